Background: an optimization exercise with open tools, aiming at small area. Do not read the settings as production practice.
RTL that was checked went through simulation tests only; none was proved equivalent to the original.
Order is by start time. A run may have started before the one above it ended, and the first run may already hold edits.
Not every run is shown, and edits may drop behaviour that the tests do not exercise.
For runs 3 to 6, only the layout was checked, not whether the RTL still works.
The clock port is modelled as an ideal driver; clocking choices that lean on that would not hold on a real chip.

==> flow/design.v <==
module fifo13(input clk,resetn,wr_en,sreset_0,re_enb,lfd_state,
              input [7:0]d_in,
              output empty,full,
              output reg[7:0]d_out);
reg[3:0]read_poin;
reg[3:0]write_poin;
reg [4:0]fifo_counter;
reg [6:0]pkt_count;
reg lfd_s;
reg[8:0]mem[15:0];
integer i;
wire do_write,do_read;
assign empty=(fifo_counter==5'b0)?1'b1:1'b0;
assign full=(fifo_counter==5'b10000)?1'b1:1'b0;
assign do_write=wr_en && (!full);
assign do_read=re_enb && (!empty);
always@(posedge clk)
begin
if(!resetn)
lfd_s<=1'b0;
else
lfd_s<=lfd_state;
end
always@(posedge clk)
begin
if(!resetn || sreset_0)
begin
for(i=0;i<16;i=i+1)
mem[i]<=9'b0;
write_poin<=4'b0;
read_poin<=4'b0;
fifo_counter<=5'b0;
pkt_count<=7'b0;
d_out<=8'b0;
end
else
begin
if(do_write)
begin
mem[write_poin]<={lfd_s,d_in};
write_poin<=write_poin+1'b1;
end
if(do_read)
begin
d_out<=mem[read_poin][7:0];
read_poin<=read_poin+1'b1;
if(mem[read_poin][8])
pkt_count<={1'b0,mem[read_poin][7:2]}+7'd1;
else if(pkt_count!=7'd0)
pkt_count<=pkt_count-7'd1;
end
else if(pkt_count==7'd0)
d_out<=8'b0;
if(do_write && !do_read)
fifo_counter<=fifo_counter+1'b1;
else if(do_read && !do_write)
fifo_counter<=fifo_counter-1'b1;
end
end
endmodule
module fsm13( input clk,resetn,pktvalid,
            input fifofull,fifoempty0,fifoempty1,fifoempty2,lowpktvalid,
            input [1:0]data,
            input [1:0]addr,
            output detectadd,ldstate,lafstate,lpstate,fullstate,writeenreg,rstintreg,lfdstate,busy);
reg [2:0]state,nextstate;
localparam
dadress = 3'b000,
lfirstdata   = 3'b001,
waittillempty=3'b010,
loaddata=3'b011,
loadparity=3'b100,
checkparity=3'b101,
fifofullstate=3'b110,
loadafterdata=3'b111;
wire data_empty,addr_empty;
assign data_empty=(data==2'b00)?fifoempty0:(data==2'b01)?fifoempty1:(data==2'b10)?fifoempty2:1'b0;
assign addr_empty=(addr==2'b00)?fifoempty0:(addr==2'b01)?fifoempty1:(addr==2'b10)?fifoempty2:1'b0;
always@(posedge clk)
begin
if(!resetn)
state<=dadress;
else
state<=nextstate;
end
always@(*)
begin
case(state)
dadress : if(pktvalid && (data!=2'b11) && data_empty)
           nextstate=lfirstdata;
          else if(pktvalid && (data!=2'b11))
           nextstate=waittillempty;
          else
           nextstate=dadress;
lfirstdata: nextstate=loaddata;
waittillempty: if(addr_empty)
              nextstate=lfirstdata;
             else
              nextstate=waittillempty;
loaddata: if(fifofull)
           nextstate=fifofullstate;
          else if(!pktvalid)
           nextstate=loadparity;
          else
           nextstate=loaddata;
loadparity: if(fifofull)
             nextstate=loadparity;
            else
             nextstate=checkparity;
checkparity: nextstate=dadress;
fifofullstate: if(!fifofull)
              nextstate=loadafterdata;
              else
                nextstate=fifofullstate;
loadafterdata: if(lowpktvalid)
                 nextstate=loadparity;
               else
                 nextstate=loaddata;
default: nextstate=dadress;
endcase
end
assign detectadd=(state==dadress)? 1'b1 :1'b0;
assign ldstate=(state==loaddata)?1'b1 : 1'b0;
assign lfdstate=(state==lfirstdata)?1'b1:1'b0;
assign lafstate=(state==loadafterdata)?1'b1:1'b0;
assign lpstate=(state==loadparity)?1'b1:1'b0;
assign fullstate=(state==fifofullstate)?1'b1:1'b0;
assign writeenreg=((state==loaddata)||(state==loadparity)||(state==loadafterdata))?1'b1:1'b0;
assign rstintreg=((state==checkparity))?1'b1:1'b0;
assign busy = ((state==lfirstdata)||(state==loadparity)||(state==fifofullstate)||(state==loadafterdata)||(state==waittillempty)||(state==checkparity))?1'b1:1'b0;
endmodule
module syn13(input [1:0]data_in,
             input clk,resetn,detect_add,wr_en_reg,pkt_valid,ren0,ren1,ren2,full0,full1,full2,empty0,empty1,empty2,
             output  validout_0,validout_1,validout_2,
             output reg sreset_0,sreset_1,sreset_2,
             output fifo_full,
             output [2:0]write_enb,
             output reg [1:0]addr);
integer readcount0;
integer readcount1;
integer readcount2;
assign validout_0=~empty0;
assign validout_1=~empty1;
assign validout_2=~empty2;
always@(posedge clk)
begin
if(!resetn)
addr<=2'b00;
else if(detect_add && pkt_valid)
addr<=data_in;
end
assign fifo_full=(addr==2'b00)?full0:(addr==2'b01)?full1:(addr==2'b10)?full2:1'b0;
assign write_enb=(!wr_en_reg)?3'b000:
                 (addr==2'b00)?3'b001:
                 (addr==2'b01)?3'b010:
                 (addr==2'b10)?3'b100:3'b000;
always@(posedge clk)
begin
if(!resetn)
	begin
	readcount0<=0;
	sreset_0<=1'b0;
	end
else if(~validout_0 || ren0)
	begin
	readcount0<=0;
	sreset_0<=1'b0;
	end
else if(readcount0==30)
	begin
	sreset_0<=1'b1;
	readcount0<=0;
	end
else
	begin
	readcount0<=readcount0+1;
	sreset_0<=1'b0;
	end
end
always@(posedge clk)
begin
if(!resetn)
	begin
	readcount1<=0;
	sreset_1<=1'b0;
	end
else if(~validout_1 || ren1)
	begin
	readcount1<=0;
	sreset_1<=1'b0;
	end
else if(readcount1==30)
	begin
	sreset_1<=1'b1;
	readcount1<=0;
	end
else
	begin
	readcount1<=readcount1+1;
	sreset_1<=1'b0;
	end
end
always@(posedge clk)
begin
if(!resetn)
	begin
	readcount2<=0;
	sreset_2<=1'b0;
	end
else if(~validout_2 || ren2)
	begin
	readcount2<=0;
	sreset_2<=1'b0;
	end
else if(readcount2==30)
	begin
	sreset_2<=1'b1;
	readcount2<=0;
	end
else
	begin
	readcount2<=readcount2+1;
	sreset_2<=1'b0;
	end
end
endmodule
module register13(input clk,resetn,pktvalid,fifofull,rstintreg,detectadd,ldstate,lafstate,lpstate,fullstate,lfdstate,
                  input [7:0]datain,
                  output reg lowpktvalid,error,
                  output reg [7:0]dout);
reg [7:0]temp,temp2,intparity,packetparity;
always@(posedge clk)
begin
if(!resetn)
  lowpktvalid<=1'b0;
else if(rstintreg)
  lowpktvalid<=1'b0;
else if(ldstate && (!pktvalid))
  lowpktvalid<=1'b1;
end
always@(posedge clk)
begin
if(!resetn)
  begin
  dout<=8'b0;
  temp<=8'b0;
  temp2<=8'b0;
  end
else
  begin
  if(detectadd && pktvalid)
    temp<=datain;
  if(lfdstate)
    dout<=temp;
  else if(ldstate && (!fifofull))
    dout<=datain;
  else if(lafstate)
    dout<=temp2;
  if(ldstate && fifofull)
    temp2<=datain;
  end
end
always@(posedge clk)
begin
if(!resetn)
  intparity<=8'b0;
else if(detectadd)
  intparity<=datain;
else if(ldstate && pktvalid)
  intparity<=intparity^datain;
end
always@(posedge clk)
begin
if(!resetn)
  packetparity<=8'b0;
else if((!pktvalid) && (ldstate))
  packetparity<=datain;
end
always@(posedge clk)
begin
if(!resetn)
  error<=1'b0;
else if(lpstate)
  error<=(packetparity!=intparity)?1'b1:1'b0;
end
endmodule
module router13(input clk,resetn,read_enb_0,read_enb_1,read_enb_2,pkt_valid,
              input [7:0]data_in,
              output [7:0]data_out_0,data_out_1,data_out_2,
              output vld_out_0,vld_out_1,vld_out_2,error,busy);
wire [2:0]write_enb;
wire [1:0]datain;
wire [1:0]addr;
wire detect_add,wr_en_reg,full0,full1,full2,empty0,empty1,empty2,soft_reset_0,
         soft_reset_1,soft_reset_2,fifo_full;
wire low_pkt_valid,ld_state,laf_state,lp_state,full_state,rst_int_reg,lfd_state;
wire [7:0]d_in;
assign datain={data_in[1],data_in[0]};
syn13 synchronizer(datain,clk,resetn,detect_add,wr_en_reg,pkt_valid,read_enb_0,read_enb_1,read_enb_2,full0,full1,full2,empty0,empty1,empty2,vld_out_0,vld_out_1,vld_out_2,
             soft_reset_0,soft_reset_1,soft_reset_2,fifo_full,write_enb,addr);
fsm13 fsm1(clk,resetn,pkt_valid,
           fifo_full,empty0,empty1,empty2,low_pkt_valid,
          datain,addr,detect_add,ld_state,laf_state,lp_state,full_state,wr_en_reg,rst_int_reg,lfd_state,busy);
fifo13 fifo1(clk,resetn,write_enb[0],soft_reset_0,read_enb_0,lfd_state,
        d_in,empty0,full0,data_out_0);
fifo13 fifo2(clk,resetn,write_enb[1],soft_reset_1,read_enb_1,lfd_state,
        d_in,empty1,full1,data_out_1);
fifo13 fifo3(clk,resetn,write_enb[2],soft_reset_2,read_enb_2,lfd_state,
        d_in,empty2,full2,data_out_2);
register13 register(clk,resetn,pkt_valid,fifo_full,rst_int_reg,detect_add,ld_state,laf_state,lp_state,full_state,lfd_state,data_in,low_pkt_valid,error,d_in);
endmodule
==> flow/run.sh <==
#!/bin/bash
# synth_recipe.tcl (not shown) runs the flow's synth.tcl, then flattens the netlist and writes it again
# the make line also repeats each setting of config.mk as NAME=value (left out here)
make -C /OpenROAD-flow-scripts/flow DESIGN_CONFIG=/design/flow/config.mk WORK_HOME=/design/flow/orfs CLKGATE_MAP_FILE= SYNTH_SCRIPT=/design/flow/synth_recipe.tcl finish
==> flow/config.mk <==
export PLATFORM = sky130hd
export DESIGN_NAME = router13
export DESIGN_NICKNAME = router13
export VERILOG_FILES = /design/flow/design.v
export SDC_FILE = /design/flow/constraint.sdc
export NUM_CORES = 4
export LEC_CHECK = 0
export CAP_MARGIN = 20
export CORE_MARGIN = 2
export CORE_UTILIZATION = 40
export PLACE_DENSITY = 0.6
export SLEW_MARGIN = 20
==> flow/constraint.sdc <==
create_clock -name core_clock -period 5.0 [get_ports {clk}]
set_input_delay 1.0000 -clock core_clock [delete_from_list [all_inputs] [get_ports {clk}]]
set_output_delay 1.0000 -clock core_clock [all_outputs]
set_load 0.01 [all_outputs]
==> results of run 1 <==
cells in the mapped netlist, drive strengths merged, types with 27 or more instances:
| library cell | count | share of area, % |
|---|---|---|
| edfxtp | 432 | 42 |
| mux4 | 118 | 8.6 |
| nand4 | 27 | 0.54 |
| and3 | 167 | 3.4 |
| a21oi | 98 | 1.6 |
| ha | 43 | 1.7 |
| nor2 | 229 | 2.8 |
| xor2 | 82 | 2.3 |
| xnor2 | 45 | 1.3 |
| nor3 | 29 | 0.55 |
| a22oi | 48 | 1.2 |
| inv | 43 | 0.52 |
| dfxtp | 241 | 16 |
| nand2 | 175 | 2.1 |
| and2 | 304 | 6.1 |
| buf | 30 | 0.51 |
| nand3 | 89 | 1.4 |
| o21ai | 79 | 1.3 |
| nor4 | 30 | 0.60 |
| clkbuf | 150 | 1.8 |
cell type report:
class	instances	area (sq um)
antenna	1	2.50
multi-input combinational	1740	12400
clock inverter	34	383
inverter	43	161
sequential	673	17800
clock buffer	104	2100
fill	6923	42200
tap	1040	1300
timing repair buffer	101	880
stage by stage:
step           hold WS [ps]  util [%]  area (sq um)  cells
3_3_place_gp            443      42.1         32500   3595
3_5_place_dp            451      42.1         32500   3596
2_1_floorplan           437         -         31100   2636
5_1_grt                 484      45.4         35000   3735
4_1_cts                 459      45.4         35000   3734
6_report                458      45.4         35000   3736
flip-flops by register name, summed over array words and instances, names as in the netlist, 8 cells and up, named ones only:
| signal | count |
|---|---|
| fifo1.mem | 144 |
| fifo2.mem | 144 |
| fifo3.mem | 144 |
| synchronizer.readcount0 | 32 |
| synchronizer.readcount1 | 32 |
| synchronizer.readcount2 | 32 |
| fifo1.d_out | 8 |
| fifo2.d_out | 8 |
| fifo3.d_out | 8 |
| register.dout | 8 |
| register.intparity | 8 |
| register.packetparity | 8 |
| register.temp2 | 8 |
path summary, 6_finish.rpt:
kind | startpoint | to | slack [ps]
hold reg to reg | register.temp[2]$_SDFFE_PN0P_ | register.temp[2]$_SDFFE_PN0P_ | 460
hold / removal | register.temp[2]$_SDFFE_PN0P_ | register.temp[2]$_SDFFE_PN0P_ | 460
setup / recovery | fsm1.state[2]$_SDFF_PN0_ | fifo2.fifo_counter[4]$_SDFFE_PP0P_ | 1270
setup reg to reg | fsm1.state[2]$_SDFF_PN0_ | fifo2.fifo_counter[4]$_SDFFE_PP0P_ | 1270
metal layers:
layer / up-vias / GRT usage, % / part of all wire (%)
li1: 9536 / - / -
met1: 10100 / 25.9 / 44
met2: 547 / 31.5 / 48
met3: 102 / 2.52 / 5.2
met4: 0 / 5.52 / 2.1
met5: - / 0 / 0
logic make-up (layout without fill, tap and decap cells):
kind of cell,Yosys count,count (layout)
AO/OA/AOI/OAI,307,307
XOR/XNOR,127,127
adder cells (fa/ha/maj),46,46
buffers and inverters,223,282
flip-flops,673,673
multiplexers,126,126
other,0,1
AND/OR/NAND/NOR,1134,1134
tightest hold or removal path, cell delays in order (launching register included):
cell     delay (ps)
dfxtp_1         310
nand2_1          50
a21oi_1          50
==> summary.md, run 1 <==
| Metric | Value |
|---|---|
| Status | `no timing/DRC/antenna violations` |
| Minimum clock period | `3730 ps` |
| Post-cts resize count | `0` |
| RSZ-0062 raised after global routing | `no` |
| Clock Pin Slew Worst Setup and Hold Paths | `60 ps` |
| Post-route clock skew | `19.2 ps` |
| # IOs | `43` |
| Crit path DAT | `4270 ps` |
| Sum Neg Setup Slack | `0 ps` |
| Synth Instances | `2636` |
| Slowest CP cell | `dfxtp_1` |
| First-pass GRT wire length | `117000 microns` |
| Core area | `77200 sq um` |
| F_max | `268 MHz` |
| Post-CTS setup buffers | `0` |
| #FFs+latches synth | `673` |
| Clock sinks | `673` |
| Gpl congestion | `0.815` |
| Final setup violation count | `0` |
| Worst slack at placement | `1050 ps` |
| Layout cells sized above 1 | `12.1%` |
| Syn_area_per_cell | `11.8 sq um` |
| Remaining DRCs | `0` |
| Synth Warn # | `4` |
| XOR/XNOR Fraction of Synth Area | `3.58%` |
| Worst relative slew slack | `27.9%` |
| Die area | `79900 sq um` |
| DR vias | `20300` |
| HPWL Detailed | `48500 microns` |
| Critical path's top delay family | `compound AO/OA/AOI/OAI gates` |
| Post-Synth Simple-Gate Area | `19.5%` |
| Largest stage delay, worst path | `520 ps` |
| Worst path depth | `11` |
| Max Cap Viol | `0` |
| Mux share of post-synthesis cell area | `8.82%` |
| Cells along the critical path | `or3b_1 > a21oi_1 > o211a_1 > ha_1 > inv_1 > fa_1 > a21o_1 > a21oi_1 > xnor2_1 > or3_1 > a21oi_1` |
| P&R area growth vs syn | `12.8%` |
| Worst Path Required | `5540 ps` |
| Pin count of the biggest net entering global routing | `50` |
| Syn_nets | `2696` |
| TritonCTS clock tree | `built` |
| Root Driver | `clkbuf_16` |
| CTS Buffer Depth | `3` |
| Number of port buffers | `42` |
| Async SR Flop Fraction | `0%` |
| Worst Setup Start Kind | `flop` |
| Hold Path Class | `flop to flop` |
| Post-route clock period utilization | `74.6%` |
| Row cnt | `102` |
| Slew @ Worst Pin | `1080 ps` |
| Part of the Yosys area used for sequential elements | `57.3%` |
| Initial antenna violation count | `0` |
| H-Tree Depth | `3` |
| CP Max Fanout | `11` |
| Die X | `283 microns` |
| Post-Syn Area | `31100 sq um` |
| Reg2Reg Depth | `11` |
| Hold Vio Cnt, Final | `0` |
| Routed length per placed instance | `20.0 microns` |
| Critical path endpoint category | `flop` |
| Number of synthesized flops with an enable pin | `432` |
| Most used DFF post-synth | `edfxtp_1` |
| PnR worst setup slack | `1270 ps` |
| Adder-cell share of the synthesized area | `1.93%` |
| Num CTS Buffers | `74` |
| Max-slew violation count | `0` |
| Most frequent CP cell | `a21oi_1` |
| Crit Path Class | `flop to flop` |
| Die Ht | `283 microns` |
| Detailed-route vias per instance | `5.43` |
| Nets | `2693` |
| Iter 0 DRT Violations | `1695` |
| Distinct cell type count after synthesis | `74` |
| Starting Density | `40.2%` |
| All-Layer GR Usage | `18.9%` |
| Latest clock arrival within the worst-skew pair | `620 ps` |
| Final ANT Viol Nets | `0` |
| Pre-Repair DR Iteration Count | `5` |
| Hold buffer count at cts | `0` |
| Total grt overflow | `0` |
| Commonest non-fill, non-tap cell in the layout | `edfxtp_1` |
| Hold depth | `2` |
| Vias in the first global route | `20100` |
| Detailed-route wire length | `74800 microns` |
| Worst Path Buf+Inv | `1` |
| Largest family of logic cells by synthesized area | `simple AND/OR/NAND/NOR gates` |
| Synth Area in Compound Gates | `6.07%` |
| Most frequent cells in the layout | `432 x edfxtp_1, 302 x and2_1, 232 x dfxtp_1, 227 x nor2_1, 175 x nand2_1` |
Power of run 1 is not shown: the default activity estimate is doubtful for this run.
==> run 2, diff against run 1 <==
==> flow/design.v (replaced) <==
module router13(input clk,resetn,read_enb_0,read_enb_1,read_enb_2,pkt_valid,
              input [7:0]data_in,
              output [7:0]data_out_0,data_out_1,data_out_2,
              output vld_out_0,vld_out_1,vld_out_2,error,busy);
localparam DA=3'b000, LFD=3'b001, WTE=3'b010, LD=3'b011,
           LP=3'b100, CP=3'b101, FFS=3'b110, LAF=3'b111;
reg [2:0]state,nextstate;
reg [1:0]addr;
reg [7:0]dout,temp2,par;
reg lpv,lfd_s,error_r;
wire [2:0]empty,full;
wire st_da=(state==DA), st_ld=(state==LD), st_lp=(state==LP), st_laf=(state==LAF);
wire wr_st=st_ld|st_lp|st_laf;
wire [1:0]din_a=data_in[1:0];
wire data_empty=(din_a==2'd0)?empty[0]:(din_a==2'd1)?empty[1]:(din_a==2'd2)?empty[2]:1'b0;
wire addr_empty=(addr==2'd0)?empty[0]:(addr==2'd1)?empty[1]:(addr==2'd2)?empty[2]:1'b0;
wire fifo_full=(addr==2'd0)?full[0]:(addr==2'd1)?full[1]:(addr==2'd2)?full[2]:1'b0;
wire [2:0]we={wr_st&&addr==2'd2,wr_st&&addr==2'd1,wr_st&&addr==2'd0};
always@(posedge clk)
  if(!resetn) state<=DA; else state<=nextstate;
always@(*)
  case(state)
  DA: nextstate=(pkt_valid&&din_a!=2'b11)?(data_empty?LFD:WTE):DA;
  LFD: nextstate=LD;
  WTE: nextstate=addr_empty?LFD:WTE;
  LD: nextstate=fifo_full?FFS:(!pkt_valid?LP:LD);
  LP: nextstate=fifo_full?LP:CP;
  CP: nextstate=DA;
  FFS: nextstate=fifo_full?FFS:LAF;
  default: nextstate=lpv?LP:LD;
  endcase
assign busy=!(st_da|st_ld);
always@(posedge clk)
  if(!resetn) addr<=2'b00;
  else if(st_da&&pkt_valid) addr<=din_a;
always@(posedge clk)
  if(!resetn) lfd_s<=1'b0; else lfd_s<=(state==LFD);
always@(posedge clk)
begin
  if((st_da&&pkt_valid)||(st_ld&&!fifo_full)) dout<=data_in;
  else if(st_laf) dout<=temp2;
  if(st_ld&&fifo_full) temp2<=data_in;
  if(st_ld) lpv<=!pkt_valid;
end
always@(posedge clk)
  if(st_da) par<=data_in;
  else if(st_ld) par<=par^data_in;
always@(posedge clk)
  if(!resetn) error_r<=1'b0;
  else if(st_lp) error_r<=|par;
assign error=error_r;
wire [2:0]ren={read_enb_2,read_enb_1,read_enb_0};
wire [23:0]dq;
genvar n;
generate for(n=0;n<3;n=n+1) begin:f
  reg [7:0]mem[0:15];
  reg [4:0]rp,wp;
  reg [6:0]pc;
  reg hdr;
  reg [7:0]q;
  reg [4:0]cnt;
  reg sr;
  wire e=(rp==wp);
  wire fl=(rp[3:0]==wp[3:0])&&(rp[4]!=wp[4]);
  wire dw=we[n]&&!fl;
  wire dr=ren[n]&&!e;
  wire clr=!resetn||sr;
  wire [7:0]m=mem[rp[3:0]];
  assign empty[n]=e;
  assign full[n]=fl;
  assign dq[8*n+:8]=q;
  always@(posedge clk)
    if(dw) mem[wp[3:0]]<=dout;
  always@(posedge clk)
    if(clr) begin
      rp<=5'd0; wp<=5'd0; pc<=7'd0; hdr<=1'b0; q<=8'd0;
    end else begin
      if(dw) wp<=wp+1'b1;
      if(dw&&lfd_s) hdr<=1'b1;
      else if(dr) hdr<=1'b0;
      if(dr) begin
        rp<=rp+1'b1;
        q<=m;
        if(hdr) pc<={1'b0,m[7:2]}+7'd1;
        else if(pc!=7'd0) pc<=pc-7'd1;
      end else if(pc==7'd0) q<=8'd0;
    end
  always@(posedge clk)
    if(!resetn||e||ren[n]) begin cnt<=5'd0; sr<=1'b0; end
    else if(cnt==5'd30) begin cnt<=5'd0; sr<=1'b1; end
    else begin cnt<=cnt+1'b1; sr<=1'b0; end
end endgenerate
assign data_out_0=dq[7:0];
assign data_out_1=dq[15:8];
assign data_out_2=dq[23:16];
assign vld_out_0=!empty[0];
assign vld_out_1=!empty[1];
assign vld_out_2=!empty[2];
endmodule
==> run 2 against run 1 <==
Core utilization rose by 0.40 points. Global-route usage fell by 2.1 points. Critical endpoint is now vld_out_0. Cell count fell by 42%. Synthesized cell count fell by 48%. Clock skew rose by 4.0 ps. Final area fell by 30%. Still clean.
==> summary.md, run 2 <==
| Metric | Value |
|---|---|
| First-pass GRT wire length | `71500 microns` |
| Pin count of the biggest net entering global routing | `49` |
| Pre-Repair DR Iteration Count | `7` |
| Part of the Yosys area used for sequential elements | `67.6%` |
| Total grt overflow | `0` |
| Hold Path Class | `flop to flop` |
| Initial antenna violation count | `0` |
| P&R area growth vs syn | `13.7%` |
| Root Driver | `clkbuf_16` |
| Async SR Flop Fraction | `0%` |
| Final ANT Viol Nets | `0` |
| Detailed-route vias per instance | `5.47` |
| All-Layer GR Usage | `16.8%` |
| Top Layer Used | `met4` |
| WHS | `463 ps` |
| Post-cts resize count | `0` |
| Row cnt | `85` |
| Commonest non-fill, non-tap cell in the layout | `edfxtp_1` |
| PnR worst setup slack | `1240 ps` |
| Remaining DRCs | `0` |
| WL met2 | `22200 microns` |
| Post-CTS setup buffers | `0` |
| RSZ-0062 raised after global routing | `no` |
| Met3 wire length | `2250 microns` |
| Most used DFF post-synth | `edfxtp_1` |
| Synth Warn # | `1` |
| Sum Neg Setup Slack | `0 ps` |
| Crit Path Class | `flop to output pin` |
| H-Tree Depth | `2` |
| HPWL Detailed | `29600 microns` |
| Clock Pin Slew Worst Setup and Hold Paths | `60 ps` |
| Max Cap Viol | `0` |
| Die X | `236 microns` |
| Num CTS Buffers | `53` |
| Number of synthesized flops with an enable pin | `409` |
| Worst relative slew slack | `34.7%` |
| Synth top area share | `56.9%` |
| Iter 0 DRT Violations | `1027` |
| DR vias | `11900` |
| Latest clock arrival within the worst-skew pair | `610 ps` |
| F_max | `266 MHz` |
| Fillers | `4665` |
| Die area | `55800 sq um` |
| Wire length on met1 | `20900 microns` |
| Syn_nets | `1418` |
| Gpl congestion | `0.815` |
| Vias in the first global route | `11900` |
| Largest register FFs | `384` |
| Post-route clock period utilization | `75.2%` |
| Die Ht | `236 microns` |
| Nets | `1490` |
| Core area | `53600 sq um` |
| Clock sinks | `524` |
| CTS Buffer Depth | `3` |
| Post-Syn Area | `21600 sq um` |
| Status | `no timing/DRC/antenna violations` |
| Cells along the critical path | `xor2_1 > nor4_2 > nand2_1 > clkdlybuf4s50_1` |
| Minimum clock period | `3760 ps` |
| Layout cells sized above 1 | `14.1%` |
| CP Max Fanout | `10` |
| Syn_area_per_cell | `15.7 sq um` |
| Most frequent cells in the layout | `409 x edfxtp_1, 122 x nor2_1, 112 x dfxtp_1, 103 x nand2_1, 63 x mux4_2` |
| Routed length per placed instance | `21.3 microns` |
| Number of port buffers | `42` |
| Detailed-route wire length | `46600 microns` |
| Critical path endpoint category | `output pin` |
| Worst Path Required | `4000 ps` |
| #FFs+latches synth | `524` |
| Area leader, netlist | `edfxtp_1` |
| Hold buffer count at cts | `0` |
| Slowest CP cell | `dfxtp_1` |
| Top-count cell post-synth | `edfxtp_1` |
| Top cells by count, synth | `409 x edfxtp_1, 122 x nor2_1, 115 x dfxtp_1` |
| Crit path DAT | `2760 ps` |
| Largest stage delay, worst path | `590 ps` |
| Starting Density | `40.3%` |
| Ant. Diodes | `0` |
| Slew @ Worst Pin | `975 ps` |
| Hold Vio Cnt, Final | `0` |
| # IOs | `43` |
| Distinct cell type count after synthesis | `73` |
| Synth Instances | `1374` |
| Post-route clock skew | `23.3 ps` |
| Ranking of synthesized cells by area | `edfxtp_1 57%, dfxtp_1 11%, mux4_2 6.6%, mux4_1 5.0%, nor2_1 2.1%` |
| Worst slack at placement | `1640 ps` |
| TritonCTS clock tree | `built` |
| Final setup violation count | `0` |
| Worst Setup Start Kind | `flop` |
| Max-slew violation count | `0` |
## run 2: changes by cell type in the layout (fill, tap and decap cells not counted), sizes merged, moves of 51 or more
cell and change:
dfxtp -126, a21oi -51, nand2 -71, and3 -164, nor2 -107, and2 -301
## run 2: critical path, delay by kind of cell (launching register included)
kind / cells / cell delay, ps
buffers and inverters: 1 / 590
and+or+nand+nor: 2 / 840
DFF: 1 / 590
xor gates and xnor gates: 1 / 140
## run 2: metrics by stage
stage	cells	instance area (sq um)	util [%]
2_1_floorplan	1374	21600	-
3_3_place_gp	2085	22800	42.5
3_5_place_dp	2085	22800	42.5
4_1_cts	2182	24500	45.8
5_1_grt	2184	24500	45.8
6_report	2184	24500	45.8
## run 2: cells by family after synthesis
logic type	Yosys count	synth area share (%)
flip-flops	524	67.6
AO/OA/AOI/OAI	178	5.63
multiplexers	113	12.2
adder cells (fa/ha/maj)	30	1.74
buffers and inverters	90	2.20
AND/OR/NAND/NOR	377	8.20
XOR/XNOR	62	2.52
## run 2: path summary, 6_finish.rpt
path / cells past startpoint / from / end / slack, ps
setup / recovery: 4 / f[0].wp[3]$_SDFFE_PP0P_ / vld_out_0 / 1240
hold / removal: 1 / f[2].cnt[0]$_SDFF_PP0_ / f[2].cnt[0]$_SDFF_PP0_ / 460
setup reg to reg: 5 / state[2]$_SDFF_PN0_ / f[0].mem[3][5]$_DFFE_PP_ / 1800
hold reg to reg: 1 / f[2].cnt[0]$_SDFF_PP0_ / f[2].cnt[0]$_SDFF_PP0_ / 460
## run 2: area by class of cell
type | count | area [sq um] | share of cell area, %
flip-flops and latches | 524 | 14600 | 59.4
inverters | 31 | 116 | 0.474
well taps | 696 | 871 | 3.55
clock buffers | 67 | 1430 | 5.82
clock inverters | 30 | 315 | 1.28
repair buffers | 76 | 671 | 2.73
multi-input cells | 760 | 6560 | 26.7
## run 2: metal layers
metal,up-vias,track usage (%)
met1,6083,23.4
met3,69,2.55
met5,-,0
li1,5488,-
met2,297,27.2
met4,0,5.73
Power of run 2 is not shown: the default activity estimate is doubtful for this run.
==> run 3, diff against run 2 <==
--- a/flow/design.v
+++ b/flow/design.v
@@ -66,5 +66,10 @@
   wire dr=ren[n]&&!e;
   wire clr=!resetn||sr;
-  wire [7:0]m=mem[rp[3:0]];
+  reg [7:0]m;
+  integer i;
+  always@(*) begin
+    m=8'd0;
+    for(i=0;i<16;i=i+1) m=m|({8{rp[3:0]==i}}&mem[i]);
+  end
   assign empty[n]=e;
   assign full[n]=fl;
--- a/flow/config.mk
+++ b/flow/config.mk
@@ -8,5 +8,6 @@
 export CAP_MARGIN = 20
 export CORE_MARGIN = 2
-export CORE_UTILIZATION = 40
-export PLACE_DENSITY = 0.6
+export CORE_UTILIZATION = 60
+export CTS_BUF_LIST = sky130_fd_sc_hd__clkbuf_2 sky130_fd_sc_hd__clkbuf_4
+export PLACE_DENSITY = 0.7
 export SLEW_MARGIN = 20
==> run 3 against run 2 <==
First-iteration DRC count is 31% higher. Worst hold slack hardly changed. Highest routed layer unchanged. Largest cell class unchanged. Cell count increased by 3.6%. Synthesized area fell by 1.5%. Non-clock buffer count increased by 2. Synthesized cell count grew 16%. Die area fell by 34%. Wire length increased by 7.9%.
==> summary.md, run 3 <==
| Metric | Value |
|---|---|
| CTS Buffer Depth | `3` |
| Worst relative slew slack | `26.2%` |
| Iter 0 DRT Violations | `1342` |
| P&R area growth vs syn | `12.2%` |
| Clock sinks | `512` |
| Worst Path Required | `4000 ps` |
| Largest register FFs | `384` |
| Row cnt | `68` |
| Commonest non-fill, non-tap cell in the layout | `edfxtp_1` |
| Core area | `34700 sq um` |
| Area leader, netlist | `edfxtp_1` |
| Initial antenna violation count | `1` |
| Ranking of synthesized cells by area | `edfxtp_1 58%, dfxtp_1 9.7%, nand2_1 2.3%, nor2_1 2.2%, ha_1 2.2%` |
| Fillers | `2498` |
| RSZ-0062 raised after global routing | `no` |
| Crit path DAT | `2870 ps` |
| Sum Neg Setup Slack | `0 ps` |
| Synth Warn # | `1` |
| Max-slew violation count | `0` |
| Pin count of the biggest net entering global routing | `49` |
| Max Cap Viol | `0` |
| Die Ht | `192 microns` |
| Post-DP Area | `22100 sq um` |
| CP Max Fanout | `40` |
| Starting Density | `61.3%` |
| Pre-Repair DR Iteration Count | `8` |
| Latest clock arrival within the worst-skew pair | `800 ps` |
| Post-route cell area | `23900 sq um` |
| Final ANT Viol Nets | `0` |
| Post-route clock skew | `38.9 ps` |
| Part of the Yosys area used for sequential elements | `67.4%` |
| Hold Vio Cnt, Final | `0` |
| Total grt overflow | `0` |
| Post-route clock period utilization | `77.5%` |
| Hold Path Class | `flop to flop` |
| Slowest CP cell | `clkdlybuf4s50_1` |
| Synth top area share | `57.7%` |
| Most used DFF post-synth | `edfxtp_1` |
| Worst Path Buf+Inv | `2` |
| Detailed-route vias per instance | `6.22` |
| Routed length per placed instance | `22.2 microns` |
| Die X | `192 microns` |
| Post-Syn Area | `21300 sq um` |
| Slew @ Worst Pin | `1100 ps` |
| Critical path's top delay family | `buffers and inverters` |
| Status | `no timing/DRC/antenna violations` |
| Final setup violation count | `0` |
| Syn_area_per_cell | `13.4 sq um` |
| All-Layer GR Usage | `27.9%` |
| Gpl congestion | `0.846` |
| Layout cells sized above 1 | `16.8%` |
| Critical path endpoint category | `output pin` |
| F_max | `258 MHz` |
| Hold buffer count at cts | `0` |
| #FFs+latches synth | `512` |
| Top-count cell post-synth | `edfxtp_1` |
| Vias in the first global route | `13700` |
| Minimum clock period | `3870 ps` |
| Root Driver | `clkbuf_4` |
| First-pass GRT wire length | `77400 microns` |
| Distinct cell type count after synthesis | `84` |
| HPWL Detailed | `30000 microns` |
| Async SR Flop Fraction | `0%` |
| Syn_nets | `1641` |
| Number of port buffers | `42` |
| Nets | `1758` |
| Cells along the critical path | `buf_4 > xor2_2 > nor4_4 > nand2_2 > clkdlybuf4s50_1` |
| Num CTS Buffers | `133` |
| TritonCTS clock tree | `built` |
| Post-cts resize count | `0` |
| Crit Path Class | `flop to output pin` |
| # IOs | `43` |
| Die area | `37000 sq um` |
| Number of synthesized flops with an enable pin | `409` |
| Synth Instances | `1589` |
| Most frequent cells in the layout | `409 x edfxtp_1, 201 x clkbuf_4, 133 x nand2_1, 127 x nor2_1, 102 x dfxtp_1` |
| Detailed-route wire length | `50300 microns` |
| DR vias | `14100` |
| Worst Setup Start Kind | `flop` |
| Largest stage delay, worst path | `530 ps` |
| H-Tree Depth | `4` |
| Top cells by count, synth | `409 x edfxtp_1, 133 x nand2_1, 127 x nor2_1` |
| Remaining DRCs | `0` |
| Post-CTS setup buffers | `0` |
| Clock Pin Slew Worst Setup and Hold Paths | `60 ps` |
run 3: changes by cell type in the layout (fill, tap and decap cells not counted), sizes merged, moves of 10 or more:
cell | previous run | this run
a22oi | 27 | 60
a22o | 4 | 17
xnor2 | 24 | 34
o21ai | 31 | 42
a222oi | 1 | 22
a21oi | 47 | 61
nand3 | 50 | 68
mux4 | 104 | 9
a221oi | 4 | 41
mux2i | 1 | 17
clkbuf | 68 | 201
dfxtp | 115 | 103
nand2 | 104 | 137
run 3: cell type report:
type,instances,area (sq um),area share [%]
Sequential cell,512,14300,60.1
Multi-Input combinational cell,947,6390,26.8
Clock buffer,201,1510,6.32
Timing Repair Buffer,78,691,2.89
Tap cell,455,569,2.38
Clock inverter,35,239,1.00
Inverter,34,128,0.535
Antenna cell,1,2.50,0.0105
run 3: per-layer routing:
| metal | up-vias | global-route usage [%] | routed length, microns |
|---|---|---|---|
| li1 | 6429 | - | - |
| met1 | 6887 | 38.9 | 20700 |
| met2 | 671 | 43.1 | 23800 |
| met3 | 85 | 7.16 | 4650 |
| met4 | 0 | 9.84 | 1080 |
| met5 | - | 0 | 0 |
run 3: worst paths after layout:
kind,from,to,slack [ps],cells after the start
worst max-delay path,f[1].rp[2]$_SDFFE_PP0P_,vld_out_1,1130,5
worst min-delay path,f[0].cnt[0]$_SDFF_PP0_,f[0].cnt[0]$_SDFF_PP0_,460,1
worst max register to register,f[1].rp[2]$_SDFFE_PP0P_,f[1].mem[5][0]$_DFFE_PP_,1780,7
worst min register to register,f[0].cnt[0]$_SDFF_PP0_,f[0].cnt[0]$_SDFF_PP0_,460,1
run 3: cells by family (layout without fill, tap and decap cells):
family	Yosys count	count (layout)	synth area share, %
XOR/XNOR	65	65	2.75
AND/OR/NAND/NOR	461	461	10.5
flip-flops	512	512	67.4
other	0	1	0
adder cells (fa/ha/maj)	38	38	2.24
AO/OA/AOI/OAI	342	342	11.8
multiplexers	41	41	2.56
buffers and inverters	130	348	2.72
run 3: stage by stage:
stage	utilization, %	cells	hold slack (ps)	setup slack, ps
finish	68.8	2263	463	1130
global route	68.8	2263	486	925
CTS	68.7	2262	467	1080
detailed placement	63.7	2026	454	1760
global placement	63.6	2026	444	1750
floorplan	-	1589	430	2400
Power of run 3 is not shown: the default activity estimate is doubtful for this run.
==> run 4, diff against run 3 <==
--- a/flow/config.mk
+++ b/flow/config.mk
@@ -8,6 +8,6 @@
 export CAP_MARGIN = 20
 export CORE_MARGIN = 2
-export CORE_UTILIZATION = 60
-export CTS_BUF_LIST = sky130_fd_sc_hd__clkbuf_2 sky130_fd_sc_hd__clkbuf_4
-export PLACE_DENSITY = 0.7
+export CORE_UTILIZATION = 40
+export CTS_BUF_LIST = sky130_fd_sc_hd__clkbuf_4
+export PLACE_DENSITY = 0.6
 export SLEW_MARGIN = 20
==> run 4 against run 3 <==
Count of clock-buffer cells in the layout rose by 6. Critical path depth did not move. Register-to-register slack got worse by 140 ps. First-iteration DRC count rose by 8.9%. Synthesized area did not move. Wire length rose by 6.1%. Critical endpoint is now vld_out_2.
==> summary.md, run 4 <==
| Metric | Value |
|---|---|
| Detailed-route wire length | `53400 microns` |
| Largest register FFs | `384` |
| Post-Syn Area | `21300 sq um` |
| Adder-cell share of the synthesized area | `2.24%` |
| Hold Vio Cnt, Final | `0` |
| Core area | `52600 sq um` |
| First-pass GRT wire length | `81200 microns` |
| Distinct cell type count after synthesis | `84` |
| CTS Buffer Depth | `3` |
| TritonCTS clock tree | `built` |
| Minimum clock period | `4020 ps` |
| Remaining DRCs | `0` |
| Pre-Repair DR Iteration Count | `6` |
| Most used DFF post-synth | `edfxtp_1` |
| Critical path endpoint category | `output pin` |
| Slew @ Worst Pin | `1160 ps` |
| Syn_area_per_cell | `13.4 sq um` |
| Top cells by count, synth | `409 x edfxtp_1, 133 x nand2_1, 127 x nor2_1` |
| Clock Pin Slew Worst Setup and Hold Paths | `60 ps` |
| Synth Warn # | `1` |
| Post-CTS setup buffers | `0` |
| Mux share of post-synthesis cell area | `2.56%` |
| Crit Path Class | `flop to output pin` |
| Worst r2r src | `f[1].rp[3]$_SDFFE_PP0P_` |
| Root Driver | `clkbuf_4` |
| Fillers | `4771` |
| Reg2Reg Depth | `6` |
| Crit path to | `vld_out_2` |
| # IOs | `43` |
| RSZ-0062 raised after global routing | `no` |
| Number of port buffers | `42` |
| Gpl congestion | `0.865` |
| Post-Synth Simple-Gate Area | `10.5%` |
| #FFs+latches synth | `512` |
| Number of synthesized flops with an enable pin | `409` |
| Pin count of the biggest net entering global routing | `49` |
| Die Ht | `235 microns` |
| FF/Latch Area | `14300 sq um` |
| Part of the Yosys area used for sequential elements | `67.4%` |
| Largest family of logic cells by synthesized area | `compound AO/OA/AOI/OAI gates` |
| Nets | `1765` |
| Post-route clock skew | `55.7 ps` |
| Synth Instances | `1589` |
| R2r setup slk | `1640 ps` |
| F_max | `249 MHz` |
| Row cnt | `84` |
| Worst hold start | `f[0].cnt[0]$_SDFF_PP0_` |
| Hold Path Class | `flop to flop` |
| Top-count cell post-synth | `edfxtp_1` |
| Max Cap Viol | `0` |
| All-Layer GR Usage | `19.5%` |
| Latest clock arrival within the worst-skew pair | `860 ps` |
| Critical Path Start | `f[2].rp[2]$_SDFFE_PP0P_` |
| Post-cts resize count | `0` |
| Max-slew violation count | `0` |
| H-Tree Depth | `4` |
| Die area | `55000 sq um` |
| Multi-input logic area | `6370 sq um` |
| Area leader, netlist | `edfxtp_1` |
| Iter 0 DRT Violations | `1462` |
| Num CTS Buffers | `135` |
| P&R area growth vs syn | `14.4%` |
| DR vias | `14100` |
| Worst Setup Start Kind | `flop` |
| PnR worst setup slack | `982 ps` |
| Worst slack at placement | `1710 ps` |
| Final ANT Viol Nets | `0` |
| Sum Neg Setup Slack | `0 ps` |
| Clock sinks | `512` |
| Synth Area in Compound Gates | `11.8%` |
| Syn_nets | `1641` |
| Worst relative slew slack | `22.7%` |
| Starting Density | `40.5%` |
| XOR/XNOR Fraction of Synth Area | `2.75%` |
| CP Max Fanout | `25` |
| Synth top area share | `57.7%` |
| Most frequent cells in the layout | `409 x edfxtp_1, 207 x clkbuf_4, 133 x nand2_1, 127 x nor2_1, 102 x dfxtp_1` |
| Layout cells sized above 1 | `17.4%` |
| Async SR Flop Fraction | `0%` |
| Total grt overflow | `0` |
| Final setup violation count | `0` |
| Post-route clock period utilization | `80.4%` |
| Status | `no timing/DRC/antenna violations` |
| Initial antenna violation count | `1` |
| Worst Path Required | `4000 ps` |
| Die X | `235 microns` |
| Commonest non-fill, non-tap cell in the layout | `edfxtp_1` |
| R2r endpoint | `f[1].mem[14][4]$_DFFE_PP_` |
| Routed length per placed instance | `21.3 microns` |
| Crit path DAT | `3020 ps` |
| Vias in the first global route | `14000` |
| Ranking of synthesized cells by area | `edfxtp_1 58%, dfxtp_1 9.7%, nand2_1 2.3%, nor2_1 2.2%, ha_1 2.2%` |
| Hold buffer count at cts | `0` |
| HPWL Detailed | `32900 microns` |
| Detailed-route vias per instance | `5.62` |
## run 4: cell counts after synthesis
Identical to the previous run, type by type.
## run 4: cell type report
class                      instances  area share (%)
sequential                       512            59.0
multi-input combinational        947            26.2
clock buffer                     207            6.39
tap                              688            3.54
timing repair buffer              83            2.98
clock inverter                    30            1.39
inverter                          34           0.525
antenna                            1          0.0103
## run 4: cell families (layout without fill, tap and decap cells)
family / count (synthesis) / count (layout)
AND/OR/NAND/NOR: 461 / 461
XOR/XNOR: 65 / 65
buffers and inverters: 130 / 354
AO/OA/AOI/OAI: 342 / 342
multiplexers: 41 / 41
adder cells (fa/ha/maj): 38 / 38
other: 0 / 1
flip-flops: 512 / 512
## run 4: worst max-delay path, stage by stage (launching register included)
cell	delay (ps)
dfxtp_1	910
xnor2_1	200
nand4_1	210
nor2_1	230
inv_1	140
clkdlybuf4s50_1	510
## run 4: how the worst min path moves through the flow
| stage | endpoint | slack (ps) | cells after the start |
|---|---|---|---|
| 4_1_cts | f[0].q[2]$_SDFFE_PP0P_ | 470 | 2 |
| 3_3_place_gp | f[0].cnt[0]$_SDFF_PP0_ | 440 | 1 |
| 5_1_grt | f[0].q[2]$_SDFFE_PP0P_ | 490 | 2 |
| 3_5_place_dp | f[2].cnt[0]$_SDFF_PP0_ | 460 | 1 |
| 2_1_floorplan | f[1].cnt[0]$_SDFF_PP0_ | 430 | 1 |
| 6_report | f[0].cnt[0]$_SDFF_PP0_ | 460 | 1 |
## run 4: metrics by stage
step                util, %  cells  hold WS (ps)  instance area [sq um]
floorplan                 -   1589           430                  21300
global placement       42.6   2263           445                  22400
detailed placement     42.6   2263           456                  22400
CTS                    46.2   2500           469                  24300
global route           46.3   2502           486                  24300
finish                 46.3   2502           462                  24300
## run 4: layer usage
metal | up-vias | global-route usage, % | share of wire [%]
met4 | 0 | 6.17 | 1.7
met5 | - | 0 | 0
met1 | 6967 | 27.0 | 44
met3 | 73 | 5.23 | 8.6
met2 | 589 | 30.0 | 46
li1 | 6435 | - | -
Power of run 4 is not shown: the default activity estimate is doubtful for this run.
==> run 5, diff against run 4 <==
--- a/flow/design.v
+++ b/flow/design.v
@@ -56,9 +56,10 @@
   reg [7:0]mem[0:15];
   reg [4:0]rp,wp;
-  reg [6:0]pc;
-  reg hdr;
+  reg [5:0]pc;       
+  reg pnz;           
+  reg hdr;           
   reg [7:0]q;
-  reg [4:0]cnt;
-  reg sr;
+  reg [4:0]cnt;      
+  wire sr=&cnt;
   wire e=(rp==wp);
   wire fl=(rp[3:0]==wp[3:0])&&(rp[4]!=wp[4]);
@@ -79,5 +80,5 @@
   always@(posedge clk)
     if(clr) begin
-      rp<=5'd0; wp<=5'd0; pc<=7'd0; hdr<=1'b0; q<=8'd0;
+      rp<=5'd0; wp<=5'd0; pnz<=1'b0; hdr<=1'b0; q<=8'd0;
     end else begin
       if(dw) wp<=wp+1'b1;
@@ -87,12 +88,15 @@
         rp<=rp+1'b1;
         q<=m;
-        if(hdr) pc<={1'b0,m[7:2]}+7'd1;
-        else if(pc!=7'd0) pc<=pc-7'd1;
-      end else if(pc==7'd0) q<=8'd0;
+        if(hdr) begin pc<=m[7:2]; pnz<=1'b1; end
+        else if(pnz) begin
+          pc<=pc-1'b1;
+          if(pc==6'd0) pnz<=1'b0;
+        end
+      end else if(!pnz) q<=8'd0;
     end
   always@(posedge clk)
-    if(!resetn||e||ren[n]) begin cnt<=5'd0; sr<=1'b0; end
-    else if(cnt==5'd30) begin cnt<=5'd0; sr<=1'b1; end
-    else begin cnt<=cnt+1'b1; sr<=1'b0; end
+    if(!resetn||e||ren[n]) cnt<=5'd0;
+    else if(sr) cnt<=5'd1;
+    else cnt<=cnt+1'b1;
 end endgenerate
 assign data_out_0=dq[7:0];
==> flow/flow/run.sh (new file) <==
#!/bin/bash
# Standard ORFS layout with port buffers of the smallest buffer and a clock
# tree of clkbuf_8 leaf clusters without dummy loads.
export BUFFER_PORTS_ARGS="-buffer_cell sky130_fd_sc_hd__buf_1"
export CTS_ARGS="-sink_clustering_enable -repair_clock_nets -dont_use_dummy_load -buf_list sky130_fd_sc_hd__clkbuf_8 -sink_clustering_size ${CTS_SIZE:-18} -sink_clustering_max_diameter ${CTS_DIAM:-70}"
bash standard.sh > standard.log 2>&1
==> flow/standard.sh (new file) <==
#!/bin/bash
# synth_recipe.tcl (not shown) runs the flow's synth.tcl, then flattens the netlist and writes it again
# the make line also repeats each setting of config.mk as NAME=value (left out here)
make -C /OpenROAD-flow-scripts/flow DESIGN_CONFIG=/design/flow/config.mk WORK_HOME=/design/flow/orfs CLKGATE_MAP_FILE= SYNTH_SCRIPT=/design/flow/synth_recipe.tcl "${@:-finish}"
==> flow/config.mk (replaced) <==
export PLATFORM = sky130hd
export DESIGN_NAME = router13
export DESIGN_NICKNAME = router13
export VERILOG_FILES = /design/flow/design.v
export SDC_FILE = /design/flow/constraint.sdc
export NUM_CORES = 4
export LEC_CHECK = 0
export CAP_MARGIN = 5
export CORE_MARGIN = 2
export CORE_UTILIZATION = 60
export GPL_TIMING_DRIVEN = 0
export PLACE_DENSITY = 0.7
export SLEW_MARGIN = 5
removed: flow/run.sh
==> run 5 against run 4 <==
Critical path type unchanged. Die area down 35%. Setup slack better by 350 ps. Still clean on timing, DRC and antenna. Core utilization rose by 19 points. Wire length is 4.8% lower.
==> summary.md, run 5 <==
| Metric | Value |
|---|---|
| Worst Setup Start Kind | `flop` |
| Final ANT Viol Nets | `0` |
| CTS Buffer Depth | `3` |
| Nets | `1608` |
| Status | `no timing/DRC/antenna violations` |
| Remaining DRCs | `0` |
| Post-CTS setup buffers | `0` |
| Die Ht | `190 microns` |
| Largest register FFs | `384` |
| Synth top area share | `61.9%` |
| Cells along the critical path | `clkbuf_1 > nand2_1 > o21ai_1 > inv_1 > buf_1` |
| Die area | `36000 sq um` |
| Top cells by count, synth | `427 x edfxtp_1, 114 x nor2_1, 103 x nand2_1` |
| Hold Path Class | `flop to flop` |
| Final setup violation count | `0` |
| Most used DFF post-synth | `edfxtp_1` |
| #FFs+latches synth | `509` |
| Post-route clock period utilization | `73.4%` |
| Worst relative slew slack | `14.1%` |
| Pre-Repair DR Iteration Count | `9` |
| Max-slew violation count | `0` |
| Hold buffer count at cts | `0` |
| Slowest CP cell | `o21ai_1` |
| Pin count of the biggest net entering global routing | `30` |
| Most frequent cells in the layout | `427 x edfxtp_1, 114 x nor2_1, 103 x nand2_1, 82 x dfxtp_1, 61 x buf_1` |
| Number of synthesized flops with an enable pin | `427` |
| Die X | `190 microns` |
| Sum Neg Setup Slack | `0 ps` |
| TritonCTS clock tree | `built` |
| Routed length per placed instance | `25.3 microns` |
| Async SR Flop Fraction | `0%` |
| Clock Pin Slew Worst Setup and Hold Paths | `70 ps` |
| Post-route clock skew | `40.5 ps` |
| Worst Path Required | `4000 ps` |
| Minimum clock period | `3670 ps` |
| Crit Path Class | `flop to output pin` |
| DR vias | `13000` |
| R2r setup slk | `1710 ps` |
| Layout cells sized above 1 | `8.48%` |
| All-Layer GR Usage | `28.3%` |
| Critical Path Start | `state[1]$_SDFF_PN0_` |
| Crit path to | `busy` |
| # IOs | `43` |
| Syn_area_per_cell | `14.2 sq um` |
| Part of the Yosys area used for sequential elements | `69.9%` |
| Post-Syn Area | `20700 sq um` |
| Max Cap Viol | `0` |
| Synth Warn # | `1` |
| Worst r2r src | `f[1].rp[1]$_SDFFE_PP0P_` |
| Gpl congestion | `0.871` |
| Hold Vio Cnt, Final | `0` |
| Top-count cell post-synth | `edfxtp_1` |
| Num CTS Buffers | `35` |
| Slew @ Worst Pin | `1280 ps` |
| Largest stage delay, worst path | `730 ps` |
| H-Tree Depth | `2` |
| Root Driver | `clkbuf_8` |
| Critical path endpoint category | `output pin` |
| Distinct cell type count after synthesis | `68` |
| Critical path's top delay family | `compound AO/OA/AOI/OAI gates` |
| Vias in the first global route | `12600` |
| Ranking of synthesized cells by area | `edfxtp_1 62%, dfxtp_1 7.9%, a222oi_1 2.2%, ha_1 2.1%, nor2_1 2.1%` |
| P&R area growth vs syn | `8.05%` |
| First-pass GRT wire length | `76100 microns` |
| RSZ-0062 raised after global routing | `no` |
| CP Max Fanout | `10` |
| Starting Density | `60.4%` |
| R2r endpoint | `f[1].pc[4]$_DFFE_PP_` |
| Latest clock arrival within the worst-skew pair | `570 ps` |
| Ant. Diodes | `0` |
| Syn_nets | `1507` |
| Synth Instances | `1458` |
| Area leader, netlist | `edfxtp_1` |
| Detailed-route wire length | `50800 microns` |
| HPWL Detailed | `34400 microns` |
| Crit path DAT | `2670 ps` |
| Commonest non-fill, non-tap cell in the layout | `edfxtp_1` |
| Iter 0 DRT Violations | `1664` |
| Core area | `34300 sq um` |
| Worst path depth | `5` |
| Initial antenna violation count | `0` |
| Worst Path Buf+Inv | `3` |
| Number of port buffers | `42` |
| Reg2Reg Depth | `11` |
| Row cnt | `68` |
| Detailed-route vias per instance | `6.47` |
| Total grt overflow | `0` |
| Post-cts resize count | `0` |
| Clock sinks | `509` |
| F_max | `273 MHz` |
==> run 5: how the worst min path moves through the flow <==
| stage | slack (ps) | end | from | cells after the start |
|---|---|---|---|---|
| 6_report | 480 | f[1].q[7]$_SDFFE_PP0P_ | f[1].q[7]$_SDFFE_PP0P_ | 2 |
| 3_5_place_dp | 470 | f[1].q[7]$_SDFFE_PP0P_ | f[1].q[7]$_SDFFE_PP0P_ | 2 |
| 2_1_floorplan | 440 | f[2].cnt[0]$_SDFF_PP0_ | f[2].cnt[0]$_SDFF_PP0_ | 1 |
| 4_1_cts | 480 | f[1].q[7]$_SDFFE_PP0P_ | f[1].q[7]$_SDFFE_PP0P_ | 2 |
| 3_3_place_gp | 460 | f[2].cnt[0]$_SDFF_PP0_ | f[2].cnt[0]$_SDFF_PP0_ | 1 |
| 5_1_grt | 510 | f[2].q[4]$_SDFFE_PP0P_ | f[2].q[4]$_SDFFE_PP0P_ | 2 |
==> run 5: cells by family after synthesis <==
kind of cell	after synthesis	share of synthesized area, %
multiplexers	56	3.54
adder cells (fa/ha/maj)	35	2.12
XOR/XNOR	66	2.79
flip-flops	509	69.9
AO/OA/AOI/OAI	305	11.1
AND/OR/NAND/NOR	365	8.30
buffers and inverters	122	2.31
==> run 5: worst reg2reg max path, stage by stage, from the launching register on <==
cell	delay, ps
dfxtp_1	390
inv_1	110
ha_1	170
clkbuf_1	420
clkbuf_1	520
buf_1	550
a222oi_1	270
o2bb2ai_1	250
nand2_1	80
nand3_1	170
nand2_1	70
o21ai_0	90
==> run 5: through the flow <==
stage,setup slack (ps),std cells,hold WS (ps),util [%],cell area [sq um]
floorplan,2230,1458,436,-,20700
global placement,1320,1955,455,62.5,21400
detailed placement,1650,1977,467,63.8,21900
CTS,1040,2012,483,65.2,22400
global route,1110,2012,514,65.2,22400
finish,1330,2012,480,65.2,22400
==> run 5: area by class of cell <==
class,instances,area [sq um]
plain buffers,88,350
clock buffers,35,482
multi-input cells,827,5820
inverters,34,128
repair buffers,64,556
fillers,2520,11900
flip-flops and latches,509,14500
well taps,455,569
==> run 5: metal layers <==
layer	track usage, %	vias to the layer above	part of all wire [%]
li1	-	5807	-
met1	40.8	6433	41
met2	45.2	693	47
met3	5.28	84	9.9
met4	7.16	0	2.1
met5	0	-	0
Power of run 5 is not shown: the default activity estimate is doubtful for this run.
==> run 6, diff against run 5 <==
--- a/flow/config.mk
+++ b/flow/config.mk
@@ -6,8 +6,8 @@
 export NUM_CORES = 4
 export LEC_CHECK = 0
-export CAP_MARGIN = 5
+export CAP_MARGIN = 20
 export CORE_MARGIN = 2
 export CORE_UTILIZATION = 60
 export GPL_TIMING_DRIVEN = 0
 export PLACE_DENSITY = 0.7
-export SLEW_MARGIN = 5
+export SLEW_MARGIN = 20
==> run 6 against run 5 <==
Largest cell class unchanged. Core utilization shrank 0.11 points. Global-route usage grew 0.15 points. Non-clock buffer count grew 5. Register-to-register slack lost 90 ps. Count of clock-buffer cells in the layout is the same. Die area is the same. Final area shrank 0.17%. Flip-flop and latch count is the same. Clock skew grew 2.7 ps. Via count grew 1.2%.
==> summary.md, run 6 <==
| Metric | Value |
|---|---|
| Num CTS Buffers | `35` |
| Most frequent cells in the layout | `427 x edfxtp_1, 113 x nor2_1, 103 x nand2_1, 82 x dfxtp_1, 61 x buf_1` |
| Crit path DAT | `2600 ps` |
| R2r endpoint | `f[1].pc[4]$_DFFE_PP_` |
| Worst relative slew slack | `24.5%` |
| Fillers | `2480` |
| Most used DFF post-synth | `edfxtp_1` |
| F_max | `277 MHz` |
| Post-route clock skew | `43.2 ps` |
| Minimum clock period | `3600 ps` |
| P&R area growth vs syn | `7.86%` |
| Synth top area share | `61.9%` |
| Layout cells sized above 1 | `8.90%` |
| Post-route clock period utilization | `72.1%` |
| Post-Synth Simple-Gate Area | `8.30%` |
| XOR/XNOR Fraction of Synth Area | `2.79%` |
| DR vias | `13200` |
| Clock sinks | `509` |
| # IOs | `43` |
| #FFs+latches synth | `509` |
| Status | `no timing/DRC/antenna violations` |
| Hold Path Class | `flop to flop` |
| Worst Setup Start Kind | `flop` |
| Row cnt | `68` |
| Clock Pin Slew Worst Setup and Hold Paths | `80 ps` |
| Worst Path Required | `4000 ps` |
| Part of the Yosys area used for sequential elements | `69.9%` |
| Post-CTS setup buffers | `0` |
| R2r setup slk | `1620 ps` |
| Worst r2r src | `f[1].rp[0]$_SDFFE_PP0P_` |
| Worst hold start | `f[1].q[7]$_SDFFE_PP0P_` |
| Routed length per placed instance | `25.2 microns` |
| Max Cap Viol | `0` |
| TritonCTS clock tree | `built` |
| Reg2Reg Depth | `11` |
| Synth Warn # | `1` |
| Hold EP | `f[1].q[7]$_SDFFE_PP0P_` |
| Top-count cell post-synth | `edfxtp_1` |
| Syn_area_per_cell | `14.2 sq um` |
| Synth Area in Compound Gates | `11.1%` |
| Starting Density | `60.4%` |
| Ant. Diodes | `0` |
| Number of synthesized flops with an enable pin | `427` |
| CP Max Fanout | `10` |
| Async SR Flop Fraction | `0%` |
| Final setup violation count | `0` |
| Total grt overflow | `0` |
| Die area | `36000 sq um` |
| Gpl congestion | `0.871` |
| Die Ht | `190 microns` |
| Nets | `1613` |
| Distinct cell type count after synthesis | `68` |
| RSZ-0062 raised after global routing | `no` |
| Pre-Repair DR Iteration Count | `7` |
| Vias in the first global route | `12700` |
| Number of port buffers | `42` |
| Initial antenna violation count | `0` |
| Mux share of post-synthesis cell area | `3.54%` |
| Hold buffer count at cts | `0` |
| Remaining DRCs | `0` |
| Max-slew violation count | `0` |
| All-Layer GR Usage | `28.5%` |
| Critical path endpoint category | `output pin` |
| First-pass GRT wire length | `76400 microns` |
| Adder-cell share of the synthesized area | `2.12%` |
| Top cells by count, synth | `427 x edfxtp_1, 114 x nor2_1, 103 x nand2_1` |
| Root Driver | `clkbuf_8` |
| Die X | `190 microns` |
| Hold Vio Cnt, Final | `0` |
| Syn_nets | `1507` |
| Critical Path Start | `state[1]$_SDFF_PN0_` |
| Crit Path Class | `flop to output pin` |
| Iter 0 DRT Violations | `1936` |
| Detailed-route wire length | `50800 microns` |
| Post-cts resize count | `0` |
| Largest register FFs | `384` |
| Detailed-route vias per instance | `6.53` |
| H-Tree Depth | `2` |
| Largest family of logic cells by synthesized area | `compound AO/OA/AOI/OAI gates` |
| Hold depth | `2` |
| Area leader, netlist | `edfxtp_1` |
| Core area | `34300 sq um` |
| Final ANT Viol Nets | `0` |
| Synth Instances | `1458` |
| Pin count of the biggest net entering global routing | `25` |
| Ranking of synthesized cells by area | `edfxtp_1 62%, dfxtp_1 7.9%, a222oi_1 2.2%, ha_1 2.1%, nor2_1 2.1%` |
| Latest clock arrival within the worst-skew pair | `570 ps` |
| Post-Syn Area | `20700 sq um` |
| CTS Buffer Depth | `3` |
| HPWL Detailed | `34800 microns` |
| Commonest non-fill, non-tap cell in the layout | `edfxtp_1` |
| Slew @ Worst Pin | `1130 ps` |
| Sum Neg Setup Slack | `0 ps` |
-- run 6: cell count changes in the layout (fill, tap and decap cells not counted), sizes merged --
cell	delta
buf	+5
-- run 6: worst max-delay path, stage by stage (launching register included) --
cell and delay (ps):
dfxtp_1 420, clkbuf_1 390, nand2_1 330, o21ai_1 680
inv_1 80, buf_1 150
-- run 6: logic make-up (layout without fill, tap and decap cells) --
kind of cell	Yosys count	count (layout)
buffers and inverters	122	226
AOI/OAI and AO/OA	305	305
xor gates and xnor gates	66	66
adders and majority gates	35	35
muxes	56	56
and+or+nand+nor	365	365
DFF	509	509
-- run 6: final cells by class --
class | count | area, sq um | area share (%)
tap | 455 | 569 | 2.55
sequential | 509 | 14500 | 64.8
timing repair buffer | 69 | 509 | 2.28
clock buffer | 35 | 482 | 2.16
multi-input combinational | 827 | 5830 | 26.1
inverter | 34 | 128 | 0.571
buffer | 88 | 350 | 1.57
-- run 6: how the worst max path moves through the flow --
stage | end | slack [ps] | cells after the start
5_1_grt | busy | 1150 | 5
6_report | busy | 1400 | 5
4_1_cts | busy | 1380 | 5
3_3_place_gp | f[2].mem[2][3]$_DFFE_PP_ | 1320 | 6
3_5_place_dp | f[2].mem[10][3]$_DFFE_PP_ | 1750 | 5
2_1_floorplan | busy | 2230 | 4
-- run 6: routing by layer --
layer  vias up  wire, microns  track usage [%]
met5         -              0                0
met4         0           1430             8.62
met3       109           5020             5.37
met2       716          23600             45.0
met1      6535          20800             40.8
li1       5807              -                -
-- run 6: metrics by stage --
step / cell area (sq um) / std cells / setup WS [ps] / hold slack, ps / utilization [%]
after global routing: 22300 / 2017 / 1150 / 518 / 65.1
final: 22300 / 2017 / 1400 / 481 / 65.1
after detailed placement: 21800 / 1981 / 1750 / 467 / 63.7
after CTS: 22300 / 2016 / 1380 / 485 / 65.1
after floorplan: 20700 / 1458 / 2230 / 436 / -
after global placement: 21400 / 1955 / 1320 / 455 / 62.5
Power of run 6 is not shown: the default activity estimate is doubtful for this run.
==> run 7, diff against run 6 <==
--- a/flow/design.v
+++ b/flow/design.v
@@ -55,5 +55,6 @@
 generate for(n=0;n<3;n=n+1) begin:f
   reg [7:0]mem[0:15];
-  reg [4:0]rp,wp;
+  reg [3:0]rp,wp;    
+  reg rw,ww;         
   reg [5:0]pc;       
   reg pnz;           
@@ -61,7 +62,7 @@
   reg [7:0]q;
   reg [4:0]cnt;      
-  wire sr=&cnt;
-  wire e=(rp==wp);
-  wire fl=(rp[3:0]==wp[3:0])&&(rp[4]!=wp[4]);
+  wire sr=(cnt==5'b10000);
+  wire e=(rp==wp)&&(rw==ww);
+  wire fl=(rp==wp)&&(rw!=ww);
   wire dw=we[n]&&!fl;
   wire dr=ren[n]&&!e;
@@ -71,5 +72,5 @@
   always@(*) begin
     m=8'd0;
-    for(i=0;i<16;i=i+1) m=m|({8{rp[3:0]==i}}&mem[i]);
+    for(i=0;i<16;i=i+1) m=m|({8{rp==i}}&mem[i]);
   end
   assign empty[n]=e;
@@ -77,14 +78,18 @@
   assign dq[8*n+:8]=q;
   always@(posedge clk)
-    if(dw) mem[wp[3:0]]<=dout;
+    if(dw) mem[wp]<=dout;
   always@(posedge clk)
     if(clr) begin
-      rp<=5'd0; wp<=5'd0; pnz<=1'b0; hdr<=1'b0; q<=8'd0;
+      rp<=4'd0; wp<=4'd0; rw<=1'b0; ww<=1'b0; pnz<=1'b0; hdr<=1'b0; q<=8'd0;
     end else begin
-      if(dw) wp<=wp+1'b1;
+      if(dw) begin
+        wp<={wp[2:0],wp[3]^wp[2]^(wp[2:0]==3'd0)};
+        if(wp==4'b1000) ww<=!ww;
+      end
       if(dw&&lfd_s) hdr<=1'b1;
       else if(dr) hdr<=1'b0;
       if(dr) begin
-        rp<=rp+1'b1;
+        rp<={rp[2:0],rp[3]^rp[2]^(rp[2:0]==3'd0)};
+        if(rp==4'b1000) rw<=!rw;
         q<=m;
         if(hdr) begin pc<=m[7:2]; pnz<=1'b1; end
@@ -97,6 +102,5 @@
   always@(posedge clk)
     if(!resetn||e||ren[n]) cnt<=5'd0;
-    else if(sr) cnt<=5'd1;
-    else cnt<=cnt+1'b1;
+    else cnt<={cnt[3:0],cnt[4]^cnt[2]^(cnt[3:0]==4'd0)};
 end endgenerate
 assign data_out_0=dq[7:0];
--- a/flow/config.mk
+++ b/flow/config.mk
@@ -8,6 +8,5 @@
 export CAP_MARGIN = 20
 export CORE_MARGIN = 2
-export CORE_UTILIZATION = 60
-export GPL_TIMING_DRIVEN = 0
-export PLACE_DENSITY = 0.7
+export CORE_UTILIZATION = 75
+export PLACE_DENSITY = 0.85
 export SLEW_MARGIN = 20
==> run 7 against run 6 <==
Cell count fell by 10%. Flip-flop and latch count did not move. Critical endpoint is now vld_out_0. Synthesized cell count is 0.34% lower. Via count shrank 1.8%. Clock skew shrank 15 ps. Still clean. Critical path depth shrank 1.
==> summary.md, run 7 <==
| Metric | Value |
|---|---|
| Syn_area_per_cell | `14.3 sq um` |
| Synth Instances | `1453` |
| Sum Neg Setup Slack | `0 ps` |
| Hold Path Class | `flop to flop` |
| Part of the Yosys area used for sequential elements | `69.8%` |
| CP Max Fanout | `23` |
| CTS Buffer Depth | `3` |
| Max-slew violation count | `0` |
| Cells along the critical path | `xnor2_1 > nand4_2 > or2_2 > buf_1` |
| Iter 0 DRT Violations | `1944` |
| Core area | `27000 sq um` |
| Nets | `1516` |
| Crit path DAT | `2530 ps` |
| All-Layer GR Usage | `32.6%` |
| Detailed-route wire length | `46200 microns` |
| Ranking of synthesized cells by area | `edfxtp_1 62%, dfxtp_1 7.9%, ha_1 1.8%, nand2_1 1.8%, a22oi_1 1.8%` |
| Post-Syn Area | `20700 sq um` |
| F_max | `283 MHz` |
| Pre-Repair DR Iteration Count | `7` |
| Num CTS Buffers | `34` |
| Most frequent cells in the layout | `427 x edfxtp_1, 99 x nand2_1, 82 x dfxtp_1, 79 x nor2_1, 71 x a21oi_1` |
| Die area | `29000 sq um` |
| Detailed-route vias per instance | `7.14` |
| Synth Warn # | `1` |
| Minimum clock period | `3530 ps` |
| Top cells by count, synth | `427 x edfxtp_1, 99 x nand2_1, 82 x dfxtp_1` |
| Synth top area share | `61.8%` |
| Latest clock arrival within the worst-skew pair | `560 ps` |
| Initial antenna violation count | `1` |
| Slew @ Worst Pin | `1050 ps` |
| RSZ-0062 raised after global routing | `no` |
| Routed length per placed instance | `25.5 microns` |
| Post-CTS setup buffers | `0` |
| Clock Pin Slew Worst Setup and Hold Paths | `100 ps` |
| Max Cap Viol | `0` |
| Crit Path Class | `flop to output pin` |
| Vias in the first global route | `12300` |
| Status | `no timing/DRC/antenna violations` |
| P&R area growth vs syn | `4.55%` |
| H-Tree Depth | `2` |
| HPWL Detailed | `28700 microns` |
| Post-cts resize count | `0` |
| Final setup violation count | `0` |
| Hold Vio Cnt, Final | `0` |
| Die X | `170 microns` |
| Util after Layout | `80.2%` |
| Commonest non-fill, non-tap cell in the layout | `edfxtp_1` |
| Hold buffer count at cts | `0` |
| Number of synthesized flops with an enable pin | `427` |
| # IOs | `43` |
| Post-route clock skew | `28.5 ps` |
| Remaining DRCs | `0` |
| Largest register FFs | `384` |
| Gpl congestion | `0.857` |
| Total grt overflow | `0` |
| Worst Setup Start Kind | `flop` |
| Fillers | `1513` |
| Worst relative slew slack | `29.7%` |
| Critical path endpoint category | `output pin` |
| Top-count cell post-synth | `edfxtp_1` |
| Most used DFF post-synth | `edfxtp_1` |
| Post-route clock period utilization | `70.6%` |
| Number of port buffers | `42` |
| Area leader, netlist | `edfxtp_1` |
| Starting Density | `76.7%` |
| Distinct cell type count after synthesis | `70` |
| Root Driver | `clkbuf_8` |
| TritonCTS clock tree | `built` |
| First-pass GRT wire length | `70800 microns` |
| DR vias | `12900` |
| #FFs+latches synth | `509` |
| Pin count of the biggest net entering global routing | `49` |
| Slowest CP cell | `dfxtp_1` |
| Layout cells sized above 1 | `8.50%` |
| Syn_nets | `1497` |
| Final ANT Viol Nets | `0` |
| Async SR Flop Fraction | `0%` |
| Worst Path Required | `4000 ps` |
| Largest stage delay, worst path | `980 ps` |
| Die Ht | `170 microns` |
| Clock sinks | `509` |
| Row cnt | `60` |
==> run 7: cell count changes in the layout (fill, tap and decap cells not counted), moves of 13 or more <==
cell      before  now
clkbuf_1      59    0
nor2_1       113   79
xor2_1        38   10
buf_4         12   33
buf_1         61   42
and3_1         8   24
buf_8         13    0
o21ai_0       43   56
==> run 7: critical path: cells and delay by family (launching register included) <==
family	cells	cell delay, ps
DFF	1	980
xor gates and xnor gates	1	210
and+or+nand+nor	2	650
buffers and inverters	1	140
==> run 7: logic make-up after synthesis <==
| logic type | synth area share, % |
|---|---|
| AO/OA/AOI/OAI | 12.1 |
| XOR/XNOR | 1.78 |
| adder cells (fa/ha/maj) | 1.81 |
| buffers and inverters | 2.43 |
| flip-flops | 69.8 |
| multiplexers | 3.95 |
| AND/OR/NAND/NOR | 8.15 |
==> run 7: area by class of cell <==
| class | instances | area [sq um] | share of cell area, % |
|---|---|---|---|
| timing repair buffer | 76 | 410 | 1.89 |
| sequential | 509 | 14500 | 66.7 |
| clock buffer | 34 | 468 | 2.16 |
| antenna | 1 | 2.50 | 0.0115 |
| tap | 341 | 427 | 1.97 |
| multi-input combinational | 822 | 5800 | 26.8 |
| inverter | 29 | 109 | 0.502 |
==> run 7: through the flow <==
| step | hold slack, ps | area (sq um) | std cells | worst slack [ps] |
|---|---|---|---|---|
| floorplan | 421 | 20700 | 1453 | 2280 |
| global placement | 424 | 21200 | 1776 | 1840 |
| detailed placement | 438 | 21200 | 1776 | 1700 |
| CTS | 461 | 21600 | 1810 | 1470 |
| global route | 476 | 21700 | 1812 | 1300 |
| finish | 462 | 21700 | 1812 | 1470 |
==> run 7: path summary, 6_finish.rpt <==
path,startpoint,end,slack (ps),depth (start not counted)
min reg2reg,f[2].cnt[3]$_SDFF_PP0_,f[2].cnt[4]$_SDFF_PP0_,460,1
max,f[0].rp[0]$_SDFFE_PP0P_,vld_out_0,1470,4
max reg2reg,state[2]$_SDFF_PN0_,f[1].mem[12][3]$_DFFE_PP_,1670,5
min,f[2].cnt[3]$_SDFF_PP0_,f[2].cnt[4]$_SDFF_PP0_,460,1
==> run 7: routing by layer <==
layer	track usage (%)	wire (microns)
met3	5.35	5410
met1	48.0	17600
met5	0	0
met4	10.4	1560
met2	51.1	21700
Power of run 7 is not shown: the default activity estimate is doubtful for this run.
==> run 8, diff against run 7 <==
--- a/flow/config.mk
+++ b/flow/config.mk
@@ -8,5 +8,5 @@
 export CAP_MARGIN = 20
 export CORE_MARGIN = 2
-export CORE_UTILIZATION = 75
-export PLACE_DENSITY = 0.85
+export CORE_UTILIZATION = 60
+export PLACE_DENSITY = 0.7
 export SLEW_MARGIN = 20
==> run 8 against run 7 <==
Via count shrank 1.7%. Core utilization shrank 16 points. Largest cell class unchanged. Clock skew grew 19 ps. Flip-flop and latch count is the same. Die area grew 24%. Cell count grew 6.5%. Synthesized cell count is the same. Highest routed layer unchanged. Critical path depth grew 1. Register-to-register slack lost 120 ps. Setup slack gained 80 ps. Worst hold slack gained 3.3 ps.
==> summary.md, run 8 <==
| Metric | Value |
|---|---|
| Status | `no timing/DRC/antenna violations` |
| Async SR Flop Fraction | `0%` |
| Worst r2r src | `state[2]$_SDFF_PN0_` |
| Largest register FFs | `384` |
| Row cnt | `68` |
| Detailed-route vias per instance | `6.59` |
| Synth Warn # | `1` |
| Crit path DAT | `3660 ps` |
| First-pass GRT wire length | `73100 microns` |
| Hold Vio Cnt, Final | `0` |
| Hold buffer count at cts | `0` |
| Ranking of synthesized cells by area | `edfxtp_1 62%, dfxtp_1 7.9%, ha_1 1.8%, nand2_1 1.8%, a22oi_1 1.8%` |
| Hold Path Class | `flop to flop` |
| TritonCTS clock tree | `built` |
| Core area | `34300 sq um` |
| Part of the Yosys area used for sequential elements | `69.8%` |
| Most frequent cells in the layout | `427 x edfxtp_1, 99 x nand2_1, 82 x dfxtp_1, 79 x nor2_1, 71 x a21oi_1` |
| Vias in the first global route | `12100` |
| Worst relative slew slack | `26.4%` |
| Cell total after placement | `1893` |
| Number of synthesized flops with an enable pin | `427` |
| Iter 0 DRT Violations | `1637` |
| RSZ-0062 raised after global routing | `no` |
| DR vias | `12700` |
| Post-Syn Area | `20700 sq um` |
| Num CTS Buffers | `35` |
| Worst Path Buf+Inv | `0` |
| All-Layer GR Usage | `26.8%` |
| Layout cells sized above 1 | `8.55%` |
| Synth Instances | `1453` |
| CTS Buffer Depth | `3` |
| Slew @ Worst Pin | `1100 ps` |
| Crit Path Class | `flop to flop` |
| Top-count cell post-synth | `edfxtp_1` |
| Pin count of the biggest net entering global routing | `49` |
| Distinct cell type count after synthesis | `70` |
| Worst slack at placement | `1580 ps` |
| Sum Neg Setup Slack | `0 ps` |
| Post-route clock skew | `48.0 ps` |
| Starting Density | `60.5%` |
| Nets | `1520` |
| Slowest CP cell | `nor3_1` |
| Top cells by count, synth | `427 x edfxtp_1, 99 x nand2_1, 82 x dfxtp_1` |
| Non-filler cells in the finished layout | `1929` |
| F_max | `290 MHz` |
| HPWL Detailed | `29400 microns` |
| Clock Pin Slew Worst Setup and Hold Paths | `110 ps` |
| CP Max Fanout | `16` |
| Max Cap Viol | `0` |
| Largest stage delay, worst path | `860 ps` |
| Max-slew violation count | `0` |
| Area leader, netlist | `edfxtp_1` |
| P&R area growth vs syn | `5.36%` |
| Cells along the critical path | `or3b_1 > a21oi_1 > a21boi_2 > nand2_1 > nor3_1` |
| Die X | `190 microns` |
| Critical path's top delay family | `simple AND/OR/NAND/NOR gates` |
| # IOs | `43` |
| PnR worst setup slack | `1550 ps` |
| Hold depth | `2` |
| Die area | `36100 sq um` |
| Post-DP Area | `21300 sq um` |
| R2r endpoint | `f[1].mem[4][4]$_DFFE_PP_` |
| Worst hold start | `f[2].cnt[2]$_SDFF_PP0_` |
| Die Ht | `190 microns` |
| Most used DFF post-synth | `edfxtp_1` |
| Clock sinks | `509` |
| Minimum clock period | `3450 ps` |
| Latest clock arrival within the worst-skew pair | `570 ps` |
| Detailed-route wire length | `47800 microns` |
| Commonest non-fill, non-tap cell in the layout | `edfxtp_1` |
| Gpl congestion | `0.847` |
| Number of port buffers | `42` |
| Post-route clock period utilization | `69.0%` |
| Worst Path Required | `5210 ps` |
| #FFs+latches synth | `509` |
| Remaining DRCs | `0` |
| Initial antenna violation count | `0` |
| Root Driver | `clkbuf_8` |
| Synth top area share | `61.8%` |
| Critical path endpoint category | `flop` |
| Reg2Reg Depth | `5` |
| Total grt overflow | `0` |
| H-Tree Depth | `2` |
| Post-CTS setup buffers | `0` |
| Post-route cell area | `21800 sq um` |
| Final ANT Viol Nets | `0` |
| Ant. Diodes | `0` |
| Hold EP | `f[2].cnt[3]$_SDFF_PP0_` |
| Worst Setup Start Kind | `flop` |
| Syn_area_per_cell | `14.3 sq um` |
| R2r setup slk | `1550 ps` |
| Pre-Repair DR Iteration Count | `9` |
| Routed length per placed instance | `24.8 microns` |
| Syn_nets | `1497` |
| Post-cts resize count | `0` |
| Final setup violation count | `0` |
run 8: worst max path at each step:
stage | start | endpoint | slack (ps) | cells after the start
floorplan | state[0]$_SDFF_PN0_ | busy | 2280 | 4
global placement | state[2]$_SDFF_PN0_ | f[1].mem[0][5]$_DFFE_PP_ | 1750 | 5
detailed placement | state[2]$_SDFF_PN0_ | f[1].mem[4][7]$_DFFE_PP_ | 1580 | 5
CTS | state[2]$_SDFF_PN0_ | f[1].mem[4][0]$_DFFE_PP_ | 1580 | 5
global route | state[2]$_SDFF_PN0_ | f[1].mem[12][0]$_DFFE_PP_ | 1390 | 5
finish | state[2]$_SDFF_PN0_ | f[1].mem[4][4]$_DFFE_PP_ | 1550 | 5
run 8: metal layers:
metal / global-route usage (%) / wire [microns] / vias to the layer above
li1: - / - / 5681
met1: 39.8 / 20300 / 6324
met2: 41.5 / 22000 / 624
met3: 4.00 / 4180 / 87
met4: 7.90 / 1290 / 0
met5: 0 / 0 / -
run 8: tightest hold or removal path, cell delays in order, from the launching register on:
cell	delay (ps)
dfxtp_1	320
inv_1	80
nor4_1	60
run 8: per-stage QoR:
| stage | hold WS [ps] | util (%) |
|---|---|---|
| 6_report | 465 | 63.7 |
| 2_1_floorplan | 421 | - |
| 3_3_place_gp | 432 | 62.2 |
| 3_5_place_dp | 438 | 62.3 |
| 4_1_cts | 460 | 63.7 |
| 5_1_grt | 480 | 63.7 |
run 8: final cells by class:
type | count | area, sq um
Timing Repair Buffer | 79 | 435
Multi-Input combinational cell | 822 | 5790
Tap cell | 455 | 569
Clock buffer | 35 | 482
Fill cell | 2589 | 12400
Inverter | 29 | 109
Sequential cell | 509 | 14500
run 8: cells by family after synthesis:
group / Yosys count / synth area share, %
adders and majority gates: 30 / 1.81
muxes: 63 / 3.95
xor gates and xnor gates: 40 / 1.78
and+or+nand+nor: 342 / 8.15
DFF: 509 / 69.8
AOI/OAI and AO/OA: 347 / 12.1
buffers and inverters: 122 / 2.43
Power of run 8 is not shown: the default activity estimate is doubtful for this run.
==> run 9, diff against run 8 <==
==> flow/flow/run.sh (replaced) <==
#!/bin/bash
# The standard layout (standard.sh) with three changes:
#  - synthesis maps logic with an area-oriented ABC script (flow/abc_area.script);
#    everything else in synthesis, registers included, is the standard synthesis
#  - port buffers use the smallest buffer
#  - the clock tree uses clkbuf_8 leaf clusters and no dummy loads
set -e
here=$(pwd)
{
  echo 'proc abc {args} {'
  echo '  set i [lsearch -exact $args -script]'
  echo "  if {\$i >= 0} { set args [lreplace \$args [expr {\$i + 1}] [expr {\$i + 1}] $here/flow/abc_area.script] }"
  echo '  yosys abc {*}$args'
  echo '}'
  cat synth_recipe.tcl
} > area_synth.tcl
sed "s#SYNTH_SCRIPT=[^ ]*#SYNTH_SCRIPT=$here/area_synth.tcl#" standard.sh > area_standard.sh
export BUFFER_PORTS_ARGS="-buffer_cell sky130_fd_sc_hd__buf_1"
export CTS_ARGS="-sink_clustering_enable -repair_clock_nets -dont_use_dummy_load -buf_list sky130_fd_sc_hd__clkbuf_8 -sink_clustering_size 18 -sink_clustering_max_diameter 70"
bash area_standard.sh > standard.log 2>&1
==> flow/flow/abc_area.script (new file) <==
strash
&get -n
&st
&dch
&nf -a
&st
&dch
&nf -a
&put
==> run 9 against run 8 <==
Still clean. Wire length down 4.8%. Register-to-register slack better by 80 ps. Sequential share of layout area up 2.9 points. Final area down 4.1%. Clock skew down 12 ps. Setup slack worse by 120 ps. Worst hold slack worse by 1.6 ps. Critical path depth unchanged. Maximum frequency down 3.3%. Non-clock buffer count down 13. Synthesized cell count down 12%. First-iteration DRC count up 4.2%. Highest routed layer unchanged.
==> summary.md, run 9 <==
| Metric | Value |
|---|---|
| Die area | `34000 sq um` |
| Post-cts resize count | `0` |
| Die Ht | `184 microns` |
| Most used DFF post-synth | `edfxtp_1` |
| Remaining DRCs | `0` |
| Die X | `184 microns` |
| Worst Setup Start Kind | `flop` |
| Latest clock arrival within the worst-skew pair | `570 ps` |
| Syn_nets | `1317` |
| HPWL Detailed | `28900 microns` |
| Hold EP | `f[2].cnt[3]$_SDFF_PP0_` |
| CTS Buffer Depth | `3` |
| Iter 0 DRT Violations | `1706` |
| Total grt overflow | `0` |
| Top cells by count, synth | `427 x edfxtp_1, 102 x nor2_1, 82 x dfxtp_1` |
| #FFs+latches synth | `509` |
| R2r setup slk | `1630 ps` |
| Core area | `32300 sq um` |
| Mux share of post-synthesis cell area | `0.570%` |
| Worst Path Required | `4000 ps` |
| Layout cells sized above 1 | `5.03%` |
| Synth top area share | `65.7%` |
| Root Driver | `clkbuf_8` |
| Pin count of the biggest net entering global routing | `49` |
| Largest register FFs | `384` |
| Detailed-route wire length | `45500 microns` |
| # IOs | `43` |
| Num CTS Buffers | `34` |
| Post-route clock period utilization | `71.3%` |
| Multi-input logic area | `5000 sq um` |
| Pre-Repair DR Iteration Count | `9` |
| Area leader, netlist | `edfxtp_1` |
| Worst relative slew slack | `24.2%` |
| Sum Neg Setup Slack | `0 ps` |
| Starting Density | `60.5%` |
| Distinct cell type count after synthesis | `44` |
| Fillers | `2388` |
| Clock Pin Slew Worst Setup and Hold Paths | `110 ps` |
| Adder-cell share of the synthesized area | `1.92%` |
| Synth Warn # | `1` |
| Gpl congestion | `0.868` |
| Post-CTS setup buffers | `0` |
| Max-slew violation count | `0` |
| Ranking of synthesized cells by area | `edfxtp_1 66%, dfxtp_1 8.4%, a222oi_1 3.7%, a22oi_1 2.7%, nor2_1 2.0%` |
| Most frequent cells in the layout | `427 x edfxtp_1, 102 x nor2_1, 82 x dfxtp_1, 74 x nand2_1, 72 x a222oi_1` |
| Hold depth | `2` |
| Post-Syn Area | `19500 sq um` |
| Initial antenna violation count | `0` |
| Hold Path Class | `flop to flop` |
| Part of the Yosys area used for sequential elements | `74.1%` |
| Crit Path Class | `flop to output pin` |
| Minimum clock period | `3560 ps` |
| Status | `no timing/DRC/antenna violations` |
| R2r endpoint | `dout[2]$_DFFE_PP_` |
| CP Max Fanout | `20` |
| Row cnt | `66` |
| FF/Latch Area | `14500 sq um` |
| Synth Instances | `1273` |
| Nets | `1419` |
| Largest family of logic cells by synthesized area | `compound AO/OA/AOI/OAI gates` |
| Worst r2r src | `f[1].rp[1]$_SDFFE_PP0P_` |
| Detailed-route vias per instance | `6.46` |
| Crit path DAT | `2560 ps` |
| All-Layer GR Usage | `27.1%` |
| Post-route clock skew | `36.3 ps` |
| Syn_area_per_cell | `15.3 sq um` |
| Hold Vio Cnt, Final | `0` |
| Number of synthesized flops with an enable pin | `427` |
| Commonest non-fill, non-tap cell in the layout | `edfxtp_1` |
| H-Tree Depth | `2` |
| Async SR Flop Fraction | `0%` |
| XOR/XNOR Fraction of Synth Area | `1.84%` |
| First-pass GRT wire length | `67900 microns` |
| P&R area growth vs syn | `7.25%` |
| F_max | `281 MHz` |
| Max Cap Viol | `0` |
| Post-Synth Simple-Gate Area | `10.4%` |
| Number of port buffers | `42` |
| TritonCTS clock tree | `built` |
| Slew @ Worst Pin | `1130 ps` |
| RSZ-0062 raised after global routing | `no` |
| Hold buffer count at cts | `0` |
| Top-count cell post-synth | `edfxtp_1` |
| Synth Area in Compound Gates | `10.5%` |
| Clock sinks | `509` |
| DR vias | `11700` |
| Vias in the first global route | `11100` |
| Final ANT Viol Nets | `0` |
| Critical path endpoint category | `output pin` |
| Reg2Reg Depth | `6` |
| Routed length per placed instance | `25.0 microns` |
| Worst hold start | `f[2].cnt[2]$_SDFF_PP0_` |
| Final setup violation count | `0` |
## run 9: final cells by class
type,instances,share of cell area [%]
antenna,1,0.0119
clock buffer,34,2.23
multi-input combinational,731,23.9
timing repair buffer,66,1.61
sequential,509,69.1
inverter,33,0.591
tap,442,2.64
## run 9: how the worst max path moves through the flow
stage,startpoint,endpoint,slack (ps),depth (start not counted)
after detailed placement,f[1].rp[0]$_SDFFE_PP0P_,dout[5]$_DFFE_PP_,1640,6
after floorplan,f[0].rp[1]$_SDFFE_PP0P_,dout[0]$_DFFE_PP_,2380,6
after CTS,f[1].rp[1]$_SDFFE_PP0P_,vld_out_1,1450,5
final,f[1].rp[1]$_SDFFE_PP0P_,vld_out_1,1440,5
after global placement,resetn,f[0].pc[0]$_DFFE_PP_,1830,4
after global routing,f[1].rp[0]$_SDFFE_PP0P_,vld_out_1,1310,5
## run 9: routing by layer
metal	vias up	share of wire, %	GRT usage [%]
met5	-	0	0
met4	0	1.6	5.47
met3	47	9.0	5.41
met2	510	48	43.4
met1	5875	42	39.3
li1	5306	-	-
## run 9: cells by family (layout without fill, tap and decap cells)
family	count (synthesis)	in the layout
DFF	509	509
adders and majority gates	30	30
xor gates and xnor gates	41	41
muxes	10	10
other	0	1
and+or+nand+nor	388	388
buffers and inverters	33	133
AOI/OAI and AO/OA	262	262
## run 9: per-stage QoR
step | worst slack (ps) | utilization, % | std cells | instance area [sq um] | hold slack (ps)
3_5_place_dp | 1640 | 63.3 | 1781 | 20400 | 449
2_1_floorplan | 2380 | - | 1273 | 19500 | 428
4_1_cts | 1450 | 64.8 | 1815 | 20900 | 463
3_3_place_gp | 1830 | 63.3 | 1781 | 20400 | 439
5_1_grt | 1310 | 64.9 | 1815 | 20900 | 486
6_report | 1440 | 64.9 | 1816 | 20900 | 463
## run 9: worst max-delay path, stage by stage, from the launching register on
cell,delay [ps]
dfxtp_1,700
xnor2_1,180
nand4_1,340
nor2_1,390
clkinv_1,230
buf_1,180
Power of run 9 is not shown: the default activity estimate is doubtful for this run.
==> run 10, diff against run 9 <==
--- a/flow/config.mk
+++ b/flow/config.mk
@@ -8,5 +8,5 @@
 export CAP_MARGIN = 20
 export CORE_MARGIN = 2
-export CORE_UTILIZATION = 60
-export PLACE_DENSITY = 0.7
+export CORE_UTILIZATION = 75
+export PLACE_DENSITY = 0.85
 export SLEW_MARGIN = 20
==> run 10 against run 9 <==
Non-clock buffer count is the same. Wire length shrank 2.1%. Critical path depth is the same. Worst hold slack lost 3.6 ps. Clock skew shrank 0.72 ps. Critical path type unchanged. First-iteration DRC count grew 34%. Synthesized area is the same. Still clean on timing, DRC and antenna. Die area shrank 20%.
==> summary.md, run 10 <==
| Metric | Value |
|---|---|
| Hold Vio Cnt, Final | `0` |
| Syn_nets | `1317` |
| RSZ-0062 raised after global routing | `no` |
| Distinct cell type count after synthesis | `44` |
| Async SR Flop Fraction | `0%` |
| Die area | `27300 sq um` |
| Synth Instances | `1273` |
| Remaining DRCs | `0` |
| Ant. Diodes | `0` |
| Core area | `25800 sq um` |
| Slew @ Worst Pin | `1180 ps` |
| CP Max Fanout | `20` |
| Layout cells sized above 1 | `4.88%` |
| Most frequent cells in the layout | `427 x edfxtp_1, 102 x nor2_1, 82 x dfxtp_1, 74 x nand2_1, 72 x a222oi_1` |
| Crit path DAT | `2520 ps` |
| Hold buffer count at cts | `0` |
| First-pass GRT wire length | `66200 microns` |
| Area leader, netlist | `edfxtp_1` |
| Num CTS Buffers | `34` |
| Initial antenna violation count | `1` |
| Synth Warn # | `1` |
| F_max | `284 MHz` |
| Final setup violation count | `0` |
| Worst relative slew slack | `21.4%` |
| Clock sinks | `509` |
| Row cnt | `59` |
| Largest stage delay, worst path | `690 ps` |
| Post-Syn Area | `19500 sq um` |
| Synth top area share | `65.7%` |
| Slowest CP cell | `dfxtp_1` |
| Max Cap Viol | `0` |
| Number of synthesized flops with an enable pin | `427` |
| # IOs | `43` |
| Total grt overflow | `0` |
| Number of port buffers | `42` |
| Minimum clock period | `3520 ps` |
| Post-CTS setup buffers | `0` |
| Part of the Yosys area used for sequential elements | `74.1%` |
| Starting Density | `75.6%` |
| Root Driver | `clkbuf_8` |
| Largest register FFs | `384` |
| Top-count cell post-synth | `edfxtp_1` |
| Nets | `1419` |
| Detailed-route wire length | `44500 microns` |
| Crit Path Class | `flop to output pin` |
| Routed length per placed instance | `26.0 microns` |
| Most used DFF post-synth | `edfxtp_1` |
| Sum Neg Setup Slack | `0 ps` |
| Cells along the critical path | `xnor2_1 > nand4_1 > nor2_1 > clkinv_1 > buf_1` |
| Final ANT Viol Nets | `0` |
| Die X | `165 microns` |
| Critical path endpoint category | `output pin` |
| Worst Setup Start Kind | `flop` |
| Pin count of the biggest net entering global routing | `49` |
| Die Ht | `165 microns` |
| Pre-Repair DR Iteration Count | `8` |
| DR vias | `12100` |
| Iter 0 DRT Violations | `2283` |
| Worst Path Required | `4000 ps` |
| CTS Buffer Depth | `3` |
| Hold Path Class | `flop to flop` |
| Clock Pin Slew Worst Setup and Hold Paths | `110 ps` |
| Status | `no timing/DRC/antenna violations` |
| Latest clock arrival within the worst-skew pair | `560 ps` |
| Top cells by count, synth | `427 x edfxtp_1, 102 x nor2_1, 82 x dfxtp_1` |
| HPWL Detailed | `28800 microns` |
| Ranking of synthesized cells by area | `edfxtp_1 66%, dfxtp_1 8.4%, a222oi_1 3.7%, a22oi_1 2.7%, nor2_1 2.0%` |
| Post-route clock period utilization | `70.5%` |
| #FFs+latches synth | `509` |
| Commonest non-fill, non-tap cell in the layout | `edfxtp_1` |
| Post-route clock skew | `35.6 ps` |
| P&R area growth vs syn | `6.50%` |
| All-Layer GR Usage | `33.1%` |
| Detailed-route vias per instance | `7.09` |
| Syn_area_per_cell | `15.3 sq um` |
| TritonCTS clock tree | `built` |
| H-Tree Depth | `2` |
| Gpl congestion | `0.924` |
| Post-cts resize count | `0` |
| Max-slew violation count | `0` |
| Vias in the first global route | `11400` |
## run 10: cell counts after synthesis
No cell type changed its count.
## run 10: final cells by class
| type | instances | area, sq um |
|---|---|---|
| Fill cell | 1416 | 5040 |
| Inverter | 33 | 124 |
| Clock buffer | 34 | 468 |
| Tap cell | 335 | 419 |
| Sequential cell | 509 | 14500 |
| Timing Repair Buffer | 66 | 338 |
| Multi-Input combinational cell | 731 | 4990 |
## run 10: metrics by stage
| stage | worst slack (ps) | hold slack [ps] | instance area (sq um) | instances | utilization (%) |
|---|---|---|---|---|---|
| final | 1480 | 460 | 20800 | 1708 | 80.5 |
| after global routing | 1300 | 485 | 20800 | 1708 | 80.5 |
| after CTS | 1450 | 462 | 20800 | 1708 | 80.4 |
| after detailed placement | 1700 | 448 | 20300 | 1674 | 78.6 |
| after global placement | 1880 | 440 | 20300 | 1674 | 78.6 |
| after floorplan | 2380 | 428 | 19500 | 1273 | - |
## run 10: worst max-delay path: cells and delay by family, from the launching register on
family | cells | cell delay (ps)
XOR/XNOR | 1 | 180
flip-flops | 1 | 690
buffers and inverters | 2 | 350
AND/OR/NAND/NOR | 2 | 730
## run 10: logic make-up (layout without fill, tap and decap cells)
group | Yosys count | after routing | synth area share [%]
adder cells (fa/ha/maj) | 30 | 30 | 1.92
flip-flops | 509 | 509 | 74.1
AND/OR/NAND/NOR | 388 | 388 | 10.4
buffers and inverters | 33 | 133 | 0.634
multiplexers | 10 | 10 | 0.570
XOR/XNOR | 41 | 41 | 1.84
AO/OA/AOI/OAI | 262 | 262 | 10.5
## run 10: path summary, 6_finish.rpt
check	from	to	slack, ps	cells after the start
setup / recovery	f[1].rp[1]$_SDFFE_PP0P_	vld_out_1	1480	5
hold / removal	f[1].q[1]$_SDFFE_PP0P_	f[1].q[1]$_SDFFE_PP0P_	460	2
setup reg to reg	f[1].rp[1]$_SDFFE_PP0P_	dout[2]$_DFFE_PP_	1570	6
hold reg to reg	f[1].q[1]$_SDFFE_PP0P_	f[1].q[1]$_SDFFE_PP0P_	460	2
## run 10: routing by layer
metal  global-route usage, %  vias up  wire, microns
met5                       0        -             13
met3                    5.14      118           5110
li1                        -     5304              -
met2                    54.0      802          21600
met4                    11.1        2           1420
met1                    46.6     5877          16400
Power of run 10 is not shown: the default activity estimate is doubtful for this run.
==> run 11, diff against run 10 <==
--- a/flow/design.v
+++ b/flow/design.v
@@ -52,17 +52,38 @@
 wire [2:0]ren={read_enb_2,read_enb_1,read_enb_0};
 wire [23:0]dq;
+function [4:0]pos(input integer k);
+  case(k)
+    0: pos=5'd0;
+    1: pos=5'd1;
+    2: pos=5'd2;
+    3: pos=5'd4;
+    4: pos=5'd9;
+    5: pos=5'd18;
+    6: pos=5'd5;
+    7: pos=5'd11;
+    8: pos=5'd22;
+    9: pos=5'd12;
+    10: pos=5'd25;
+    11: pos=5'd19;
+    12: pos=5'd7;
+    13: pos=5'd15;
+    14: pos=5'd31;
+    15: pos=5'd30;
+    16: pos=5'd28;
+    default: pos=5'd0;
+  endcase
+endfunction
 genvar n;
 generate for(n=0;n<3;n=n+1) begin:f
   reg [7:0]mem[0:15];
-  reg [3:0]rp,wp;    
-  reg rw,ww;         
+  reg [4:0]cnt;      
   reg [5:0]pc;       
   reg pnz;           
   reg hdr;           
   reg [7:0]q;
-  reg [4:0]cnt;      
-  wire sr=(cnt==5'b10000);
-  wire e=(rp==wp)&&(rw==ww);
-  wire fl=(rp==wp)&&(rw!=ww);
+  reg [4:0]tmr;      
+  wire sr=(tmr==5'b10000);
+  wire e=(cnt==5'd0);
+  wire fl=(cnt==5'd28);
   wire dw=we[n]&&!fl;
   wire dr=ren[n]&&!e;
@@ -72,5 +93,5 @@
   always@(*) begin
     m=8'd0;
-    for(i=0;i<16;i=i+1) m=m|({8{rp==i}}&mem[i]);
+    for(i=0;i<16;i=i+1) m=m|({8{cnt==pos(i+1)}}&mem[i]);
   end
   assign empty[n]=e;
@@ -78,18 +99,17 @@
   assign dq[8*n+:8]=q;
   always@(posedge clk)
-    if(dw) mem[wp]<=dout;
+    if(dw) begin
+      mem[0]<=dout;
+      for(i=1;i<16;i=i+1) mem[i]<=mem[i-1];
+    end
   always@(posedge clk)
     if(clr) begin
-      rp<=4'd0; wp<=4'd0; rw<=1'b0; ww<=1'b0; pnz<=1'b0; hdr<=1'b0; q<=8'd0;
+      cnt<=5'd0; pnz<=1'b0; hdr<=1'b0; q<=8'd0;
     end else begin
-      if(dw) begin
-        wp<={wp[2:0],wp[3]^wp[2]^(wp[2:0]==3'd0)};
-        if(wp==4'b1000) ww<=!ww;
-      end
+      if(dw&&!dr) cnt<={cnt[3:0],cnt[4]^cnt[2]^(cnt[3:0]==4'd0)};
+      else if(dr&&!dw) cnt<={cnt[0]^cnt[3]^(cnt[4:1]==4'd0),cnt[4:1]};
       if(dw&&lfd_s) hdr<=1'b1;
       else if(dr) hdr<=1'b0;
       if(dr) begin
-        rp<={rp[2:0],rp[3]^rp[2]^(rp[2:0]==3'd0)};
-        if(rp==4'b1000) rw<=!rw;
         q<=m;
         if(hdr) begin pc<=m[7:2]; pnz<=1'b1; end
@@ -101,6 +121,6 @@
     end
   always@(posedge clk)
-    if(!resetn||e||ren[n]) cnt<=5'd0;
-    else cnt<={cnt[3:0],cnt[4]^cnt[2]^(cnt[3:0]==4'd0)};
+    if(!resetn||e||ren[n]) tmr<=5'd0;
+    else tmr<={tmr[3:0],tmr[4]^tmr[2]^(tmr[3:0]==4'd0)};
 end endgenerate
 assign data_out_0=dq[7:0];
==> run 11 against run 10 <==
Still clean. Setup slack better by 300 ps. Core utilization up 1.1 points. First-iteration DRC count down 8.8%. Worst hold slack worse by 9.5 ps. Flip-flop and latch count down 15. Via count down 8.0%. Wire length down 9.6%. Maximum frequency up 9.2%. Die area down 5.4%. Non-clock buffer count up 5. Synthesized area down 5.5%. Count of clock-buffer cells in the layout down 3. Highest routed layer is now met4.
==> summary.md, run 11 <==
| Metric | Value |
|---|---|
| F_max | `310 MHz` |
| Clock Pin Slew Worst Setup and Hold Paths | `110 ps` |
| Status | `no timing/DRC/antenna violations` |
| Post-route clock skew | `37.8 ps` |
| Most frequent cells in the layout | `427 x edfxtp_1, 94 x a22oi_1, 69 x nand2_1, 68 x nor2_1, 65 x dfxtp_1` |
| XOR/XNOR Fraction of Synth Area | `1.14%` |
| DR vias | `11100` |
| Post-Syn Area | `18400 sq um` |
| RSZ-0062 raised after global routing | `no` |
| Final ANT Viol Nets | `0` |
| Hold Path Class | `flop to flop` |
| Pin count of the biggest net entering global routing | `131` |
| Top cells by count, synth | `427 x edfxtp_1, 94 x a22oi_1, 69 x nand2_1, 69 x nor2_1, 67 x dfxtp_1` |
| Die X | `161 microns` |
| Area leader, netlist | `edfxtp_1` |
| Remaining DRCs | `0` |
| Synth Instances | `1136` |
| Mux share of post-synthesis cell area | `1.72%` |
| Nets | `1263` |
| Number of synthesized flops with an enable pin | `427` |
| Latest clock arrival within the worst-skew pair | `640 ps` |
| Worst relative slew slack | `29.7%` |
| Clock sinks | `494` |
| H-Tree Depth | `1` |
| Detailed-route wire length | `40200 microns` |
| Syn_area_per_cell | `16.2 sq um` |
| Post-CTS setup buffers | `0` |
| Most used DFF post-synth | `edfxtp_1` |
| Die Ht | `161 microns` |
| Part of the Yosys area used for sequential elements | `76.8%` |
| Largest register FFs | `384` |
| Worst Setup Start Kind | `flop` |
| Layout cells sized above 1 | `6.14%` |
| Synth Warn # | `4` |
| Worst Path Required | `4000 ps` |
| Crit path DAT | `2230 ps` |
| Core area | `24200 sq um` |
| Pre-Repair DR Iteration Count | `6` |
| TritonCTS clock tree | `built` |
| CTS Buffer Depth | `3` |
| Final setup violation count | `0` |
| Max Cap Viol | `0` |
| Distinct cell type count after synthesis | `47` |
| Die area | `25900 sq um` |
| Post-Synth Simple-Gate Area | `8.78%` |
| WHS | `450 ps` |
| CP Max Fanout | `9` |
| Top-count cell post-synth | `edfxtp_1` |
| Critical path endpoint category | `output pin` |
| Total grt overflow | `0` |
| All-Layer GR Usage | `31.4%` |
| Number of port buffers | `42` |
| Largest family of logic cells by synthesized area | `compound AO/OA/AOI/OAI gates` |
| Starting Density | `76.1%` |
| Root Driver | `clkbuf_8` |
| Async SR Flop Fraction | `0%` |
| Minimum clock period | `3230 ps` |
| Hold buffer count at cts | `0` |
| Crit Path Class | `flop to output pin` |
| Slew @ Worst Pin | `1050 ps` |
| Post-route clock period utilization | `64.5%` |
| Vias in the first global route | `10800` |
| Ant. Diodes | `0` |
| Iter 0 DRT Violations | `2083` |
| Post-cts resize count | `0` |
| Initial antenna violation count | `0` |
| Commonest non-fill, non-tap cell in the layout | `edfxtp_1` |
| Row cnt | `57` |
| Ranking of synthesized cells by area | `edfxtp_1 70%, dfxtp_1 7.3%, a22oi_1 3.8%, a222oi_1 3.0%, nand2_1 1.4%` |
| # IOs | `43` |
| Synth top area share | `69.5%` |
| Max-slew violation count | `0` |
| HPWL Detailed | `26400 microns` |
| Syn_nets | `1159` |
| Gpl congestion | `0.881` |
| #FFs+latches synth | `494` |
| Synth Area in Compound Gates | `10.6%` |
| Fillers | `1229` |
| Hold Vio Cnt, Final | `0` |
| Num CTS Buffers | `31` |
| Detailed-route vias per instance | `7.13` |
| Util after Layout | `81.6%` |
| Routed length per placed instance | `25.8 microns` |
| Adder-cell share of the synthesized area | `0.610%` |
| First-pass GRT wire length | `61600 microns` |
| P&R area growth vs syn | `7.22%` |
[run 11: cell types whose count changed after synthesis, sizes merged, moves of 22 or more]
cell and delta:
nor2 -33, a22oi +25, xnor2 -24, and3b -23, o21ai -22
[run 11: through the flow]
stage	instance area (sq um)	setup TNS (ps)	setup WS [ps]	cells
floorplan	18500	-51810	-1230	1136
global placement	19300	0	2170	1531
detailed placement	19300	0	2040	1531
CTS	19800	0	1770	1562
global route	19800	0	1660	1562
finish	19800	0	1770	1562
[run 11: cell families after synthesis]
group,Yosys count
mux,29
compound gates,246
xor+xnor,24
simple gates,316
flops,494
buf+inv,18
fa+ha+maj,9
[run 11: worst max-delay path: stages (launching register included)]
cell      delay [ps]
dfxtp_1          430
or3_1            550
o21ai_0          190
buf_4            230
clkinv_1          70
buf_1            120
[run 11: area by class of cell]
type / count / area [sq um] / area share (%)
clock buffers: 31 / 427 / 2.16
inverters: 18 / 67.6 / 0.342
multi-input cells: 624 / 4330 / 21.9
flip-flops and latches: 494 / 14200 / 71.6
well taps: 324 / 405 / 2.05
repair buffers: 71 / 388 / 1.96
[run 11: metal layers]
metal,global-route usage [%],vias to the layer above,wire (microns)
met5,0,-,0
met4,12.5,0,1460
met3,6.30,120,4770
met2,47.4,785,18600
met1,46.6,5394,15400
li1,-,4838,-
[run 11: final timing paths]
| check | depth (start not counted) | from | endpoint | slack, ps |
|---|---|---|---|---|
| worst max-delay path | 5 | state[1]$_SDFF_PN0_ | busy | 1770 |
| worst min-delay path | 0 | f[0].mem[0][0]$_DFFE_PP_ | f[0].mem[1][0]$_DFFE_PP_ | 450 |
| worst max register to register | 8 | state[2]$_SDFF_PN0_ | f[0].hdr$_SDFFE_PP0P_ | 2010 |
| worst min register to register | 0 | f[0].mem[0][0]$_DFFE_PP_ | f[0].mem[1][0]$_DFFE_PP_ | 450 |
Power of run 11 is not shown: the default activity estimate is doubtful for this run.
==> run 12, diff against run 11 <==
--- a/flow/flow/run.sh
+++ b/flow/flow/run.sh
@@ -17,4 +17,4 @@
 sed "s#SYNTH_SCRIPT=[^ ]*#SYNTH_SCRIPT=$here/area_synth.tcl#" standard.sh > area_standard.sh
 export BUFFER_PORTS_ARGS="-buffer_cell sky130_fd_sc_hd__buf_1"
-export CTS_ARGS="-sink_clustering_enable -repair_clock_nets -dont_use_dummy_load -buf_list sky130_fd_sc_hd__clkbuf_8 -sink_clustering_size 18 -sink_clustering_max_diameter 70"
+export CTS_ARGS="-sink_clustering_enable -repair_clock_nets -dont_use_dummy_load -buf_list sky130_fd_sc_hd__clkbuf_16 -sink_clustering_size 28 -sink_clustering_max_diameter 80"
 bash area_standard.sh > standard.log 2>&1
==> run 12 against run 11 <==
Wire length rose by 1.6%. Synthesized cell count did not move. Global-route usage is 0.21 points higher. Register-to-register slack got worse by 40 ps. Count of clock-buffer cells in the layout down 10. Largest cell class unchanged. Highest routed layer unchanged.
==> summary.md, run 12 <==
| Metric | Value |
|---|---|
| Worst Setup Start Kind | `flop` |
| Critical path endpoint category | `output pin` |
| Post-CTS setup buffers | `0` |
| Vias in the first global route | `10900` |
| R2r setup slk | `1970 ps` |
| Number of port buffers | `42` |
| Clock Pin Slew Worst Setup and Hold Paths | `110 ps` |
| Detailed-route wire length | `40900 microns` |
| Slew @ Worst Pin | `1110 ps` |
| CTS Buffer Depth | `3` |
| Layout cells sized above 1 | `5.37%` |
| Reg2Reg Depth | `7` |
| Worst r2r src | `f[0].cnt[3]$_SDFFE_PP0P_` |
| PnR worst setup slack | `1900 ps` |
| Pre-Repair DR Iteration Count | `9` |
| DR vias | `11300` |
| Syn_area_per_cell | `16.2 sq um` |
| Cells along the critical path | `or3_1 > o21ai_0 > buf_4 > clkinv_1 > buf_1` |
| R2r endpoint | `f[0].hdr$_SDFFE_PP0P_` |
| Routed length per placed instance | `26.3 microns` |
| Synth top area share | `69.5%` |
| Root Driver | `clkbuf_16` |
| Post-route clock period utilization | `61.9%` |
| # IOs | `43` |
| Hold buffer count at cts | `0` |
| Final setup violation count | `0` |
| Post-cts resize count | `0` |
| Crit Path Class | `flop to output pin` |
| Synth Warn # | `4` |
| Post-route clock skew | `27.4 ps` |
| Post-Syn Area | `18400 sq um` |
| Ranking of synthesized cells by area | `edfxtp_1 70%, dfxtp_1 7.3%, a22oi_1 3.8%, a222oi_1 3.0%, nand2_1 1.4%` |
| Iter 0 DRT Violations | `2111` |
| Area leader, netlist | `edfxtp_1` |
| Initial antenna violation count | `0` |
| Critical path's top delay family | `simple AND/OR/NAND/NOR gates` |
| Worst slack at placement | `2040 ps` |
| H-Tree Depth | `1` |
| Worst Path Required | `4000 ps` |
| Top-count cell post-synth | `edfxtp_1` |
| Syn_nets | `1159` |
| HPWL Detailed | `26400 microns` |
| Core area | `24200 sq um` |
| Most frequent cells in the layout | `427 x edfxtp_1, 94 x a22oi_1, 69 x nand2_1, 68 x nor2_1, 65 x dfxtp_1` |
| Ant. Diodes | `0` |
| Slowest CP cell | `or3_1` |
| Worst hold start | `f[0].mem[3][1]$_DFFE_PP_` |
| All-Layer GR Usage | `31.7%` |
| Largest register FFs | `384` |
| Detailed-route vias per instance | `7.26` |
| Crit path DAT | `2100 ps` |
| Status | `no timing/DRC/antenna violations` |
| Nets | `1253` |
| Worst relative slew slack | `25.6%` |
| Hold Path Class | `flop to flop` |
| Final ANT Viol Nets | `0` |
| Row cnt | `57` |
| Minimum clock period | `3100 ps` |
| Remaining DRCs | `0` |
| Starting Density | `76.1%` |
| Max Cap Viol | `0` |
| Part of the Yosys area used for sequential elements | `76.8%` |
| Total grt overflow | `0` |
| Die X | `161 microns` |
| Max-slew violation count | `0` |
| Gpl congestion | `0.881` |
| First-pass GRT wire length | `62200 microns` |
| Number of synthesized flops with an enable pin | `427` |
| Distinct cell type count after synthesis | `47` |
| Clock sinks | `494` |
| TritonCTS clock tree | `built` |
| CP Max Fanout | `9` |
| Hold Vio Cnt, Final | `0` |
| Top cells by count, synth | `427 x edfxtp_1, 94 x a22oi_1, 69 x nand2_1, 69 x nor2_1, 67 x dfxtp_1` |
| Worst Path Buf+Inv | `3` |
| Num CTS Buffers | `21` |
| #FFs+latches synth | `494` |
| Fillers | `1195` |
| RSZ-0062 raised after global routing | `no` |
| Die area | `25900 sq um` |
| Most used DFF post-synth | `edfxtp_1` |
| Largest stage delay, worst path | `540 ps` |
| Pin count of the biggest net entering global routing | `131` |
| Commonest non-fill, non-tap cell in the layout | `edfxtp_1` |
| WHS | `450 ps` |
| F_max | `323 MHz` |
| Util after Layout | `82.0%` |
| Latest clock arrival within the worst-skew pair | `540 ps` |
| Synth Instances | `1136` |
| Hold depth | `0` |
| Die Ht | `161 microns` |
| P&R area growth vs syn | `7.75%` |
| Hold EP | `f[0].mem[4][1]$_DFFE_PP_` |
| Async SR Flop Fraction | `0%` |
==> run 12: cell families (layout without fill, tap and decap cells) <==
group	Yosys count	after routing	share of synthesized area (%)
AO/OA/AOI/OAI	246	246	10.6
AND/OR/NAND/NOR	316	316	8.78
adder cells (fa/ha/maj)	9	9	0.610
XOR/XNOR	24	24	1.14
buffers and inverters	18	110	0.366
multiplexers	29	29	1.72
flip-flops	494	494	76.8
==> run 12: worst reg2reg max path, stage by stage, from the launching register on <==
cell and delay [ps]:
dfxtp_1 440, and2_0 260, and3_4 270, nor4_4 170, buf_4 650, buf_4 810, a22oi_1 230, nor2_1 130
==> run 12: per-stage QoR <==
stage / std cells / setup TNS (ps) / instance area [sq um]
detailed placement: 1531 / 0 / 19300
floorplan: 1136 / -51810 / 18500
global route: 1552 / 0 / 19900
finish: 1552 / 0 / 19900
global placement: 1531 / 0 / 19300
CTS: 1552 / 0 / 19900
==> run 12: routing by layer <==
layer	wire length [microns]	GRT usage [%]	vias to the layer above	share of wire, %
met5	0	0	-	0
met4	1710	13.3	0	4.2
met3	4730	5.66	126	12
met2	18900	48.4	820	46
met1	15500	46.4	5503	38
li1	-	-	4818	-
==> run 12: layout make-up <==
cell class                      instances  area, sq um  area share (%)
Sequential cell                       494        14200            71.3
Multi-Input combinational cell        624         4330            21.8
Clock buffer                           21          526            2.64
Tap cell                              324          405            2.04
Timing Repair Buffer                   71          388            1.95
Inverter                               18         67.6           0.340
==> run 12: worst max-delay path by stage <==
stage / start / end / slack [ps] / cells after the start
3_3_place_gp: f[0].cnt[3]$_SDFFE_PP0P_ / f[0].hdr$_SDFFE_PP0P_ / 2170 / 7
3_5_place_dp: state[2]$_SDFF_PN0_ / f[0].hdr$_SDFFE_PP0P_ / 2040 / 8
2_1_floorplan: state[0]$_SDFF_PN0_ / f[0].cnt[4]$_SDFFE_PP0P_ / -1230 / 10
6_report: state[1]$_SDFF_PN0_ / busy / 1900 / 5
5_1_grt: state[2]$_SDFF_PN0_ / f[0].hdr$_SDFFE_PP0P_ / 1740 / 8
4_1_cts: state[1]$_SDFF_PN0_ / busy / 1890 / 5
Power of run 12 is not shown: the default activity estimate is doubtful for this run.
==> run 13, diff against run 12 <==
--- a/flow/flow/run.sh
+++ b/flow/flow/run.sh
@@ -17,4 +17,4 @@
 sed "s#SYNTH_SCRIPT=[^ ]*#SYNTH_SCRIPT=$here/area_synth.tcl#" standard.sh > area_standard.sh
 export BUFFER_PORTS_ARGS="-buffer_cell sky130_fd_sc_hd__buf_1"
-export CTS_ARGS="-sink_clustering_enable -repair_clock_nets -dont_use_dummy_load -buf_list sky130_fd_sc_hd__clkbuf_16 -sink_clustering_size 28 -sink_clustering_max_diameter 80"
+export CTS_ARGS="-sink_clustering_enable -repair_clock_nets -dont_use_dummy_load -buf_list sky130_fd_sc_hd__clkbuf_8 -sink_clustering_size 18 -sink_clustering_max_diameter 70"
 bash area_standard.sh > standard.log 2>&1
--- a/flow/config.mk
+++ b/flow/config.mk
@@ -6,7 +6,7 @@
 export NUM_CORES = 4
 export LEC_CHECK = 0
-export CAP_MARGIN = 20
+export CAP_MARGIN = 5
 export CORE_MARGIN = 2
 export CORE_UTILIZATION = 75
 export PLACE_DENSITY = 0.85
-export SLEW_MARGIN = 20
+export SLEW_MARGIN = 5
==> run 13 against run 12 <==
Count of clock-buffer cells in the layout rose by 10. Cell count rose by 0.64%. Critical path depth did not move. Maximum frequency fell by 3.7%. Setup slack got worse by 120 ps. Flip-flop and latch count did not move. Critical path type unchanged.
==> summary.md, run 13 <==
| Metric | Value |
|---|---|
| Minimum clock period | `3220 ps` |
| Area leader, netlist | `edfxtp_1` |
| Syn_area_per_cell | `16.2 sq um` |
| Ranking of synthesized cells by area | `edfxtp_1 70%, dfxtp_1 7.3%, a22oi_1 3.8%, a222oi_1 3.0%, nand2_1 1.4%` |
| Synth Instances | `1136` |
| Vias in the first global route | `10800` |
| Status | `no timing/DRC/antenna violations` |
| Top cells by count, synth | `427 x edfxtp_1, 94 x a22oi_1, 69 x nand2_1, 69 x nor2_1, 67 x dfxtp_1` |
| Crit path DAT | `2220 ps` |
| GRT met1 Usage | `46.6%` |
| Commonest non-fill, non-tap cell in the layout | `edfxtp_1` |
| Pre-Repair DR Iteration Count | `8` |
| Largest stage delay, worst path | `540 ps` |
| GR Util met3 | `6.30%` |
| First-pass GRT wire length | `61600 microns` |
| Post-DP Area | `19300 sq um` |
| Most frequent cells in the layout | `427 x edfxtp_1, 94 x a22oi_1, 69 x nand2_1, 68 x nor2_1, 65 x dfxtp_1` |
| Row cnt | `57` |
| Max Cap Viol | `0` |
| Root Driver | `clkbuf_8` |
| Critical path's top delay family | `simple AND/OR/NAND/NOR gates` |
| Post-CTS setup buffers | `0` |
| Async SR Flop Fraction | `0%` |
| #FFs+latches synth | `494` |
| Mux share of post-synthesis cell area | `1.72%` |
| Detailed-route vias per instance | `7.20` |
| DR vias | `11200` |
| Hold buffer count at cts | `0` |
| Gpl congestion | `0.881` |
| Worst Path Required | `4000 ps` |
| TritonCTS clock tree | `built` |
| Die Ht | `161 microns` |
| Pin count of the biggest net entering global routing | `131` |
| XOR/XNOR Fraction of Synth Area | `1.14%` |
| Total grt overflow | `0` |
| GR peak layer | `met2` |
| Die X | `161 microns` |
| Layout cells sized above 1 | `6.06%` |
| Crit Path Class | `flop to output pin` |
| Iter 0 DRT Violations | `2116` |
| Worst Path Buf+Inv | `3` |
| Worst relative slew slack | `4.32%` |
| Synth Area in Compound Gates | `10.6%` |
| Largest family of logic cells by synthesized area | `compound AO/OA/AOI/OAI gates` |
| P&R area growth vs syn | `7.14%` |
| Post-route clock period utilization | `64.3%` |
| All-Layer GR Usage | `31.4%` |
| Synth Warn # | `4` |
| Worst path depth | `5` |
| Final ANT Viol Nets | `0` |
| Sum Neg Setup Slack | `0 ps` |
| Cells along the critical path | `or3_1 > o21ai_0 > buf_4 > clkinv_1 > buf_1` |
| Clock sinks | `494` |
| Fillers | `1230` |
| Worst Setup Start Kind | `flop` |
| H-Tree Depth | `1` |
| Detailed-route wire length | `40500 microns` |
| Starting Density | `76.1%` |
| Nets | `1263` |
| Ant. Diodes | `0` |
| Latest clock arrival within the worst-skew pair | `640 ps` |
| Synth top area share | `69.5%` |
| Hold Path Class | `flop to flop` |
| M2 GR Usage | `47.4%` |
| Clock Pin Slew Worst Setup and Hold Paths | `110 ps` |
| Reg2Reg Depth | `11` |
| Syn_nets | `1159` |
| CP Max Fanout | `9` |
| CTS Buffer Depth | `3` |
| Initial antenna violation count | `0` |
| Num CTS Buffers | `31` |
| Number of synthesized flops with an enable pin | `427` |
| Number of port buffers | `42` |
| WHS | `452 ps` |
| Slowest CP cell | `or3_1` |
| Most used DFF post-synth | `edfxtp_1` |
| Top-count cell post-synth | `edfxtp_1` |
| Slew @ Worst Pin | `1420 ps` |
| Max-slew violation count | `0` |
| Critical path endpoint category | `output pin` |
| RSZ-0062 raised after global routing | `no` |
| HPWL Detailed | `26400 microns` |
| Routed length per placed instance | `25.9 microns` |
| F_max | `311 MHz` |
| Hold depth | `0` |
| Post-route clock skew | `40.3 ps` |
| Die area | `25900 sq um` |
| # IOs | `43` |
| Post-Syn Area | `18400 sq um` |
| Core area | `24200 sq um` |
| Part of the Yosys area used for sequential elements | `76.8%` |
| Remaining DRCs | `0` |
| Util after Layout | `81.5%` |
| Post-cts resize count | `0` |
| Post-route cell area | `19800 sq um` |
| Post-Synth Simple-Gate Area | `8.78%` |
| Hold Vio Cnt, Final | `0` |
| Distinct cell type count after synthesis | `47` |
| Final setup violation count | `0` |
| Largest register FFs | `384` |
| Adder-cell share of the synthesized area | `0.610%` |
run 13: cell counts after synthesis:
Identical to the previous run, type by type.
run 13: final cells by class:
| class | count | area (sq um) | area share [%] |
|---|---|---|---|
| Clock buffer | 31 | 427 | 2.16 |
| Inverter | 18 | 67.6 | 0.342 |
| Multi-Input combinational cell | 624 | 4310 | 21.8 |
| Sequential cell | 494 | 14200 | 71.7 |
| Tap cell | 324 | 405 | 2.05 |
| Timing Repair Buffer | 71 | 388 | 1.96 |
run 13: worst paths after layout:
path                                  from                       end  slack (ps)
setup / recovery       state[1]$_SDFF_PN0_                      busy        1780
hold reg to reg   f[0].mem[0][0]$_DFFE_PP_  f[0].mem[1][0]$_DFFE_PP_         450
setup reg to reg  f[2].cnt[2]$_SDFFE_PP0P_  f[2].cnt[4]$_SDFFE_PP0P_        1990
hold / removal    f[0].mem[0][0]$_DFFE_PP_  f[0].mem[1][0]$_DFFE_PP_         450
run 13: per-layer routing:
layer	routed length (microns)	up-vias	share of wire, %
met5	0	-	0
met4	1660	0	4.1
met3	4880	141	12
met2	18500	821	46
met1	15400	5436	38
li1	-	4841	-
run 13: stage by stage:
step / setup slack (ps) / std cells
3_5_place_dp: 2040 / 1531
3_3_place_gp: 2170 / 1531
6_report: 1780 / 1562
5_1_grt: 1660 / 1562
4_1_cts: 1770 / 1562
2_1_floorplan: -1230 / 1136
run 13: cell families after synthesis:
kind of cell,after synthesis
AO/OA/AOI/OAI,246
XOR/XNOR,24
adder cells (fa/ha/maj),9
buffers and inverters,18
flip-flops,494
multiplexers,29
AND/OR/NAND/NOR,316
Power of run 13 is not shown: the default activity estimate is doubtful for this run.
==> run 14, diff against run 13 <==
--- a/flow/flow/run.sh
+++ b/flow/flow/run.sh
@@ -1,8 +1,9 @@
 #!/bin/bash
-# The standard layout (standard.sh) with three changes:
+# The standard layout (standard.sh) with these changes:
 #  - synthesis maps logic with an area-oriented ABC script (flow/abc_area.script);
 #    everything else in synthesis, registers included, is the standard synthesis
 #  - port buffers use the smallest buffer
 #  - the clock tree uses clkbuf_8 leaf clusters and no dummy loads
+#  - after clock tree synthesis, cells with spare slack are downsized
 set -e
 here=$(pwd)
@@ -18,3 +19,4 @@
 export BUFFER_PORTS_ARGS="-buffer_cell sky130_fd_sc_hd__buf_1"
 export CTS_ARGS="-sink_clustering_enable -repair_clock_nets -dont_use_dummy_load -buf_list sky130_fd_sc_hd__clkbuf_8 -sink_clustering_size 18 -sink_clustering_max_diameter 70"
+export POST_CTS_TCL=$here/flow/post_cts.tcl
 bash area_standard.sh > standard.log 2>&1
==> flow/flow/post_cts.tcl (new file) <==
# downsize cells that have slack to spare (area recovery)
repair_timing -recover_power 100
--- a/flow/config.mk
+++ b/flow/config.mk
@@ -6,7 +6,7 @@
 export NUM_CORES = 4
 export LEC_CHECK = 0
-export CAP_MARGIN = 5
+export CAP_MARGIN = 20
 export CORE_MARGIN = 2
 export CORE_UTILIZATION = 75
 export PLACE_DENSITY = 0.85
-export SLEW_MARGIN = 5
+export SLEW_MARGIN = 20
==> run 14 against run 13 <==
Still clean. Synthesized area did not move. First-iteration DRC count fell by 10%. Sequential share of layout area rose by 0.084 points. Global-route usage barely moved. Wire length barely moved.
==> summary.md, run 14 <==
| Metric | Value |
|---|---|
| Status | `no timing/DRC/antenna violations` |
| Hold Path Class | `flop to flop` |
| Routed length per placed instance | `25.9 microns` |
| R2r setup slk | `1570 ps` |
| Iter 0 DRT Violations | `1895` |
| Total grt overflow | `0` |
| Ant. Diodes | `0` |
| Final ANT Viol Nets | `0` |
| Post-Syn Area | `18400 sq um` |
| Critical path endpoint category | `output pin` |
| Syn_nets | `1159` |
| Clock Pin Slew Worst Setup and Hold Paths | `110 ps` |
| Worst Setup Start Kind | `flop` |
| Most used DFF post-synth | `edfxtp_1` |
| Die area | `25900 sq um` |
| Die Ht | `161 microns` |
| Nets | `1266` |
| Max Cap Viol | `0` |
| Clock sinks | `494` |
| Initial antenna violation count | `0` |
| Largest register FFs | `384` |
| #FFs+latches synth | `494` |
| Crit Path Class | `flop to output pin` |
| Remaining DRCs | `0` |
| All-Layer GR Usage | `31.5%` |
| PnR worst setup slack | `1480 ps` |
| Detailed-route vias per instance | `7.20` |
| Commonest non-fill, non-tap cell in the layout | `edfxtp_1` |
| Async SR Flop Fraction | `0%` |
| Syn_area_per_cell | `16.2 sq um` |
| Max-slew violation count | `0` |
| First-pass GRT wire length | `61600 microns` |
| Post-route clock period utilization | `70.4%` |
| Worst Path Required | `4000 ps` |
| Worst r2r src | `f[1].cnt[2]$_SDFFE_PP0P_` |
| Starting Density | `76.1%` |
| Synth Instances | `1136` |
| R2r endpoint | `dout[6]$_DFFE_PP_` |
| Cells along the critical path | `or3_1 > o21ai_0 > clkbuf_1 > clkinv_1 > buf_1` |
| Latest clock arrival within the worst-skew pair | `640 ps` |
| Vias in the first global route | `10800` |
| Hold Vio Cnt, Final | `0` |
| Pin count of the biggest net entering global routing | `131` |
| Ranking of synthesized cells by area | `edfxtp_1 70%, dfxtp_1 7.3%, a22oi_1 3.8%, a222oi_1 3.0%, nand2_1 1.4%` |
| Worst Path Buf+Inv | `3` |
| Post-route clock skew | `43.4 ps` |
| Hold depth | `0` |
| TritonCTS clock tree | `built` |
| Pre-Repair DR Iteration Count | `7` |
| Minimum clock period | `3520 ps` |
| HPWL Detailed | `26400 microns` |
| Crit path DAT | `2520 ps` |
| Top cells by count, synth | `427 x edfxtp_1, 94 x a22oi_1, 69 x nand2_1, 69 x nor2_1, 67 x dfxtp_1` |
| Worst hold start | `f[0].mem[0][0]$_DFFE_PP_` |
| CP Max Fanout | `11` |
| Largest stage delay, worst path | `580 ps` |
| Reg2Reg Depth | `7` |
| Area leader, netlist | `edfxtp_1` |
| Gpl congestion | `0.881` |
| P&R area growth vs syn | `7.01%` |
| DR vias | `11300` |
| Top-count cell post-synth | `edfxtp_1` |
| Number of synthesized flops with an enable pin | `427` |
| Most frequent cells in the layout | `427 x edfxtp_1, 94 x a22oi_1, 69 x nand2_1, 69 x nor2_1, 66 x dfxtp_1` |
| Worst relative slew slack | `29.1%` |
| Slowest CP cell | `or3_1` |
| Part of the Yosys area used for sequential elements | `76.8%` |
| Detailed-route wire length | `40500 microns` |
| RSZ-0062 raised after global routing | `no` |
| Row cnt | `57` |
| Critical path's top delay family | `buffers and inverters` |
| Hold EP | `f[0].mem[1][0]$_DFFE_PP_` |
| Slew @ Worst Pin | `1060 ps` |
| Core area | `24200 sq um` |
| Number of port buffers | `42` |
| # IOs | `43` |
| Worst slack at placement | `2040 ps` |
| Distinct cell type count after synthesis | `47` |
| Synth Warn # | `4` |
| Synth top area share | `69.5%` |
| F_max | `284 MHz` |
| Layout cells sized above 1 | `5.16%` |
| Die X | `161 microns` |
| Final setup violation count | `0` |
## run 14: through the flow
step	std cells	setup TNS [ps]	utilization (%)	hold slack, ps	cell area, sq um
detailed placement	1531	0	79.8	433	19300
global route	1565	0	81.4	454	19700
floorplan	1136	-51810	-	422	18500
global placement	1531	0	79.8	429	19300
finish	1565	0	81.4	448	19700
## run 14: routing by layer
metal  share of wire (%)  wire length (microns)  track usage [%]
met1                  38                  15500             46.6
met5                   0                      0                0
met3                  12                   4870             6.35
met2                  45                  18400             47.4
met4                 4.1                   1670             12.5
## run 14: final cells by class
cell class | count | area [sq um]
Sequential cell | 494 | 14200
Fill cell | 1242 | 4510
Multi-Input combinational cell | 624 | 4260
Clock buffer | 31 | 427
Timing Repair Buffer | 74 | 413
Tap cell | 324 | 405
Inverter | 18 | 67.6
## run 14: kinds of logic after synthesis
logic type / Yosys count / synth area share (%)
DFF: 494 / 76.8
and+or+nand+nor: 316 / 8.78
AOI/OAI and AO/OA: 246 / 10.6
muxes: 29 / 1.72
xor gates and xnor gates: 24 / 1.14
buffers and inverters: 18 / 0.366
adders and majority gates: 9 / 0.610
## run 14: worst max-delay path by stage
stage / start / endpoint / slack (ps) / cells past startpoint
after global routing: state[2]$_SDFF_PN0_ / busy / 1310 / 5
final: state[2]$_SDFF_PN0_ / busy / 1480 / 5
after global placement: f[0].cnt[3]$_SDFFE_PP0P_ / f[0].hdr$_SDFFE_PP0P_ / 2170 / 7
after detailed placement: state[2]$_SDFF_PN0_ / f[0].hdr$_SDFFE_PP0P_ / 2040 / 8
after floorplan: state[0]$_SDFF_PN0_ / f[0].cnt[4]$_SDFFE_PP0P_ / -1230 / 10
Power of run 14 is not shown: the default activity estimate is doubtful for this run.
==> run 15, diff against run 14 <==
==> flow/flow/abc_area.script (replaced) <==
strash
&get -n
&st
&dch
&nf -a -R 1000
&st
&dch
&nf -a -R 1000
&put
==> run 15 against run 14 <==
Count of clock-buffer cells in the layout stayed put. Non-clock buffer count rose by 2. Cell count is 0.45% lower. Clock skew is 6.7 ps lower. Worst hold slack got worse by 8.2 ps. First-iteration DRC count is 6.9% higher. Still clean. Setup slack lost 4.7 ps.
==> summary.md, run 15 <==
| Metric | Value |
|---|---|
| Remaining DRCs | `0` |
| CP Max Fanout | `130` |
| Most frequent cells in the layout | `427 x edfxtp_1, 83 x nand2_1, 67 x nor2_1, 67 x dfxtp_1, 59 x a222oi_1` |
| First-pass GRT wire length | `61800 microns` |
| Final setup violation count | `0` |
| Commonest non-fill, non-tap cell in the layout | `edfxtp_1` |
| #FFs+latches synth | `494` |
| Die Ht | `160 microns` |
| DR vias | `11200` |
| Layout cells sized above 1 | `5.51%` |
| Max-slew violation count | `0` |
| # IOs | `43` |
| Hold Path Class | `flop to flop` |
| Area leader, netlist | `edfxtp_1` |
| Detailed-route vias per instance | `7.16` |
| Largest register FFs | `384` |
| Critical path endpoint category | `flop` |
| Crit path DAT | `4070 ps` |
| Syn_area_per_cell | `16.2 sq um` |
| All-Layer GR Usage | `31.7%` |
| Reg2Reg Depth | `11` |
| Part of the Yosys area used for sequential elements | `77.4%` |
| Core area | `24100 sq um` |
| Util after Layout | `81.3%` |
| Ranking of synthesized cells by area | `edfxtp_1 70%, dfxtp_1 7.3%, a222oi_1 3.2%, a22oi_1 2.3%, a22o_1 2.0%` |
| Pre-Repair DR Iteration Count | `7` |
| Status | `no timing/DRC/antenna violations` |
| Clock sinks | `494` |
| Async SR Flop Fraction | `0%` |
| Syn_nets | `1150` |
| Largest stage delay, worst path | `540 ps` |
| Minimum clock period | `3520 ps` |
| Number of port buffers | `42` |
| Ant. Diodes | `0` |
| Detailed-route wire length | `40500 microns` |
| Clock Pin Slew Worst Setup and Hold Paths | `110 ps` |
| Worst Setup Start Kind | `flop` |
| HPWL Detailed | `26100 microns` |
| Total grt overflow | `0` |
| F_max | `284 MHz` |
| Synth Instances | `1127` |
| Synth Warn # | `4` |
| Vias in the first global route | `10800` |
| Top-count cell post-synth | `edfxtp_1` |
| Slowest CP cell | `dfxtp_1` |
| Initial antenna violation count | `0` |
| R2r setup slk | `1480 ps` |
| Synth top area share | `70.1%` |
| Sum Neg Setup Slack | `0 ps` |
| Most used DFF post-synth | `edfxtp_1` |
| Critical Path Start | `state[2]$_SDFF_PN0_` |
| Starting Density | `75.9%` |
| Max Cap Viol | `0` |
| Routed length per placed instance | `26.0 microns` |
| RSZ-0062 raised after global routing | `no` |
| Most frequent CP cell | `nor2_1` |
| Worst relative slew slack | `33.4%` |
| Die X | `160 microns` |
| Crit Path Class | `flop to flop` |
| Crit path to | `f[0].cnt[4]$_SDFFE_PP0P_` |
| Gpl congestion | `0.844` |
| Distinct cell type count after synthesis | `38` |
| Pin count of the biggest net entering global routing | `131` |
| Worst r2r src | `state[2]$_SDFF_PN0_` |
| Hold Vio Cnt, Final | `0` |
| Worst Path Required | `5540 ps` |
| Post-route clock period utilization | `70.5%` |
| Final ANT Viol Nets | `0` |
| Fillers | `1259` |
| Post-Syn Area | `18300 sq um` |
| Latest clock arrival within the worst-skew pair | `630 ps` |
| Top cells by count, synth | `427 x edfxtp_1, 83 x nand2_1, 67 x dfxtp_1, 67 x nor2_1, 59 x a222oi_1` |
| Slew @ Worst Pin | `995 ps` |
| Nets | `1259` |
| Die area | `25700 sq um` |
| Iter 0 DRT Violations | `2026` |
| R2r endpoint | `f[0].cnt[4]$_SDFFE_PP0P_` |
| Row cnt | `57` |
| Cells along the critical path | `nor2b_1 > nor2b_1 > nor2_1 > nor4_1 > buf_12 > ha_1 > nor2_1 > a21oi_1 > xnor2_1 > nor2_1 > a211oi_1` |
| P&R area growth vs syn | `7.15%` |
| Number of synthesized flops with an enable pin | `427` |
| Post-route clock skew | `36.7 ps` |
| TritonCTS clock tree | `built` |
## run 15: changes by cell type after synthesis, sizes merged, moves of 4 or more
cell,previous run,this run
a22oi,94,57
o21ai,15,38
a221oi,5,22
a22o,25,42
nand3,32,16
mux2,22,8
nand2,69,83
nand4,7,20
xnor2,13,25
xor2,11,0
and3,15,8
or3,12,6
a21o,7,3
a222oi,55,59
## run 15: cells by family after synthesis
group | share of synthesized area [%]
AO/OA/AOI/OAI | 11.1
XOR/XNOR | 1.20
adder cells (fa/ha/maj) | 0.616
buffers and inverters | 0.369
flip-flops | 77.4
multiplexers | 0.821
AND/OR/NAND/NOR | 8.50
## run 15: layout make-up
| cell class | instances | area (sq um) | area share, % |
|---|---|---|---|
| Sequential cell | 494 | 14200 | 72.3 |
| Tap cell | 324 | 405 | 2.07 |
| Multi-Input combinational cell | 615 | 4110 | 21.0 |
| Timing Repair Buffer | 76 | 427 | 2.18 |
| Clock buffer | 31 | 427 | 2.18 |
| Inverter | 18 | 67.6 | 0.345 |
## run 15: per-layer routing
metal  wire length (microns)  track usage [%]  part of all wire [%]
met5                       0                0                     0
met4                    1550             13.1                   3.8
met3                    4800             5.61                    12
met2                   19100             49.4                    47
met1                   15000             45.4                    37
## run 15: worst min-delay path by stage
stage	start	endpoint	slack [ps]	depth (start not counted)
6_report	f[0].mem[7][7]$_DFFE_PP_	f[0].mem[8][7]$_DFFE_PP_	440	0
5_1_grt	f[2].mem[0][3]$_DFFE_PP_	f[2].mem[1][3]$_DFFE_PP_	470	0
3_5_place_dp	f[0].mem[1][5]$_DFFE_PP_	f[0].mem[2][5]$_DFFE_PP_	430	0
3_3_place_gp	f[0].mem[2][0]$_DFFE_PP_	f[0].mem[3][0]$_DFFE_PP_	430	0
2_1_floorplan	f[0].mem[0][4]$_DFFE_PP_	f[0].mem[1][4]$_DFFE_PP_	420	0
## run 15: worst max-delay path: cells and delay by family, from the launching register on
family / cells / cell delay, ps
flops: 1 / 540
fa+ha+maj: 1 / 430
xor+xnor: 1 / 130
buf+inv: 1 / 520
compound gates: 2 / 400
simple gates: 6 / 1370
## run 15: per-stage QoR
step                      worst slack [ps]  hold slack, ps  cell area (sq um)  std cells
after floorplan                      -1300             422              18400       1127
after global placement                1990             428              19200       1526
after detailed placement              1930             433              19200       1526
after global routing                  1180             466              19600       1558
final                                 1480             440              19600       1558
Power of run 15 is not shown: the default activity estimate is doubtful for this run.
==> run 16, diff against run 15 <==
--- a/flow/config.mk
+++ b/flow/config.mk
@@ -8,5 +8,5 @@
 export CAP_MARGIN = 20
 export CORE_MARGIN = 2
-export CORE_UTILIZATION = 75
-export PLACE_DENSITY = 0.85
+export CORE_UTILIZATION = 70
+export PLACE_DENSITY = 0.75
 export SLEW_MARGIN = 20
==> run 16 against run 15 <==
Die area grew 7.0%. First-iteration DRC count shrank 10%. Sequential share of layout area is 0.33 points lower. Count of clock-buffer cells in the layout is the same. Largest cell class unchanged. Highest routed layer unchanged.
==> summary.md, run 16 <==
| Metric | Value |
|---|---|
| Worst Path Required | `4000 ps` |
| Latest clock arrival within the worst-skew pair | `610 ps` |
| Core area | `25800 sq um` |
| Hold Path Class | `flop to flop` |
| Vias in the first global route | `10600` |
| Fillers | `1525` |
| All-Layer GR Usage | `28.6%` |
| Starting Density | `70.8%` |
| Row cnt | `59` |
| Post-Synth Simple-Gate Area | `8.50%` |
| Syn_area_per_cell | `16.2 sq um` |
| Met3 wire length | `3880 microns` |
| Part of the Yosys area used for sequential elements | `77.4%` |
| Synth top area share | `70.1%` |
| Mux share of post-synthesis cell area | `0.821%` |
| Critical path endpoint category | `output pin` |
| Commonest non-fill, non-tap cell in the layout | `edfxtp_1` |
| Post-route cell area | `19700 sq um` |
| P&R area growth vs syn | `7.64%` |
| Largest family of logic cells by synthesized area | `compound AO/OA/AOI/OAI gates` |
| Number of synthesized flops with an enable pin | `427` |
| Most used DFF post-synth | `edfxtp_1` |
| CP Max Fanout | `12` |
| # IOs | `43` |
| Max-slew violation count | `0` |
| Worst relative slew slack | `26.8%` |
| Largest register FFs | `384` |
| Ranking of synthesized cells by area | `edfxtp_1 70%, dfxtp_1 7.3%, a222oi_1 3.2%, a22oi_1 2.3%, a22o_1 2.0%` |
| Detailed-route wire length | `39400 microns` |
| Clock sinks | `494` |
| Initial antenna violation count | `0` |
| Die area | `27400 sq um` |
| XOR/XNOR Fraction of Synth Area | `1.20%` |
| Detailed-route vias per instance | `6.92` |
| Status | `no timing/DRC/antenna violations` |
| First-pass GRT wire length | `60400 microns` |
| DR vias | `10900` |
| Minimum clock period | `3480 ps` |
| Nets | `1265` |
| Post-route clock period utilization | `69.6%` |
| Crit Path Class | `flop to output pin` |
| Layout cells sized above 1 | `6.13%` |
| Pre-Repair DR Iteration Count | `9` |
| Synth Warn # | `4` |
| Routed length per placed instance | `25.0 microns` |
| Crit path DAT | `2480 ps` |
| Worst Setup Start Kind | `flop` |
| Most frequent cells in the layout | `427 x edfxtp_1, 83 x nand2_1, 67 x dfxtp_1, 66 x nor2_1, 59 x a222oi_1` |
| Adder-cell share of the synthesized area | `0.616%` |
| Remaining DRCs | `0` |
| Top cells by count, synth | `427 x edfxtp_1, 83 x nand2_1, 67 x dfxtp_1, 67 x nor2_1, 59 x a222oi_1` |
| Post-Syn Area | `18300 sq um` |
| #FFs+latches synth | `494` |
| Slew @ Worst Pin | `1090 ps` |
| Clock Pin Slew Worst Setup and Hold Paths | `110 ps` |
| Pin count of the biggest net entering global routing | `95` |
| F_max | `287 MHz` |
| Gpl congestion | `0.858` |
| Final setup violation count | `0` |
| Synth Area in Compound Gates | `11.1%` |
| Wire length on met1 | `15700 microns` |
| RSZ-0062 raised after global routing | `no` |
| Distinct cell type count after synthesis | `38` |
| Area leader, netlist | `edfxtp_1` |
| HPWL Detailed | `25300 microns` |
| Die X | `166 microns` |
| Max Cap Viol | `0` |
| Final ANT Viol Nets | `0` |
| Post-DP Area | `19200 sq um` |
| Hold Vio Cnt, Final | `0` |
| Synth Instances | `1127` |
| TritonCTS clock tree | `built` |
| Ant. Diodes | `0` |
| WL met2 | `18400 microns` |
| Number of port buffers | `42` |
| Iter 0 DRT Violations | `1816` |
| Total grt overflow | `0` |
| Top Layer Used | `met4` |
| Top-count cell post-synth | `edfxtp_1` |
| Post-route clock skew | `43.6 ps` |
| Syn_nets | `1150` |
| Async SR Flop Fraction | `0%` |
| Die Ht | `166 microns` |
[run 16: cell counts after synthesis]
Identical to the previous run, type by type.
[run 16: final timing paths]
check,startpoint,end,slack (ps),cells after the start
max,f[0].cnt[2]$_SDFFE_PP0P_,vld_out_0,1520,4
min,f[1].q[1]$_SDFFE_PP0P_,f[1].q[1]$_SDFFE_PP0P_,450,2
max reg2reg,f[0].cnt[4]$_SDFFE_PP0P_,dout[5]$_DFFE_PP_,1720,6
min reg2reg,f[1].q[1]$_SDFFE_PP0P_,f[1].q[1]$_SDFFE_PP0P_,450,2
[run 16: worst max-delay path, cell delays in order, from the launching register on]
cell and delay (ps):
dfxtp_1 440, or3_1 470, nor3_1 550, clkinv_1 220, buf_1 190
[run 16: area by class of cell]
class | count | area [sq um] | share of cell area [%]
Tap cell | 335 | 419 | 2.13
Multi-Input combinational cell | 615 | 4150 | 21.1
Clock buffer | 31 | 427 | 2.17
Inverter | 18 | 67.6 | 0.343
Timing Repair Buffer | 82 | 465 | 2.36
Sequential cell | 494 | 14200 | 71.9
[run 16: cell families (layout without fill, tap and decap cells)]
group | after synthesis | after routing
AOI/OAI and AO/OA | 258 | 258
xor gates and xnor gates | 25 | 25
adders and majority gates | 9 | 9
and+or+nand+nor | 309 | 309
muxes | 14 | 14
DFF | 494 | 494
buffers and inverters | 18 | 131
[run 16: routing by layer]
layer	track usage, %	vias to the layer above
met1	41.4	5339
met4	9.75	0
met5	0	-
li1	-	4840
met2	45.1	616
met3	5.09	109
[run 16: metrics by stage]
step	cells	setup slack, ps	hold WS [ps]	setup TNS, ps	utilization, %
floorplan	1127	-1300	422	-114030	-
global placement	1541	2040	424	0	74.5
detailed placement	1541	1960	433	0	74.5
global route	1575	1370	464	0	76.2
finish	1575	1520	451	0	76.2
Power of run 16 is not shown: the default activity estimate is doubtful for this run.
==> run 17, diff against run 16 <==
--- a/flow/config.mk
+++ b/flow/config.mk
@@ -6,7 +6,7 @@
 export NUM_CORES = 4
 export LEC_CHECK = 0
-export CAP_MARGIN = 20
+export CAP_MARGIN = 10
 export CORE_MARGIN = 2
-export CORE_UTILIZATION = 70
-export PLACE_DENSITY = 0.75
-export SLEW_MARGIN = 20
+export CORE_UTILIZATION = 75
+export PLACE_DENSITY = 0.85
+export SLEW_MARGIN = 10
==> run 17 against run 16 <==
Critical endpoint unchanged. First-iteration DRC count down 1.6%. Flip-flop and latch count unchanged. Count of clock-buffer cells in the layout unchanged. Highest routed layer unchanged. Setup slack worse by 13 ps.
==> summary.md, run 17 <==
| Metric | Value |
|---|---|
| Status | `no timing/DRC/antenna violations` |
| Cell total after placement | `1526` |
| Most used DFF post-synth | `edfxtp_1` |
| Nets | `1259` |
| Hold Vio Cnt, Final | `0` |
| Part of the Yosys area used for sequential elements | `77.4%` |
| Post-route clock period utilization | `69.9%` |
| Number of port buffers | `42` |
| Cells along the critical path | `or3_1 > nor3_1 > clkinv_1 > buf_1` |
| Max Cap Viol | `0` |
| Row cnt | `57` |
| Core area | `24100 sq um` |
| Top-count cell post-synth | `edfxtp_1` |
| Remaining DRCs | `0` |
| Pin count of the biggest net entering global routing | `131` |
| Largest register FFs | `384` |
| Syn_area_per_cell | `16.2 sq um` |
| DR vias | `11100` |
| Die X | `160 microns` |
| RSZ-0062 raised after global routing | `no` |
| #FFs+latches synth | `494` |
| Fillers | `1258` |
| Initial antenna violation count | `0` |
| Latest clock arrival within the worst-skew pair | `620 ps` |
| Crit Path Class | `flop to output pin` |
| Area leader, netlist | `edfxtp_1` |
| Non-filler cells in the finished layout | `1558` |
| Worst relative slew slack | `24.4%` |
| Async SR Flop Fraction | `0%` |
| Largest stage delay, worst path | `530 ps` |
| Ant. Diodes | `0` |
| Number of synthesized flops with an enable pin | `427` |
| Critical path's top delay family | `simple AND/OR/NAND/NOR gates` |
| F_max | `286 MHz` |
| Largest family of logic cells by synthesized area | `compound AO/OA/AOI/OAI gates` |
| Mux share of post-synthesis cell area | `0.821%` |
| Iter 0 DRT Violations | `1787` |
| First-pass GRT wire length | `61500 microns` |
| Minimum clock period | `3490 ps` |
| Crit path DAT | `2490 ps` |
| Clock sinks | `494` |
| Final setup violation count | `0` |
| Starting Density | `75.9%` |
| Die Ht | `160 microns` |
| Worst Setup Start Kind | `flop` |
| Total grt overflow | `0` |
| Slowest CP cell | `nor3_1` |
| Synth Instances | `1127` |
| Final ANT Viol Nets | `0` |
| XOR/XNOR Fraction of Synth Area | `1.20%` |
| Detailed-route vias per instance | `7.09` |
| Post-Synth Simple-Gate Area | `8.50%` |
| Slew @ Worst Pin | `1130 ps` |
| Sum Neg Setup Slack | `0 ps` |
| # IOs | `43` |
| HPWL Detailed | `26000 microns` |
| Max-slew violation count | `0` |
| CP Max Fanout | `12` |
| Detailed-route wire length | `40000 microns` |
| Critical path endpoint category | `output pin` |
| Most frequent cells in the layout | `427 x edfxtp_1, 83 x nand2_1, 67 x dfxtp_1, 66 x nor2_1, 59 x a222oi_1` |
| Synth top area share | `70.1%` |
| TritonCTS clock tree | `built` |
| Routed length per placed instance | `25.7 microns` |
| Top cells by count, synth | `427 x edfxtp_1, 83 x nand2_1, 67 x dfxtp_1, 67 x nor2_1, 59 x a222oi_1` |
| Distinct cell type count after synthesis | `38` |
| Commonest non-fill, non-tap cell in the layout | `edfxtp_1` |
| All-Layer GR Usage | `31.4%` |
| Post-Syn Area | `18300 sq um` |
| Adder-cell share of the synthesized area | `0.616%` |
| Synth Warn # | `4` |
| Vias in the first global route | `10800` |
| Worst Path Required | `4000 ps` |
| Clock Pin Slew Worst Setup and Hold Paths | `110 ps` |
| Hold Path Class | `flop to flop` |
| Die area | `25700 sq um` |
| Gpl congestion | `0.844` |
| Layout cells sized above 1 | `5.67%` |
| Synth Area in Compound Gates | `11.1%` |
| P&R area growth vs syn | `7.20%` |
| Pre-Repair DR Iteration Count | `7` |
| Util after Layout | `81.3%` |
| Syn_nets | `1150` |
| Post-route clock skew | `31.2 ps` |
| Worst Path Buf+Inv | `2` |
| Ranking of synthesized cells by area | `edfxtp_1 70%, dfxtp_1 7.3%, a222oi_1 3.2%, a22oi_1 2.3%, a22o_1 2.0%` |
run 17: cell counts after synthesis:
No cell type changed its count.
run 17: logic make-up (layout without fill, tap and decap cells):
kind of cell               after synthesis  in the layout
xor gates and xnor gates                25             25
and+or+nand+nor                        309            309
DFF                                    494            494
buffers and inverters                   18            125
AOI/OAI and AO/OA                      258            258
muxes                                   14             14
adders and majority gates                9              9
run 17: area by class of cell:
class / count / area, sq um / area share (%)
repair buffers: 76 / 414 / 2.11
well taps: 324 / 405 / 2.07
clock buffers: 31 / 427 / 2.18
multi-input cells: 615 / 4130 / 21.1
flip-flops and latches: 494 / 14200 / 72.2
inverters: 18 / 67.6 / 0.345
run 17: worst paths after layout:
check,startpoint,end,slack [ps],depth (start not counted)
max,f[0].cnt[2]$_SDFFE_PP0P_,vld_out_0,1510,4
min,f[0].mem[7][7]$_DFFE_PP_,f[0].mem[8][7]$_DFFE_PP_,450,0
max reg2reg,f[0].cnt[4]$_SDFFE_PP0P_,dout[7]$_DFFE_PP_,1510,6
min reg2reg,f[0].mem[7][7]$_DFFE_PP_,f[0].mem[8][7]$_DFFE_PP_,450,0
run 17: layer usage:
layer	global-route usage, %	part of all wire (%)	vias to the layer above
met4	12.4	4.1	0
met1	44.2	37	5328
li1	-	-	4836
met5	0	0	-
met2	50.0	47	763
met3	6.10	11	123
run 17: through the flow:
step	cell area, sq um	worst slack [ps]	hold slack, ps
2_1_floorplan	18400	-1300	422
3_3_place_gp	19200	1990	428
3_5_place_dp	19200	1940	434
5_1_grt	19600	1250	465
6_report	19600	1510	448
Power of run 17 is not shown: the default activity estimate is doubtful for this run.
==> run 18, diff against run 17 <==
--- a/flow/config.mk
+++ b/flow/config.mk
@@ -9,4 +9,5 @@
 export CORE_MARGIN = 2
 export CORE_UTILIZATION = 75
+export GPL_TIMING_DRIVEN = 0
 export PLACE_DENSITY = 0.85
 export SLEW_MARGIN = 10
==> run 18 against run 17 <==
Critical endpoint is now f[2].mem[6][6]$_DFFE_PP_. Maximum frequency shrank 24%. Sequential share of layout area shrank 0.50 points. Die area is the same.
==> summary.md, run 18 <==
| Metric | Value |
|---|---|
| Status | `no timing/DRC/antenna violations` |
| Syn_nets | `1150` |
| Synth Instances | `1127` |
| Clock sinks | `494` |
| Largest stage delay, worst path | `1000 ps` |
| Top-count cell post-synth | `edfxtp_1` |
| Pre-Repair DR Iteration Count | `9` |
| First-pass GRT wire length | `63300 microns` |
| Crit path DAT | `4840 ps` |
| Row cnt | `57` |
| Worst r2r src | `f[2].cnt[0]$_SDFFE_PP0P_` |
| Starting Density | `75.9%` |
| Distinct cell type count after synthesis | `38` |
| Most frequent cells in the layout | `427 x edfxtp_1, 83 x nand2_1, 67 x nor2_1, 66 x dfxtp_1, 59 x a222oi_1` |
| Die area | `25700 sq um` |
| CP Max Fanout | `17` |
| Syn_area_per_cell | `16.2 sq um` |
| Latest clock arrival within the worst-skew pair | `630 ps` |
| Crit Path Class | `flop to flop` |
| Pin count of the biggest net entering global routing | `21` |
| Area leader, netlist | `edfxtp_1` |
| R2r setup slk | `410 ps` |
| GRT met1 Usage | `45.7%` |
| Post-route clock skew | `17.9 ps` |
| P&R area growth vs syn | `7.97%` |
| Detailed-route wire length | `41100 microns` |
| Max-slew violation count | `0` |
| Number of port buffers | `42` |
| #FFs+latches synth | `494` |
| Die Ht | `160 microns` |
| Crit path to | `f[2].mem[6][6]$_DFFE_PP_` |
| Core area | `24100 sq um` |
| Critical path endpoint category | `flop` |
| Initial antenna violation count | `1` |
| Total grt overflow | `0` |
| Post-Syn Area | `18300 sq um` |
| Iter 0 DRT Violations | `2050` |
| HPWL Detailed | `27400 microns` |
| All-Layer GR Usage | `32.3%` |
| Cells along the critical path | `nor3_1 > clkbuf_1 > nor3b_1 > clkbuf_1 > clkbuf_1 > buf_8 > clkbuf_1` |
| F_max | `218 MHz` |
| R2r endpoint | `f[2].mem[6][6]$_DFFE_PP_` |
| Gpl congestion | `0.830` |
| Synth top area share | `70.1%` |
| Async SR Flop Fraction | `0%` |
| Minimum clock period | `4590 ps` |
| Routed length per placed instance | `26.2 microns` |
| Number of synthesized flops with an enable pin | `427` |
| Most frequent CP cell | `clkbuf_1` |
| Worst Path Required | `5250 ps` |
| GR Util met3 | `6.18%` |
| Top cells by count, synth | `427 x edfxtp_1, 83 x nand2_1, 67 x dfxtp_1, 67 x nor2_1, 59 x a222oi_1` |
| Commonest non-fill, non-tap cell in the layout | `edfxtp_1` |
| Post-DP Area | `19500 sq um` |
| Slowest CP cell | `nor3b_1` |
| TritonCTS clock tree | `built` |
| Vias in the first global route | `11100` |
| Slew @ Worst Pin | `1220 ps` |
| Part of the Yosys area used for sequential elements | `77.4%` |
| Hold Vio Cnt, Final | `0` |
| Reg2Reg Depth | `7` |
| Worst Setup Start Kind | `flop` |
| Remaining DRCs | `0` |
| Max Cap Viol | `0` |
| Worst hold start | `f[1].mem[14][6]$_DFFE_PP_` |
| Most used DFF post-synth | `edfxtp_1` |
| GR peak layer | `met2` |
| Nets | `1266` |
| Critical Path Start | `f[2].cnt[0]$_SDFFE_PP0P_` |
| Hold Path Class | `flop to flop` |
| M2 GR Usage | `50.4%` |
| Post-route cell area | `19700 sq um` |
| Final setup violation count | `0` |
| Fillers | `1234` |
| RSZ-0062 raised after global routing | `no` |
| Worst relative slew slack | `18.1%` |
| Clock Pin Slew Worst Setup and Hold Paths | `110 ps` |
| Largest register FFs | `384` |
| Post-route clock period utilization | `91.8%` |
| Synth Warn # | `4` |
| Final ANT Viol Nets | `0` |
| DR vias | `11400` |
| Detailed-route vias per instance | `7.29` |
| Layout cells sized above 1 | `6.53%` |
| # IOs | `43` |
| Die X | `160 microns` |
| Ranking of synthesized cells by area | `edfxtp_1 70%, dfxtp_1 7.3%, a222oi_1 3.2%, a22oi_1 2.3%, a22o_1 2.0%` |
[run 18: worst min-delay path by stage]
stage                                     end  cells past startpoint
finish              f[1].mem[15][6]$_DFFE_PP_                      0
floorplan            f[0].mem[1][4]$_DFFE_PP_                      0
detailed placement  f[2].mem[10][2]$_DFFE_PP_                      0
global placement    f[1].mem[13][3]$_DFFE_PP_                      0
global route         f[2].mem[7][6]$_DFFE_PP_                      0
[run 18: routing by layer]
metal	wire length (microns)	vias up
met5	0	-
met4	1880	0
met3	4930	150
met2	19300	855
met1	15000	5572
li1	-	4850
[run 18: worst max-delay path: cells and delay by family (launching register included)]
kind	cells	cell delay (ps)
AND/OR/NAND/NOR	2	1270
buffers and inverters	5	2340
flip-flops	1	600
[run 18: stage by stage]
step | hold WS (ps) | setup TNS (ps) | cells | worst slack (ps) | utilization, %
detailed placement | 434 | 0 | 1532 | 1180 | 80.9
finish | 454 | 0 | 1567 | 411 | 81.9
global placement | 428 | -589450 | 1493 | -2840 | 78.5
global route | 460 | 0 | 1565 | 205 | 81.9
floorplan | 422 | -114030 | 1127 | -1300 | -
[run 18: cell type report]
class / count / area [sq um] / area share [%]
flip-flops and latches: 494 / 14200 / 71.7
multi-input cells: 615 / 4220 / 21.3
repair buffers: 83 / 460 / 2.33
clock buffers: 31 / 427 / 2.16
well taps: 324 / 405 / 2.05
inverters: 18 / 67.6 / 0.342
diodes: 2 / 5.00 / 0.0253
[run 18: cells by family after synthesis]
family	after synthesis	share of synthesized area, %
DFF	494	77.4
and+or+nand+nor	309	8.50
AOI/OAI and AO/OA	258	11.1
xor gates and xnor gates	25	1.20
buffers and inverters	18	0.369
muxes	14	0.821
adders and majority gates	9	0.616
Power of run 18 is not shown: the default activity estimate is doubtful for this run.
==> run 19, diff against run 18 <==
--- a/flow/config.mk
+++ b/flow/config.mk
@@ -6,8 +6,8 @@
 export NUM_CORES = 4
 export LEC_CHECK = 0
-export CAP_MARGIN = 10
+export CAP_MARGIN = 20
 export CORE_MARGIN = 2
 export CORE_UTILIZATION = 75
 export GPL_TIMING_DRIVEN = 0
 export PLACE_DENSITY = 0.85
-export SLEW_MARGIN = 10
+export SLEW_MARGIN = 20
==> run 19 against run 18 <==
Synthesized cell count did not move. Global-route usage down 0.75 points. Non-clock buffer count stayed put. First-iteration DRC count increased by 0.49%. Via count fell by 1.1%. Wire length down 1.8%. Highest routed layer unchanged. Maximum frequency is 7.4% higher. Clock skew grew 18 ps. Count of clock-buffer cells in the layout did not move. Critical endpoint is now f[0].mem[14][3]$_DFFE_PP_. Critical path depth rose by 2. Cell count unchanged.
==> summary.md, run 19 <==
| Metric | Value |
|---|---|
| First-pass GRT wire length | `61800 microns` |
| Initial antenna violation count | `0` |
| Async SR Flop Fraction | `0%` |
| Largest family of logic cells by synthesized area | `compound AO/OA/AOI/OAI gates` |
| Top-count cell post-synth | `edfxtp_1` |
| Nets | `1266` |
| Most used DFF post-synth | `edfxtp_1` |
| Crit path to | `f[0].mem[14][3]$_DFFE_PP_` |
| Clock Pin Slew Worst Setup and Hold Paths | `100 ps` |
| F_max | `234 MHz` |
| Clock sinks | `494` |
| Wire length on met1 | `15100 microns` |
| Critical path's top delay family | `buffers and inverters` |
| Crit Path Class | `flop to flop` |
| Largest register FFs | `384` |
| Syn_nets | `1150` |
| Remaining DRCs | `0` |
| Minimum clock period | `4270 ps` |
| Synth top area share | `70.1%` |
| Synth Instances | `1127` |
| Critical Path Start | `f[0].cnt[0]$_SDFFE_PP0P_` |
| Post-Synth Simple-Gate Area | `8.50%` |
| Final setup violation count | `0` |
| Routed length per placed instance | `25.8 microns` |
| Area leader, netlist | `edfxtp_1` |
| # IOs | `43` |
| Iter 0 DRT Violations | `2060` |
| Worst r2r src | `f[0].cnt[0]$_SDFFE_PP0P_` |
| Synth Area in Compound Gates | `11.1%` |
| Die X | `160 microns` |
| Top Layer Used | `met4` |
| Final ANT Viol Nets | `0` |
| Synth Warn # | `4` |
| Critical path endpoint category | `flop` |
| Top cells by count, synth | `427 x edfxtp_1, 83 x nand2_1, 67 x dfxtp_1, 67 x nor2_1, 59 x a222oi_1` |
| P&R area growth vs syn | `7.77%` |
| Detailed-route wire length | `40400 microns` |
| All-Layer GR Usage | `31.6%` |
| Largest stage delay, worst path | `650 ps` |
| Distinct cell type count after synthesis | `38` |
| Latest clock arrival within the worst-skew pair | `630 ps` |
| Met3 wire length | `4590 microns` |
| R2r endpoint | `f[0].mem[14][3]$_DFFE_PP_` |
| Hold Vio Cnt, Final | `0` |
| Hold Path Class | `flop to flop` |
| RSZ-0062 raised after global routing | `no` |
| Starting Density | `75.9%` |
| CP Max Fanout | `14` |
| Die area | `25700 sq um` |
| Detailed-route vias per instance | `7.21` |
| Post-Syn Area | `18300 sq um` |
| Row cnt | `57` |
| Worst relative slew slack | `32.9%` |
| Adder-cell share of the synthesized area | `0.616%` |
| Status | `no timing/DRC/antenna violations` |
| Max-slew violation count | `0` |
| R2r setup slk | `730 ps` |
| Post-route clock period utilization | `85.5%` |
| Mux share of post-synthesis cell area | `0.821%` |
| HPWL Detailed | `27000 microns` |
| Crit path DAT | `4580 ps` |
| WL met2 | `18900 microns` |
| Pin count of the biggest net entering global routing | `19` |
| Worst Path Required | `5310 ps` |
| Post-route clock skew | `35.7 ps` |
| Number of port buffers | `42` |
| Slew @ Worst Pin | `1000 ps` |
| Slowest CP cell | `dfxtp_1` |
| Die Ht | `160 microns` |
| Number of synthesized flops with an enable pin | `427` |
| Part of the Yosys area used for sequential elements | `77.4%` |
| Ranking of synthesized cells by area | `edfxtp_1 70%, dfxtp_1 7.3%, a222oi_1 3.2%, a22oi_1 2.3%, a22o_1 2.0%` |
| TritonCTS clock tree | `built` |
| DR vias | `11300` |
| Cell total after placement | `1533` |
| Gpl congestion | `0.830` |
| Most frequent cells in the layout | `427 x edfxtp_1, 83 x nand2_1, 67 x nor2_1, 66 x dfxtp_1, 59 x a222oi_1` |
| Vias in the first global route | `11100` |
| XOR/XNOR Fraction of Synth Area | `1.20%` |
| Total grt overflow | `0` |
| Syn_area_per_cell | `16.2 sq um` |
| Worst Path Buf+Inv | `7` |
| Max Cap Viol | `0` |
| Pre-Repair DR Iteration Count | `9` |
| Cells along the critical path | `nor4_2 > clkbuf_1 > nor4_4 > clkbuf_1 > clkbuf_1 > buf_4 > buf_4 > buf_6 > buf_4` |
| Reg2Reg Depth | `9` |
| Core area | `24100 sq um` |
| Layout cells sized above 1 | `6.45%` |
| #FFs+latches synth | `494` |
| Commonest non-fill, non-tap cell in the layout | `edfxtp_1` |
| Worst path depth | `9` |
| Non-filler cells in the finished layout | `1567` |
| Worst Setup Start Kind | `flop` |
## run 19: area by class of cell
| cell class | instances | area, sq um |
|---|---|---|
| Sequential cell | 494 | 14200 |
| Antenna cell | 2 | 5.00 |
| Inverter | 18 | 67.6 |
| Multi-Input combinational cell | 615 | 4240 |
| Timing Repair Buffer | 83 | 397 |
| Fill cell | 1234 | 4390 |
| Tap cell | 324 | 405 |
| Clock buffer | 31 | 427 |
## run 19: worst min-delay path by stage
stage                                   start  slack (ps)                         to  cells after the start
detailed placement   f[0].mem[4][0]$_DFFE_PP_         430   f[0].mem[5][0]$_DFFE_PP_                      0
global route        f[2].mem[13][2]$_DFFE_PP_         460  f[2].mem[14][2]$_DFFE_PP_                      0
finish              f[0].mem[14][4]$_DFFE_PP_         440  f[0].mem[15][4]$_DFFE_PP_                      0
floorplan            f[0].mem[0][4]$_DFFE_PP_         420   f[0].mem[1][4]$_DFFE_PP_                      0
global placement    f[1].mem[12][3]$_DFFE_PP_         430  f[1].mem[13][3]$_DFFE_PP_                      0
## run 19: logic make-up after synthesis
kind of cell             after synthesis
buffers and inverters                 18
adder cells (fa/ha/maj)                9
multiplexers                          14
AO/OA/AOI/OAI                        258
flip-flops                           494
XOR/XNOR                              25
AND/OR/NAND/NOR                      309
## run 19: per-layer routing
layer  GRT usage (%)  vias to the layer above
li1                -                     4851
met1            44.7                     5512
met2            49.6                      812
met3            5.87                      122
met4            13.5                        0
met5               0                        -
## run 19: worst register-to-register path, stage by stage (launching register included)
cell      delay [ps]
dfxtp_1          650
nor4_2           220
clkbuf_1         240
nor4_4           510
clkbuf_1         630
clkbuf_1         580
buf_4            360
buf_4            280
buf_6            220
buf_4            240
## run 19: stage by stage
step                instance area [sq um]  TNS [ps]  hold WS, ps  util, %  worst slack (ps)
global route                        19700         0          462     81.8               501
detailed placement                  19500         0          432     80.7              1520
global placement                    18900   -589450          428     78.5             -2840
floorplan                           18400   -114030          422        -             -1300
finish                              19700         0          441     81.8               726
Power of run 19 is not shown: the default activity estimate is doubtful for this run.
==> run 20, diff against run 19 <==
--- a/flow/config.mk
+++ b/flow/config.mk
@@ -9,5 +9,4 @@
 export CORE_MARGIN = 2
 export CORE_UTILIZATION = 75
-export GPL_TIMING_DRIVEN = 0
-export PLACE_DENSITY = 0.85
+export PLACE_DENSITY = 0.92
 export SLEW_MARGIN = 20
==> run 20 against run 19 <==
Flip-flop and latch count unchanged. First-iteration DRC count increased by 5.2%. Count of clock-buffer cells in the layout unchanged. Wire length increased by 5.2%. Non-clock buffer count increased by 1. Worst hold slack improved by 11 ps. Final area about the same. Sequential share of layout area increased by 0.050 points. Core utilization decreased by 0.057 points. Synthesized cell count unchanged. Highest routed layer unchanged.
==> summary.md, run 20 <==
| Metric | Value |
|---|---|
| DR vias | `11600` |
| Gpl congestion | `0.899` |
| Part of the Yosys area used for sequential elements | `77.4%` |
| Post-Syn Area | `18300 sq um` |
| First-pass GRT wire length | `63200 microns` |
| Pin count of the biggest net entering global routing | `81` |
| Worst Setup Start Kind | `flop` |
| Number of synthesized flops with an enable pin | `427` |
| Largest register FFs | `384` |
| Final setup violation count | `0` |
| Layout cells sized above 1 | `6.12%` |
| Starting Density | `75.9%` |
| F_max | `292 MHz` |
| Distinct cell type count after synthesis | `38` |
| Remaining DRCs | `0` |
| Commonest non-fill, non-tap cell in the layout | `edfxtp_1` |
| Number of port buffers | `42` |
| Fillers | `1132` |
| PnR worst setup slack | `1580 ps` |
| Most frequent cells in the layout | `427 x edfxtp_1, 83 x nand2_1, 67 x nor2_1, 66 x dfxtp_1, 59 x a222oi_1` |
| #FFs+latches synth | `494` |
| Hold Path Class | `flop to flop` |
| Total grt overflow | `0` |
| Clock Pin Slew Worst Setup and Hold Paths | `110 ps` |
| Synth Warn # | `4` |
| Core area | `24100 sq um` |
| Row cnt | `57` |
| Iter 0 DRT Violations | `2168` |
| Synth Instances | `1127` |
| Initial antenna violation count | `1` |
| Worst relative slew slack | `32.5%` |
| Top cells by count, synth | `427 x edfxtp_1, 83 x nand2_1, 67 x dfxtp_1, 67 x nor2_1, 59 x a222oi_1` |
| Hold Vio Cnt, Final | `0` |
| Status | `no timing/DRC/antenna violations` |
| Critical path endpoint category | `output pin` |
| Sum Neg Setup Slack | `0 ps` |
| Pre-Repair DR Iteration Count | `9` |
| Minimum clock period | `3420 ps` |
| Syn_area_per_cell | `16.2 sq um` |
| HPWL Detailed | `27200 microns` |
| Multi-input logic area | `4120 sq um` |
| # IOs | `43` |
| Reg2Reg Depth | `6` |
| Max-slew violation count | `0` |
| Worst slack at placement | `1890 ps` |
| Max Cap Viol | `0` |
| FF/Latch Area | `14200 sq um` |
| Area leader, netlist | `edfxtp_1` |
| Clock sinks | `494` |
| All-Layer GR Usage | `32.6%` |
| Ant. Diodes | `0` |
| TritonCTS clock tree | `built` |
| P&R area growth vs syn | `7.70%` |
| CP Max Fanout | `12` |
| Final ANT Viol Nets | `0` |
| Non-filler cells in the finished layout | `1566` |
| Detailed-route wire length | `42500 microns` |
| Util after Layout | `81.7%` |
| Latest clock arrival within the worst-skew pair | `620 ps` |
| Async SR Flop Fraction | `0%` |
| Slew @ Worst Pin | `1000 ps` |
| Post-route clock skew | `30.0 ps` |
| Vias in the first global route | `11200` |
| Synth top area share | `70.1%` |
| Cell total after placement | `1530` |
| Crit path DAT | `2420 ps` |
| Top-count cell post-synth | `edfxtp_1` |
| Post-route clock period utilization | `68.4%` |
| Nets | `1267` |
| Syn_nets | `1150` |
| Die Ht | `160 microns` |
| Hold depth | `0` |
| RSZ-0062 raised after global routing | `no` |
| Crit Path Class | `flop to output pin` |
| Die X | `160 microns` |
| Worst Path Required | `4000 ps` |
| Die area | `25700 sq um` |
| Ranking of synthesized cells by area | `edfxtp_1 70%, dfxtp_1 7.3%, a222oi_1 3.2%, a22oi_1 2.3%, a22o_1 2.0%` |
| Detailed-route vias per instance | `7.39` |
| Most used DFF post-synth | `edfxtp_1` |
| Routed length per placed instance | `27.1 microns` |
[run 20: per-stage QoR]
step / hold slack, ps / cell area, sq um
after floorplan: 422 / 18400
after global placement: 429 / 19200
after detailed placement: 433 / 19200
after global routing: 469 / 19700
final: 452 / 19700
[run 20: worst max-delay path, stage by stage, from the launching register on]
cell and delay (ps):
dfxtp_1 460, or3_1 490, nor3_1 490, clkinv_1 170
buf_1 200
[run 20: worst paths after layout]
| check | from | to | slack (ps) |
|---|---|---|---|
| worst min register to register | f[0].mem[6][1]$_DFFE_PP_ | f[0].mem[7][1]$_DFFE_PP_ | 450 |
| worst max register to register | f[0].cnt[4]$_SDFFE_PP0P_ | dout[2]$_DFFE_PP_ | 1580 |
| worst max-delay path | f[0].cnt[2]$_SDFFE_PP0P_ | vld_out_0 | 1580 |
| worst min-delay path | f[0].mem[6][1]$_DFFE_PP_ | f[0].mem[7][1]$_DFFE_PP_ | 450 |
[run 20: metal layers]
layer  GRT usage, %  part of all wire, %  up-vias
met4           14.9                  5.0        0
met3           6.29                   13      174
met5              0                    0        -
met1           46.1                   36     5531
met2           50.6                   47     1017
li1               -                    -     4853
[run 20: area by class of cell]
class	instances	share of cell area, %
repair buffers	84	2.61
inverters	18	0.343
well taps	324	2.06
multi-input cells	615	20.9
clock buffers	31	2.17
flip-flops and latches	494	71.9
[run 20: logic make-up (layout without fill, tap and decap cells)]
logic type,count (synthesis),count (layout),synth area share (%)
flops,494,494,77.4
buf+inv,18,133,0.369
mux,14,14,0.821
compound gates,258,258,11.1
fa+ha+maj,9,9,0.616
simple gates,309,309,8.50
xor+xnor,25,25,1.20
Power of run 20 is not shown: the default activity estimate is doubtful for this run.
==> run 21, diff against run 20 <==
--- a/flow/flow/run.sh
+++ b/flow/flow/run.sh
@@ -18,5 +18,5 @@
 sed "s#SYNTH_SCRIPT=[^ ]*#SYNTH_SCRIPT=$here/area_synth.tcl#" standard.sh > area_standard.sh
 export BUFFER_PORTS_ARGS="-buffer_cell sky130_fd_sc_hd__buf_1"
-export CTS_ARGS="-sink_clustering_enable -repair_clock_nets -dont_use_dummy_load -buf_list sky130_fd_sc_hd__clkbuf_8 -sink_clustering_size 18 -sink_clustering_max_diameter 70"
+export CTS_ARGS="-sink_clustering_enable -repair_clock_nets -dont_use_dummy_load -buf_list sky130_fd_sc_hd__clkbuf_8 -sink_clustering_size 18 -sink_clustering_max_diameter 50"
 export POST_CTS_TCL=$here/flow/post_cts.tcl
 bash area_standard.sh > standard.log 2>&1
--- a/flow/config.mk
+++ b/flow/config.mk
@@ -9,4 +9,4 @@
 export CORE_MARGIN = 2
 export CORE_UTILIZATION = 75
-export PLACE_DENSITY = 0.92
+export PLACE_DENSITY = 0.85
 export SLEW_MARGIN = 20
==> run 21 against run 20 <==
Via count shrank 4.0%. Register-to-register slack lost 20 ps. Maximum frequency shrank 0.61%. Flip-flop and latch count is the same. Core utilization is essentially flat. Critical path type is now flop to flop. Worst hold slack lost 16 ps. Final area is essentially flat. Non-clock buffer count shrank 8. Largest cell class unchanged. Wire length shrank 4.8%. Sequential share of layout area is essentially flat.
==> summary.md, run 21 <==
| Metric | Value |
|---|---|
| Status | `no timing/DRC/antenna violations` |
| #FFs+latches synth | `494` |
| Clock sinks | `494` |
| Clock Pin Slew Worst Setup and Hold Paths | `110 ps` |
| Most frequent CP cell | `nor2_1` |
| Fillers | `1238` |
| # IOs | `43` |
| RSZ-0062 raised after global routing | `no` |
| Die area | `25700 sq um` |
| Synth Instances | `1127` |
| Nets | `1265` |
| Worst Setup Start Kind | `flop` |
| CP Max Fanout | `130` |
| Die X | `160 microns` |
| Remaining DRCs | `0` |
| Commonest non-fill, non-tap cell in the layout | `edfxtp_1` |
| Number of synthesized flops with an enable pin | `427` |
| Starting Density | `75.9%` |
| Max Cap Viol | `0` |
| Async SR Flop Fraction | `0%` |
| Synth top area share | `70.1%` |
| Critical path endpoint category | `flop` |
| Iter 0 DRT Violations | `2141` |
| Worst path depth | `11` |
| Most frequent cells in the layout | `427 x edfxtp_1, 83 x nand2_1, 67 x nor2_1, 67 x dfxtp_1, 59 x a222oi_1` |
| Final setup violation count | `0` |
| Cells along the critical path | `nor2b_1 > nor2b_1 > nor2_1 > nor4_1 > buf_12 > ha_1 > nor2_1 > a21oi_1 > xnor2_1 > nor2_1 > a211oi_1` |
| Top-count cell post-synth | `edfxtp_1` |
| Detailed-route wire length | `40400 microns` |
| Worst Path Required | `5500 ps` |
| Largest register FFs | `384` |
| HPWL Detailed | `26100 microns` |
| Crit Path Class | `flop to flop` |
| Core area | `24100 sq um` |
| Post-route clock skew | `68.1 ps` |
| First-pass GRT wire length | `61800 microns` |
| F_max | `291 MHz` |
| Total grt overflow | `0` |
| Part of the Yosys area used for sequential elements | `77.4%` |
| Row cnt | `57` |
| Pin count of the biggest net entering global routing | `131` |
| Distinct cell type count after synthesis | `38` |
| FF/Latch Area | `14200 sq um` |
| Syn_nets | `1150` |
| Most used DFF post-synth | `edfxtp_1` |
| Ranking of synthesized cells by area | `edfxtp_1 70%, dfxtp_1 7.3%, a222oi_1 3.2%, a22oi_1 2.3%, a22o_1 2.0%` |
| Ant. Diodes | `0` |
| P&R area growth vs syn | `7.65%` |
| Routed length per placed instance | `25.9 microns` |
| Vias in the first global route | `10800` |
| Max-slew violation count | `0` |
| Crit path DAT | `3940 ps` |
| Synth Warn # | `4` |
| Post-route clock period utilization | `68.8%` |
| Top cells by count, synth | `427 x edfxtp_1, 83 x nand2_1, 67 x dfxtp_1, 67 x nor2_1, 59 x a222oi_1` |
| Worst relative slew slack | `32.1%` |
| Die Ht | `160 microns` |
| Layout cells sized above 1 | `6.13%` |
| Post-Syn Area | `18300 sq um` |
| Worst Path Buf+Inv | `1` |
| R2r setup slk | `1560 ps` |
| TritonCTS clock tree | `built` |
| Syn_area_per_cell | `16.2 sq um` |
| Critical Path Start | `state[2]$_SDFF_PN0_` |
| Pre-Repair DR Iteration Count | `8` |
| Worst r2r src | `state[2]$_SDFF_PN0_` |
| Latest clock arrival within the worst-skew pair | `570 ps` |
| Reg2Reg Depth | `11` |
| DR vias | `11100` |
| Hold Path Class | `flop to flop` |
| Hold Vio Cnt, Final | `0` |
| Largest stage delay, worst path | `540 ps` |
| Final ANT Viol Nets | `0` |
| Slowest CP cell | `dfxtp_1` |
| Critical path's top delay family | `simple AND/OR/NAND/NOR gates` |
| Initial antenna violation count | `0` |
| Number of port buffers | `42` |
| Multi-input logic area | `4110 sq um` |
| All-Layer GR Usage | `31.8%` |
| Sum Neg Setup Slack | `0 ps` |
| Gpl congestion | `0.844` |
| Minimum clock period | `3440 ps` |
| R2r endpoint | `f[0].cnt[4]$_SDFFE_PP0P_` |
| Detailed-route vias per instance | `7.10` |
| Crit path to | `f[0].cnt[4]$_SDFFE_PP0P_` |
| Area leader, netlist | `edfxtp_1` |
| Slew @ Worst Pin | `1010 ps` |
## run 21: final cells by class
cell class / instances / share of cell area, %
inverters: 18 / 0.343
multi-input cells: 615 / 20.9
well taps: 324 / 2.06
repair buffers: 76 / 2.19
clock buffers: 37 / 2.59
flip-flops and latches: 494 / 71.9
## run 21: worst min-delay path by stage
stage | startpoint | end | slack, ps | depth (start not counted)
floorplan | f[0].mem[0][4]$_DFFE_PP_ | f[0].mem[1][4]$_DFFE_PP_ | 420 | 0
global placement | f[0].mem[2][0]$_DFFE_PP_ | f[0].mem[3][0]$_DFFE_PP_ | 430 | 0
detailed placement | f[0].mem[1][5]$_DFFE_PP_ | f[0].mem[2][5]$_DFFE_PP_ | 430 | 0
global route | f[1].mem[2][4]$_DFFE_PP_ | f[1].mem[3][4]$_DFFE_PP_ | 440 | 0
finish | f[1].mem[12][3]$_DFFE_PP_ | f[1].mem[13][3]$_DFFE_PP_ | 440 | 0
## run 21: kinds of logic (layout without fill, tap and decap cells)
| group | Yosys count | after routing | synth area share, % |
|---|---|---|---|
| xor+xnor | 25 | 25 | 1.20 |
| mux | 14 | 14 | 0.821 |
| compound gates | 258 | 258 | 11.1 |
| flops | 494 | 494 | 77.4 |
| simple gates | 309 | 309 | 8.50 |
| buf+inv | 18 | 131 | 0.369 |
| fa+ha+maj | 9 | 9 | 0.616 |
## run 21: stage by stage
stage / hold slack (ps) / area [sq um] / worst slack (ps) / util, % / instances
after floorplan: 422 / 18400 / -1300 / - / 1127
final: 436 / 19700 / 1560 / 81.7 / 1564
after global routing: 439 / 19700 / 1240 / 81.7 / 1564
after global placement: 428 / 19200 / 1990 / 79.7 / 1526
after detailed placement: 433 / 19200 / 1930 / 79.7 / 1526
## run 21: layer usage
| metal | track usage, % | vias up | part of all wire [%] |
|---|---|---|---|
| met1 | 44.9 | 5362 | 37 |
| met5 | 0 | - | 0 |
| met3 | 6.31 | 105 | 11 |
| met4 | 12.6 | 0 | 3.9 |
| met2 | 50.2 | 814 | 47 |
| li1 | - | 4830 | - |
Power of run 21 is not shown: the default activity estimate is doubtful for this run.
==> run 22, diff against run 21 <==
--- a/flow/flow/run.sh
+++ b/flow/flow/run.sh
@@ -18,5 +18,5 @@
 sed "s#SYNTH_SCRIPT=[^ ]*#SYNTH_SCRIPT=$here/area_synth.tcl#" standard.sh > area_standard.sh
 export BUFFER_PORTS_ARGS="-buffer_cell sky130_fd_sc_hd__buf_1"
-export CTS_ARGS="-sink_clustering_enable -repair_clock_nets -dont_use_dummy_load -buf_list sky130_fd_sc_hd__clkbuf_8 -sink_clustering_size 18 -sink_clustering_max_diameter 50"
+export CTS_ARGS="-sink_clustering_enable -repair_clock_nets -dont_use_dummy_load -buf_list sky130_fd_sc_hd__clkbuf_8 -sink_clustering_size 20 -sink_clustering_max_diameter 60"
 export POST_CTS_TCL=$here/flow/post_cts.tcl
 bash area_standard.sh > standard.log 2>&1
==> run 22 against run 21 <==
Count of clock-buffer cells in the layout decreased by 7. Core utilization decreased by 0.28 points. Via count about the same. Synthesized cell count unchanged. Largest cell class unchanged. Setup slack got worse by 6.6 ps. Clock skew decreased by 23 ps. Sequential share of layout area increased by 0.27 points. Synthesized area unchanged.
==> summary.md, run 22 <==
| Metric | Value |
|---|---|
| Status | `no timing/DRC/antenna violations` |
| All-Layer GR Usage | `31.4%` |
| Slowest CP cell | `nor3_1` |
| Non-filler cells in the finished layout | `1558` |
| Met3 wire length | `4380 microns` |
| CP Max Fanout | `12` |
| Hold Path Class | `flop to flop` |
| Hold Vio Cnt, Final | `0` |
| Top-count cell post-synth | `edfxtp_1` |
| Ant. Diodes | `0` |
| Max-slew violation count | `0` |
| Row cnt | `57` |
| Most used DFF post-synth | `edfxtp_1` |
| Die X | `160 microns` |
| Detailed-route wire length | `40500 microns` |
| Worst r2r src | `state[2]$_SDFF_PN0_` |
| Distinct cell type count after synthesis | `38` |
| Synth top area share | `70.1%` |
| Crit Path Class | `flop to output pin` |
| Post-Syn Area | `18300 sq um` |
| Top Layer Used | `met4` |
| Part of the Yosys area used for sequential elements | `77.4%` |
| Layout cells sized above 1 | `5.75%` |
| Worst Path Required | `4000 ps` |
| F_max | `290 MHz` |
| Number of port buffers | `42` |
| Top cells by count, synth | `427 x edfxtp_1, 83 x nand2_1, 67 x dfxtp_1, 67 x nor2_1, 59 x a222oi_1` |
| Vias in the first global route | `10700` |
| Post-route clock period utilization | `69.0%` |
| #FFs+latches synth | `494` |
| Commonest non-fill, non-tap cell in the layout | `edfxtp_1` |
| Number of synthesized flops with an enable pin | `427` |
| DR vias | `11100` |
| Detailed-route vias per instance | `7.13` |
| Core area | `24100 sq um` |
| Worst slack at placement | `1930 ps` |
| Syn_nets | `1150` |
| Synth Warn # | `4` |
| Post-route cell area | `19600 sq um` |
| Starting Density | `75.9%` |
| Die area | `25700 sq um` |
| Max Cap Viol | `0` |
| Cell total after placement | `1526` |
| Reg2Reg Depth | `9` |
| Worst relative slew slack | `24.7%` |
| Post-route clock skew | `45.3 ps` |
| Crit path to | `vld_out_0` |
| First-pass GRT wire length | `61400 microns` |
| Initial antenna violation count | `0` |
| Worst Setup Start Kind | `flop` |
| Area leader, netlist | `edfxtp_1` |
| Post-DP Area | `19200 sq um` |
| P&R area growth vs syn | `7.29%` |
| Final setup violation count | `0` |
| Routed length per placed instance | `26.0 microns` |
| Slew @ Worst Pin | `1130 ps` |
| Largest register FFs | `384` |
| Cells along the critical path | `or3_1 > nor3_1 > clkinv_1 > buf_1` |
| # IOs | `43` |
| Total grt overflow | `0` |
| Critical path endpoint category | `output pin` |
| R2r setup slk | `1780 ps` |
| Pre-Repair DR Iteration Count | `6` |
| Final ANT Viol Nets | `0` |
| Ranking of synthesized cells by area | `edfxtp_1 70%, dfxtp_1 7.3%, a222oi_1 3.2%, a22oi_1 2.3%, a22o_1 2.0%` |
| WL met2 | `19300 microns` |
| PnR worst setup slack | `1550 ps` |
| Syn_area_per_cell | `16.2 sq um` |
| Wire length on met1 | `15200 microns` |
| Die Ht | `160 microns` |
| Iter 0 DRT Violations | `2184` |
| Pin count of the biggest net entering global routing | `131` |
| Async SR Flop Fraction | `0%` |
| Crit path DAT | `2450 ps` |
| Largest stage delay, worst path | `520 ps` |
| Clock sinks | `494` |
| Minimum clock period | `3450 ps` |
| Synth Instances | `1127` |
| Nets | `1259` |
| Critical Path Start | `f[0].cnt[2]$_SDFFE_PP0P_` |
| HPWL Detailed | `26100 microns` |
| RSZ-0062 raised after global routing | `no` |
| Most frequent cells in the layout | `427 x edfxtp_1, 83 x nand2_1, 66 x nor2_1, 66 x dfxtp_1, 59 x a222oi_1` |
| R2r endpoint | `f[2].hdr$_SDFFE_PP0P_` |
| Remaining DRCs | `0` |
| Latest clock arrival within the worst-skew pair | `620 ps` |
| Gpl congestion | `0.844` |
| Clock Pin Slew Worst Setup and Hold Paths | `120 ps` |
| TritonCTS clock tree | `built` |
-- run 22: kinds of logic (layout without fill, tap and decap cells) --
logic type | after synthesis | after routing | synth area share (%)
flops | 494 | 494 | 77.4
simple gates | 309 | 309 | 8.50
compound gates | 258 | 258 | 11.1
xor+xnor | 25 | 25 | 1.20
buf+inv | 18 | 125 | 0.369
mux | 14 | 14 | 0.821
fa+ha+maj | 9 | 9 | 0.616
-- run 22: metal layers --
layer	vias to the layer above	track usage [%]
li1	4837	-
met1	5398	45.0
met2	761	50.0
met5	-	0
met3	107	5.53
met4	0	11.4
-- run 22: through the flow --
stage,setup TNS [ps],utilization [%],hold WS (ps)
6_report,0,81.4,439
5_1_grt,0,81.4,447
3_5_place_dp,0,79.7,433
3_3_place_gp,0,79.7,428
2_1_floorplan,-114030,-,422
-- run 22: final cells by class --
class                           count  area, sq um
Tap cell                          324          405
Fill cell                        1252         4480
Multi-Input combinational cell    615         4120
Clock buffer                       30          413
Timing Repair Buffer               77          452
Sequential cell                   494        14200
Inverter                           18         67.6
-- run 22: worst min-delay path by stage --
stage / start / to / slack (ps) / cells past startpoint
global placement: f[0].mem[2][0]$_DFFE_PP_ / f[0].mem[3][0]$_DFFE_PP_ / 430 / 0
finish: f[1].mem[4][7]$_DFFE_PP_ / f[1].mem[5][7]$_DFFE_PP_ / 440 / 0
detailed placement: f[0].mem[1][5]$_DFFE_PP_ / f[0].mem[2][5]$_DFFE_PP_ / 430 / 0
global route: f[1].mem[4][7]$_DFFE_PP_ / f[1].mem[5][7]$_DFFE_PP_ / 450 / 0
floorplan: f[0].mem[0][4]$_DFFE_PP_ / f[0].mem[1][4]$_DFFE_PP_ / 420 / 0
-- run 22: worst max-delay path: cells and delay by family (launching register included) --
kind,cells,cell delay [ps]
simple gates,2,990
flops,1,440
buf+inv,2,420
Power of run 22 is not shown: the default activity estimate is doubtful for this run.
==> run 23, diff against run 22 <==
--- a/flow/flow/run.sh
+++ b/flow/flow/run.sh
@@ -18,5 +18,5 @@
 sed "s#SYNTH_SCRIPT=[^ ]*#SYNTH_SCRIPT=$here/area_synth.tcl#" standard.sh > area_standard.sh
 export BUFFER_PORTS_ARGS="-buffer_cell sky130_fd_sc_hd__buf_1"
-export CTS_ARGS="-sink_clustering_enable -repair_clock_nets -dont_use_dummy_load -buf_list sky130_fd_sc_hd__clkbuf_8 -sink_clustering_size 20 -sink_clustering_max_diameter 60"
+export CTS_ARGS="-sink_clustering_enable -repair_clock_nets -dont_use_dummy_load -buf_list sky130_fd_sc_hd__clkbuf_8 -sink_clustering_size 18 -sink_clustering_max_diameter 70"
 export POST_CTS_TCL=$here/flow/post_cts.tcl
 bash area_standard.sh > standard.log 2>&1
==> flow/flow/abc_area.script (replaced) <==
strash
&get -n
&deepsyn -T 60
&st
&dch
&nf -a -R 1000
&st
&dch
&nf -a -R 1000
&put
==> run 23 against run 22 <==
Still clean on timing, DRC and antenna. Global-route usage rose by 1.1 points. Cell count rose by 0.19%. Wire length rose by 3.4%. Non-clock buffer count did not move. Clock skew fell by 12 ps. Count of clock-buffer cells in the layout rose by 1. Core utilization barely moved. First-iteration DRC count rose by 7.6%. Critical path type is now flop to flop. Critical endpoint is now dout[3]$_DFFE_PP_.
==> summary.md, run 23 <==
| Metric | Value |
|---|---|
| Synth top area share | `70.2%` |
| Minimum clock period | `3570 ps` |
| Reg2Reg Depth | `6` |
| TritonCTS clock tree | `built` |
| R2r setup slk | `1430 ps` |
| Hold depth | `0` |
| Detailed-route vias per instance | `7.26` |
| # IOs | `43` |
| Fillers | `1265` |
| #FFs+latches synth | `494` |
| Worst hold start | `f[1].mem[11][0]$_DFFE_PP_` |
| Pre-Repair DR Iteration Count | `7` |
| Synth Instances | `1129` |
| CP Max Fanout | `12` |
| Crit path DAT | `3820 ps` |
| Post-DP Area | `19200 sq um` |
| Post-Syn Area | `18300 sq um` |
| Ant. Diodes | `0` |
| Synth Warn # | `4` |
| Clock sinks | `494` |
| Die X | `160 microns` |
| Post-route clock period utilization | `71.3%` |
| FF/Latch Area | `14200 sq um` |
| Pin count of the biggest net entering global routing | `81` |
| Hold Path Class | `flop to flop` |
| Iter 0 DRT Violations | `2351` |
| Latest clock arrival within the worst-skew pair | `640 ps` |
| All-Layer GR Usage | `32.5%` |
| Core area | `24100 sq um` |
| Die area | `25600 sq um` |
| Async SR Flop Fraction | `0%` |
| Largest register FFs | `384` |
| Number of port buffers | `42` |
| Syn_area_per_cell | `16.2 sq um` |
| RSZ-0062 raised after global routing | `no` |
| Hold EP | `f[1].mem[12][0]$_DFFE_PP_` |
| P&R area growth vs syn | `7.40%` |
| Worst relative slew slack | `32.4%` |
| Clock Pin Slew Worst Setup and Hold Paths | `120 ps` |
| Initial antenna violation count | `1` |
| Final ANT Viol Nets | `0` |
| Die Ht | `160 microns` |
| Slew @ Worst Pin | `1010 ps` |
| Worst Path Required | `5260 ps` |
| Critical path endpoint category | `flop` |
| Most frequent cells in the layout | `427 x edfxtp_1, 106 x nand2_1, 70 x a222oi_1, 63 x dfxtp_1, 54 x nor2_1` |
| Worst r2r src | `f[2].cnt[3]$_SDFFE_PP0P_` |
| F_max | `280 MHz` |
| Post-route clock skew | `32.9 ps` |
| Row cnt | `57` |
| Max-slew violation count | `0` |
| Starting Density | `75.8%` |
| Syn_nets | `1152` |
| Detailed-route wire length | `41800 microns` |
| Post-route cell area | `19600 sq um` |
| Vias in the first global route | `10900` |
| Number of synthesized flops with an enable pin | `427` |
| Max Cap Viol | `0` |
| Status | `no timing/DRC/antenna violations` |
| Routed length per placed instance | `26.8 microns` |
| Worst slack at placement | `1920 ps` |
| R2r endpoint | `dout[3]$_DFFE_PP_` |
| First-pass GRT wire length | `63000 microns` |
| Worst Setup Start Kind | `flop` |
| HPWL Detailed | `26500 microns` |
| Area leader, netlist | `edfxtp_1` |
| Part of the Yosys area used for sequential elements | `77.5%` |
| PnR worst setup slack | `1430 ps` |
| Total grt overflow | `0` |
| Crit Path Class | `flop to flop` |
| Gpl congestion | `0.848` |
| Most used DFF post-synth | `edfxtp_1` |
| Top cells by count, synth | `427 x edfxtp_1, 107 x nand2_1, 70 x a222oi_1` |
| Distinct cell type count after synthesis | `42` |
| Ranking of synthesized cells by area | `edfxtp_1 70%, dfxtp_1 7.3%, a222oi_1 3.8%, nand2_1 2.2%, a22oi_1 2.1%` |
| Nets | `1262` |
| Final setup violation count | `0` |
| Remaining DRCs | `0` |
| Top-count cell post-synth | `edfxtp_1` |
| Multi-input logic area | `4130 sq um` |
| Layout cells sized above 1 | `6.22%` |
| Sum Neg Setup Slack | `0 ps` |
| Hold Vio Cnt, Final | `0` |
| Util after Layout | `81.4%` |
| Commonest non-fill, non-tap cell in the layout | `edfxtp_1` |
| DR vias | `11300` |
run 23: kinds of logic after synthesis:
group                    Yosys count  share of synthesized area, %
multiplexers                      10                         0.603
XOR/XNOR                          25                          1.20
flip-flops                       494                          77.5
AND/OR/NAND/NOR                  329                          8.90
buffers and inverters             15                         0.308
adder cells (fa/ha/maj)            9                         0.616
AO/OA/AOI/OAI                    247                          10.8
run 23: layout make-up:
type	count	share of cell area, %
sequential	494	72.2
inverter	15	0.312
timing repair buffer	77	2.17
tap	324	2.07
multi-input combinational	620	21.0
clock buffer	31	2.17
run 23: routing by layer:
layer | vias up | global-route usage (%) | wire (microns)
met5 | - | 0 | 0
met4 | 0 | 12.5 | 1800
met3 | 129 | 7.84 | 5480
met2 | 853 | 49.5 | 19000
met1 | 5505 | 46.8 | 15500
li1 | 4848 | - | -
run 23: worst max path at each step:
stage,start,endpoint,slack (ps),cells after the start
floorplan,state[0]$_SDFF_PN0_,f[0].cnt[0]$_SDFFE_PP0P_,-1280,9
global route,f[2].cnt[3]$_SDFFE_PP0P_,dout[2]$_DFFE_PP_,1190,6
detailed placement,resetn,f[0].pc[2]$_DFFE_PP_,1920,6
global placement,resetn,f[0].pc[3]$_DFFE_PP_,2060,6
finish,f[2].cnt[3]$_SDFFE_PP0P_,dout[3]$_DFFE_PP_,1430,6
run 23: metrics by stage:
stage	cells	hold slack, ps
2_1_floorplan	1129	422
3_3_place_gp	1528	427
3_5_place_dp	1528	432
5_1_grt	1561	456
6_report	1561	444
run 23: critical path, cell delays in order (launching register included):
cell and delay [ps]:
dfxtp_1 580, nand2b_1 180, nor3_2 120, clkbuf_1 640
a221oi_1 410, a21oi_1 810, nand2_1 440
Power of run 23 is not shown: the default activity estimate is doubtful for this run.

[port drivers added, routing unchanged]
Ports are ideal in the flow. The routed layouts listed here were re-timed in OpenROAD. Step 1 (the two cells are an assumption about what drives the block):
set clk [get_ports {clk}]
set_driving_cell -lib_cell sky130_fd_sc_hd__clkbuf_16 $clk
set_driving_cell -lib_cell sky130_fd_sc_hd__buf_2 [delete_from_list [all_inputs] $clk]
Step 2 times the ports against the registers' clock, not the clock port: input delays grow and output delays shrink by t, the midpoint of the rising clock arrivals with the driver on. a / b / c = ideal / step 1 / step 2; a / b = the first two.
run | shift t [ns] | setup slack, ns | worst setup path after step 2 | latest minus earliest clock arrival (ns) | pins driven straight from the clock port
run 1 | 0.676 | 1.270 / 1.270 / 1.047 | input to register | 0.020 / 0.020 | 1
run 2 | 0.655 | 1.241 / 1.186 / 1.798 | register to register | 0.026 / 0.027 | 1
run 3 | 0.837 | 1.125 / 1.074 / 1.776 | register to register | 0.043 / 0.042 | 1
run 4 | 0.887 | 0.982 / 0.931 / 1.638 | register to register | 0.056 / 0.056 | 1
run 5 | 0.607 | 1.330 / 1.278 / 1.708 | register to register | 0.040 / 0.041 | 1
run 6 | 0.602 | 1.396 / 1.346 / 1.618 | register to register | 0.044 / 0.044 | 1
run 7 | 0.592 | 1.472 / 1.426 / 1.674 | register to register | 0.034 / 0.034 | 1
run 8 | 0.607 | 1.552 / 1.552 / 1.552 | register to register | 0.056 / 0.057 | 1
run 9 | 0.597 | 1.435 / 1.387 / 1.627 | register to register | 0.036 / 0.037 | 1
run 10 | 0.585 | 1.476 / 1.431 / 1.569 | register to register | 0.044 / 0.043 | 1
run 11 | 0.664 | 1.774 / 1.728 / 2.010 | register to register | 0.039 / 0.040 | 1
run 12 | 0.574 | 1.903 / 1.853 / 1.970 | register to register | 0.028 / 0.028 | 1
run 13 | 0.665 | 1.785 / 1.740 / 1.995 | register to register | 0.040 / 0.041 | 1
run 14 | 0.666 | 1.481 / 1.435 / 1.573 | register to register | 0.043 / 0.043 | 1
run 15 | 0.656 | 1.476 / 1.476 / 1.476 | register to register | 0.041 / 0.040 | 1
run 16 | 0.636 | 1.520 / 1.470 / 1.725 | register to register | 0.044 / 0.044 | 1
run 17 | 0.648 | 1.507 / 1.463 / 1.511 | register to register | 0.032 / 0.032 | 1
run 18 | 0.667 | 0.411 / 0.411 / 0.411 | register to register | 0.021 / 0.021 | 1
run 19 | 0.665 | 0.726 / 0.726 / 0.726 | register to register | 0.040 / 0.039 | 1
run 20 | 0.659 | 1.579 / 1.530 / 1.581 | register to register | 0.030 / 0.031 | 1
run 21 | 0.586 | 1.558 / 1.558 / 1.558 | register to register | 0.068 / 0.068 | 1
run 22 | 0.646 | 1.551 / 1.503 / 1.776 | register to register | 0.045 / 0.046 | 1
run 23 | 0.669 | 1.434 / 1.417 / 1.363 | input to register | 0.033 / 0.033 | 1
After both steps every run listed still meets setup and hold. For run 1, which loses most, drivers alone change the setup slack by 0.000 ns; drivers and shift together by -0.223 ns.
